This design comes from an exercise in tuning for small area on the open sky130 flow, not from production work. At most, simulation tests tie the RTL to the original design; equivalence was not proved. Runs are listed by start time; runs that overlapped did not see each other's results, and the first one shown may already differ from the original design. Not every run is shown, and edits may drop behaviour that the tests do not exercise. For run 3, only the layout was checked, not whether the RTL still works.

## flow/config.mk

```make
export PLATFORM = sky130hd
export DESIGN_NAME = CLOCK_TOP
export DESIGN_NICKNAME = CLOCK_TOP
export VERILOG_FILES = /design/flow/design.v
export SDC_FILE = /design/flow/constraint.sdc
export NUM_CORES = 4
export LEC_CHECK = 0
export CAP_MARGIN = 20
export CORE_MARGIN = 2
export CORE_UTILIZATION = 40
export SLEW_MARGIN = 20
```

## flow/constraint.sdc

```tcl
create_clock -name core_clock -period 20.0 [get_ports {CLK50M}]
set_input_delay 4.0000 -clock core_clock [delete_from_list [all_inputs] [get_ports {CLK50M}]]
set_output_delay 4.0000 -clock core_clock [all_outputs]
set_load 0.01 [all_outputs]
```

## flow/design.v

```verilog
module GENCLK1K( 
		CLK1K, EN1K,
		CLK50M, RSTN
		);
   input CLK50M, RSTN;
   output reg CLK1K;
   output     EN1K;
   reg [7:0] CNT, next_cnt;
   reg next_clk1k;
   assign EN1K = (CNT == 8'd249) & ~CLK1K;
   always @(posedge CLK50M or negedge RSTN) begin
      if (!RSTN) begin
	 CLK1K <= 1'h0;
	 CNT <= 8'h0;
      end
      else begin
	 CNT <= next_cnt;
	 CLK1K <= next_clk1k;
      end
   end
   always @(*) begin
	next_cnt = (CNT == 8'd249) ? 8'd0 : CNT + 8'd1;
	next_clk1k = (CNT == 8'd249) ? ~CLK1K : CLK1K;
   end
endmodule
module GENCLK10K( 
		 CLK10K, EN10K,
		 CLK50M, RSTN
		 );
   input CLK50M;
   input RSTN;
   output reg CLK10K;
   output     EN10K;
   reg [4:0] CNT, next_cnt;
   reg        next_clk10k;
   assign EN10K = (CNT == 5'd24) & ~CLK10K;
   always @(posedge CLK50M, negedge RSTN) begin
      if (!RSTN) begin
         CNT <= 5'd1;
         CLK10K <= 1'b0;
      end
      else begin
         CNT <= next_cnt;
         CLK10K <= next_clk10k;
      end
   end
   always @(*) begin
      next_cnt = (CNT == 5'd24) ? 5'd1 : CNT + 5'd1;
      next_clk10k = (CNT == 5'd24) ? ~CLK10K : CLK10K;
   end
endmodule
module DEBOUNCE #(parameter SET = 1'b1)( 
		KEY_OUT,
		CLK, EN1K, RSTN, KEY_IN
		);
   input CLK, EN1K, RSTN;  
   input KEY_IN;
   output reg KEY_OUT;
   localparam STABLE_CNT = 50;
   reg [5:0]  CNT, next_cnt;
   reg 	      PREV_KEY_IN, next_key_out, next_prev_key_in;
   always @(posedge CLK or negedge RSTN) begin
      if (!RSTN) begin
	 CNT <= 5'h0;
	 KEY_OUT <= SET;
	 PREV_KEY_IN <= SET;
      end
      else if (EN1K) begin
	 CNT <= next_cnt;
	 KEY_OUT <= next_key_out;
	 PREV_KEY_IN <= next_prev_key_in;
      end
   end
   always @(*) begin
      next_cnt = CNT;
      next_key_out = KEY_OUT;
      next_prev_key_in = PREV_KEY_IN;
      if (KEY_IN == PREV_KEY_IN) begin
	 if (CNT < STABLE_CNT) begin
	    next_cnt = CNT + 5'd1;
	 end
	 else begin
	    next_key_out = KEY_IN;
	 end
      end
      else begin
	 next_prev_key_in = KEY_IN;
      end
   end
endmodule
module BCDCNTR #(parameter MAXL = 4'h5, parameter MAXR = 4'h9, parameter SETL = 4'h0, parameter SETR = 4'h0)( 
													     BCD, CARRY,
													     CLK, EN1K, RSTN, EN, SW1, BCD_SET
													     );
   input CLK, EN1K, RSTN, EN, SW1;  
   input [7:0] BCD_SET;
   output reg [7:0] BCD;
   output reg 	    CARRY;
   reg [3:0] 	    next_left_bcd, next_right_bcd;
   reg 		    next_carry;
   always @(posedge CLK or negedge RSTN) begin
      if (!RSTN) begin
	 BCD <= {SETL, SETR};
	 CARRY <= 1'h0;
      end
      else if (EN1K) begin
	 if (SW1) begin
	    BCD <= BCD_SET;
	    CARRY <= next_carry;
	 end
	 else begin
	    BCD <= {next_left_bcd, next_right_bcd};
	    CARRY <= next_carry;
	 end
      end
   end
   always @(*) begin
      if (EN) begin
	 if (BCD[7:4] == MAXL) begin
	    if (BCD[3:0] == MAXR) begin
	       next_left_bcd = SETL;
	       next_right_bcd = SETR;
	       next_carry = 1'b1;
	    end
	    else begin
	       next_left_bcd = BCD[7:4];
	       next_right_bcd = BCD[3:0] + 4'h1;
		   next_carry = 1'b0;
	    end
	 end
	 else begin
	    if (BCD[3:0] == 4'h9) begin
	       next_right_bcd = 4'h0;
	       next_left_bcd = BCD[7:4] + 4'h1;
		   next_carry = 1'b0;
	    end
	    else begin
	       next_right_bcd = BCD[3:0] + 4'h1;
	       next_left_bcd = BCD[7:4];
		   next_carry = 1'b0;
	    end
	 end
      end
      else begin
	 next_right_bcd = BCD[3:0];
	 next_left_bcd = BCD[7:4];
	 next_carry = 1'b0;
      end
   end
endmodule
module SW_BCDCNTR #(parameter MAXL = 4'h5, parameter MAXR = 4'h9, parameter SETL = 4'h0, parameter SETR = 4'h0)( 
														BCD, CARRY,
														CLK, EN1K, RSTN, EN
														);
   input CLK, EN1K, RSTN, EN;  
   output reg [7:0] BCD;
   output reg 	    CARRY;
   reg [3:0] 	    next_left_bcd, next_right_bcd;
   reg 		    next_carry;
   always @(posedge CLK or negedge RSTN) begin
      if (!RSTN) begin
	 BCD <= {SETL, SETR};
	 CARRY <= 1'h0;
      end
      else if (EN1K) begin
	 BCD <= {next_left_bcd, next_right_bcd};
	 CARRY <= next_carry;
      end
   end
   always @(*) begin
      if (EN) begin
	 if (BCD[7:4] == MAXL) begin
	    if (BCD[3:0] == MAXR) begin
	       next_left_bcd = SETL;
	       next_right_bcd = SETR;
	       next_carry = 1'b1;
	    end
	    else begin
	       next_left_bcd = BCD[7:4];
	       next_right_bcd = BCD[3:0] + 4'h1;
		   next_carry = 1'b0;
	    end
	 end
	 else begin
	    if (BCD[3:0] == 4'h9) begin
	       next_right_bcd = 4'h0;
	       next_left_bcd = BCD[7:4] + 4'h1;
		   next_carry = 1'b0;
	    end
	    else begin
	       next_right_bcd = BCD[3:0] + 4'h1;
	       next_left_bcd = BCD[7:4];
		   next_carry = 1'b0;
	    end
	 end
      end
      else begin
	 next_right_bcd = BCD[3:0];
	 next_left_bcd = BCD[7:4];
	 next_carry = 1'b0;
      end
   end
endmodule
module DIGITCLOCK( 
		  SEC, MIN, HOUR, DAY,
		  CLK, EN1K, RSTN, SW1, SW2, SW3, SEC_SET, MIN_SET, HOUR_SET, DAY_SET,
		  SW_SEC, SW_MIN, SW_HOUR, SW_DAY
		  );
   input CLK, EN1K, RSTN, SW1, SW2, SW3;  
   input [7:0] SEC_SET, MIN_SET, HOUR_SET, DAY_SET;
   input [7:0] SW_SEC, SW_MIN, SW_HOUR, SW_DAY;
   output [7:0] SEC, MIN, HOUR, DAY;
   reg [9:0] 	CNT, next_cnt;
   reg 		EN, next_en;
   wire [7:0] 	NORMAL_SEC, NORMAL_MIN, NORMAL_HOUR, NORMAL_DAY;
   wire 	CARRY_SEC, CARRY_MIN, CARRY_HOUR, CARRY_DAY;
   assign DAY = (SW2 == 1'b1) ? SW_DAY : NORMAL_DAY;
   assign HOUR = (SW2 == 1'b1) ? SW_HOUR : NORMAL_HOUR;
   assign MIN = (SW2 == 1'b1) ? SW_MIN : NORMAL_MIN;
   assign SEC = (SW2 == 1'b1) ? SW_SEC : NORMAL_SEC;
   BCDCNTR #(.MAXL(4'h3), .MAXR(4'h1), .SETL(4'h0), .SETR(4'h1))
   UDAY ( 
	 .BCD				(NORMAL_DAY),
	 .CARRY				(CARRY_DAY),
	 .CLK				(CLK),
	 .EN1K				(EN1K),
	 .RSTN				(RSTN),
	 .EN				(CARRY_HOUR),
	 .SW1				(SW1),
	 .BCD_SET			(DAY_SET));
   BCDCNTR #(.MAXL(4'h2), .MAXR(4'h3), .SETL(4'h0), .SETR(4'h0))
   UHOUR ( 
	  .BCD				(NORMAL_HOUR),
	  .CARRY			(CARRY_HOUR),
	  .CLK			(CLK),
	 .EN1K			(EN1K),
	  .RSTN				(RSTN),
	  .EN				(CARRY_MIN),
	  .SW1				(SW1),
	  .BCD_SET			(HOUR_SET));
   BCDCNTR #(.MAXL(4'h5), .MAXR(4'h9), .SETL(4'h0), .SETR(4'h0))
   UMIN ( 
	 .BCD				(NORMAL_MIN),
	 .CARRY				(CARRY_MIN),
	 .CLK				(CLK),
	 .EN1K				(EN1K),
	 .RSTN				(RSTN),
	 .EN				(CARRY_SEC),
	 .SW1				(SW1),
	 .BCD_SET			(MIN_SET));
   BCDCNTR #(.MAXL(4'h5), .MAXR(4'h9), .SETL(4'h0), .SETR(4'h0))
   USEC ( 
	 .BCD				(NORMAL_SEC),
	 .CARRY				(CARRY_SEC),
	 .CLK				(CLK),
	 .EN1K				(EN1K),
	 .RSTN				(RSTN),
	 .EN				(EN),
	 .SW1				(SW1),
	 .BCD_SET			(SEC_SET));
   always @(posedge CLK or negedge RSTN) begin
      if (!RSTN) begin
	 CNT <= 10'h0;
	 EN <= 1'h0;
      end
      else if (EN1K) begin
	 CNT <= next_cnt;
	 EN <= next_en;
      end
   end
   always @(*) begin
      if (SW1) begin
         next_cnt = CNT;
         next_en  = 1'b0;
      end
      else begin
	 if (SW3) begin
            next_cnt = (CNT >= 10'd9) ? 10'd0 : CNT + 10'd1;
            next_en  = (CNT >= 10'd9) ? 1'd1 : 1'd0;
	 end
	 else begin
            next_cnt = (CNT >= 10'd998) ? 10'd0 : CNT + 10'd1;
            next_en  = (CNT >= 10'd998) ? 1'd1 : 1'd0;
	 end
      end
   end
endmodule
module STOPWATCH( 
		 SW_SEC, SW_MIN, SW_HOUR, SW_DAY,
		 CLK, EN1K, RSTN, SW3, KEY3
		 );
   input CLK, EN1K, RSTN, SW3, KEY3;  
   output [7:0] SW_SEC, SW_MIN, SW_HOUR, SW_DAY;
   reg [9:0] 	CNT, next_cnt;
   reg 		EN, next_en;
   reg 		STATE, next_state;
   reg [1:0] 	KEY3_SYNC, next_key3_sync;
   wire 	CARRY_SEC, CARRY_MIN, CARRY_HOUR, CARRY_DAY;
   localparam STOP = 1'b0;
   localparam START = 1'b1;
   SW_BCDCNTR #(.MAXL(4'h3), .MAXR(4'h1), .SETL(4'h0), .SETR(4'h0))
   SWDAY ( 
	  .BCD				(SW_DAY),
	  .CARRY			(CARRY_DAY),
	  .CLK			(CLK),
	 .EN1K			(EN1K),
	  .RSTN				(RSTN),
	  .EN				(CARRY_HOUR));
   SW_BCDCNTR #(.MAXL(4'h2), .MAXR(4'h3), .SETL(4'h0), .SETR(4'h0))
   SWHOUR ( 
	   .BCD				(SW_HOUR),
	   .CARRY			(CARRY_HOUR),
	   .CLK			(CLK),
	 .EN1K			(EN1K),
	   .RSTN			(RSTN),
	   .EN				(CARRY_MIN));
   SW_BCDCNTR #(.MAXL(4'h5), .MAXR(4'h9), .SETL(4'h0), .SETR(4'h0))
   SWMIN ( 
	  .BCD				(SW_MIN),
	  .CARRY			(CARRY_MIN),
	  .CLK			(CLK),
	 .EN1K			(EN1K),
	  .RSTN				(RSTN),
	  .EN				(CARRY_SEC));
   SW_BCDCNTR #(.MAXL(4'h5), .MAXR(4'h9), .SETL(4'h0), .SETR(4'h0))
   SWSEC ( 
	  .BCD				(SW_SEC),
	  .CARRY			(CARRY_SEC),
	  .CLK			(CLK),
	 .EN1K			(EN1K),
	  .RSTN				(RSTN),
	  .EN				(EN));
   always @(posedge CLK or negedge RSTN) begin
      if (!RSTN) begin
	 CNT <= 10'h0;
	 EN <= 1'h0;
	 STATE <= STOP;
	 KEY3_SYNC <= 2'b11;
      end
      else if (EN1K) begin
	 CNT <= next_cnt;
	 EN <= next_en;
	 STATE <= next_state;
	 KEY3_SYNC <= next_key3_sync;
      end
   end
   always @(*) begin
      next_cnt = CNT;
      next_en = EN;
      next_state = STATE;
      next_key3_sync = {KEY3_SYNC[0], KEY3};
      if (KEY3_SYNC == 2'b10) begin
	 next_state = (STATE == START) ? STOP : START;
      end
      else begin
	 case (STATE)
	   STOP : begin
	      next_cnt = CNT;
	      next_en = EN;
	      next_state = STATE;
	   end
	   START : begin
	      if (SW3) begin
		 next_cnt = (CNT >= 10'd9) ? 10'd0 : CNT + 10'd1;
		 next_en = (CNT >= 10'd9) ? 1'd1 : 1'd0;
		 next_state = STATE;
	      end
	      else begin
		 next_cnt = (CNT >= 10'd998) ? 10'd0 : CNT + 10'd1;
		 next_en = (CNT >= 10'd998) ? 1'd1 : 1'd0;
		 next_state = STATE;
	      end
	   end
	 endcase
      end
   end
endmodule
module MANSET( 
	      SEC_SET, MIN_SET, HOUR_SET, DAY_SET,
	      CLK, EN1K, RSTN, SW1, KEY1, KEY2, KEY3, PREV_SEC, PREV_MIN, PREV_HOUR,
	      PREV_DAY
	      );
   input CLK, EN1K, RSTN;  
   input SW1, KEY1, KEY2, KEY3;
   input [7:0] PREV_SEC, PREV_MIN, PREV_HOUR, PREV_DAY;
   output reg [7:0] SEC_SET, MIN_SET, HOUR_SET, DAY_SET;
   reg [1:0] 	    SEL, next_sel;
   reg [7:0] 	    next_sec_set, next_min_set, next_hour_set, next_day_set;
   reg [1:0] 	    KEY1_SYNC, KEY2_SYNC, KEY3_SYNC;
   reg [1:0]  next_key1_sync, next_key2_sync, next_key3_sync;
   localparam SEC_SEL = 2'b00;
   localparam MIN_SEL = 2'b01;
   localparam HOUR_SEL = 2'b10;
   localparam DAY_SEL = 2'b11;
   always @(posedge CLK or negedge RSTN) begin
      if (!RSTN) begin
	 DAY_SET <= 8'h1;
	 HOUR_SET <= 8'h0;
	 MIN_SET <= 8'h0;
	 SEC_SET <= 8'h0;
	 SEL <= 2'b00;
	 KEY1_SYNC <= 2'b11;
	 KEY2_SYNC <= 2'b11;
	 KEY3_SYNC <= 2'b11;
      end
      else if (EN1K) begin
	 DAY_SET <= next_day_set;
	 HOUR_SET <= next_hour_set;
	 MIN_SET <= next_min_set;
	 SEC_SET <= next_sec_set;
	 SEL <= next_sel;
	 KEY1_SYNC <= next_key1_sync;
	 KEY2_SYNC <= next_key2_sync;
	 KEY3_SYNC <= next_key3_sync;
      end
   end
   always @(*) begin
   next_key1_sync = {KEY1_SYNC[0], KEY1};
   next_key2_sync = {KEY2_SYNC[0], KEY2};
   next_key3_sync = {KEY3_SYNC[0], KEY3};
      if (SW1) begin
	  next_sel = SEL;
		next_sec_set = SEC_SET;
		next_min_set = MIN_SET;
		next_hour_set = HOUR_SET;
		next_day_set = DAY_SET;
	 if (KEY3_SYNC == 2'b10) begin
	    next_sel = (SEL == DAY_SEL) ? SEC_SEL : SEL + 2'b01;
	 end
	 else if (KEY2_SYNC == 2'b10) begin
	    case (SEL) 
	      SEC_SEL : begin
			if (SEC_SET[7:4] == 4'h5) begin
				if (SEC_SET[3:0] == 4'h9) begin
					next_sec_set[7:4] = 4'h0;
					next_sec_set[3:0] = 4'h0;
				end
				else begin
					next_sec_set[7:4] = SEC_SET[7:4];
					next_sec_set[3:0] = SEC_SET[3:0] + 4'h1;
				end
			end
			else begin
				if (SEC_SET[3:0] == 4'h9) begin
					next_sec_set[3:0] = 4'h0;
					next_sec_set[7:4] = SEC_SET[7:4] + 4'h1;
				end
				else begin
					next_sec_set[3:0] = SEC_SET[3:0] + 4'h1;
					next_sec_set[7:4] = SEC_SET[7:4];
				end
			end
		  end
	      MIN_SEL : begin
			if (MIN_SET[7:4] == 4'h5) begin
				if (MIN_SET[3:0] == 4'h9) begin
					next_min_set[7:4] = 4'h0;
					next_min_set[3:0] = 4'h0;
				end
				else begin
					next_min_set[7:4] = MIN_SET[7:4];
					next_min_set[3:0] = MIN_SET[3:0] + 4'h1;
				end
			end
			else begin
				if (MIN_SET[3:0] == 4'h9) begin
					next_min_set[3:0] = 4'h0;
					next_min_set[7:4] = MIN_SET[7:4] + 4'h1;
				end
				else begin
					next_min_set[3:0] = MIN_SET[3:0] + 4'h1;
					next_min_set[7:4] = MIN_SET[7:4];
				end
			end
		  end
	      HOUR_SEL : begin
			if (HOUR_SET[7:4] == 4'h2) begin
				if (HOUR_SET[3:0] == 4'h3) begin
					next_hour_set[7:4] = 4'h0;
					next_hour_set[3:0] = 4'h0;
				end
				else begin
					next_hour_set[7:4] = HOUR_SET[7:4];
					next_hour_set[3:0] = HOUR_SET[3:0] + 4'h1;
				end
			end
			else begin
				if (HOUR_SET[3:0] == 4'h9) begin
					next_hour_set[3:0] = 4'h0;
					next_hour_set[7:4] = HOUR_SET[7:4] + 4'h1;
				end
				else begin
					next_hour_set[3:0] = HOUR_SET[3:0] + 4'h1;
					next_hour_set[7:4] = HOUR_SET[7:4];
				end
			end
		  end
	      DAY_SEL : begin
			if (DAY_SET[7:4] == 4'h3) begin
				if (DAY_SET[3:0] == 4'h1) begin
					next_day_set[7:4] = 4'h0;
					next_day_set[3:0] = 4'h1;
				end
				else begin
					next_day_set[7:4] = DAY_SET[7:4];
					next_day_set[3:0] = DAY_SET[3:0] + 4'h1;
				end
			end
			else begin
				if (DAY_SET[3:0] == 4'h9) begin
					next_day_set[3:0] = 4'h0;
					next_day_set[7:4] = DAY_SET[7:4] + 4'h1;
				end
				else begin
					next_day_set[3:0] = DAY_SET[3:0] + 4'h1;
					next_day_set[7:4] = DAY_SET[7:4];
				end
			end
		  end
	    endcase
	 end
	 else if (KEY1_SYNC == 2'b10) begin
	    case (SEL) 
	      SEC_SEL : begin
			if (SEC_SET[7:4] == 4'h0) begin
				if (SEC_SET[3:0] == 4'h0) begin
					next_sec_set[7:4] = 4'h5;
					next_sec_set[3:0] = 4'h9;
				end
				else begin
					next_sec_set[7:4] = SEC_SET[7:4];
					next_sec_set[3:0] = SEC_SET[3:0] - 4'h1;
				end
			end
			else begin
				if (SEC_SET[3:0] == 4'h0) begin
					next_sec_set[3:0] = 4'h9;
					next_sec_set[7:4] = SEC_SET[7:4] - 4'h1;
				end
				else begin
					next_sec_set[3:0] = SEC_SET[3:0] - 4'h1;
					next_sec_set[7:4] = SEC_SET[7:4];
				end
			end
		  end
	      MIN_SEL : begin
			if (MIN_SET[7:4] == 4'h0) begin
				if (MIN_SET[3:0] == 4'h0) begin
					next_min_set[7:4] = 4'h5;
					next_min_set[3:0] = 4'h9;
				end
				else begin
					next_min_set[7:4] = MIN_SET[7:4];
					next_min_set[3:0] = MIN_SET[3:0] - 4'h1;
				end
			end
			else begin
				if (MIN_SET[3:0] == 4'h0) begin
					next_min_set[3:0] = 4'h9;
					next_min_set[7:4] = MIN_SET[7:4] - 4'h1;
				end
				else begin
					next_min_set[3:0] = MIN_SET[3:0] - 4'h1;
					next_min_set[7:4] = MIN_SET[7:4];
				end
			end
		  end
	      HOUR_SEL : begin
			if (HOUR_SET[7:4] == 4'h0) begin
				if (HOUR_SET[3:0] == 4'h0) begin
					next_hour_set[7:4] = 4'h2;
					next_hour_set[3:0] = 4'h3;
				end
				else begin
					next_hour_set[7:4] = HOUR_SET[7:4];
					next_hour_set[3:0] = HOUR_SET[3:0] - 4'h1;
				end
			end
			else begin
				if (HOUR_SET[3:0] == 4'h0) begin
					next_hour_set[3:0] = 4'h9;
					next_hour_set[7:4] = HOUR_SET[7:4] - 4'h1;
				end
				else begin
					next_hour_set[3:0] = HOUR_SET[3:0] - 4'h1;
					next_hour_set[7:4] = HOUR_SET[7:4];
				end
			end
		  end
	      DAY_SEL : begin
			if (DAY_SET[7:4] == 4'h0) begin
				if (DAY_SET[3:0] == 4'h1) begin
					next_day_set[7:4] = 4'h3;
					next_day_set[3:0] = 4'h1;
				end
				else begin
					next_day_set[7:4] = DAY_SET[7:4];
					next_day_set[3:0] = DAY_SET[3:0] - 4'h1;
				end
			end
			else begin
				if (DAY_SET[3:0] == 4'h0) begin
					next_day_set[3:0] = 4'h9;
					next_day_set[7:4] = DAY_SET[7:4] - 4'h1;
				end
				else begin
					next_day_set[3:0] = DAY_SET[3:0] - 4'h1;
					next_day_set[7:4] = DAY_SET[7:4];
				end
			end
		  end
	    endcase
	 end
      end
	  else begin
		next_sel = SEC_SEL;
		next_sec_set = PREV_SEC;
		next_min_set = PREV_MIN;
		next_hour_set = PREV_HOUR;
		next_day_set = PREV_DAY;
	  end
   end
endmodule
module DISPLAY7SEG( 
		   SEG,
		   OUT, PWM_ACT
		   );
   input [3:0] OUT;
   input       PWM_ACT;
   output reg [6:0] SEG;
   always @(*) begin
      case (OUT)
	4'h0 : SEG = (PWM_ACT) ? 7'b1000000 : 7'b1111111;
	4'h1 : SEG = (PWM_ACT) ? 7'b1111001 : 7'b1111111;
	4'h2 : SEG = (PWM_ACT) ? 7'b0100100 : 7'b1111111;
	4'h3 : SEG = (PWM_ACT) ? 7'b0110000 : 7'b1111111;
	4'h4 : SEG = (PWM_ACT) ? 7'b0011001 : 7'b1111111;
	4'h5 : SEG = (PWM_ACT) ? 7'b0010010 : 7'b1111111;
	4'h6 : SEG = (PWM_ACT) ? 7'b0000010 : 7'b1111111;
	4'h7 : SEG = (PWM_ACT) ? 7'b1111000 : 7'b1111111;
	4'h8 : SEG = (PWM_ACT) ? 7'b0000000 : 7'b1111111;
	4'h9 : SEG = (PWM_ACT) ? 7'b0010000 : 7'b1111111;
	default : SEG = 7'b1111111;
      endcase
   end
endmodule
module KNOCK_LED ( 
		  ALARM, LED,
		  CLK, EN1K, RSTN, SW3, KNOCK
		  );
   input CLK, EN1K, RSTN;  
   input SW3, KNOCK;
   output reg ALARM;
   output reg [17:0] LED;
   reg [9:0] 	     ONE_SEC_CNT, next_one_sec_cnt;
   reg [5:0] 	     SEC_CNT, next_sec_cnt;
   reg [4:0] 	     MIN_REMAIN, next_min_remain;
   reg 		     TIMER_EN, next_timer_en;
   reg 		     KNOCK_D, next_knock_d;
   reg 		     KNOCK_FALL, next_knock_fall;
   reg 		     ALARM_PULSE, next_alarm_pulse;
   reg 		     next_alarm;
   reg [17:0] 	     next_led;
   always @(posedge CLK or negedge RSTN) begin
      if (!RSTN) begin
	 ALARM <= 1'h0;
	 KNOCK_D <= 1'h1;
	 KNOCK_FALL <= 1'h0;
	 LED <= 18'h0;
	 MIN_REMAIN <= 5'h0;
	 ONE_SEC_CNT <= 10'h0;
	 SEC_CNT <= 6'h0;
	 TIMER_EN <= 1'h0;
	 ALARM_PULSE <= 1'b0;
      end
      else if (EN1K) begin
	 ALARM <= next_alarm;
	 LED <= next_led;
	 ONE_SEC_CNT <= next_one_sec_cnt;
	 SEC_CNT <= next_sec_cnt;
	 MIN_REMAIN <= next_min_remain;
	 TIMER_EN <= next_timer_en;
	 KNOCK_D <= next_knock_d;
	 KNOCK_FALL <= next_knock_fall;
	 ALARM_PULSE <= next_alarm_pulse;
      end
   end
   always @(*) begin
      next_knock_d = KNOCK;
      next_knock_fall = KNOCK_D & ~KNOCK;
      next_alarm = 1'b0;
	  next_led = (MIN_REMAIN == 5'd0) ? 18'd0 : (18'b1 << MIN_REMAIN) - 18'b1;
      next_one_sec_cnt = ONE_SEC_CNT;
      next_sec_cnt = SEC_CNT;
      next_min_remain = MIN_REMAIN;
      next_timer_en = TIMER_EN;
      next_alarm_pulse = 1'b0;
	  if (KNOCK_FALL) begin
		next_timer_en = 1'b1;
		next_min_remain = (MIN_REMAIN < 5'd19) ? MIN_REMAIN + 5'd1 : MIN_REMAIN;
	  end
	  else begin
		if (TIMER_EN) begin
			if (SW3) begin
				if (ONE_SEC_CNT >= 10'd9) begin
					if (MIN_REMAIN != 5'd0) begin
						if (SEC_CNT == 6'd00) begin
							next_sec_cnt = 6'd59;
							next_min_remain = MIN_REMAIN - 5'd1;
							next_one_sec_cnt = 10'd0;
						end
						else begin
							next_sec_cnt = SEC_CNT - 6'd1;
							next_one_sec_cnt = 10'd0;
						end
					end
					else begin
						if (SEC_CNT == 6'd00) begin
							next_timer_en = 1'b0;
							next_alarm_pulse = 1'b1;
							next_sec_cnt = 6'd0;
							next_one_sec_cnt = 10'd0;
						end
						else begin
							next_sec_cnt = SEC_CNT - 6'd1;
							next_one_sec_cnt = 10'd0;
						end
					end
				end
				else begin
					next_one_sec_cnt = ONE_SEC_CNT + 10'd1;
				end
			end
			else begin
				if (ONE_SEC_CNT >= 10'd999) begin
					if (MIN_REMAIN != 5'd0) begin
						if (SEC_CNT == 6'd00) begin
							next_sec_cnt = 6'd59;
							next_min_remain = MIN_REMAIN - 5'd1;
							next_one_sec_cnt = 10'd0;
						end
						else begin
							next_sec_cnt = SEC_CNT - 6'd1;
							next_one_sec_cnt = 10'd0;
						end
					end
					else begin
						if (SEC_CNT == 6'd00) begin
							next_timer_en = 1'b0;
							next_alarm_pulse = 1'b1;
							next_sec_cnt = 6'd0;
							next_one_sec_cnt = 10'd0;
						end
						else begin
							next_sec_cnt = SEC_CNT - 6'd1;
							next_one_sec_cnt = 10'd0;
						end
					end
				end
				else begin
					next_one_sec_cnt = ONE_SEC_CNT + 10'd1;
				end
			end
		end
		else begin
			next_alarm = (ALARM_PULSE == 1'b1) ? 1'b1 : 1'b0;
		end
	  end
   end
endmodule
module KNOCK_LED_ALARM( 
	     BUZ_OUT,
	     CLK, EN1K, RSTN, ALARM
	     );
   input CLK, EN1K, RSTN;  
   input ALARM;
   output reg BUZ_OUT;
   parameter IDLE = 1'b0;
   parameter BUZ = 1'b1;
   reg 	      STATE, next_state;
   reg 	      next_buz_out;
   reg 	      CLK500, next_clk500;
   reg [6:0]  BEEP_CNT1, next_beep_cnt1;
   reg [8:0]  BEEP_CNT2, next_beep_cnt2;
   reg [2:0]  ALARM_DONE, next_alarm_done;
   always @(posedge CLK or negedge RSTN) begin
      if (!RSTN) begin
	 ALARM_DONE <= 3'h0;
	 BEEP_CNT1 <= 7'h0;
	 BEEP_CNT2 <= 9'h0;
	 BUZ_OUT <= 1'h0;
	 CLK500 <= 1'h0;
	 STATE <= 1'h0;
      end
      else if (EN1K) begin
	 STATE <= next_state;
	 BUZ_OUT <= next_buz_out;
	 CLK500 <= next_clk500;
	 BEEP_CNT1 <= next_beep_cnt1;
	 BEEP_CNT2 <= next_beep_cnt2;
	 ALARM_DONE <= next_alarm_done;
      end
   end
   always @(*) begin
      next_clk500 = ~CLK500;
      case (STATE) 
	IDLE : begin
	   if (ALARM) begin
	      next_state = BUZ;
	      next_buz_out = 1'b0;
	      next_beep_cnt1 = 7'b0;
	      next_beep_cnt2 = 9'd0;
	      next_alarm_done = 3'd0;
	   end
	   else begin
	      next_state = IDLE;
	      next_buz_out = 1'b0;
	      next_beep_cnt1 = 7'b0;
	      next_beep_cnt2 = 8'b0;
	      next_alarm_done = 3'd0;
	   end
	end
	BUZ : begin
	   if (ALARM_DONE == 3'd4) begin
	      next_state = IDLE;
	      next_buz_out = 1'b0;
	      next_beep_cnt1 = 7'd0;
	      next_beep_cnt2 = 9'd0;
	      next_alarm_done = 3'd0;
	   end
	   else begin
	      if (BEEP_CNT2 >= 9'd4) begin
		 next_state = BUZ;
		 next_buz_out = 1'b0;
		 next_beep_cnt1 = 7'd0;
		 next_beep_cnt2 = (BEEP_CNT2 == 9'd511) ? 9'd0 : BEEP_CNT2 + 9'd1;
		 next_alarm_done = (BEEP_CNT2 == 9'd511) ? ALARM_DONE + 3'd1 : ALARM_DONE;
	      end
	      else begin
		 if (BEEP_CNT1 >= 7'd64) begin
		    next_state = BUZ;
		    next_buz_out = CLK500;
		    next_beep_cnt1 = (BEEP_CNT1 == 7'd127) ? 7'd0 : BEEP_CNT1 + 7'd1;
		    next_beep_cnt2 = (BEEP_CNT1 == 7'd127) ? BEEP_CNT2 + 9'd1 : BEEP_CNT2;
		    next_alarm_done = ALARM_DONE;
		 end
		 else begin
		    next_state = BUZ;
		    next_buz_out = 1'b0;
		    next_beep_cnt1 = BEEP_CNT1 + 7'd1;
		    next_beep_cnt2 = BEEP_CNT2;
		    next_alarm_done = ALARM_DONE;
		 end
	      end
	   end
	end
	default : begin
	   next_state = IDLE;
	   next_buz_out = 1'b0;
	   next_beep_cnt1 = 7'd0;
	   next_beep_cnt2 = 3'd0;
	   next_alarm_done = 1'b0;
	end
      endcase
   end
endmodule
module FIRE_DETECT( 
		   FIRE_ALARM,
		   CLK, EN1K, RSTN, SENSOR
		   );
   input CLK, EN1K, RSTN;  
   input SENSOR;
   output reg FIRE_ALARM;
   reg 	  next_fire_alarm;
   always @(posedge CLK or negedge RSTN) begin
      if (!RSTN) begin
	 FIRE_ALARM <= 1'h0;
      end
      else if (EN1K) begin
	 FIRE_ALARM <= next_fire_alarm;
      end
   end
   always @(*) begin
      next_fire_alarm = (SENSOR) ? 1'b1 : 1'b0;
   end
endmodule
module FIRE_ALARM( 
		       BUZ_OUT, FIRE_VALID,
		       CLK, EN1K, RSTN, FIRE_ALARM, KNOCK
		       );
   input CLK, EN1K, RSTN;  
   input FIRE_ALARM, KNOCK;
   output reg BUZ_OUT, FIRE_VALID;
   parameter IDLE = 1'b0;
   parameter BUZ = 1'b1;
   reg 	      STATE, next_state;
   reg 	      next_buz_out;
	reg         next_fire_valid;
   reg 	      CLK500, next_clk500;
   reg 	      KNOCK_D, next_knock_d;
   reg 	      KNOCK_FALL, next_knock_fall;
   reg [8:0]  BEEP_CNT, next_beep_cnt;
   always @(posedge CLK or negedge RSTN) begin
      if (!RSTN) begin
	 BEEP_CNT <= 8'h0;
	 BUZ_OUT <= 1'h0;
	 FIRE_VALID <= 1'h0;
	 CLK500 <= 1'h0;
	 KNOCK_D <= 1'h0;
	 KNOCK_FALL <= 1'h0;
	 STATE <= 1'h0;
      end
      else if (EN1K) begin
	 STATE <= next_state;
	 BUZ_OUT <= next_buz_out;
	 FIRE_VALID <= next_fire_valid;
	 CLK500 <= next_clk500;
	 BEEP_CNT <= next_beep_cnt;
	 KNOCK_D <= next_knock_d;
	 KNOCK_FALL <= next_knock_fall;
      end
   end
   always @(*) begin
      next_clk500 = ~CLK500;
      next_knock_d = KNOCK;
      next_knock_fall = KNOCK_D & ~KNOCK;
		next_fire_valid = FIRE_VALID;
      case (STATE) 
	IDLE : begin
	   if (FIRE_ALARM) begin
	      next_state = BUZ;
	      next_buz_out = 1'b0;
	      next_beep_cnt = 8'b0;
			next_fire_valid = 1'b1;
	   end
	   else begin
	      next_state = IDLE;
	      next_buz_out = 1'b0;
	      next_beep_cnt = 8'b0;
			next_fire_valid = 1'b0;
	   end
	end
	BUZ : begin
	   if (KNOCK_FALL) begin
	      next_state = IDLE;
	      next_buz_out = 1'b0;
	      next_beep_cnt = 8'd0;
			next_fire_valid = 1'b0;
	   end
	   else begin
	      if (BEEP_CNT >= 9'd256) begin
		 next_state = BUZ;
		 next_buz_out = CLK500;
		 next_beep_cnt = (BEEP_CNT == 8'd128) ? 8'd0 : BEEP_CNT + 8'd1;
	      end
	      else begin
		 next_state = BUZ;
		 next_buz_out = 1'b0;
		 next_beep_cnt = BEEP_CNT + 8'd1;
	      end
	   end
	end
	default : begin
	   next_state = IDLE;
	   next_buz_out = 1'b0;
	   next_beep_cnt = 8'd0;
	end
      endcase
   end
endmodule
module ROT_PWMGEN ( 
		   PWM_ACT,
		   CLK, EN10K, RSTN, SW5, ROT_A, ROT_B
		   );
   input CLK, EN10K, RSTN, SW5;
   input ROT_A, ROT_B;
   output reg PWM_ACT;
   reg [7:0]  brightness;
   reg [1:0]  prev_state;
   reg [7:0]  pwm_counter;
   wire [1:0] current_state = {ROT_A, ROT_B};
   always @(posedge CLK or negedge RSTN) begin
		if (!RSTN) begin
			brightness <= 8'd255;
		end
		else if (EN10K) begin
		if (SW5) begin
      case ({prev_state, current_state})
        4'b0001, 4'b0111, 4'b1110, 4'b1000: begin
           if (brightness <= 8'd247)
             brightness <= brightness + 8'd8;
           else
             brightness <= 8'd255;
        end
        4'b0010, 4'b0100, 4'b1101, 4'b1011: begin
           if (brightness >= 8'd8)
             brightness <= brightness - 8'd8;
           else
             brightness <= 8'd0;
        end
        default: brightness <= brightness;
      endcase
		end
		else begin
			brightness <= brightness;
		end
		end
   end
   always @(posedge CLK) begin
      if (EN10K) prev_state <= current_state;
   end
   always @(posedge CLK or negedge RSTN) begin
      if (!RSTN) begin
	 pwm_counter <= 8'b0;
      end
      else if (EN10K) begin
	 pwm_counter <= (pwm_counter == 8'd255) ? 8'd0 : pwm_counter + 8'd1;
      end
   end
   always @(posedge CLK or negedge RSTN) begin
      if (!RSTN) begin
	 PWM_ACT <= 1'b1;
      end
      else if (EN10K) begin
	 if (pwm_counter < brightness) PWM_ACT <= 1'b1;
	 else PWM_ACT <= 1'b0;
      end
   end
endmodule
module CLOCK_TOP( 
	   SEG0, SEG1, SEG2, SEG3, SEG4, SEG5, SEG6, SEG7, LED, BUZ_OUT,
	   CLK50M, KEY1, KEY2, KEY3, SW0, SW1, SW2, SW3, SW4, SW5, KNOCK,
	   SENSOR, ROT_A, ROT_B
	   );
   input CLK50M, KEY1, KEY2, KEY3, SW0, SW1, SW2, SW3, SW4, SW5, KNOCK, SENSOR, ROT_A, ROT_B;
   output [6:0] SEG0, SEG1, SEG2, SEG3, SEG4, SEG5, SEG6, SEG7;
   output [17:0] LED;
   output 	 BUZ_OUT;
   wire 	 CLK1K, CLK10K, EN1K, EN10K, CLEAN_KEY1, CLEAN_KEY2, CLEAN_KEY3, CLEAN_SW1, CLEAN_SW2, CLEAN_SW3, CLEAN_SW4, CLEAN_SW5, ALARM, FIRE_ALARM, FIRE_VALID, PWM_ACT, FIRE_BUZ, KNOCK_LED_BUZ;
   wire [7:0] 	 SEC, MIN, HOUR, DAY;
   wire [7:0] 	 SEC_SET, MIN_SET, HOUR_SET, DAY_SET;
   wire [7:0] 	 SW_SEC, SW_MIN, SW_HOUR, SW_DAY;
   assign BUZ_OUT = (FIRE_VALID) ? FIRE_BUZ : KNOCK_LED_BUZ;
   GENCLK1K
     UGENCLK1K
       ( 
	.RSTN				(SW0),
	.CLK1K				(CLK1K),
	.EN1K				(EN1K),
	.CLK50M				(CLK50M));
   GENCLK10K
     UGENCLK10K
       ( 
	.RSTN					(SW0),
	.CLK10K				(CLK10K),
	.EN10K				(EN10K),
	.CLK50M				(CLK50M));
   DEBOUNCE #(.SET(1'b1))
   UDEBOUNCE_KEY1
     ( 
      .KEY_OUT				(CLEAN_KEY1),
      .KEY_IN				(KEY1),
      .RSTN				(SW0),
      .CLK				(CLK50M),
      .EN1K				(EN1K));
   DEBOUNCE #(.SET(1'b1))
   UDEBOUNCE_KEY2
     ( 
      .KEY_OUT				(CLEAN_KEY2),
      .KEY_IN				(KEY2),
      .RSTN				(SW0),
      .CLK				(CLK50M),
      .EN1K				(EN1K));
   DEBOUNCE #(.SET(1'b1))
   UDEBOUNCE_KEY3
     ( 
      .KEY_OUT				(CLEAN_KEY3),
      .KEY_IN				(KEY3),
      .RSTN				(SW0),
      .CLK				(CLK50M),
      .EN1K				(EN1K));
   DEBOUNCE #(.SET(1'b0))
   UDEBOUNCE_SW1
     ( 
      .KEY_OUT				(CLEAN_SW1),
      .KEY_IN				(SW1),
      .RSTN				(SW0),
      .CLK				(CLK50M),
      .EN1K				(EN1K));
   DEBOUNCE #(.SET(1'b0))
   UDEBOUNCE_SW2
     ( 
      .KEY_OUT				(CLEAN_SW2),
      .KEY_IN				(SW2),
      .RSTN				(SW0),
      .CLK				(CLK50M),
      .EN1K				(EN1K));
   DEBOUNCE #(.SET(1'b0))
   UDEBOUNCE_SW3
     ( 
      .KEY_OUT				(CLEAN_SW3),
      .KEY_IN				(SW3),
      .RSTN				(SW0),
      .CLK				(CLK50M),
      .EN1K				(EN1K));
   DEBOUNCE #(.SET(1'b0))
   UDEBOUNCE_SW4
     ( 
      .KEY_OUT				(CLEAN_SW4),
      .KEY_IN				(SW4),
      .RSTN				(SW0),
      .CLK				(CLK50M),
      .EN1K				(EN1K));
   DEBOUNCE #(.SET(1'b0))
   UDEBOUNCE_SW5
     ( 
      .KEY_OUT				(CLEAN_SW5),
      .KEY_IN				(SW5),
      .RSTN				(SW0),
      .CLK				(CLK50M),
      .EN1K				(EN1K));
   DIGITCLOCK
     UDIGITCLOCK
       ( 
	.SEC					(SEC[7:0]),
	.MIN					(MIN[7:0]),
	.HOUR					(HOUR[7:0]),
	.DAY					(DAY[7:0]),
	.SEC_SET				(SEC_SET[7:0]),
	.MIN_SET				(MIN_SET[7:0]),
	.HOUR_SET				(HOUR_SET[7:0]),
	.DAY_SET				(DAY_SET[7:0]),
	.SW_SEC				(SW_SEC[7:0]),
	.SW_MIN				(SW_MIN[7:0]),
	.SW_HOUR				(SW_HOUR[7:0]),
	.SW_DAY				(SW_DAY[7:0]),
	.RSTN				(SW0),
	.CLK				(CLK50M),
	.EN1K				(EN1K),
	.SW1				(CLEAN_SW1),
	.SW2				(CLEAN_SW2),
	.SW3				(CLEAN_SW3));
   DISPLAY7SEG
     URSEC7SEG
       ( 
	.SEG				(SEG0[6:0]),
	.OUT				(SEC[3:0]),
	.PWM_ACT			(PWM_ACT));
   DISPLAY7SEG
     ULSEC7SEG
       ( 
	.SEG				(SEG1[6:0]),
	.OUT				(SEC[7:4]),
	.PWM_ACT			(PWM_ACT));
   DISPLAY7SEG
     URMIN7SEG
       ( 
	.SEG				(SEG2[6:0]),
	.OUT				(MIN[3:0]),
	.PWM_ACT			(PWM_ACT));
   DISPLAY7SEG
     ULMIN7SEG
       ( 
	.SEG				(SEG3[6:0]),
	.OUT				(MIN[7:4]),
	.PWM_ACT			(PWM_ACT));
   DISPLAY7SEG
     URHOUR7SEG
       ( 
	.SEG				(SEG4[6:0]),
	.OUT				(HOUR[3:0]),
	.PWM_ACT			(PWM_ACT));
   DISPLAY7SEG
     ULHOUR7SEG
       ( 
	.SEG				(SEG5[6:0]),
	.OUT				(HOUR[7:4]),
	.PWM_ACT			(PWM_ACT));
   DISPLAY7SEG
     URDAY7SEG
       ( 
	.SEG				(SEG6[6:0]),
	.OUT				(DAY[3:0]),
	.PWM_ACT			(PWM_ACT));
   DISPLAY7SEG
     ULDAY7SEG
       ( 
	.SEG				(SEG7[6:0]),
	.OUT				(DAY[7:4]),
	.PWM_ACT			(PWM_ACT));
   MANSET
     UMANSET
       ( 
	.SEC_SET				(SEC_SET[7:0]),
	.MIN_SET				(MIN_SET[7:0]),
	.HOUR_SET				(HOUR_SET[7:0]),
	.DAY_SET				(DAY_SET[7:0]),
	.KEY1					(CLEAN_KEY1),
	.KEY2					(CLEAN_KEY2),
	.KEY3					(CLEAN_KEY3),
	.PREV_SEC				(SEC[7:0]),
	.PREV_MIN				(MIN[7:0]),
	.PREV_HOUR				(HOUR[7:0]),
	.PREV_DAY				(DAY[7:0]),
	.RSTN				(SW0),
	.CLK				(CLK50M),
	.EN1K				(EN1K),
	.SW1				(CLEAN_SW1));
   STOPWATCH
     USTOPWATCH
       ( 
	.SW_SEC				(SW_SEC[7:0]),
	.SW_MIN				(SW_MIN[7:0]),
	.SW_HOUR				(SW_HOUR[7:0]),
	.SW_DAY				(SW_DAY[7:0]),
	.KEY3					(CLEAN_KEY3),
	.RSTN (CLEAN_SW2),
	.CLK				(CLK50M),
	.EN1K				(EN1K),
	.SW3				(CLEAN_SW3));
   KNOCK_LED_ALARM
     UALARM
       ( 
	.BUZ_OUT			(KNOCK_LED_BUZ),
	.CLK				(CLK50M),
	.EN1K				(EN1K),
	.RSTN					(SW0),
	.ALARM				(ALARM));
   KNOCK_LED
     UKNOCK
       ( 
	.LED					(LED[17:0]),
	.ALARM				(ALARM),
	.CLK				(CLK50M),
	.EN1K				(EN1K),
	.RSTN					(CLEAN_SW4),
	.SW3				(CLEAN_SW3),
	.KNOCK				(KNOCK));
   FIRE_DETECT
     UFIRE_DETECT
       ( 
	.FIRE_ALARM				(FIRE_ALARM),
	.CLK					(CLK50M),
	.EN1K					(EN1K),
	.RSTN					(SW0),
	.SENSOR				(SENSOR));
   FIRE_ALARM
     UFIRE_ALARM
       ( 
	.BUZ_OUT				(FIRE_BUZ),
	.FIRE_VALID       (FIRE_VALID),
	.CLK					(CLK50M),
	.EN1K					(EN1K),
	.RSTN					(SW0),
	.FIRE_ALARM				(FIRE_ALARM),
	.KNOCK					(KNOCK));
   ROT_PWMGEN
     UROT_PWMGEN
       ( 
	.RSTN					(SW0),
	.PWM_ACT			(PWM_ACT),
	.CLK				(CLK50M),
	.EN10K				(EN10K),
	.SW5				(CLEAN_SW5),
	.ROT_A				(ROT_A),
	.ROT_B				(ROT_B));
endmodule
```

## flow/run.sh

```bash
#!/bin/bash
# synth_recipe.tcl (not shown) runs the flow's synth.tcl, then flattens the netlist and writes it again
# the make line also repeats each setting of config.mk as NAME=value (left out here)
make -C /OpenROAD-flow-scripts/flow DESIGN_CONFIG=/design/flow/config.mk WORK_HOME=/design/flow/orfs CLKGATE_MAP_FILE= SYNTH_SCRIPT=/design/flow/synth_recipe.tcl finish
```

==> impl_metrics.csv, run 1 <==
group,metric,value,unit
status,outcome,"finished clean",
setup_path,max_stage_delay,0.95,ns
sta,post-route-period-util,41.3,%
sta,fin_crit,8.25,ns
synthesis,synthMuxAreaShare,5.26,%
final_layout,insertedDiodeCount,0,
floorplanning,die_w,223,um
clock_network,ctsHoldBuffers,0,
detailed_routing,via_count,16000,
setup_path,path_cells,"buf_4, mux2i_1, and2_1, nand2_1, o21a_1, o221ai_1, clkdlybuf4s50_1",
detailed_routing,dr.pass1.iters,6,
sta,slew_headroom,36.6,%
synthesis,synth_cell_types,88,
placement,place_area,20500,um^2
placement,dp_hpwl,31200,um
detailed_routing,vias_per_cell,5.58,
setup_path,cp_top_family,"buffers and inverters",
placement,gp_congestion,0.785,
synthesis,synth_ff_type,"dfrtp_1",
sta,setup_viol,0,
setup_path,rrSetupSlack,16.53,ns
grt,grt_pass1_vias,15700,
final_layout,areaGrowthSynthToFinish,14.2,%
clock_network,cts.path.max_buffers,3,
setup_path,end_kind,"output port",
clock_network,root_buffer,"clkbuf_16",
detailed_routing,routedWlPerCell,16.1,um
sta,finalHoldViolCount,0,
final_layout,multi_input_area,10600,um^2
synthesis,yosys_warnings,19,
setup_path,path_buf_inv,2,
setup_path,crit_type,"register to output port",
floorplanning,die_area,49700,um^2
floorplanning,io_pins,89,
synthesis,synthesis.area,19200,um^2
synthesis,synth_simple_gate_area_share,19.8,%
synthesis,synth_edf_count,2,
clock_network,cts_made_buffers,39,
setup_path,crit_fanout,60,
synthesis,synth_top_area_share,37.3,%
synthesis,synth-async-reset-ratio,99.4,%
final_layout,seq_area,7880,um^2
synthesis,synth_top_area_cell,"dfrtp_1",
detailed_routing,final_antenna_net_count,0,
final_layout,fillers,4552,
clock_network,worstSkewPairLatency,0.56,ns
setup_path,cpMaxStageDelayCell,"dfrtp_4",
min_path,holdCritPathClass,"register to asynchronous set/reset pin",
synthesis,synth_nets,2284,
sta,holdWs,0.343,ns
synthesis,synth-compound-area-share,20.0,%
floorplanning,rows,80,
clock_network,cts_setup_buffers,0,
setup_path,crit_required,16.00,ns
clock_network,cts_max_level,2,
setup_path,startpoint_type,"register",
synthesis,synth_top_family_by_area,"compound AO/OA/AOI/OAI gates",
detailed_routing,drtIter0Drc,1000,
synthesis,ys_seq_area_share,41.1,%
final_layout,fin_area,21900,um^2
sta,tightest_slew,0.947,ns
final_layout,nets,2319,
synthesis,yosysMostFrequentCell,"nand2_1",
clock_network,clk_transition_reported_paths,0.05,ns
synthesis,synthTopCellsByArea,"dfrtp_1 (37%), o21ai_0 (6.6%), nand2_1 (6.4%), ha_1 (5.4%), dfstp_2 (3.4%)",
grt,grt-ovfl-total,0,
floorplanning,die_h,223,um
sta,slew_viol_final,0,
floorplanning,initial_core_util,40.3,%
grt,antenna_found_initial,0,
detailed_routing,drc_errors,0,
grt,grt_pass1_wl,77700,um
synthesis,synth_xor_area_share,4.48,%
setup_path,worst_ep_arrival_time,4.25,ns
sta,max_freq,0.121,GHz
final_layout,drive_gt1_share,8.17,%
grt,grtUsageTotal,18.6,%
placement,io_buffers,88,
synthesis,synth_seq_cells,313,
clock_network,cts.sinks,313,
clock_network,cts_tree,"yes",
synthesis,synth.avg_cell_area,8.77,um^2
job,maxCapViolCount,0,
clock_network,cts_resized,0,
detailed_routing,wirelength,46100,um
synthesis,synth_cells,2186,
sta,grt_setup_unrepaired,"no",
sta,tns,0,ns
synthesis,synth-adder-area-share,5.52,%
sta,skew,0.0193,ns
floorplanning,core_area,47500,um^2
synthesis,synthTopCellsByCount,"nand2_1 (325), dfrtp_1 (286), o21ai_0 (251)",
grt,grt_max_degree,102,
-- layout make-up --
type	count	share of cell area (%)
clock buffer	54	5.13
clock inverter	17	1.19
tap	615	3.52
inverter	81	1.39
sequential	313	36.0
multi-input combinational	1685	48.3
timing repair buffer	101	4.49
-- per-layer routing --
| layer | global-route usage [%] | up-vias | wire, um |
|---|---|---|---|
| met5 | 0 | - | 0 |
| met2 | 31.2 | 301 | 21600 |
| li1 | - | 7887 | - |
| met4 | 6.34 | 0 | 1220 |
| met1 | 24.7 | 7720 | 21700 |
| met3 | 2.58 | 76 | 1570 |
-- registers in the layout (all words and copies together), names as in the netlist, 9 cells and up --
| register | flops |
|---|---|
| USTOPWATCH.CNT | 10 |
| UKNOCK.LED | 18 |
| UALARM.BEEP_CNT2 | 9 |
| UDIGITCLOCK.CNT | 10 |
| UKNOCK.ONE_SEC_CNT | 10 |
| UFIRE_ALARM.BEEP_CNT | 9 |
-- worst paths after layout --
check,to,depth (start not counted),start
setup / recovery,SEG3[3],7,UDEBOUNCE_SW2.KEY_OUT
hold / removal,UKNOCK.LED[14],0,UDEBOUNCE_SW4.KEY_OUT
setup reg to reg,UMANSET.MIN_SET[7],9,UGENCLK1K.CNT[1]
hold reg to reg,UKNOCK.LED[14],0,UDEBOUNCE_SW4.KEY_OUT
max in group asynchronous,UDIGITCLOCK.UMIN.BCD[6],2,SW0
min in group core_clock,USTOPWATCH.KEY3_SYNC[1],2,USTOPWATCH.KEY3_SYNC[0]
-- cells by family (layout without fill, tap and decap cells) --
kind of cell	count (synthesis)	after routing
buffers and inverters	188	253
adder cells (fa/ha/maj)	84	84
flip-flops	313	313
AND/OR/NAND/NOR	791	791
AO/OA/AOI/OAI	618	618
XOR/XNOR	98	98
multiplexers	94	94
-- stage by stage --
step / utilization, % / setup slack (ns) / instances
floorplan: - / 12.89 / 2186
CTS: 46.0 / 11.72 / 2866
detailed placement: 43.1 / 12.32 / 2795
global placement: 43.1 / 12.42 / 2795
global route: 46.0 / 11.43 / 2866
finish: 46.0 / 11.75 / 2866
-- layout by cell type (no fill, tap or decap), types with 20 or more instances in the layout --
| cell | count |
|---|---|
| mux2_2 | 42 |
| a21oi_1 | 123 |
| dfrtp_1 | 283 |
| clkbuf_16 | 40 |
| nand2_1 | 325 |
| dfstp_2 | 25 |
| o21ai_0 | 251 |
| a31oi_1 | 31 |
| and3_1 | 24 |
| xor2_1 | 42 |
| xnor2_1 | 56 |
| nor2b_1 | 20 |
| mux2i_1 | 49 |
| nor2_1 | 144 |
| nor3_1 | 45 |
| ha_1 | 83 |
| clkdlybuf4s50_1 | 87 |
| nand2b_1 | 29 |
| inv_1 | 80 |
| nand4_1 | 33 |
| nand3_1 | 78 |
Power of run 1 is not shown: the default activity estimate is doubtful for this run.
==> run 2: changes to the inputs <==
==> flow/design.v (replaced) <==
module DEBOUNCE #(parameter SET = 1'b1)(
   input  CLK, EN1K, RSTN, KEY_IN,
   output reg KEY_OUT);
   reg [5:0] CNT;
   reg       PREV_KEY_IN;
   wire      stable = (KEY_IN == PREV_KEY_IN);
   wire      armed = CNT[5] & CNT[4] & CNT[1];
   always @(posedge CLK or negedge RSTN) begin
      if (!RSTN) begin
         CNT <= 6'd0;
         KEY_OUT <= SET;
         PREV_KEY_IN <= SET;
      end
      else if (EN1K) begin
         PREV_KEY_IN <= KEY_IN;
         if (stable & ~armed) CNT <= CNT + 6'd1;
         if (stable & armed) KEY_OUT <= KEY_IN;
      end
   end
endmodule
module CLOCK_TOP(
   input        CLK50M, KEY1, KEY2, KEY3, SW0, SW1, SW2, SW3, SW4, SW5, KNOCK, SENSOR, ROT_A, ROT_B,
   output [6:0] SEG0, SEG1, SEG2, SEG3, SEG4, SEG5, SEG6, SEG7,
   output [17:0] LED,
   output       BUZ_OUT);
   reg  [8:0] lfsr1k;
   wire       EN1K = &lfsr1k;
   always @(posedge CLK50M or negedge SW0) begin
      if (!SW0) lfsr1k <= 9'd12;
      else if (EN1K) lfsr1k <= 9'd123;
      else lfsr1k <= {lfsr1k[7:0], lfsr1k[8] ^ lfsr1k[4]};
   end
   reg  [5:0] lfsr10k;
   wire       EN10K = &lfsr10k;
   always @(posedge CLK50M or negedge SW0) begin
      if (!SW0) lfsr10k <= 6'd37;
      else if (EN10K) lfsr10k <= 6'd49;
      else lfsr10k <= {lfsr10k[4:0], lfsr10k[5] ^ lfsr10k[4]};
   end
   wire CLEAN_KEY1, CLEAN_KEY2, CLEAN_KEY3, CLEAN_SW1, CLEAN_SW2, CLEAN_SW3, CLEAN_SW4, CLEAN_SW5;
   DEBOUNCE #(.SET(1'b1)) UDEBOUNCE_KEY1 (.CLK(CLK50M), .EN1K(EN1K), .RSTN(SW0), .KEY_IN(KEY1), .KEY_OUT(CLEAN_KEY1));
   DEBOUNCE #(.SET(1'b1)) UDEBOUNCE_KEY2 (.CLK(CLK50M), .EN1K(EN1K), .RSTN(SW0), .KEY_IN(KEY2), .KEY_OUT(CLEAN_KEY2));
   DEBOUNCE #(.SET(1'b1)) UDEBOUNCE_KEY3 (.CLK(CLK50M), .EN1K(EN1K), .RSTN(SW0), .KEY_IN(KEY3), .KEY_OUT(CLEAN_KEY3));
   DEBOUNCE #(.SET(1'b0)) UDEBOUNCE_SW1 (.CLK(CLK50M), .EN1K(EN1K), .RSTN(SW0), .KEY_IN(SW1), .KEY_OUT(CLEAN_SW1));
   DEBOUNCE #(.SET(1'b0)) UDEBOUNCE_SW2 (.CLK(CLK50M), .EN1K(EN1K), .RSTN(SW0), .KEY_IN(SW2), .KEY_OUT(CLEAN_SW2));
   DEBOUNCE #(.SET(1'b0)) UDEBOUNCE_SW3 (.CLK(CLK50M), .EN1K(EN1K), .RSTN(SW0), .KEY_IN(SW3), .KEY_OUT(CLEAN_SW3));
   DEBOUNCE #(.SET(1'b0)) UDEBOUNCE_SW4 (.CLK(CLK50M), .EN1K(EN1K), .RSTN(SW0), .KEY_IN(SW4), .KEY_OUT(CLEAN_SW4));
   DEBOUNCE #(.SET(1'b0)) UDEBOUNCE_SW5 (.CLK(CLK50M), .EN1K(EN1K), .RSTN(SW0), .KEY_IN(SW5), .KEY_OUT(CLEAN_SW5));
   reg CLK500;
   always @(posedge CLK50M or negedge SW0) begin
      if (!SW0) CLK500 <= 1'b0;
      else if (EN1K) CLK500 <= ~CLK500;
   end
   function ms_max; input [6:0] v; ms_max = v[6] & v[4] & v[3] & v[0]; endfunction
   function hr_max; input [5:0] v; hr_max = v[5] & v[1] & v[0]; endfunction
   function dy_max; input [5:0] v; dy_max = v[5] & v[4] & v[0]; endfunction
   function [6:0] ms_inc; input [6:0] v;
      if (ms_max(v)) ms_inc = 7'h00;
      else if (v[3] & v[0]) ms_inc = {v[6:4] + 3'd1, 4'd0};
      else ms_inc = {v[6:4], v[3:0] + 4'd1};
   endfunction
   function [5:0] hr_inc; input [5:0] v;
      if (hr_max(v)) hr_inc = 6'h00;
      else if (v[3] & v[0]) hr_inc = {v[5:4] + 2'd1, 4'd0};
      else hr_inc = {v[5:4], v[3:0] + 4'd1};
   endfunction
   function [5:0] dy_inc; input [5:0] v; input [3:0] setr;
      if (dy_max(v)) dy_inc = {2'd0, setr};
      else if (v[3:0] == 4'd9) dy_inc = {v[5:4] + 2'd1, 4'd0};
      else dy_inc = {v[5:4], v[3:0] + 4'd1};
   endfunction
   function [6:0] ms_dec; input [6:0] v;
      if (v[3:0] == 4'd0) begin
         if (v[6:4] == 3'd0) ms_dec = {3'd5, 4'd9};
         else ms_dec = {v[6:4] - 3'd1, 4'd9};
      end
      else ms_dec = {v[6:4], v[3:0] - 4'd1};
   endfunction
   function [5:0] hr_dec; input [5:0] v;
      if (v[3:0] == 4'd0) begin
         if (v[5:4] == 2'd0) hr_dec = {2'd2, 4'd3};
         else hr_dec = {v[5:4] - 2'd1, 4'd9};
      end
      else hr_dec = {v[5:4], v[3:0] - 4'd1};
   endfunction
   function [5:0] dy_dec; input [5:0] v;
      if (v[5:4] == 2'd0) begin
         if (v[3:0] == 4'd1) dy_dec = {2'd3, 4'd1};
         else dy_dec = {2'd0, v[3:0] - 4'd1};
      end
      else if (v[3:0] == 4'd0) dy_dec = {v[5:4] - 2'd1, 4'd9};
      else dy_dec = {v[5:4], v[3:0] - 4'd1};
   endfunction
   reg [6:0] n_sec, n_min;
   reg [5:0] n_hour, n_day;
   reg       c_sec, c_min, c_hour;
   reg [9:0] c_cnt;
   reg       c_en;
   reg [6:0] s_sec, s_min;
   reg [5:0] s_hour, s_day;
   reg [1:0] sel;
   reg [1:0] k1s, k2s, k3s;
   reg [6:0] w_sec, w_min;
   reg [5:0] w_hour, w_day;
   reg       wc_sec, wc_min, wc_hour;
   reg [9:0] w_cnt;
   reg       w_en, w_state;
   reg [1:0] wk3s;
   wire [6:0] d_sec  = CLEAN_SW2 ? w_sec  : n_sec;
   wire [6:0] d_min  = CLEAN_SW2 ? w_min  : n_min;
   wire [5:0] d_hour = CLEAN_SW2 ? w_hour : n_hour;
   wire [5:0] d_day  = CLEAN_SW2 ? w_day  : n_day;
   wire c_wrap = CLEAN_SW3 ? (c_cnt[9:4] != 6'd0) | (c_cnt[3] & (c_cnt[2:0] != 3'd0))
                           : (&c_cnt[9:5]) & c_cnt[2] & c_cnt[1];
   wire w_wrap = CLEAN_SW3 ? (w_cnt[9:4] != 6'd0) | (w_cnt[3] & (w_cnt[2:0] != 3'd0))
                           : (&w_cnt[9:5]) & w_cnt[2] & w_cnt[1];
   always @(posedge CLK50M or negedge SW0) begin
      if (!SW0) begin
         n_sec <= 7'h00; n_min <= 7'h00; n_hour <= 6'h00; n_day <= 6'h01;
         c_sec <= 1'b0; c_min <= 1'b0; c_hour <= 1'b0;
         c_cnt <= 10'd0; c_en <= 1'b0;
      end
      else if (EN1K) begin
         c_sec  <= c_en & ms_max(n_sec);
         c_min  <= c_sec & ms_max(n_min);
         c_hour <= c_min & hr_max(n_hour);
         if (CLEAN_SW1) begin
            n_sec <= s_sec; n_min <= s_min; n_hour <= s_hour; n_day <= s_day;
            c_en <= 1'b0;
         end
         else begin
            if (c_en)   n_sec  <= ms_inc(n_sec);
            if (c_sec)  n_min  <= ms_inc(n_min);
            if (c_min)  n_hour <= hr_inc(n_hour);
            if (c_hour) n_day  <= dy_inc(n_day, 4'd1);
            c_cnt <= c_wrap ? 10'd0 : c_cnt + 10'd1;
            c_en <= c_wrap;
         end
      end
   end
   wire k1_fall = k1s[1] & ~k1s[0];
   wire k2_fall = k2s[1] & ~k2s[0];
   wire k3_fall = k3s[1] & ~k3s[0];
   always @(posedge CLK50M or negedge SW0) begin
      if (!SW0) begin
         s_sec <= 7'h00; s_min <= 7'h00; s_hour <= 6'h00; s_day <= 6'h01;
         sel <= 2'd0;
         k1s <= 2'b11; k2s <= 2'b11; k3s <= 2'b11;
      end
      else if (EN1K) begin
         k1s <= {k1s[0], CLEAN_KEY1};
         k2s <= {k2s[0], CLEAN_KEY2};
         k3s <= {k3s[0], CLEAN_KEY3};
         if (!CLEAN_SW1) begin
            sel <= 2'd0;
            s_sec <= d_sec; s_min <= d_min; s_hour <= d_hour; s_day <= d_day;
         end
         else if (k3_fall) sel <= sel + 2'd1;
         else if (k2_fall) begin
            case (sel)
              2'd0: s_sec  <= ms_inc(s_sec);
              2'd1: s_min  <= ms_inc(s_min);
              2'd2: s_hour <= hr_inc(s_hour);
              2'd3: s_day  <= dy_inc(s_day, 4'd1);
            endcase
         end
         else if (k1_fall) begin
            case (sel)
              2'd0: s_sec  <= ms_dec(s_sec);
              2'd1: s_min  <= ms_dec(s_min);
              2'd2: s_hour <= hr_dec(s_hour);
              2'd3: s_day  <= dy_dec(s_day);
            endcase
         end
      end
   end
   always @(posedge CLK50M or negedge CLEAN_SW2) begin
      if (!CLEAN_SW2) begin
         w_sec <= 7'h00; w_min <= 7'h00; w_hour <= 6'h00; w_day <= 6'h00;
         wc_sec <= 1'b0; wc_min <= 1'b0; wc_hour <= 1'b0;
         w_cnt <= 10'd0; w_en <= 1'b0; w_state <= 1'b0;
         wk3s <= 2'b11;
      end
      else if (EN1K) begin
         wk3s <= {wk3s[0], CLEAN_KEY3};
         wc_sec  <= w_en & ms_max(w_sec);
         wc_min  <= wc_sec & ms_max(w_min);
         wc_hour <= wc_min & hr_max(w_hour);
         if (w_en)    w_sec  <= ms_inc(w_sec);
         if (wc_sec)  w_min  <= ms_inc(w_min);
         if (wc_min)  w_hour <= hr_inc(w_hour);
         if (wc_hour) w_day  <= dy_inc(w_day, 4'd0);
         if (wk3s[1] & ~wk3s[0]) w_state <= ~w_state;
         else if (w_state) begin
            w_cnt <= w_wrap ? 10'd0 : w_cnt + 10'd1;
            w_en <= w_wrap;
         end
      end
   end
   reg       ALARM, ALARM_PULSE, TIMER_EN, KNOCK_D, KNOCK_FALL;
   reg [4:0] MIN_REMAIN, MIN_SHOWN;
   reg [9:0] ONE_SEC_CNT;
   reg [5:0] SEC_CNT;
   wire      osc_wrap = CLEAN_SW3 ? (ONE_SEC_CNT[9:4] != 6'd0) | (ONE_SEC_CNT[3] & (ONE_SEC_CNT[2:0] != 3'd0))
                                  : (&ONE_SEC_CNT[9:5]) & (&ONE_SEC_CNT[2:0]);
   always @(posedge CLK50M or negedge CLEAN_SW4) begin
      if (!CLEAN_SW4) begin
         ALARM <= 1'b0; ALARM_PULSE <= 1'b0; TIMER_EN <= 1'b0;
         KNOCK_D <= 1'b1; KNOCK_FALL <= 1'b0;
         MIN_REMAIN <= 5'd0; MIN_SHOWN <= 5'd0;
         ONE_SEC_CNT <= 10'd0; SEC_CNT <= 6'd0;
      end
      else if (EN1K) begin
         KNOCK_D <= KNOCK;
         KNOCK_FALL <= KNOCK_D & ~KNOCK;
         MIN_SHOWN <= MIN_REMAIN;
         ALARM <= ~KNOCK_FALL & ~TIMER_EN & ALARM_PULSE;
         ALARM_PULSE <= 1'b0;
         if (KNOCK_FALL) begin
            TIMER_EN <= 1'b1;
            if (MIN_REMAIN != 5'd19) MIN_REMAIN <= MIN_REMAIN + 5'd1;
         end
         else if (TIMER_EN) begin
            if (osc_wrap) begin
               ONE_SEC_CNT <= 10'd0;
               if (SEC_CNT != 6'd0) SEC_CNT <= SEC_CNT - 6'd1;
               else if (MIN_REMAIN != 5'd0) begin
                  SEC_CNT <= 6'd59;
                  MIN_REMAIN <= MIN_REMAIN - 5'd1;
               end
               else begin
                  TIMER_EN <= 1'b0;
                  ALARM_PULSE <= 1'b1;
               end
            end
            else ONE_SEC_CNT <= ONE_SEC_CNT + 10'd1;
         end
      end
   end
   genvar gi;
   generate
      for (gi = 0; gi < 18; gi = gi + 1) begin : g_led
         assign LED[gi] = (MIN_SHOWN > gi);
      end
   endgenerate
   reg       a_state, a_buz;
   reg [1:0] a_done;
   reg [9:0] a_phase;
   wire      a_last = (&a_phase[9:3]) & ~a_phase[2] & a_phase[1] & a_phase[0];    
   wire      a_end = a_phase[2];                                                 
   always @(posedge CLK50M or negedge SW0) begin
      if (!SW0) begin
         a_state <= 1'b0; a_buz <= 1'b0; a_done <= 2'd0; a_phase <= 10'd0;
      end
      else if (EN1K) begin
         a_buz <= 1'b0;
         if (!a_state) begin
            if (ALARM) begin
               a_state <= 1'b1; a_done <= 2'd0; a_phase <= 10'd0;
            end
         end
         else if ((&a_done) & (&a_phase[9:3]) & a_end) a_state <= 1'b0;
         else begin
            a_buz <= ~a_phase[9] & a_phase[6] & CLK500;
            if (a_last & ~(&a_done)) begin
               a_phase <= 10'd0;
               a_done <= a_done + 2'd1;
            end
            else a_phase <= a_phase + 10'd1;
         end
      end
   end
   reg       FIRE_ALARM, FIRE_VALID, f_buz, f_knock_d, f_knock_fall;
   reg [8:0] BEEP_CNT;
   always @(posedge CLK50M or negedge SW0) begin
      if (!SW0) begin
         FIRE_ALARM <= 1'b0; FIRE_VALID <= 1'b0; f_buz <= 1'b0;
         f_knock_d <= 1'b0; f_knock_fall <= 1'b0; BEEP_CNT <= 9'd0;
      end
      else if (EN1K) begin
         FIRE_ALARM <= SENSOR;
         f_knock_d <= KNOCK;
         f_knock_fall <= f_knock_d & ~KNOCK;
         if (FIRE_VALID & ~f_knock_fall) begin
            f_buz <= BEEP_CNT[8] & CLK500;
            BEEP_CNT <= BEEP_CNT + 9'd1;
         end
         else begin
            f_buz <= 1'b0;
            BEEP_CNT <= 9'd0;
            FIRE_VALID <= ~FIRE_VALID & FIRE_ALARM;
         end
      end
   end
   assign BUZ_OUT = FIRE_VALID ? f_buz : a_buz;
   reg [4:0] b_hi;
   reg       b_lo;
   reg [1:0] prev_state;
   reg [7:0] pwm_counter;
   reg       PWM_ACT;
   wire [3:0] rot = {prev_state, ROT_A, ROT_B};
   wire rot_up = (rot == 4'b0001) | (rot == 4'b0111) | (rot == 4'b1110) | (rot == 4'b1000);
   wire rot_dn = (rot == 4'b0010) | (rot == 4'b0100) | (rot == 4'b1101) | (rot == 4'b1011);
   always @(posedge CLK50M or negedge SW0) begin
      if (!SW0) begin
         b_hi <= 5'd31; b_lo <= 1'b1;
         pwm_counter <= 8'd0; PWM_ACT <= 1'b1;
      end
      else if (EN10K) begin
         pwm_counter <= pwm_counter + 8'd1;
         PWM_ACT <= (pwm_counter[7:3] < b_hi) | ((pwm_counter[7:3] == b_hi) & b_lo & ~(&pwm_counter[2:0]));
         if (CLEAN_SW5 & rot_up) begin
            if (&b_hi) b_lo <= 1'b1;
            else b_hi <= b_hi + 5'd1;
         end
         else if (CLEAN_SW5 & rot_dn) begin
            if (b_hi == 5'd0) b_lo <= 1'b0;
            else b_hi <= b_hi - 5'd1;
         end
      end
   end
   always @(posedge CLK50M) begin
      if (EN10K) prev_state <= {ROT_A, ROT_B};
   end
   function [6:0] dec10;
      input [3:0] x;
      begin
      dec10[0] = (~x[0] & ~x[1] & x[2]) | (x[0] & ~x[1] & ~x[2] & ~x[3]);
      dec10[1] = (~x[0] & x[1] & x[2]) | (x[0] & ~x[1] & x[2]);
      dec10[2] = (~x[0] & x[1] & ~x[2]);
      dec10[3] = (~x[0] & ~x[1] & x[2]) | (x[0] & x[1] & x[2]) | (x[0] & ~x[1] & ~x[2] & ~x[3]);
      dec10[4] = (~x[1] & x[2]) | (x[0]);
      dec10[5] = (x[1] & ~x[2]) | (x[0] & x[1]) | (x[0] & ~x[2] & ~x[3]);
      dec10[6] = (x[0] & x[1] & x[2]) | (~x[1] & ~x[2] & ~x[3]);
      end
   endfunction
   function [6:0] dec6;
      input [2:0] x;
      begin
      dec6[0] = (x[0] & ~x[1] & ~x[2]) | (~x[0] & x[2]);
      dec6[1] = (x[0] & x[2]);
      dec6[2] = (~x[0] & x[1]);
      dec6[3] = (x[0] & ~x[1] & ~x[2]) | (~x[0] & x[2]);
      dec6[4] = ~((~x[0] & ~x[2]));
      dec6[5] = (x[0] & ~x[2]) | (x[1]);
      dec6[6] = (~x[1] & ~x[2]);
      end
   endfunction
   function [6:0] dec3;
      input [1:0] x;
      begin
      dec3[0] = (x[0]);
      dec3[1] = 1'b0;
      dec3[2] = (x[1]);
      dec3[3] = (x[0]);
      dec3[4] = (x[0]);
      dec3[5] = ~((~x[0] & ~x[1]));
      dec3[6] = (~x[1]);
      end
   endfunction
   function [6:0] dec4;
      input [1:0] x;
      begin
      dec4[0] = (x[0] & ~x[1]);
      dec4[1] = 1'b0;
      dec4[2] = (~x[0] & x[1]);
      dec4[3] = (x[0] & ~x[1]);
      dec4[4] = (x[0]);
      dec4[5] = ~((~x[0] & ~x[1]));
      dec4[6] = (~x[1]);
      end
   endfunction
   function [6:0] decfull;
      input [3:0] x;
      begin
      decfull[0] = (~x[0] & ~x[1] & x[2]) | (x[0] & ~x[1] & ~x[2] & ~x[3]) | (x[1] & x[3]) | (x[2] & x[3]);
      decfull[1] = (x[2] & x[3]) | (~x[0] & x[1] & x[2]) | (x[1] & x[3]) | (x[0] & ~x[1] & x[2]);
      decfull[2] = ~((x[2] & ~x[3]) | (x[0] & ~x[3]) | (~x[1] & ~x[2]));
      decfull[3] = (~x[0] & ~x[1] & x[2]) | (x[0] & x[1] & x[2]) | (x[2] & x[3]) | (x[0] & ~x[1] & ~x[2] & ~x[3]) | (x[1] & x[3]);
      decfull[4] = (~x[1] & x[2]) | (x[0]) | (x[1] & x[3]);
      decfull[5] = (x[1] & ~x[2]) | (x[0] & x[1]) | (x[2] & x[3]) | (x[0] & ~x[2] & ~x[3]);
      decfull[6] = (x[0] & x[1] & x[2]) | (~x[1] & ~x[2] & ~x[3]) | (x[2] & x[3]) | (x[1] & x[3]);
      end
   endfunction
   wire [6:0] blank = {7{~PWM_ACT}};
   assign SEG0 = blank | dec10(d_sec[3:0]);
   assign SEG1 = blank | dec6(d_sec[6:4]);
   assign SEG2 = blank | dec10(d_min[3:0]);
   assign SEG3 = blank | dec6(d_min[6:4]);
   assign SEG4 = blank | dec10(d_hour[3:0]);
   assign SEG5 = blank | dec3(d_hour[5:4]);
   assign SEG6 = blank | decfull(d_day[3:0]);
   assign SEG7 = blank | dec4(d_day[5:4]);
endmodule
==> run 2 against run 1 <==
Register-to-register slack better by 0.62 ns. Cell count is 19% lower. Fmax is 8.8% higher. Wire length is 22% lower. Hold slack worse by 0.23 ns. Core utilization is 0.80 points higher. Highest routed layer unchanged. Worst setup slack better by 0.67 ns. Area after synthesis is 17% lower. First-iteration DRC count is 15% lower. Via count is 20% lower. Still clean on timing, DRC and antenna.
==> impl_metrics.csv, run 2 <==
group,metric,value,unit
final_layout,areaGrowthSynthToFinish,15.0,%
synthesis,synth_top_area_cell,"dfrtp_1",
setup_path,crit_type,"register to output port",
sta,setup_viol,0,
setup_path,startpoint_type,"register",
min_path,holdCritPathClass,"register to asynchronous set/reset pin",
sta,tns,0,ns
floorplanning,core_area,38900,um^2
synthesis,synth_cell_types,82,
sta,fin_crit,7.58,ns
detailed_routing,drtIter0Drc,846,
synthesis,synthTopCellsByCount,"dfrtp_1 (242), nand2_1 (240), o21ai_0 (133)",
setup_path,crit_fanout,54,
detailed_routing,wirelength,35900,um
placement,place_area,17100,um^2
synthesis,ys_seq_area_share,43.4,%
sta,finalHoldViolCount,0,
detailed_routing,drc_errors,0,
final_layout,fin_area,18200,um^2
status,outcome,"finished clean",
setup_path,max_stage_delay,0.68,ns
clock_network,clk_transition_reported_paths,0.06,ns
detailed_routing,top_layer,"met4",
setup_path,cpMaxStageDelayCell,"dfrtp_4",
sta,skew,0.0226,ns
clock_network,cts_tree,"yes",
synthesis,synth-async-reset-ratio,99.3,%
floorplanning,die_h,203,um
floorplanning,io_pins,89,
detailed_routing,vias_per_cell,5.47,
floorplanning,die_area,41200,um^2
sta,slew_headroom,39.0,%
detailed_routing,wl_met2,16700,um
clock_network,root_buffer,"clkbuf_16",
grt,antenna_found_initial,0,
detailed_routing,met3WireLength,1510,um
detailed_routing,wl_met1,17000,um
setup_path,rrSetupSlack,17.15,ns
synthesis,yosysMostFrequentCell,"dfrtp_1",
setup_path,path_cells,"buf_4, mux2_2, or3_1, a21o_1, nand3_1, clkdlybuf4s50_1",
setup_path,worst_ep_arrival_time,3.58,ns
placement,gp_congestion,0.841,
clock_network,worstSkewPairLatency,0.51,ns
sta,post-route-period-util,37.9,%
setup_path,path_buf_inv,2,
grt,grt_pass1_wl,61400,um
placement,io_buffers,88,
sta,max_freq,0.132,GHz
synthesis,synth_ff_type,"dfrtp_1",
final_layout,drive_gt1_share,8.51,%
grt,grtUsageTotal,17.6,%
synthesis,synthesis.area,15900,um^2
final_layout,insertedDiodeCount,0,
detailed_routing,dr.pass1.iters,5,
synthesis,synth_top_area_share,38.2,%
floorplanning,die_w,203,um
sta,grt_setup_unrepaired,"no",
detailed_routing,routedWlPerCell,15.4,um
placement,dp_hpwl,24500,um
clock_network,cts_made_buffers,34,
clock_network,cts_setup_buffers,0,
floorplanning,initial_core_util,40.7,%
sta,tightest_slew,0.916,ns
synthesis,yosys_warnings,3,
clock_network,cts.path.max_buffers,3,
floorplanning,rows,72,
synthesis,synth_nets,1821,
job,maxCapViolCount,0,
clock_network,ctsHoldBuffers,0,
synthesis,synthTopCellsByArea,"dfrtp_1 (38%), ha_1 (5.7%), nand2_1 (5.7%), dfstp_2 (4.8%), o21ai_0 (4.2%)",
clock_network,cts.sinks,273,
synthesis,synth_edf_count,2,
synthesis,synth_seq_cells,273,
final_layout,nets,1872,
grt,grt_pass1_vias,12500,
setup_path,end_kind,"output port",
setup_path,crit_required,16.00,ns
detailed_routing,final_antenna_net_count,0,
synthesis,synth_cells,1733,
synthesis,synth.avg_cell_area,9.15,um^2
grt,grt-ovfl-total,0,
grt,grt_max_degree,88,
final_layout,final_cell_mix,"dfrtp_1 (240), nand2_1 (240), o21ai_0 (133), nor2_1 (116), a21oi_1 (90)",
setup_path,cp_top_family,"buffers and inverters",
detailed_routing,via_count,12700,
clock_network,cts_max_level,2,
clock_network,cts_resized,0,
sta,slew_viol_final,0,
run 2: cells by family after synthesis:
kind of cell               Yosys count  synth area share (%)
and+or+nand+nor                    665                  20.6
muxes                               78                  5.21
adders and majority gates           74                  5.94
DFF                                273                  43.4
AOI/OAI and AO/OA                  412                  16.6
buffers and inverters              150                  3.86
xor gates and xnor gates            81                  4.48
run 2: layout make-up:
class / instances / area [um^2]
Fill cell: 3733 / 20700
Timing Repair Buffer: 99 / 971
Tap cell: 518 / 648
Clock inverter: 13 / 121
Multi-Input combinational cell: 1310 / 8380
Clock buffer: 48 / 975
Sequential cell: 273 / 6880
Inverter: 66 / 248
run 2: worst register-to-register path, cell delays in order (launching register included):
cell	delay (ns)
dfrtp_1	0.36
and3_1	0.42
nand3_4	0.41
buf_4	0.48
a211o_1	0.47
a31o_2	0.31
mux2_2	0.27
run 2: layer usage:
layer	global-route usage, %	up-vias
li1	-	6274
met1	24.0	6206
met2	29.4	201
met3	2.76	52
met4	4.35	0
met5	0	-
run 2: path summary, 6_finish.rpt:
| check | from | end | cells after the start |
|---|---|---|---|
| hold reg to reg | UDEBOUNCE_SW4.KEY_OUT | MIN_SHOWN[0] | 0 |
| max in group asynchronous | SW0 | s_day[0] | 3 |
| min in group core_clock | lfsr10k[3] | lfsr10k[4] | 0 |
| hold / removal | UDEBOUNCE_SW4.KEY_OUT | MIN_SHOWN[0] | 0 |
| setup reg to reg | lfsr1k[1] | s_min[6] | 6 |
| setup / recovery | UDEBOUNCE_SW2.KEY_OUT | SEG2[3] | 6 |
run 2: stage by stage:
| step | utilization, % | hold slack [ns] | std cells | worst slack, ns |
|---|---|---|---|---|
| after floorplan | - | 0.418 | 1733 | 13.02 |
| after global placement | 44.0 | 0.116 | 2266 | 13.00 |
| after detailed placement | 44.0 | 0.113 | 2266 | 12.94 |
| after CTS | 46.8 | 0.125 | 2327 | 12.38 |
| after global routing | 46.8 | 0.138 | 2327 | 12.11 |
| final | 46.8 | 0.117 | 2327 | 12.42 |
Power of run 2 is not shown: the default activity estimate is doubtful for this run.
==> run 3: changes to the inputs <==
--- a/flow/design.v
+++ b/flow/design.v
@@ -143,9 +143,36 @@
    wire k3_fall = k3s[1] & ~k3s[0];
-   always @(posedge CLK50M or negedge SW0) begin
-      if (!SW0) begin
-         s_sec <= 7'h00; s_min <= 7'h00; s_hour <= 6'h00; s_day <= 6'h01;
-         sel <= 2'd0;
-         k1s <= 2'b11; k2s <= 2'b11; k3s <= 2'b11;
+   wire       sel_hr = (sel == 2'd2);
+   wire       sel_dy = (sel == 2'd3);
+   reg  [6:0] set_x;
+   always @(*) begin
+      case (sel)
+        2'd0: set_x = s_sec;
+        2'd1: set_x = s_min;
+        2'd2: set_x = {1'b0, s_hour};
+        default: set_x = {1'b0, s_day};
+      endcase
+   end
+   wire [2:0] sx_t = set_x[6:4];
+   wire [3:0] sx_u = set_x[3:0];
+   wire [2:0] smax_t = sel_hr ? 3'd2 : sel_dy ? 3'd3 : 3'd5;
+   wire [3:0] smax_u = sel_hr ? 4'd3 : sel_dy ? 4'd1 : 4'd9;
+   wire       sx_at_max = sel_hr ? (sx_t[1] & sx_u[1] & sx_u[0])
+                        : sel_dy ? (sx_t[1] & sx_t[0] & sx_u[0])
+                        : (sx_t[2] & sx_t[0] & sx_u[3] & sx_u[0]);
+   wire       sx_at_min = (sx_t == 3'd0) & (sx_u == {3'd0, sel_dy});
+   reg  [6:0] set_y;
+   always @(*) begin
+      if (k2_fall) begin
+         if (sx_at_max) set_y = {3'd0, 3'd0, sel_dy};
+         else if (sx_u == 4'd9) set_y = {sx_t + 3'd1, 4'd0};
+         else set_y = {sx_t, sx_u + 4'd1};
+      end
+      else begin
+         if (sx_at_min) set_y = {smax_t, smax_u};
+         else if ((sx_u == 4'd0) & (sx_t != 3'd0)) set_y = {sx_t - 3'd1, 4'd9};
+         else set_y = {sx_t, sx_u - 4'd1};
       end
-      else if (EN1K) begin
+   end
+   always @(posedge CLK50M) begin
+      if (EN1K) begin
          k1s <= {k1s[0], CLEAN_KEY1};
@@ -158,16 +185,8 @@
          else if (k3_fall) sel <= sel + 2'd1;
-         else if (k2_fall) begin
-            case (sel)
-              2'd0: s_sec  <= ms_inc(s_sec);
-              2'd1: s_min  <= ms_inc(s_min);
-              2'd2: s_hour <= hr_inc(s_hour);
-              2'd3: s_day  <= dy_inc(s_day, 4'd1);
-            endcase
-         end
-         else if (k1_fall) begin
+         else if (k2_fall | k1_fall) begin
             case (sel)
-              2'd0: s_sec  <= ms_dec(s_sec);
-              2'd1: s_min  <= ms_dec(s_min);
-              2'd2: s_hour <= hr_dec(s_hour);
-              2'd3: s_day  <= dy_dec(s_day);
+              2'd0: s_sec  <= set_y;
+              2'd1: s_min  <= set_y;
+              2'd2: s_hour <= set_y[5:0];
+              2'd3: s_day  <= set_y[5:0];
             endcase
@@ -249,23 +268,23 @@
    wire      a_last = (&a_phase[9:3]) & ~a_phase[2] & a_phase[1] & a_phase[0];    
-   wire      a_end = a_phase[2];                                                 
+   wire      a_stop = (&a_done) & (&a_phase[9:2]);                                
    always @(posedge CLK50M or negedge SW0) begin
       if (!SW0) begin
-         a_state <= 1'b0; a_buz <= 1'b0; a_done <= 2'd0; a_phase <= 10'd0;
+         a_state <= 1'b0; a_buz <= 1'b0;
       end
       else if (EN1K) begin
-         a_buz <= 1'b0;
+         a_buz <= a_state & ~a_stop & ~a_phase[9] & a_phase[6] & CLK500;
+         if (!a_state) a_state <= ALARM;
+         else if (a_stop) a_state <= 1'b0;
+      end
+   end
+   always @(posedge CLK50M) begin
+      if (EN1K) begin
          if (!a_state) begin
-            if (ALARM) begin
-               a_state <= 1'b1; a_done <= 2'd0; a_phase <= 10'd0;
-            end
+            a_done <= 2'd0; a_phase <= 10'd0;
          end
-         else if ((&a_done) & (&a_phase[9:3]) & a_end) a_state <= 1'b0;
-         else begin
-            a_buz <= ~a_phase[9] & a_phase[6] & CLK500;
-            if (a_last & ~(&a_done)) begin
-               a_phase <= 10'd0;
-               a_done <= a_done + 2'd1;
-            end
-            else a_phase <= a_phase + 10'd1;
+         else if (a_last & ~(&a_done)) begin
+            a_phase <= 10'd0;
+            a_done <= a_done + 2'd1;
          end
+         else a_phase <= a_phase + 10'd1;
       end
@@ -274,6 +293,6 @@
    reg [8:0] BEEP_CNT;
+   wire      f_run = FIRE_VALID & ~f_knock_fall;
    always @(posedge CLK50M or negedge SW0) begin
       if (!SW0) begin
-         FIRE_ALARM <= 1'b0; FIRE_VALID <= 1'b0; f_buz <= 1'b0;
-         f_knock_d <= 1'b0; f_knock_fall <= 1'b0; BEEP_CNT <= 9'd0;
+         FIRE_ALARM <= 1'b0; FIRE_VALID <= 1'b0;
       end
@@ -281,13 +300,11 @@
          FIRE_ALARM <= SENSOR;
+         if (!f_run) FIRE_VALID <= ~FIRE_VALID & FIRE_ALARM;
+      end
+   end
+   always @(posedge CLK50M) begin
+      if (EN1K) begin
          f_knock_d <= KNOCK;
          f_knock_fall <= f_knock_d & ~KNOCK;
-         if (FIRE_VALID & ~f_knock_fall) begin
-            f_buz <= BEEP_CNT[8] & CLK500;
-            BEEP_CNT <= BEEP_CNT + 9'd1;
-         end
-         else begin
-            f_buz <= 1'b0;
-            BEEP_CNT <= 9'd0;
-            FIRE_VALID <= ~FIRE_VALID & FIRE_ALARM;
-         end
+         f_buz <= f_run & BEEP_CNT[8] & CLK500;
+         BEEP_CNT <= f_run ? BEEP_CNT + 9'd1 : 9'd0;
       end
--- a/flow/config.mk
+++ b/flow/config.mk
@@ -9,3 +9,5 @@
 export CORE_MARGIN = 2
-export CORE_UTILIZATION = 40
+export CORE_UTILIZATION = 70
+export CTS_BUF_LIST = sky130_fd_sc_hd__clkbuf_4 sky130_fd_sc_hd__clkbuf_8
+export PLACE_DENSITY = 0.8
 export SLEW_MARGIN = 20
==> run 3 against run 2 <==
Design area is 8.0% lower. Area after synthesis is 6.3% lower. Clock skew is 0.0027 ns higher. Cell count is 18% lower. Hold slack better by 0.043 ns. Worst setup slack better by 0.21 ns. Register-to-register slack worse by 1.1 ns. Core utilization is 33 points higher. Sequential share of layout area is 4.9 points higher. Flip-flop and latch count stayed put. Wire length is 4.7% lower. Critical path type unchanged.
==> impl_metrics.csv, run 3 <==
group,metric,value,unit
floorplanning,core_area,20900,um^2
final_layout,final_cell_mix,"nand2_1 (201), dfrtp_1 (189), o21ai_0 (128), nor2_1 (103), clkdlybuf4s50_1 (87)",
synthesis,ys_seq_area_share,48.2,%
detailed_routing,dr.pass1.iters,6,
synthesis,synth_nets,1610,
synthesis,synth_top_family_by_area,"simple AND/OR/NAND/NOR gates",
setup_path,end_kind,"output port",
grt,grt_pass1_vias,11400,
min_path,holdCritPathClass,"register to asynchronous set/reset pin",
setup_path,critPathLaunch,"UDEBOUNCE_SW2.KEY_OUT",
sta,grt_setup_unrepaired,"no",
detailed_routing,drc_errors,0,
clock_network,cts_resized,0,
final_layout,multi_input_area,7190,um^2
setup_path,rrSetupSlack,16.09,ns
synthesis,synth-async-reset-ratio,78.0,%
synthesis,synthTopCellsByCount,"nand2_1 (201), dfrtp_1 (191), o21ai_0 (129)",
placement,dp_hpwl,22900,um
detailed_routing,wirelength,34200,um
grt,top_usage_layer,"met2",
placement,io_buffers,88,
detailed_routing,final_antenna_net_count,0,
setup_path,worst_ep_arrival_time,3.38,ns
clock_network,cts.path.max_buffers,3,
synthesis,synth_cell_types,85,
synthesis,synth_edf_count,60,
synthesis,yosys_warnings,3,
synthesis,synth_cells,1537,
synthesis,synthTopCellsByArea,"dfrtp_1 (32%), edfxtp_1 (12%), nand2_1 (5.1%), ha_1 (4.8%), o21ai_0 (4.3%)",
floorplanning,die_w,150,um
grt,grt_use_met3,5.67,%
floorplanning,io_pins,89,
clock_network,worstSkewPairLatency,0.58,ns
clock_network,cts_tree,"yes",
synthesis,synth_top_area_share,32.2,%
final_layout,nets,1681,
job,maxCapViolCount,0,
clock_network,root_buffer,"clkbuf_8",
floorplanning,initial_core_util,71.1,%
clock_network,cts.sinks,273,
synthesis,synthMuxAreaShare,3.54,%
setup_path,crit_fanout,82,
synthesis,synth_ff_type,"dfrtp_1",
setup_path,crit_required,16.00,ns
synthesis,synth_top_area_cell,"dfrtp_1",
detailed_routing,via_count,11900,
placement,post-place-ws,12.97,ns
final_layout,seq_area,7160,um^2
synthesis,synth-compound-area-share,15.7,%
synthesis,synth_simple_gate_area_share,18.7,%
grt,antenna_found_initial,0,
final_layout,drive_gt1_share,9.19,%
sta,tns,0,ns
detailed_routing,vias_per_cell,6.22,
setup_path,r2r_end,"s_hour[4]",
grt,grtUsageMet2,49.7,%
synthesis,synthesis.area,14800,um^2
detailed_routing,drtIter0Drc,835,
clock_network,ctsHoldBuffers,0,
grt,grt-ovfl-total,0,
setup_path,cp-endpoint,"SEG4[3]",
synthesis,synth_seq_cells,273,
sta,finalHoldViolCount,0,
setup_path,ff2ff_path_depth,10,
setup_path,startpoint_type,"register",
setup_path,crit-reg2reg-launch,"sel[0]",
grt,grtUsageTotal,31.0,%
clock_network,cts_max_level,2,
placement,gp_congestion,0.948,
clock_network,cts_made_buffers,44,
setup_path,crit_type,"register to output port",
final_layout,fillers,1385,
sta,slew_headroom,40.2,%
floorplanning,die_h,150,um
floorplanning,die_area,22400,um^2
grt,grt_max_degree,90,
status,outcome,"finished clean",
floorplanning,rows,53,
final_layout,insertedDiodeCount,0,
synthesis,synth_xor_area_share,5.31,%
synthesis,synth.avg_cell_area,9.66,um^2
clock_network,cts_setup_buffers,0,
sta,skew,0.0253,ns
clock_network,clk_transition_reported_paths,0.06,ns
synthesis,yosysMostFrequentCell,"nand2_1",
sta,post-route-period-util,36.9,%
synthesis,synth-adder-area-share,5.07,%
sta,fin_crit,7.38,ns
sta,max_freq,0.136,GHz
final_layout,areaGrowthSynthToFinish,13.0,%
sta,setup_slack,12.62,ns
sta,slew_viol_final,0,
grt,grt_pass1_wl,56100,um
sta,tightest_slew,0.888,ns
sta,setup_viol,0,
grt,use_met1,42.4,%
final_layout,mostFrequentLayoutCell,"nand2_1",
detailed_routing,routedWlPerCell,17.8,um
## run 3: worst max-delay path, stage by stage (launching register included)
cell and delay (ns):
dfrtp_4 0.42, buf_6 0.61, mux2i_1 0.64, nor2b_1 0.13, mux2i_1 0.16, o21ai_0 0.13, nand2b_1 0.21, clkdlybuf4s50_1 0.47
## run 3: metal layers
layer	vias to the layer above	part of all wire, %
li1	5647	-
met1	5780	43
met2	406	47
met3	95	6.2
met4	0	3.4
met5	-	0
## run 3: layout make-up
| class | instances | area share, % |
|---|---|---|
| inverter | 51 | 1.17 |
| multi-input combinational | 1144 | 42.9 |
| clock inverter | 4 | 0.209 |
| clock buffer | 77 | 5.46 |
| sequential | 273 | 42.7 |
| tap | 275 | 2.05 |
| timing repair buffer | 94 | 5.55 |
## run 3: cell families after synthesis
logic type | after synthesis
fa+ha+maj | 59
mux | 50
buf+inv | 120
simple gates | 573
compound gates | 372
flops | 273
xor+xnor | 90
## run 3: worst min-delay path by stage
stage                       endpoint  cells past startpoint
after CTS                 SEC_CNT[4]                      0
after floorplan                ALARM                      0
after global routing      SEC_CNT[0]                      0
after detailed placement  SEC_CNT[0]                      0
after global placement    SEC_CNT[0]                      0
final                     SEC_CNT[2]                      0
## run 3: stage by stage
| stage | util [%] | std cells | cell area, um^2 | hold slack (ns) |
|---|---|---|---|---|
| finish | 80.3 | 1918 | 16800 | 0.160 |
| global route | 80.3 | 1918 | 16800 | 0.207 |
| CTS | 80.3 | 1918 | 16800 | 0.172 |
| detailed placement | 75.7 | 1837 | 15800 | 0.168 |
| global placement | 75.7 | 1837 | 15800 | 0.166 |
| floorplan | - | 1537 | 14800 | 0.419 |
Power of run 3 is not shown: the default activity estimate is doubtful for this run.
==> run 4: changes to the inputs <==
--- a/flow/design.v
+++ b/flow/design.v
@@ -6,6 +6,6 @@
    wire      stable = (KEY_IN == PREV_KEY_IN);
-   wire      armed = CNT[5] & CNT[4] & CNT[1];
+   wire      armed = &CNT;
    always @(posedge CLK or negedge RSTN) begin
       if (!RSTN) begin
-         CNT <= 6'd0;
+         CNT <= 6'd6;
          KEY_OUT <= SET;
@@ -15,3 +15,3 @@
          PREV_KEY_IN <= KEY_IN;
-         if (stable & ~armed) CNT <= CNT + 6'd1;
+         if (stable & ~armed) CNT <= {CNT[4:0], CNT[5] ^ CNT[4]};
          if (stable & armed) KEY_OUT <= KEY_IN;
==> flow/flow/run.sh (new file) <==
#!/bin/bash
set -euo pipefail
export BUFFER_PORTS_ARGS="-buffer_cell sky130_fd_sc_hd__buf_1"
export CTS_ARGS="-sink_clustering_enable -repair_clock_nets -buf_list {sky130_fd_sc_hd__clkbuf_4 sky130_fd_sc_hd__clkbuf_8} -sink_clustering_size 20 -sink_clustering_max_diameter 60 -dont_use_dummy_load"
bash standard.sh "BUFFER_PORTS_ARGS=$BUFFER_PORTS_ARGS" "CTS_ARGS=$CTS_ARGS" finish > standard.log 2>&1
==> flow/standard.sh (new file) <==
#!/bin/bash
# synth_recipe.tcl (not shown) runs the flow's synth.tcl, then flattens the netlist and writes it again
# the make line also repeats each setting of config.mk as NAME=value (left out here)
make -C /OpenROAD-flow-scripts/flow DESIGN_CONFIG=/design/flow/config.mk WORK_HOME=/design/flow/orfs CLKGATE_MAP_FILE= SYNTH_SCRIPT=/design/flow/synth_recipe.tcl "${@:-finish}"
--- a/flow/config.mk
+++ b/flow/config.mk
@@ -9,5 +9,4 @@
 export CORE_MARGIN = 2
-export CORE_UTILIZATION = 70
-export CTS_BUF_LIST = sky130_fd_sc_hd__clkbuf_4 sky130_fd_sc_hd__clkbuf_8
-export PLACE_DENSITY = 0.8
+export CORE_UTILIZATION = 80
+export PLACE_DENSITY = 0.9
 export SLEW_MARGIN = 20
removed: flow/run.sh
==> run 4 against run 3 <==
Cell count is 7.7% lower. Wire length shrank 3.0%. Worst setup slack better by 0.019 ns.
==> impl_metrics.csv, run 4 <==
group,metric,value,unit
status,outcome,"finished clean",
synthesis,synth_top_area_share,29.7,%
sta,fin_crit,7.36,ns
synthesis,yosys_warnings,3,
clock_network,cts_tree,"yes",
final_layout,drive_gt1_share,9.73,%
grt,grtUsageTotal,34.2,%
final_layout,areaGrowthSynthToFinish,4.71,%
clock_network,worstSkewPairLatency,0.57,ns
detailed_routing,met3WireLength,2540,um
detailed_routing,top_layer,"met4",
detailed_routing,final_antenna_net_count,0,
sta,grt_setup_unrepaired,"no",
clock_network,cts_setup_buffers,0,
detailed_routing,drc_errors,0,
setup_path,crit_required,16.00,ns
synthesis,synth_nets,1563,
sta,finalHoldViolCount,0,
floorplanning,die_area,19500,um^2
floorplanning,io_pins,89,
placement,post-place-ws,13.28,ns
floorplanning,die_w,140,um
clock_network,cts_resized,0,
sta,setup_viol,0,
final_layout,nets,1619,
synthesis,synthTopCellsByArea,"dfrtp_1 (30%), edfxtp_1 (12%), dfstp_2 (6.8%), ha_1 (5.0%), mux2_2 (4.9%)",
final_layout,final_cell_mix,"nand2_1 (184), dfrtp_1 (173), nor2_1 (116), o21ai_0 (107), buf_1 (87)",
detailed_routing,wl_met2,16500,um
sta,tightest_slew,0.931,ns
min_path,holdCritPathClass,"register to asynchronous set/reset pin",
sta,max_freq,0.136,GHz
synthesis,synth_cells,1488,
clock_network,root_buffer,"clkbuf_8",
placement,io_buffers,88,
floorplanning,initial_core_util,81.7,%
placement,dp_hpwl,22900,um
detailed_routing,routedWlPerCell,18.7,um
synthesis,ys_seq_area_share,48.8,%
synthesis,synth.avg_cell_area,9.90,um^2
setup_path,crit_type,"register to output port",
setup_path,r2r_end,"s_day[3]",
setup_path,rrSetupSlack,16.22,ns
grt,grt_max_degree,84,
final_layout,mostFrequentLayoutCell,"nand2_1",
clock_network,cts.sinks,273,
clock_network,cts.path.max_buffers,3,
clock_network,clk_transition_reported_paths,0.12,ns
synthesis,synth_cell_types,74,
detailed_routing,dr.pass1.iters,7,
synthesis,synth_ff_type,"dfrtp_1",
detailed_routing,drtIter0Drc,1145,
detailed_routing,via_count,11700,
final_layout,insertedDiodeCount,0,
setup_path,startpoint_type,"register",
detailed_routing,wl_met1,13100,um
detailed_routing,wirelength,33200,um
synthesis,synth-async-reset-ratio,78.0,%
setup_path,end_kind,"output port",
final_layout,final_core_util,85.5,%
synthesis,synth_seq_cells,273,
setup_path,worst_ep_arrival_time,3.36,ns
synthesis,synthTopCellsByCount,"nand2_1 (184), dfrtp_1 (175), nor2_1 (116)",
clock_network,ctsHoldBuffers,0,
sta,setup_slack,12.64,ns
setup_path,crit_fanout,50,
clock_network,cts_made_buffers,20,
grt,grt_pass1_wl,55000,um
synthesis,synth_edf_count,60,
synthesis,yosysMostFrequentCell,"nand2_1",
clock_network,cts_max_level,1,
setup_path,ff2ff_path_depth,6,
grt,grt_pass1_vias,11300,
grt,antenna_found_initial,0,
detailed_routing,vias_per_cell,6.62,
placement,placed_cells,1751,
sta,skew,0.0637,ns
sta,slew_headroom,37.5,%
job,maxCapViolCount,0,
sta,post-route-period-util,36.8,%
sta,tns,0,ns
placement,gp_congestion,0.975,
synthesis,synthesis.area,14700,um^2
final_layout,final_cell_count_no_fill,1771,
floorplanning,core_area,18000,um^2
grt,grt-ovfl-total,0,
sta,slew_viol_final,0,
setup_path,crit-reg2reg-launch,"lfsr1k[2]",
floorplanning,rows,49,
synthesis,synth_top_area_cell,"dfrtp_1",
floorplanning,die_h,140,um
run 4: cell count changes after synthesis, moves of 14 or more:
| cell | change |
|---|---|
| mux2_2 | +46 |
| a21oi_1 | +14 |
| o21ai_0 | -21 |
| dfrtp_1 | -16 |
| nand2_1 | -17 |
| xnor2_1 | -22 |
| dfstp_2 | +16 |
| nand4_1 | -15 |
| o21ai_1 | -20 |
run 4: worst max-delay path by stage:
stage	from	endpoint	slack (ns)	depth (start not counted)
4_1_cts	UDEBOUNCE_SW2.KEY_OUT	SEG0[3]	12.67	7
6_report	UDEBOUNCE_SW2.KEY_OUT	SEG0[3]	12.64	7
3_3_place_gp	UDEBOUNCE_SW2.KEY_OUT	SEG0[3]	13.40	7
5_1_grt	UDEBOUNCE_SW2.KEY_OUT	SEG2[3]	12.35	7
2_1_floorplan	UDEBOUNCE_SW2.KEY_OUT	SEG3[3]	12.42	8
3_5_place_dp	UDEBOUNCE_SW2.KEY_OUT	SEG2[3]	13.28	7
run 4: critical path, cell delays in order (launching register included):
cell,delay (ns)
dfrtp_4,0.74
buf_4,0.65
mux2i_1,0.61
nor2b_1,0.15
mux2i_1,0.16
o21ai_0,0.12
nand2b_1,0.20
buf_1,0.12
run 4: metal layers:
| layer | vias up | track usage [%] |
|---|---|---|
| met5 | - | 0 |
| met4 | 0 | 11.8 |
| met3 | 96 | 4.71 |
| met2 | 528 | 58.0 |
| met1 | 5666 | 45.9 |
| li1 | 5430 | - |
run 4: through the flow:
stage | area, um^2 | hold slack, ns
after global routing | 15400 | 0.323
after global placement | 15100 | 0.282
after CTS | 15400 | 0.311
final | 15400 | 0.319
after floorplan | 14700 | 0.417
after detailed placement | 15100 | 0.289
run 4: cells by family after synthesis:
| family | Yosys count | synth area share, % |
|---|---|---|
| AO/OA/AOI/OAI | 333 | 14.3 |
| XOR/XNOR | 60 | 3.57 |
| adder cells (fa/ha/maj) | 61 | 5.29 |
| buffers and inverters | 117 | 3.23 |
| flip-flops | 273 | 48.8 |
| multiplexers | 100 | 7.40 |
| AND/OR/NAND/NOR | 544 | 17.4 |
run 4: final cells by class:
type,instances,area (um^2)
multi-input cells,1098,7070
inverters,56,210
fillers,1026,2610
clock buffers,20,275
repair buffers,95,390
well taps,229,287
flip-flops and latches,273,7180
Power of run 4 is not shown: the default activity estimate is doubtful for this run.
==> run 5: changes to the inputs <==
==> flow/run.sh (new file) <==
#!/bin/bash
# synth_recipe.tcl (not shown) runs the flow's synth.tcl, then flattens the netlist and writes it again
# the make line also repeats each setting of config.mk as NAME=value (left out here)
make -C /OpenROAD-flow-scripts/flow DESIGN_CONFIG=/design/flow/config.mk WORK_HOME=/design/flow/orfs CLKGATE_MAP_FILE= SYNTH_SCRIPT=/design/flow/synth_recipe.tcl finish
--- a/flow/config.mk
+++ b/flow/config.mk
@@ -10,2 +10,5 @@
 export CORE_UTILIZATION = 80
+export CTS_BUF_LIST = sky130_fd_sc_hd__clkbuf_4 sky130_fd_sc_hd__clkbuf_8
+export CTS_CLUSTER_DIAMETER = 45
+export CTS_CLUSTER_SIZE = 14
 export PLACE_DENSITY = 0.9
removed: flow/flow/run.sh
removed: flow/standard.sh
==> run 5 against run 4 <==
Still clean on timing, DRC and antenna. First-iteration DRC count is 60% higher. Die area stayed put. Wire length is 25% higher. Count of clock-buffer cells in the layout is 16 higher. Global-route usage is 8.3 points higher. Critical path depth is 1 lower. Flip-flop and latch count stayed put. Hold slack worse by 0.030 ns. Critical endpoint is now SEG0[5].
==> impl_metrics.csv, run 5 <==
group,metric,value,unit
status,outcome,"finished clean",
synthesis,synth_top_family_by_area,"simple AND/OR/NAND/NOR gates",
synthesis,synth_xor_area_share,3.57,%
clock_network,ctsHoldBuffers,0,
grt,grt_use_met3,5.92,%
clock_network,clk_transition_reported_paths,0.09,ns
synthesis,synth-adder-area-share,5.29,%
detailed_routing,vias_per_cell,7.14,
sta,skew,0.0401,ns
detailed_routing,wirelength,41400,um
synthesis,synth_top_area_share,29.7,%
min_path,holdCritPathClass,"register to asynchronous set/reset pin",
placement,gp_congestion,0.977,
synthesis,synth_seq_cells,273,
clock_network,worstSkewPairLatency,0.60,ns
grt,grtUsageTotal,42.5,%
synthesis,synth.avg_cell_area,9.90,um^2
floorplanning,die_area,19500,um^2
placement,io_buffers,88,
floorplanning,io_pins,89,
floorplanning,die_w,140,um
detailed_routing,dr.pass1.iters,8,
synthesis,synth-compound-area-share,14.3,%
placement,dp_hpwl,24500,um
floorplanning,die_h,140,um
synthesis,synthMuxAreaShare,7.40,%
final_layout,fillers,715,
sta,finalHoldViolCount,0,
final_layout,mostFrequentLayoutCell,"nand2_1",
final_layout,drive_gt1_share,11.7,%
grt,grt-ovfl-total,0,
floorplanning,rows,49,
sta,tns,0,ns
sta,slew_viol_final,0,
setup_path,crit-reg2reg-launch,"sel[0]",
sta,max_freq,0.130,GHz
synthesis,synth_top_area_cell,"dfrtp_1",
setup_path,worst_ep_arrival_time,3.71,ns
clock_network,cts_resized,0,
detailed_routing,via_count,12900,
grt,antenna_found_initial,0,
sta,fin_crit,7.71,ns
grt,grt_pass1_vias,12900,
clock_network,cts_max_level,1,
clock_network,root_buffer,"clkbuf_8",
clock_network,cts_setup_buffers,0,
sta,grt_setup_unrepaired,"no",
synthesis,synth-async-reset-ratio,78.0,%
setup_path,critPathLaunch,"UDEBOUNCE_SW2.KEY_OUT",
sta,holdWs,0.289,ns
grt,grtUsageMet2,72.0,%
sta,tightest_slew,0.976,ns
setup_path,crit_required,16.00,ns
floorplanning,core_area,18000,um^2
clock_network,cts_tree,"yes",
synthesis,synth_ff_type,"dfrtp_1",
grt,use_met1,53.9,%
final_layout,nets,1628,
synthesis,yosys_warnings,3,
synthesis,synth_nets,1563,
final_layout,final_core_util,91.0,%
grt,top_usage_layer,"met2",
detailed_routing,drtIter0Drc,1830,
final_layout,final_cell_mix,"nand2_1 (184), dfrtp_1 (173), nor2_1 (116), o21ai_0 (107), clkdlybuf4s50_1 (87)",
job,maxCapViolCount,0,
synthesis,yosysMostFrequentCell,"nand2_1",
synthesis,synth_edf_count,60,
sta,setup_viol,0,
grt,grt_pass1_wl,66800,um
sta,slew_headroom,35.0,%
detailed_routing,final_antenna_net_count,0,
synthesis,synthTopCellsByCount,"nand2_1 (184), dfrtp_1 (175), nor2_1 (116)",
floorplanning,initial_core_util,81.7,%
final_layout,insertedDiodeCount,0,
setup_path,ff2ff_path_depth,8,
synthesis,synth_cells,1488,
detailed_routing,drc_errors,0,
setup_path,crit_type,"register to output port",
synthesis,synthesis.area,14700,um^2
sta,post-route-period-util,38.6,%
clock_network,cts.path.max_buffers,3,
clock_network,cts_made_buffers,29,
final_layout,areaGrowthSynthToFinish,11.3,%
clock_network,cts.sinks,273,
grt,grt_max_degree,78,
synthesis,synthTopCellsByArea,"dfrtp_1 (30%), edfxtp_1 (12%), dfstp_2 (6.8%), ha_1 (5.0%), mux2_2 (4.9%)",
synthesis,ys_seq_area_share,48.8,%
setup_path,crit_fanout,50,
detailed_routing,routedWlPerCell,22.9,um
synthesis,synth_cell_types,74,
setup_path,end_kind,"output port",
setup_path,startpoint_type,"register",
synthesis,synth_simple_gate_area_share,17.4,%
==> run 5: cell type report <==
class,count,area (um^2),area share (%)
Multi-Input combinational cell,1098,7070,43.1
Clock buffer,36,458,2.79
Timing Repair Buffer,95,935,5.70
Clock inverter,18,249,1.52
Tap cell,229,287,1.75
Inverter,56,210,1.28
Sequential cell,273,7180,43.8
==> run 5: metrics by stage <==
stage | cells | setup WS (ns) | area (um^2)
floorplan | 1488 | 12.42 | 14700
global placement | 1751 | 13.07 | 15700
global route | 1805 | 11.99 | 16400
detailed placement | 1751 | 12.95 | 15700
finish | 1805 | 12.29 | 16400
CTS | 1805 | 12.33 | 16400
==> run 5: path summary, 6_finish.rpt <==
kind	to	slack (ns)
worst max-delay path	SEG0[5]	12.29
worst min-delay path	w_hour[5]	0.29
worst max register to register	s_day[2]	16.25
worst min register to register	w_hour[5]	0.29
max in group asynchronous	UDEBOUNCE_SW2.KEY_OUT	15.10
min in group core_clock	lfsr1k[6]	0.40
==> run 5: cell families after synthesis <==
group | after synthesis
AO/OA/AOI/OAI | 333
buffers and inverters | 117
XOR/XNOR | 60
AND/OR/NAND/NOR | 544
multiplexers | 100
flip-flops | 273
adder cells (fa/ha/maj) | 61
==> run 5: worst max-delay path, cell delays in order, from the launching register on <==
cell and delay (ns):
dfrtp_4 0.73, buf_4 0.64, mux2i_1 0.61, nor2b_1 0.14, o21ai_0 0.25, o211ai_1 0.17, clkdlybuf4s50_1 0.54
==> run 5: routing by layer <==
layer	share of wire (%)	vias up	wire length (um)
met5	0	-	0
met4	6.3	0	2590
met3	8.8	270	3660
met2	49	975	20500
met1	35	6173	14700
li1	-	5469	-
Power of run 5 is not shown: the default activity estimate is doubtful for this run.
==> run 6: changes to the inputs <==
==> flow/flow/run.sh (new file) <==
#!/bin/bash
set -euo pipefail
export BUFFER_PORTS_ARGS="-buffer_cell sky130_fd_sc_hd__buf_1"
export CTS_ARGS="-sink_clustering_enable -repair_clock_nets -buf_list {sky130_fd_sc_hd__clkbuf_4 sky130_fd_sc_hd__clkbuf_8} -sink_clustering_size 14 -sink_clustering_max_diameter 45 -dont_use_dummy_load"
bash standard.sh "BUFFER_PORTS_ARGS=$BUFFER_PORTS_ARGS" "CTS_ARGS=$CTS_ARGS" finish > standard.log 2>&1
==> flow/standard.sh (new file) <==
#!/bin/bash
# synth_recipe.tcl (not shown) runs the flow's synth.tcl, then flattens the netlist and writes it again
# the make line also repeats each setting of config.mk as NAME=value (left out here)
make -C /OpenROAD-flow-scripts/flow DESIGN_CONFIG=/design/flow/config.mk WORK_HOME=/design/flow/orfs CLKGATE_MAP_FILE= SYNTH_SCRIPT=/design/flow/synth_recipe.tcl "${@:-finish}"
--- a/flow/config.mk
+++ b/flow/config.mk
@@ -10,5 +10,2 @@
 export CORE_UTILIZATION = 80
-export CTS_BUF_LIST = sky130_fd_sc_hd__clkbuf_4 sky130_fd_sc_hd__clkbuf_8
-export CTS_CLUSTER_DIAMETER = 45
-export CTS_CLUSTER_SIZE = 14
 export PLACE_DENSITY = 0.9
removed: flow/run.sh
==> run 6 against run 5 <==
Still clean on timing, DRC and antenna. Sequential share of layout area increased by 2.3 points. Via count decreased by 8.9%. Global-route usage fell by 7.8 points. Highest routed layer unchanged.
==> impl_metrics.csv, run 6 <==
group,metric,value,unit
final_layout,fillers,991,
setup_path,critPathMostFrequentCell,"mux2i_1",
detailed_routing,via_count,11700,
sta,slew_viol_final,0,
floorplanning,die_w,140,um
grt,top_usage_layer,"met2",
job,maxCapViolCount,0,
grt,grt_pass1_vias,11600,
setup_path,ff2ff_path_depth,6,
synthesis,synthTopCellsByArea,"dfrtp_1 (30%), edfxtp_1 (12%), dfstp_2 (6.8%), ha_1 (5.0%), mux2_2 (4.9%)",
setup_path,crit_type,"register to output port",
synthesis,synthesis.area,14700,um^2
synthesis,synth_cells,1488,
synthesis,synthTopCellsByCount,"nand2_1 (184), dfrtp_1 (175), nor2_1 (116)",
detailed_routing,drc_errors,0,
synthesis,synth_cell_types,74,
grt,grtUsageMet2,59.1,%
clock_network,cts_made_buffers,31,
sta,slew_headroom,42.4,%
grt,antenna_found_initial,0,
sta,skew,0.0464,ns
status,outcome,"finished clean",
synthesis,synth_ff_type,"dfrtp_1",
placement,io_buffers,88,
floorplanning,die_h,140,um
clock_network,worstSkewPairLatency,0.59,ns
setup_path,cp_top_family,"multiplexers",
final_layout,mostFrequentLayoutCell,"nand2_1",
clock_network,cts_setup_buffers,0,
floorplanning,initial_core_util,81.7,%
synthesis,synth_top_area_share,29.7,%
sta,post-route-period-util,36.7,%
synthesis,synth.avg_cell_area,9.90,um^2
sta,max_freq,0.136,GHz
setup_path,crit_required,16.00,ns
setup_path,path_cells,"buf_4, mux2i_1, nor2b_1, mux2i_1, o21ai_0, nand2b_1, buf_1",
setup_path,startpoint_type,"register",
detailed_routing,vias_per_cell,6.59,
synthesis,synth_nets,1563,
grt,grt_max_degree,84,
detailed_routing,dr.pass1.iters,6,
sta,fin_crit,7.34,ns
synthesis,synth_edf_count,60,
synthesis,ys_seq_area_share,48.8,%
grt,grt-ovfl-total,0,
sta,tns,0,ns
clock_network,cts_max_level,1,
synthesis,yosys_warnings,3,
setup_path,worst_ep_arrival_time,3.34,ns
detailed_routing,routedWlPerCell,18.9,um
detailed_routing,drtIter0Drc,1034,
final_layout,nets,1630,
synthesis,synth_seq_cells,273,
final_layout,areaGrowthSynthToFinish,5.74,%
floorplanning,io_pins,89,
setup_path,r2r_end,"s_day[4]",
detailed_routing,final_antenna_net_count,0,
min_path,holdCritPathClass,"register to asynchronous set/reset pin",
final_layout,insertedDiodeCount,0,
clock_network,cts.sinks,273,
clock_network,ctsHoldBuffers,0,
floorplanning,rows,49,
synthesis,synth-async-reset-ratio,78.0,%
floorplanning,core_area,18000,um^2
setup_path,max_stage_delay,0.73,ns
grt,grt_pass1_wl,56000,um
placement,dp_hpwl,22900,um
setup_path,end_kind,"output port",
final_layout,final_core_util,86.4,%
final_layout,drive_gt1_share,10.4,%
placement,gp_congestion,0.975,
synthesis,synth_top_area_cell,"dfrtp_1",
setup_path,rrSetupSlack,16.20,ns
sta,finalHoldViolCount,0,
grt,use_met1,45.7,%
grt,grt_use_met3,4.96,%
clock_network,cts_tree,"yes",
clock_network,clk_transition_reported_paths,0.09,ns
setup_path,cpMaxStageDelayCell,"dfrtp_4",
detailed_routing,wirelength,33700,um
clock_network,cts_resized,0,
synthesis,yosysMostFrequentCell,"nand2_1",
setup_path,crit-reg2reg-launch,"lfsr1k[2]",
setup_path,crit_fanout,50,
sta,setup_viol,0,
sta,tightest_slew,0.859,ns
floorplanning,die_area,19500,um^2
grt,grtUsageTotal,34.7,%
clock_network,root_buffer,"clkbuf_8",
sta,grt_setup_unrepaired,"no",
clock_network,cts.path.max_buffers,3,
final_layout,final_cell_mix,"nand2_1 (184), dfrtp_1 (173), nor2_1 (116), o21ai_0 (107), buf_1 (87)",
setup_path,path_buf_inv,2,
run 6: cell count changes in the layout (fill, tap and decap cells not counted), moves of 3 or more:
| cell | delta |
|---|---|
| clkdlybuf4s50_1 | -87 |
| clkinv_4 | -3 |
| clkbuf_4 | -5 |
| clkinv_2 | -4 |
| buf_1 | +87 |
| bufinv_16 | -5 |
run 6: final cells by class:
class	instances	area (um^2)	area share, %
tap	229	287	1.84
sequential	273	7180	46.1
timing repair buffer	95	390	2.51
clock buffer	31	427	2.74
inverter	56	210	1.35
multi-input combinational	1098	7070	45.4
run 6: cells by family after synthesis:
group                    Yosys count  synth area share [%]
buffers and inverters            117                  3.23
flip-flops                       273                  48.8
XOR/XNOR                          60                  3.57
multiplexers                     100                  7.40
adder cells (fa/ha/maj)           61                  5.29
AND/OR/NAND/NOR                  544                  17.4
AO/OA/AOI/OAI                    333                  14.3
run 6: per-stage QoR:
stage               cell area (um^2)  setup WS [ns]  hold WS (ns)  cells
floorplan                      14700          12.42         0.417   1488
global placement               15100          13.40         0.282   1751
finish                         15600          12.66         0.295   1782
detailed placement             15100          13.28         0.289   1751
global route                   15600          12.33         0.313   1782
CTS                            15600          12.65         0.291   1782
run 6: routing by layer:
layer	wire length (um)	up-vias	share of wire [%]
met2	16700	541	49
met3	2530	100	7.5
met4	1160	0	3.5
met1	13300	5647	40
met5	0	-	0
li1	-	5454	-
run 6: how the worst max path moves through the flow:
stage | from | endpoint | slack [ns] | cells after the start
detailed placement | UDEBOUNCE_SW2.KEY_OUT | SEG2[3] | 13.28 | 7
CTS | UDEBOUNCE_SW2.KEY_OUT | SEG0[3] | 12.65 | 7
global placement | UDEBOUNCE_SW2.KEY_OUT | SEG0[3] | 13.40 | 7
finish | UDEBOUNCE_SW2.KEY_OUT | SEG2[3] | 12.66 | 7
floorplan | UDEBOUNCE_SW2.KEY_OUT | SEG3[3] | 12.42 | 8
global route | UDEBOUNCE_SW2.KEY_OUT | SEG2[3] | 12.33 | 7
Power of run 6 is not shown: the default activity estimate is doubtful for this run.
==> run 7: changes to the inputs <==
==> flow/flow/run.sh (replaced) <==
#!/bin/bash
# The standard layout (standard.sh, ORFS) with these changes:
#  - synthesis: flow/synth.tcl, the standard script with ABC mapping by flow/area.abc, and
#    no adder extraction (ADDER_MAP_FILE empty), so adders are mapped by ABC as plain logic;
#  - port buffers use sky130_fd_sc_hd__buf_1 (every input and output port still gets one);
#  - clock tree synthesis with clkbuf_4/clkbuf_8, sink clusters of at most 14 within 45 um,
#    and no dummy loads.
# make's full output goes to standard.log in this folder; ORFS keeps each step's log under
# orfs/logs/.
set -euo pipefail
here=$(pwd)
export MY_ABC_SCRIPT="$here/flow/area.abc"
export BUFFER_PORTS_ARGS="-buffer_cell sky130_fd_sc_hd__buf_1"
export CTS_ARGS="-sink_clustering_enable -repair_clock_nets -buf_list {sky130_fd_sc_hd__clkbuf_4 sky130_fd_sc_hd__clkbuf_8} -sink_clustering_size 14 -sink_clustering_max_diameter 45 -dont_use_dummy_load"
bash standard.sh "SYNTH_SCRIPT=$here/flow/synth.tcl" "ADDER_MAP_FILE=" \
  "BUFFER_PORTS_ARGS=$BUFFER_PORTS_ARGS" "CTS_ARGS=$CTS_ARGS" finish > standard.log 2>&1
==> flow/flow/area.abc (new file) <==
strash
dc2
strash
dch -f
amap
==> flow/flow/synth.tcl (new file) <==
# synth_recipe.tcl (the standard synthesis) with one change: the ABC technology mapping uses
# the area-oriented script in area.abc (via $MY_ABC_SCRIPT) instead of ORFS's abc_speed
# script. Liberty, dont_use cells and constraints are passed to ABC unchanged. Registers are
# mapped by dfflibmap before ABC runs, so they are the standard synthesis's.
proc synth {args} { yosys synth -nofsm -noshare {*}$args }
proc abc {args} {
  set keep {}
  set skip 0
  foreach a $args {
    if { $skip } { set skip 0; continue }
    if { $a eq "-script" } { set skip 1; continue }
    lappend keep $a
  }
  lappend keep -script $::env(MY_ABC_SCRIPT)
  yosys abc {*}$keep
}
source $::env(SCRIPTS_DIR)/synth.tcl
# left out here: clear keep_hierarchy, flatten, clean up, hide names made inside functions, write 1_2_yosys.v
==> run 7 against run 6 <==
Worst setup slack better by 0.13 ns. Via count shrank 0.78%. Critical path type unchanged. Still clean on timing, DRC and antenna. Die area down 11%. Core utilization increased by 1.7 points. Hold slack worse by 0.028 ns. Design area shrank 10%.
==> impl_metrics.csv, run 7 <==
group,metric,value,unit
job,maxCapViolCount,0,
clock_network,clk_transition_reported_paths,0.09,ns
detailed_routing,drtIter0Drc,1194,
floorplanning,die_area,17300,um^2
synthesis,synth_top_area_share,33.7,%
setup_path,crit-reg2reg-launch,"lfsr1k[2]",
sta,slew_viol_final,0,
detailed_routing,wirelength,32300,um
synthesis,yosysMostFrequentCell,"nor2_1",
final_layout,areaGrowthSynthToFinish,7.62,%
clock_network,cts.sinks,273,
sta,fin_crit,7.22,ns
detailed_routing,routedWlPerCell,18.2,um
setup_path,startpoint_type,"register",
grt,grt_pass1_vias,11300,
grt,grt_pass1_wl,53300,um
grt,grtUsageTotal,37.6,%
min_path,holdCritPathClass,"register to asynchronous set/reset pin",
synthesis,synth_seq_cells,273,
synthesis,synth_cell_types,50,
detailed_routing,final_antenna_net_count,0,
synthesis,synth_ff_type,"dfrtp_1",
clock_network,cts_setup_buffers,0,
clock_network,ctsHoldBuffers,0,
placement,gp_congestion,0.981,
clock_network,root_buffer,"clkbuf_8",
detailed_routing,drc_errors,0,
sta,skew,0.0321,ns
clock_network,cts_made_buffers,28,
final_layout,fin_area,14000,um^2
synthesis,synthTopCellsByArea,"dfrtp_1 (34%), edfxtp_1 (14%), dfstp_2 (7.7%), nor2_1 (6.7%), clkinv_1 (6.5%)",
placement,io_buffers,88,
setup_path,ff2ff_path_depth,15,
sta,post-route-period-util,36.1,%
setup_path,critPathLaunch,"UDEBOUNCE_SW2.KEY_OUT",
sta,grt_setup_unrepaired,"no",
synthesis,synth_top_area_cell,"dfrtp_1",
synthesis,synth_nets,1456,
synthesis,synth_edf_count,60,
setup_path,crit_type,"register to output port",
detailed_routing,vias_per_cell,6.59,
floorplanning,die_w,131,um
clock_network,worstSkewPairLatency,0.57,ns
synthesis,synth-async-reset-ratio,78.0,%
clock_network,cts_max_level,1,
sta,tns,0,ns
setup_path,end_kind,"output port",
grt,grt_max_degree,79,
synthesis,synth.avg_cell_area,9.02,um^2
final_layout,nets,1569,
floorplanning,initial_core_util,81.8,%
detailed_routing,via_count,11700,
clock_network,cts.path.max_buffers,3,
grt,antenna_found_initial,0,
synthesis,synthesis.area,13000,um^2
setup_path,worst_ep_arrival_time,3.22,ns
detailed_routing,dr.pass1.iters,7,
floorplanning,io_pins,89,
final_layout,insertedDiodeCount,0,
setup_path,crit_required,16.00,ns
grt,grt-ovfl-total,0,
synthesis,synthTopCellsByCount,"nor2_1 (231), clkinv_1 (226), dfrtp_1 (175)",
final_layout,drive_gt1_share,5.09,%
sta,tightest_slew,0.928,ns
floorplanning,core_area,15900,um^2
final_layout,final_core_util,88.1,%
placement,dp_hpwl,22000,um
clock_network,cts_resized,0,
synthesis,yosys_warnings,3,
status,outcome,"finished clean",
final_layout,mostFrequentLayoutCell,"nor2_1",
sta,finalHoldViolCount,0,
sta,holdWs,0.267,ns
floorplanning,rows,46,
final_layout,final_cell_mix,"nor2_1 (231), clkinv_1 (226), dfrtp_1 (173), o21ai_0 (129), nand2_1 (109)",
sta,slew_headroom,38.1,%
sta,setup_viol,0,
sta,max_freq,0.139,GHz
synthesis,ys_seq_area_share,55.2,%
clock_network,cts_tree,"yes",
synthesis,synth_cells,1442,
placement,place_area,13600,um^2
setup_path,crit_fanout,69,
floorplanning,die_h,131,um
-- run 7: changes by cell type after synthesis, sizes merged, moves of 57 or more --
cell	change
clkinv	+226
nor2	+115
o22ai	+82
nand2	-75
mux2	-65
ha	-59
nand3	-57
-- run 7: metal layers --
metal	global-route usage, %	wire length, um	vias to the layer above	share of wire [%]
met1	48.9	12200	5481	38
met2	62.1	15600	700	48
met5	0	0	-	0
met4	17.3	1470	0	4.6
met3	6.91	3000	154	9.3
li1	-	-	5315	-
-- run 7: stage by stage --
step,setup WS (ns),instances
floorplan,7.66,1442
global placement,13.51,1741
detailed placement,13.40,1741
CTS,12.78,1769
global route,12.55,1769
finish,12.78,1769
-- run 7: cell type report --
class | count | area, um^2
Sequential cell | 273 | 7180
Multi-Input combinational cell | 929 | 4900
Fill cell | 845 | 1890
Inverter | 226 | 848
Timing Repair Buffer | 97 | 402
Clock buffer | 28 | 385
Tap cell | 216 | 270
-- run 7: cells by family (layout without fill, tap and decap cells) --
group	count (synthesis)	after routing	share of synthesized area, %
simple gates	489	489	16.3
flops	273	273	55.2
buf+inv	240	351	7.10
compound gates	440	440	21.4
-- run 7: critical path, stage by stage, from the launching register on --
cell and delay [ns]:
dfrtp_2 0.38, buf_4 0.63, o22ai_1 0.29, clkinv_1 0.19
nor2_1 0.09, or3_1 0.40, a221o_1 0.29, or2_0 0.23
buf_1 0.13
-- run 7: worst paths after layout --
path	end	slack [ns]
setup reg to reg	w_cnt[9]	15.65
max in group asynchronous	UDEBOUNCE_SW1.KEY_OUT	14.84
hold reg to reg	MIN_REMAIN[2]	0.27
hold / removal	MIN_REMAIN[2]	0.27
min in group core_clock	lfsr1k[3]	0.37
setup / recovery	SEG6[3]	12.78
Power of run 7 is not shown: the default activity estimate is doubtful for this run.
==> run 8: changes to the inputs <==
--- a/flow/flow/run.sh
+++ b/flow/flow/run.sh
@@ -13,3 +13,3 @@
 export BUFFER_PORTS_ARGS="-buffer_cell sky130_fd_sc_hd__buf_1"
-export CTS_ARGS="-sink_clustering_enable -repair_clock_nets -buf_list {sky130_fd_sc_hd__clkbuf_4 sky130_fd_sc_hd__clkbuf_8} -sink_clustering_size 14 -sink_clustering_max_diameter 45 -dont_use_dummy_load"
+export CTS_ARGS="-sink_clustering_enable -repair_clock_nets -buf_list {sky130_fd_sc_hd__clkbuf_2 sky130_fd_sc_hd__clkbuf_4 sky130_fd_sc_hd__clkbuf_8} -sink_clustering_size 10 -sink_clustering_max_diameter 40 -dont_use_dummy_load"
 bash standard.sh "SYNTH_SCRIPT=$here/flow/synth.tcl" "ADDER_MAP_FILE=" \
--- a/flow/config.mk
+++ b/flow/config.mk
@@ -9,4 +9,4 @@
 export CORE_MARGIN = 2
-export CORE_UTILIZATION = 80
-export PLACE_DENSITY = 0.9
+export CORE_UTILIZATION = 60
+export PLACE_DENSITY = 0.75
 export SLEW_MARGIN = 20
==> run 8 against run 7 <==
Area after synthesis unchanged. Fmax down 8.6%. Wire length down 11%. Die area increased by 32%. Design area grew 1.9%.
==> impl_metrics.csv, run 8 <==
group,metric,value,unit
sta,grt_setup_unrepaired,"no",
grt,antenna_found_initial,1,
placement,io_buffers,88,
detailed_routing,wirelength,28900,um
detailed_routing,final_antenna_net_count,0,
synthesis,synth-async-reset-ratio,78.0,%
clock_network,ctsHoldBuffers,0,
setup_path,end_kind,"output port",
final_layout,drive_gt1_share,5.87,%
clock_network,cts_made_buffers,41,
detailed_routing,routedWlPerCell,15.7,um
detailed_routing,drtIter0Drc,624,
setup_path,crit_required,16.00,ns
sta,finalHoldViolCount,0,
synthesis,synth_cells,1442,
sta,fin_crit,7.89,ns
sta,skew,0.0586,ns
floorplanning,rows,53,
synthesis,synth_ff_type,"dfrtp_1",
final_layout,mostFrequentLayoutCell,"nor2_1",
sta,tightest_slew,0.925,ns
floorplanning,die_h,151,um
synthesis,synth_top_area_share,33.7,%
detailed_routing,dr.pass1.iters,5,
floorplanning,core_area,21200,um^2
detailed_routing,vias_per_cell,5.95,
min_path,holdCritPathClass,"register to asynchronous set/reset pin",
setup_path,ff2ff_path_depth,11,
final_layout,areaGrowthSynthToFinish,9.66,%
final_layout,final_cell_mix,"nor2_1 (231), clkinv_1 (226), dfrtp_1 (173), o21ai_0 (129), nand2_1 (109)",
setup_path,max_stage_delay,0.92,ns
setup_path,path_cells,"clkinv_1, o22ai_1, clkinv_1, nor2_1, or3_1, a221o_1, or2_0, buf_1",
clock_network,root_buffer,"clkbuf_8",
synthesis,synth_top_area_cell,"dfrtp_1",
sta,tns,0,ns
synthesis,synth_nets,1456,
floorplanning,die_area,22900,um^2
sta,slew_headroom,37.9,%
placement,dp_hpwl,20200,um
sta,setup_viol,0,
clock_network,worstSkewPairLatency,0.55,ns
clock_network,clk_transition_reported_paths,0.07,ns
grt,grt-ovfl-total,0,
setup_path,r2r_end,"s_sec[4]",
status,outcome,"finished clean",
sta,post-route-period-util,39.5,%
sta,max_freq,0.127,GHz
synthesis,yosys_warnings,3,
final_layout,insertedDiodeCount,0,
setup_path,cpMaxStageDelayCell,"clkinv_1",
setup_path,crit_type,"register to output port",
clock_network,cts.path.max_buffers,3,
clock_network,cts_resized,0,
synthesis,synth_cell_types,50,
synthesis,synth.avg_cell_area,9.02,um^2
synthesis,ys_seq_area_share,55.2,%
floorplanning,initial_core_util,61.5,%
job,maxCapViolCount,0,
grt,grt_pass1_vias,10300,
grt,grtUsageTotal,26.1,%
setup_path,critPathMostFrequentCell,"clkinv_1",
clock_network,cts_setup_buffers,0,
clock_network,cts_tree,"yes",
setup_path,startpoint_type,"register",
clock_network,cts.sinks,273,
detailed_routing,drc_errors,0,
placement,gp_congestion,0.941,
sta,slew_viol_final,0,
grt,grt_max_degree,80,
clock_network,cts_max_level,2,
synthesis,synthTopCellsByCount,"nor2_1 (231), clkinv_1 (226), dfrtp_1 (175)",
synthesis,yosysMostFrequentCell,"nor2_1",
setup_path,critPathLaunch,"UDEBOUNCE_SW2.KEY_OUT",
setup_path,crit-reg2reg-launch,"sel[1]",
floorplanning,io_pins,89,
setup_path,rrSetupSlack,16.02,ns
detailed_routing,via_count,10900,
synthesis,synthTopCellsByArea,"dfrtp_1 (34%), edfxtp_1 (14%), dfstp_2 (7.7%), nor2_1 (6.7%), clkinv_1 (6.5%)",
synthesis,synth_seq_cells,273,
grt,grt_pass1_wl,48200,um
synthesis,synth_edf_count,60,
floorplanning,die_w,151,um
synthesis,synthesis.area,13000,um^2
setup_path,crit_fanout,31,
setup_path,worst_ep_arrival_time,3.89,ns
final_layout,nets,1582,
==> run 8: cell counts after synthesis <==
No cell type changed its count.
==> run 8: cells by family (layout without fill, tap and decap cells) <==
logic type             after synthesis  after routing  synth area share [%]
and+or+nand+nor                    489            489                  16.3
AOI/OAI and AO/OA                  440            440                  21.4
DFF                                273            273                  55.2
buffers and inverters              240            364                  7.10
==> run 8: final cells by class <==
cell class | instances | area (um^2)
inverter | 226 | 848
timing repair buffer | 97 | 414
fill | 1725 | 6900
sequential | 273 | 7180
tap | 275 | 344
multi-input combinational | 929 | 4900
clock buffer | 41 | 564
==> run 8: worst max-delay path: cells and delay by family (launching register included) <==
kind / cells / cell delay, ns
AND/OR/NAND/NOR: 3 / 0.49
flip-flops: 1 / 0.75
buffers and inverters: 3 / 1.31
AO/OA/AOI/OAI: 2 / 0.79
==> run 8: routing by layer <==
metal | track usage (%) | up-vias | routed length [um]
met5 | 0 | - | 13
met4 | 8.36 | 2 | 775
met3 | 4.46 | 76 | 1820
met2 | 42.4 | 342 | 13300
met1 | 36.1 | 5158 | 13000
li1 | - | 5368 | -
==> run 8: worst max path at each step <==
stage                      end  depth (start not counted)
global placement       SEG6[3]                          8
CTS                    SEG6[3]                          8
detailed placement     SEG6[3]                          8
finish                 SEG6[3]                          8
global route           SEG6[3]                          8
floorplan           SEC_CNT[5]                         10
==> run 8: per-stage QoR <==
stage / area [um^2] / util [%] / hold WS [ns] / setup slack [ns] / instances
3_5_place_dp: 13700 / 64.6 / 0.277 / 12.80 / 1799
4_1_cts: 14200 / 67.3 / 0.281 / 12.21 / 1840
6_report: 14300 / 67.4 / 0.279 / 12.11 / 1841
5_1_grt: 14300 / 67.4 / 0.325 / 11.70 / 1841
3_3_place_gp: 13700 / 64.6 / 0.266 / 12.96 / 1799
2_1_floorplan: 13000 / - / 0.410 / 7.66 / 1442
Power of run 8 is not shown: the default activity estimate is doubtful for this run.
==> run 9: changes to the inputs <==
--- a/flow/flow/run.sh
+++ b/flow/flow/run.sh
@@ -13,3 +13,3 @@
 export BUFFER_PORTS_ARGS="-buffer_cell sky130_fd_sc_hd__buf_1"
-export CTS_ARGS="-sink_clustering_enable -repair_clock_nets -buf_list {sky130_fd_sc_hd__clkbuf_2 sky130_fd_sc_hd__clkbuf_4 sky130_fd_sc_hd__clkbuf_8} -sink_clustering_size 10 -sink_clustering_max_diameter 40 -dont_use_dummy_load"
+export CTS_ARGS="-sink_clustering_enable -repair_clock_nets -buf_list {sky130_fd_sc_hd__clkbuf_4} -sink_clustering_size 12 -sink_clustering_max_diameter 40 -dont_use_dummy_load"
 bash standard.sh "SYNTH_SCRIPT=$here/flow/synth.tcl" "ADDER_MAP_FILE=" \
--- a/flow/config.mk
+++ b/flow/config.mk
@@ -9,4 +9,4 @@
 export CORE_MARGIN = 2
-export CORE_UTILIZATION = 60
-export PLACE_DENSITY = 0.75
+export CORE_UTILIZATION = 80
+export PLACE_DENSITY = 0.9
 export SLEW_MARGIN = 20
==> run 9 against run 8 <==
Flip-flop and latch count unchanged. First-iteration DRC count increased by 75%. Fmax increased by 8.1%. Area after synthesis unchanged. Largest cell class unchanged. Highest routed layer is now met4.
==> impl_metrics.csv, run 9 <==
group,metric,value,unit
status,outcome,"finished clean",
floorplanning,rows,46,
setup_path,r2r_end,"w_cnt[9]",
setup_path,rrSetupSlack,15.74,ns
setup_path,max_stage_delay,0.63,ns
synthesis,synth_edf_count,60,
sta,slew_viol_final,0,
synthesis,synth_top_area_share,33.7,%
floorplanning,die_h,131,um
synthesis,synth.avg_cell_area,9.02,um^2
synthesis,synth_top_area_cell,"dfrtp_1",
setup_path,crit_fanout,69,
detailed_routing,final_antenna_net_count,0,
floorplanning,die_w,131,um
setup_path,critPathLaunch,"UDEBOUNCE_SW2.KEY_OUT",
synthesis,synth_nets,1456,
setup_path,cp_top_family,"buffers and inverters",
placement,io_buffers,88,
detailed_routing,routedWlPerCell,17.4,um
setup_path,path_cells,"buf_4, o22ai_1, clkinv_1, nor2_1, or3_1, a221o_1, or2_0, buf_1",
setup_path,startpoint_type,"register",
grt,antenna_found_initial,1,
setup_path,end_kind,"output port",
clock_network,root_buffer,"clkbuf_4",
setup_path,path_depth,8,
synthesis,synthTopCellsByCount,"nor2_1 (231), clkinv_1 (226), dfrtp_1 (175)",
synthesis,synthTopCellsByArea,"dfrtp_1 (34%), edfxtp_1 (14%), dfstp_2 (7.7%), nor2_1 (6.7%), clkinv_1 (6.5%)",
synthesis,yosys_warnings,3,
clock_network,cts.sinks,273,
setup_path,cpMaxStageDelayCell,"buf_4",
grt,grtUsageTotal,36.1,%
synthesis,synth_cell_types,50,
clock_network,ctsHoldBuffers,0,
synthesis,ys_seq_area_share,55.2,%
clock_network,cts_made_buffers,35,
grt,grt_pass1_vias,11100,
detailed_routing,drtIter0Drc,1089,
detailed_routing,drc_errors,0,
placement,dp_hpwl,22000,um
job,maxCapViolCount,0,
clock_network,cts_resized,0,
setup_path,crit_required,16.00,ns
clock_network,cts_max_level,2,
final_layout,nets,1576,
synthesis,synth_seq_cells,273,
final_layout,mostFrequentLayoutCell,"nor2_1",
sta,grt_setup_unrepaired,"no",
min_path,holdCritPathClass,"register to asynchronous set/reset pin",
final_layout,drive_gt1_share,5.51,%
setup_path,crit_type,"register to output port",
clock_network,cts_setup_buffers,0,
floorplanning,io_pins,89,
sta,max_freq,0.137,GHz
detailed_routing,vias_per_cell,6.52,
clock_network,cts_tree,"yes",
placement,gp_congestion,0.981,
grt,grt_max_degree,79,
floorplanning,initial_core_util,81.8,%
synthesis,synthesis.area,13000,um^2
sta,post-route-period-util,36.5,%
final_layout,final_cell_count_no_fill,1777,
sta,slew_headroom,39.1,%
setup_path,worst_ep_arrival_time,3.30,ns
setup_path,crit-reg2reg-launch,"lfsr1k[3]",
synthesis,synth-async-reset-ratio,78.0,%
synthesis,synth_cells,1442,
setup_path,ff2ff_path_depth,15,
grt,grt-ovfl-total,0,
final_layout,fillers,888,
setup_path,cp-endpoint,"SEG6[3]",
clock_network,clk_transition_reported_paths,0.12,ns
sta,finalHoldViolCount,0,
sta,tns,0,ns
sta,tightest_slew,0.914,ns
floorplanning,die_area,17300,um^2
clock_network,worstSkewPairLatency,0.65,ns
synthesis,synth_ff_type,"dfrtp_1",
sta,skew,0.0501,ns
final_layout,final_cell_mix,"nor2_1 (231), clkinv_1 (226), dfrtp_1 (173), o21ai_0 (129), nand2_1 (109)",
placement,placed_cells,1741,
sta,setup_viol,0,
clock_network,cts.path.max_buffers,3,
synthesis,yosysMostFrequentCell,"nor2_1",
setup_path,path_buf_inv,3,
detailed_routing,via_count,11600,
detailed_routing,wirelength,31000,um
detailed_routing,dr.pass1.iters,6,
sta,fin_crit,7.30,ns
final_layout,areaGrowthSynthToFinish,6.70,%
floorplanning,core_area,15900,um^2
grt,grt_pass1_wl,51300,um
[run 9: cell types whose count changed in the layout (fill, tap and decap cells not counted), sizes merged]
cell and delta:
clkbuf -6, diode +1
[run 9: worst reg2reg max path, cell delays in order (launching register included)]
cell and delay, ns:
dfstp_2 0.55, nand4_1 0.11, nor4_2 0.20, buf_4 0.78
clkinv_1 0.24, buf_4 0.35, nor3_1 0.47, nand2_1 0.14
nor2_1 0.19, nand2_1 0.14, nor2_1 0.18, nand2_1 0.11
nor3b_1 0.33, and2_0 0.23, nor2_1 0.07, nor2_1 0.08
[run 9: routing by layer]
layer,GRT usage [%],wire length [um],vias up
met1,47.5,11900,5466
met4,16.4,1240,0
met2,59.5,15000,650
met3,6.56,2840,115
li1,-,-,5353
met5,0,0,-
[run 9: cell type report]
class,count,area (um^2),share of cell area (%)
sequential,273,7180,51.8
tap,216,270,1.95
multi-input combinational,929,4900,35.4
clock buffer,35,263,1.89
inverter,226,848,6.12
timing repair buffer,97,402,2.90
antenna,1,2.50,0.0180
[run 9: worst min path at each step]
stage,start,endpoint,slack [ns],cells past startpoint
after floorplan,UDEBOUNCE_SW4.KEY_OUT,ALARM,0.41,0
after global placement,UDEBOUNCE_SW4.KEY_OUT,MIN_SHOWN[1],0.26,1
after detailed placement,UDEBOUNCE_SW4.KEY_OUT,MIN_REMAIN[1],0.27,1
after CTS,UDEBOUNCE_SW4.KEY_OUT,ONE_SEC_CNT[1],0.27,1
after global routing,UDEBOUNCE_SW4.KEY_OUT,ONE_SEC_CNT[1],0.30,1
final,UDEBOUNCE_SW4.KEY_OUT,ONE_SEC_CNT[1],0.25,1
[run 9: cells by family (layout without fill, tap and decap cells)]
kind of cell,after synthesis,after routing,share of synthesized area (%)
other,0,1,0
AO/OA/AOI/OAI,440,440,21.4
buffers and inverters,240,358,7.10
flip-flops,273,273,55.2
AND/OR/NAND/NOR,489,489,16.3
[run 9: through the flow]
stage	hold WS, ns	setup slack (ns)	utilization (%)	instance area [um^2]
6_report	0.254	12.70	87.3	13900
5_1_grt	0.304	12.48	87.3	13900
4_1_cts	0.266	12.69	87.3	13900
3_5_place_dp	0.270	13.40	85.7	13600
3_3_place_gp	0.263	13.51	85.7	13600
2_1_floorplan	0.410	7.66	-	13000
Power of run 9 is not shown: the default activity estimate is doubtful for this run.
==> run 10: changes to the inputs <==
--- a/flow/flow/run.sh
+++ b/flow/flow/run.sh
@@ -13,3 +13,3 @@
 export BUFFER_PORTS_ARGS="-buffer_cell sky130_fd_sc_hd__buf_1"
-export CTS_ARGS="-sink_clustering_enable -repair_clock_nets -buf_list {sky130_fd_sc_hd__clkbuf_4} -sink_clustering_size 12 -sink_clustering_max_diameter 40 -dont_use_dummy_load"
+export CTS_ARGS="-sink_clustering_enable -repair_clock_nets -buf_list {sky130_fd_sc_hd__clkbuf_4} -sink_clustering_size 9 -sink_clustering_max_diameter 35 -dont_use_dummy_load"
 bash standard.sh "SYNTH_SCRIPT=$here/flow/synth.tcl" "ADDER_MAP_FILE=" \
==> run 10 against run 9 <==
Still clean. Flip-flop and latch count unchanged. Wire length rose by 0.50%. First-iteration DRC count grew 5.9%. Via count is 0.38% higher. Critical path depth stayed put. Hold slack gained 0.016 ns. Area after synthesis did not move. Count of clock-buffer cells in the layout increased by 5. Register-to-register slack is essentially flat. Largest cell class unchanged.
==> impl_metrics.csv, run 10 <==
group,metric,value,unit
synthesis,synthesis.area,13000,um^2
sta,tightest_slew,0.946,ns
floorplanning,die_h,131,um
synthesis,synth-async-reset-ratio,78.0,%
sta,skew,0.0605,ns
sta,post-route-period-util,36.6,%
clock_network,root_buffer,"clkbuf_4",
floorplanning,die_w,131,um
detailed_routing,dr.pass1.iters,8,
synthesis,synth_seq_cells,273,
final_layout,final_cell_mix,"nor2_1 (231), clkinv_1 (226), dfrtp_1 (173), o21ai_0 (129), nand2_1 (109)",
sta,grt_setup_unrepaired,"no",
grt,grt_pass1_vias,11200,
detailed_routing,via_count,11600,
clock_network,cts_made_buffers,40,
sta,tns,0,ns
synthesis,ys_seq_area_share,55.2,%
placement,gp_congestion,0.981,
detailed_routing,drc_errors,0,
synthesis,synthMuxAreaShare,0,%
setup_path,crit_required,16.00,ns
clock_network,cts_setup_buffers,0,
grt,grt_max_degree,79,
detailed_routing,routedWlPerCell,17.5,um
final_layout,drive_gt1_share,5.81,%
sta,slew_viol_final,0,
clock_network,clk_transition_reported_paths,0.10,ns
placement,io_buffers,88,
detailed_routing,final_antenna_net_count,0,
synthesis,synth_ff_type,"dfrtp_1",
synthesis,synth_edf_count,60,
clock_network,worstSkewPairLatency,0.66,ns
synthesis,synth_xor_area_share,0,%
setup_path,startpoint_type,"register",
synthesis,synth-compound-area-share,21.4,%
job,maxCapViolCount,0,
min_path,holdCritPathClass,"register to asynchronous set/reset pin",
synthesis,yosys_warnings,3,
synthesis,synth_cell_types,50,
placement,dp_hpwl,22000,um
sta,fin_crit,7.31,ns
grt,grt_pass1_wl,51900,um
setup_path,max_stage_delay,0.64,ns
sta,setup_viol,0,
floorplanning,initial_core_util,81.8,%
placement,place_area,13600,um^2
synthesis,yosysMostFrequentCell,"nor2_1",
detailed_routing,vias_per_cell,6.53,
floorplanning,rows,46,
setup_path,crit_fanout,69,
floorplanning,core_area,15900,um^2
synthesis,synth_simple_gate_area_share,16.3,%
synthesis,synth_top_area_share,33.7,%
synthesis,synthTopCellsByArea,"dfrtp_1 (34%), edfxtp_1 (14%), dfstp_2 (7.7%), nor2_1 (6.7%), clkinv_1 (6.5%)",
floorplanning,die_area,17300,um^2
grt,antenna_found_initial,1,
sta,max_freq,0.137,GHz
synthesis,synth_top_area_cell,"dfrtp_1",
setup_path,path_cells,"buf_4, o22ai_1, clkinv_1, nor2_1, or3_1, a221o_1, or2_0, buf_1",
setup_path,end_kind,"output port",
status,outcome,"finished clean",
clock_network,ctsHoldBuffers,0,
synthesis,synth_top_family_by_area,"compound AO/OA/AOI/OAI gates",
detailed_routing,wirelength,31100,um
grt,grtUsageTotal,36.4,%
clock_network,cts.sinks,273,
detailed_routing,drtIter0Drc,1153,
final_layout,fin_area,13900,um^2
grt,grt-ovfl-total,0,
clock_network,cts_resized,0,
synthesis,synth_cells,1442,
floorplanning,io_pins,89,
clock_network,cts.path.max_buffers,3,
clock_network,cts_tree,"yes",
synthesis,synthTopCellsByCount,"nor2_1 (231), clkinv_1 (226), dfrtp_1 (175)",
synthesis,synth_nets,1456,
sta,holdWs,0.270,ns
setup_path,worst_ep_arrival_time,3.31,ns
clock_network,cts_max_level,2,
final_layout,nets,1581,
sta,slew_headroom,36.9,%
setup_path,cp_top_family,"buffers and inverters",
synthesis,synth.avg_cell_area,9.02,um^2
final_layout,mostFrequentLayoutCell,"nor2_1",
setup_path,cpMaxStageDelayCell,"buf_4",
setup_path,crit_type,"register to output port",
sta,finalHoldViolCount,0,
setup_path,path_buf_inv,3,
synthesis,synth-adder-area-share,0,%
final_layout,areaGrowthSynthToFinish,6.99,%
[run 10: cell counts after synthesis]
No cell type changed its count.
[run 10: per-layer routing]
metal	GRT usage [%]	share of wire (%)	vias to the layer above
met4	15.9	3.6	0
met1	47.3	38	5509
met3	7.14	9.3	119
met5	0	0	-
met2	60.4	49	626
li1	-	-	5374
[run 10: final cells by class]
cell class,instances,area (um^2)
antenna,1,2.50
clock buffer,40,300
fill,872,1980
inverter,226,848
multi-input combinational,929,4900
sequential,273,7180
tap,216,270
timing repair buffer,97,402
[run 10: stage by stage]
step           utilization (%)  setup WS (ns)  instances
6_report                  87.6          12.69       1782
5_1_grt                   87.6          12.47       1782
4_1_cts                   87.5          12.70       1781
3_5_place_dp              85.7          13.40       1741
3_3_place_gp              85.7          13.51       1741
2_1_floorplan                -           7.66       1442
[run 10: worst paths after layout]
path | slack [ns] | cells after the start | start | end
max | 12.69 | 8 | UDEBOUNCE_SW2.KEY_OUT | SEG6[3]
min | 0.27 | 1 | UDEBOUNCE_SW4.KEY_OUT | MIN_SHOWN[1]
max reg2reg | 15.74 | 15 | lfsr1k[3] | w_cnt[9]
min reg2reg | 0.27 | 1 | UDEBOUNCE_SW4.KEY_OUT | MIN_SHOWN[1]
max in group asynchronous | 14.91 | 3 | SW0 | UDEBOUNCE_SW2.KEY_OUT
min in group core_clock | 0.36 | 0 | lfsr1k[2] | lfsr1k[3]
[run 10: worst register-to-register path, delay by kind of cell, from the launching register on]
family	cells	cell delay, ns
simple gates	12	2.25
flops	1	0.55
buf+inv	3	1.40
[run 10: cell families after synthesis]
group,count (synthesis)
compound gates,440
buf+inv,240
flops,273
simple gates,489
Power of run 10 is not shown: the default activity estimate is doubtful for this run.
==> run 11: changes to the inputs <==
--- a/flow/flow/run.sh
+++ b/flow/flow/run.sh
@@ -5,3 +5,3 @@
 #  - port buffers use sky130_fd_sc_hd__buf_1 (every input and output port still gets one);
-#  - clock tree synthesis with clkbuf_4/clkbuf_8, sink clusters of at most 14 within 45 um,
+#  - clock tree synthesis with clkbuf_4 only, sink clusters of at most 9 within 35 um,
 #    and no dummy loads.
==> run 11 against run 10 <==
Synthesized cell count unchanged. Critical path depth is the same. Global-route usage unchanged. Register-to-register slack about the same. Fmax unchanged. Largest cell class unchanged. Area after synthesis stayed put. Hold slack unchanged. Core utilization stayed put. Still clean. Cell count unchanged. Clock skew is the same.
==> impl_metrics.csv, run 11 <==
group,metric,value,unit
status,outcome,"finished clean",
grt,grtUsageTotal,36.4,%
synthesis,synthTopCellsByCount,"nor2_1 (231), clkinv_1 (226), dfrtp_1 (175)",
job,maxCapViolCount,0,
synthesis,yosysMostFrequentCell,"nor2_1",
detailed_routing,routedWlPerCell,17.5,um
sta,post-route-period-util,36.6,%
placement,dp_hpwl,22000,um
sta,fin_crit,7.31,ns
setup_path,crit_type,"register to output port",
placement,place_area,13600,um^2
detailed_routing,final_antenna_net_count,0,
grt,antenna_found_initial,1,
final_layout,final_cell_mix,"nor2_1 (231), clkinv_1 (226), dfrtp_1 (173), o21ai_0 (129), nand2_1 (109)",
final_layout,mostFrequentLayoutCell,"nor2_1",
synthesis,synth_top_area_share,33.7,%
sta,setup_viol,0,
floorplanning,die_h,131,um
synthesis,synth_seq_cells,273,
floorplanning,rows,46,
final_layout,drive_gt1_share,5.81,%
clock_network,worstSkewPairLatency,0.66,ns
synthesis,synth_cells,1442,
synthesis,yosys_warnings,3,
final_layout,fillers,872,
clock_network,cts_tree,"yes",
clock_network,root_buffer,"clkbuf_4",
grt,grt_pass1_vias,11200,
sta,slew_viol_final,0,
detailed_routing,dr.pass1.iters,8,
sta,finalHoldViolCount,0,
clock_network,cts.sinks,273,
synthesis,ys_seq_area_share,55.2,%
synthesis,synthTopCellsByArea,"dfrtp_1 (34%), edfxtp_1 (14%), dfstp_2 (7.7%), nor2_1 (6.7%), clkinv_1 (6.5%)",
detailed_routing,vias_per_cell,6.53,
floorplanning,die_area,17300,um^2
synthesis,synth.avg_cell_area,9.02,um^2
sta,skew,0.0605,ns
final_layout,nets,1581,
clock_network,cts.path.max_buffers,3,
setup_path,startpoint_type,"register",
sta,tightest_slew,0.946,ns
detailed_routing,via_count,11600,
floorplanning,die_w,131,um
synthesis,synthesis.area,13000,um^2
synthesis,synth_nets,1456,
sta,slew_headroom,36.9,%
sta,grt_setup_unrepaired,"no",
clock_network,cts_setup_buffers,0,
setup_path,end_kind,"output port",
synthesis,synth-async-reset-ratio,78.0,%
grt,grt_pass1_wl,51900,um
detailed_routing,drc_errors,0,
clock_network,ctsHoldBuffers,0,
grt,grt-ovfl-total,0,
placement,io_buffers,88,
synthesis,synth_cell_types,50,
min_path,holdCritPathClass,"register to asynchronous set/reset pin",
placement,gp_congestion,0.981,
sta,tns,0,ns
final_layout,fin_area,13900,um^2
final_layout,areaGrowthSynthToFinish,6.99,%
clock_network,clk_transition_reported_paths,0.10,ns
synthesis,synth_ff_type,"dfrtp_1",
setup_path,crit_required,16.00,ns
detailed_routing,drtIter0Drc,1153,
clock_network,cts_max_level,2,
floorplanning,io_pins,89,
setup_path,worst_ep_arrival_time,3.31,ns
floorplanning,core_area,15900,um^2
floorplanning,initial_core_util,81.8,%
sta,max_freq,0.137,GHz
clock_network,cts_made_buffers,40,
sta,holdWs,0.270,ns
synthesis,synth_edf_count,60,
setup_path,crit_fanout,69,
synthesis,synth_top_area_cell,"dfrtp_1",
clock_network,cts_resized,0,
detailed_routing,wirelength,31100,um
grt,grt_max_degree,79,
[run 11: cell counts after synthesis]
No cell type changed its count.
[run 11: path summary, 6_finish.rpt]
kind,from,end,slack (ns),cells after the start
min in group core_clock,lfsr1k[2],lfsr1k[3],0.36,0
max in group asynchronous,SW0,UDEBOUNCE_SW2.KEY_OUT,14.91,3
min reg2reg,UDEBOUNCE_SW4.KEY_OUT,MIN_SHOWN[1],0.27,1
max reg2reg,lfsr1k[3],w_cnt[9],15.74,15
max,UDEBOUNCE_SW2.KEY_OUT,SEG6[3],12.69,8
min,UDEBOUNCE_SW4.KEY_OUT,MIN_SHOWN[1],0.27,1
[run 11: cell families (layout without fill, tap and decap cells)]
family                 count (synthesis)  count (layout)  synth area share [%]
AND/OR/NAND/NOR                      489             489                  16.3
other                                  0               1                     0
flip-flops                           273             273                  55.2
buffers and inverters                240             363                  7.10
AO/OA/AOI/OAI                        440             440                  21.4
[run 11: cell type report]
cell class / count / area, um^2 / area share [%]
sequential: 273 / 7180 / 51.6
multi-input combinational: 929 / 4900 / 35.3
inverter: 226 / 848 / 6.10
timing repair buffer: 97 / 402 / 2.89
clock buffer: 40 / 300 / 2.16
tap: 216 / 270 / 1.94
antenna: 1 / 2.50 / 0.0180
[run 11: critical path, cell delays in order (launching register included)]
cell	delay (ns)
dfrtp_2	0.38
buf_4	0.64
o22ai_1	0.30
clkinv_1	0.19
nor2_1	0.09
or3_1	0.40
a221o_1	0.29
or2_0	0.23
buf_1	0.13
[run 11: metrics by stage]
stage / utilization, % / setup WS (ns) / cells
after floorplan: - / 7.66 / 1442
after global routing: 87.6 / 12.47 / 1782
final: 87.6 / 12.69 / 1782
after CTS: 87.5 / 12.70 / 1781
after detailed placement: 85.7 / 13.40 / 1741
after global placement: 85.7 / 13.51 / 1741
[run 11: routing by layer]
metal / vias up / track usage (%) / wire, um
li1: 5374 / - / -
met1: 5509 / 47.3 / 11900
met2: 626 / 60.4 / 15300
met3: 119 / 7.14 / 2890
met4: 0 / 15.9 / 1110
met5: - / 0 / 0
Power of run 11 is not shown: the default activity estimate is doubtful for this run.

==> what the ideal ports hide <==
No port has a modelled driver above. Below, the same layouts with a new extraction and two added sets of constraints.
Step 1 sets driving cells, clkbuf_16 on the clock port and buf_2 on the other inputs (assumed; they add their load-dependent delay and slew).
Step 2 adds t to the input delays and takes it off the output delays; t is the mean of the earliest and latest rising clock arrival at the registers after step 1. Input paths then give back, and output paths get back, about the clock's delay inside the block.
Three values: ideal, step 1, step 2; two values: the first two.
run	t (ns)	slack for setup (ns)	slew at the worst register clock pin (ns)	cell pins on the clock port's net
run 1	0.603	11.746 / 11.691 / 12.293	0.06 / 0.06	1
run 2	0.553	12.416 / 12.363 / 12.916	0.06 / 0.06	1
run 3	0.615	12.623 / 12.578 / 13.193	0.07 / 0.07	1
run 4	0.574	12.642 / 12.601 / 13.175	0.12 / 0.12	1
run 5	0.623	12.288 / 12.243 / 12.865	0.10 / 0.10	1
run 6	0.612	12.660 / 12.619 / 13.231	0.09 / 0.09	1
run 7	0.595	12.785 / 12.742 / 13.336	0.09 / 0.09	1
run 8	0.559	12.106 / 12.062 / 12.621	0.07 / 0.07	1
run 9	0.669	12.697 / 12.655 / 13.324	0.12 / 0.12	1
run 10	0.670	12.690 / 12.645 / 13.315	0.10 / 0.10	1
run 11	0.670	12.690 / 12.645 / 13.315	0.10 / 0.10	1
After both steps setup and hold are still met in every run listed.
